This is an optimization exercise on Yosys and OpenROAD, whose aim is small area, a short achievable clock period and few clock cycles per item, not a production implementation.
At most, simulation tests tie the RTL to the original design; equivalence was not proved.
Order is by start time. A run may have started before the one above it ended, and the first run may already hold edits.
Some runs may be left out. An edit can pass the tests and still lose a function that they never use.
Only the layout flow was run in runs 2 to 7, 10, 11, 18 and 19; the RTL was not checked for function there.
The clock port is modelled as an ideal driver, which makes a skipped or thinned clock tree look cheaper than it is; a real chip needs a root buffer or a tree.
Power and IR drop assume default switching activity.

### design.v
module packet_parser (
	input  logic         clk,
	input  logic         rst_n,       
	input  logic         s_tvalid,
	input  logic [7:0]   s_tdata,
	input  logic         s_tlast,
	output logic         s_tready,
	output logic         m_tvalid,
	input  logic         m_tready,
	output logic [367:0] m_tdata
	);
logic       fill;           
logic       pend;           
logic       pad;            
logic [5:0] pos;            
logic take, acc_b, adv, p48, stored, inwin, go_pend, go_pad;
assign take    = pend && m_tready;
assign acc_b   = s_tvalid && fill;
assign adv     = acc_b || pad;
assign p48     = (pos == 6'd48);
assign stored  = (pos <= 6'd14) || (pos == 6'd16) || (pos == 6'd17) ||
                 (pos == 6'd23) || (pos >= 6'd26 && pos <= 6'd47);
assign inwin   = (pos >= 6'd14) && (pos <= 6'd37);
assign go_pend = p48 && ((acc_b && s_tlast) || pad);
assign go_pad  = acc_b && s_tlast && !p48;
always_ff @(posedge clk or negedge rst_n) begin
	if (!rst_n) begin
		fill <= 1'b1;
		pend <= 1'b0;
		pad  <= 1'b0;
		pos  <= 6'd0;
	end
	else if (pend) begin
		if (m_tready) begin
			pend <= 1'b0;
			fill <= 1'b1;
			pos  <= 6'd0;
		end
	end
	else begin
		if (adv && !p48)
			pos <= pos + 6'd1;
		if (go_pend) begin
			pend <= 1'b1;
			fill <= 1'b0;
			pad  <= 1'b0;
		end
		else if (go_pad) begin
			pad  <= 1'b1;
			fill <= 1'b0;
		end
	end
end
logic [7:0]   in_byte;
logic [319:0] ch;           
logic [15:0]  cnt;          
logic [15:0]  cnt_inc;
logic [7:0]   din;          
logic         dstep, dfirst;
logic [15:0]  acc;          
logic         pc;           
assign in_byte = s_tdata & {8{fill}};
assign cnt_inc = (cnt == 16'hFFFF) ? cnt : cnt + 16'd1;
always_ff @(posedge clk) begin
	if (adv && stored)
		ch <= {ch[311:0], in_byte};
	if (acc_b)
		cnt <= (pos == 6'd0) ? 16'd1 : cnt_inc;
	din    <= in_byte & {8{pos <= 6'd33}};    
	dstep  <= adv && inwin;
	dfirst <= (pos == 6'd14);
	if (dstep)
		{pc, acc} <= (dfirst ? 17'd0 : {1'b0, acc[7:0], acc[15:8]}) +
		             {8'd0, pc && !dfirst, din};
end
function integer slot(input integer b);
	integer i;
	begin
		if (b <= 14)      i = b;
		else if (b == 16) i = 15;
		else if (b == 17) i = 16;
		else if (b == 23) i = 17;
		else              i = b - 8;
		slot = 8 * (39 - i);
	end
endfunction
logic [47:0]  dest_mac, src_mac;
logic [15:0]  eth_type, total_length;
logic [7:0]   b14, protocol;
logic [31:0]  src_ip, dest_ip;
logic [111:0] payload;
genvar g;
generate
	for (g = 0; g < 6; g++) begin : MAC
		assign dest_mac[47-8*g -: 8] = ch[slot(g)   +: 8];
		assign src_mac [47-8*g -: 8] = ch[slot(6+g) +: 8];
	end
	for (g = 0; g < 4; g++) begin : IP
		assign src_ip [31-8*g -: 8] = ch[slot(26+g) +: 8];
		assign dest_ip[31-8*g -: 8] = ch[slot(30+g) +: 8];
	end
	for (g = 0; g < 14; g++) begin : PAY
		assign payload[8*g +: 8] = ch[slot(34+g) +: 8];
	end
endgenerate
assign eth_type     = {ch[slot(12) +: 8], ch[slot(13) +: 8]};
assign b14          = ch[slot(14) +: 8];
assign total_length = {ch[slot(16) +: 8], ch[slot(17) +: 8]};
assign protocol     = ch[slot(23) +: 8];
logic        f_v4, f_v6, f_short, f_ck, f_len;
logic        is_ipv4;
logic [15:0] len_now;
assign is_ipv4 = (eth_type == 16'h0800);
assign len_now = fill ? cnt_inc : cnt;
always_ff @(posedge clk) begin
	if (go_pend) begin
		f_v4    <= is_ipv4;
		f_v6    <= (eth_type == 16'h86DD);
		f_short <= (len_now < 16'd48);
		f_ck    <= is_ipv4 && (b14 == 8'h45) && (acc == 16'hFFFF);
		f_len   <= is_ipv4 && ({1'b0, total_length} + 17'd14 == {1'b0, len_now});
	end
end
assign s_tready = fill;
assign m_tvalid = pend;
assign m_tdata  = {11'b0, f_len, f_ck, f_short, f_v6, f_v4, acc, cnt, payload,
                   dest_ip, src_ip, protocol, total_length, b14[7:4], b14[3:0],
                   eth_type, src_mac, dest_mac};
endmodule
### run.sh
#!/bin/bash
# synth_recipe.tcl (not shown) runs the flow's synth.tcl, then flattens the netlist and writes it again
# the make line also repeats each setting of config.mk as NAME=value (left out here)
make -C /OpenROAD-flow-scripts/flow DESIGN_CONFIG=/design/flow/config.mk WORK_HOME=/design/flow/orfs CLKGATE_MAP_FILE= SYNTH_SCRIPT=/design/flow/synth_recipe.tcl finish
### config.mk
export PLATFORM = sky130hd
export DESIGN_NAME = packet_parser
export DESIGN_NICKNAME = packet_parser
export VERILOG_FILES = /design/flow/design.v
export SDC_FILE = /design/flow/constraint.sdc
export NUM_CORES = 4
export LEC_CHECK = 0
export CAP_MARGIN = 20
export CORE_MARGIN = 2
export CORE_UTILIZATION = 40
export PLACE_DENSITY = 0.6
export SLEW_MARGIN = 20
### constraint.sdc
create_clock -name core_clock -period 13.5 [get_ports {clk}]
set_input_delay 2.7000 -clock core_clock [delete_from_list [all_inputs] [get_ports {clk}]]
set_output_delay 2.7000 -clock core_clock [all_outputs]
set_load 0.01 [all_outputs]
==> run_results.csv, run 1 <==
group,metric,value,unit
outcome,status,"finished clean",
finish,final_cell_mix,"371 x clkdlybuf4s50_1, 358 x edfxtp_1, 41 x clkbuf_16, 39 x xnor2_1, 37 x nand2_1",
clock_tree,clockBufferDepth,3,
sta,report.final.slew_viol_count,0,
clock_tree,htree_levels,2,
routing,vias,8251,
sta,setup_ws,6.72,ns
yosys,syn_area,13900,um^2
routing,via_per_inst,4.97,
finish,final_common_cell,"clkdlybuf4s50_1",
yosys,synth_cell_types,63,
finish,fin_area,19300,um^2
routing,route.detailed.wl_per_inst,21.2,um
finish,fillers,2780,
global_routing,grt_max_degree,189,
worst_setup_path,endpoint_kind,"flip-flop",
clock_tree,cts-root-buf,"clkbuf_16",
routing,drtIter0Drc,611,
worst_setup_path,arrival,6.94,ns
yosys,synthArstFlopShare,2.39,%
routing,routed_wl,35200,um
finish,drive_above_1_share,6.22,%
sta,hold_viol_final,0,
placed_design,pre_cts_slack,6.13,ns
routing,post-route-drc-count,0,
yosys,synthFlopType,"edfxtp_1",
hold_path,hp-class,"reg -> reg",
sta,relSlewSlack,12.7,%
worst_setup_path,start_kind,"input pin",
yosys,ys_seq_area_share,80.4,%
sta,tightest_slew,1.31,ns
yosys,ys_ff_latch,377,
global_routing,grt-ovfl-total,0,
sta,rsz0062_at_grt,"no",
placed_design,postPlaceCellArea,18000,um^2
clock_tree,post_cts_buffers,0,
routing,drtPass1Iterations,5,
yosys,avgSynthCellArea,17.6,um^2
worst_setup_path,critPathKind,"in -> reg",
global_routing,grtUsageTotal,18.9,%
yosys,syn_inst,788,
sta,fin_setup_tns,0,ns
die,rows,68,
finish,fin_cells,1660,
finish,final_nets,1204,
routing,ant_nets,0,
power_and_ir_drop,powerDensity,278,nW/um^2
finish,antenna_cells,0,
global_routing,grt_first_pass_wirelength,50800,um
sta,fin_crit_sh,50.2,%
clock_tree,clk_latency,0.54,ns
worst_setup_path,worstPathRequired,13.66,ns
placed_design,dp.cells,1587,
die,dieArea,36200,um^2
sta,finClkSkew,0.0141,ns
worst_setup_path,crit_fanout,188,
sta,finalSetupViolCount,0,
power_and_ir_drop,power_leakage,0.00688,uW
yosys,yosysWarnings,1,
sta,period_needed,6.78,ns
yosys,synth_edf_count,358,
power_and_ir_drop,fin_total_pwr,5360,uW
placed_design,post-dp-hpwl,25400,um
placed_design,port_buffers,371,
die,die_y,190,um
clock_tree,cts-buffers-inserted,41,
die,die_w,190,um
global_routing,grt_pass1_vias,8136,
placed_design,place_congestion,0.872,
die,start_util,40.4,%
clock_tree,cts_tree,"yes",
clock_tree,post_cts_resized,0,
die,io_pins,383,
clock_tree,clock-sinks,377,
finish,areaGrowthSynthToFinish,38.6,%
clock_tree,cts_hold_buf,0,
die,coreArea,34400,um^2
power_and_ir_drop,ir_worst_vdd,184,uV
global_routing,antenna_found_initial,0,
sta,fmax,147,MHz
flow_run,max_cap_violations,0,
clock_tree,clk_pin_slew_worst_paths,0.05,ns
stage by stage:
stage / hold slack, ns / util (%)
after CTS: 0.444 / 56.0
after global placement: 0.430 / 52.4
after floorplan: 0.483 / -
after global routing: 0.446 / 56.0
after detailed placement: 0.430 / 52.4
final: 0.442 / 56.0
worst max-delay path, cell delays in order:
cell             delay [ns]
clkdlybuf4s50_1        0.47
and2_1                 0.67
nor2_1                 0.20
a31o_2                 0.29
a21oi_4                0.13
buf_12                 0.44
buf_4                  0.87
buf_4                  0.69
synthesized netlist by cell type, types with 3 or more instances:
cell type | number | share of area (%)
a211o_1 | 3 | 0.19
a211oi_1 | 3 | 0.16
a21o_1 | 3 | 0.16
a21oi_1 | 29 | 1.0
a31oi_1 | 5 | 0.23
and2_1 | 11 | 0.50
and3_1 | 13 | 0.59
and4_1 | 6 | 0.38
buf_2 | 5 | 0.18
buf_4 | 22 | 1.2
clkbuf_1 | 11 | 0.30
dfrtp_1 | 8 | 1.4
dfxtp_1 | 10 | 1.4
edfxtp_1 | 358 | 77
ha_1 | 15 | 1.4
inv_1 | 8 | 0.22
mux2i_1 | 6 | 0.43
nand2_1 | 37 | 1.0
nand3_1 | 17 | 0.61
nand4_1 | 18 | 0.81
nor2_1 | 28 | 0.76
nor2b_1 | 18 | 0.81
nor3_1 | 14 | 0.50
nor4_1 | 10 | 0.45
o21ai_0 | 19 | 0.68
o21ai_1 | 3 | 0.11
or3_1 | 9 | 0.41
xnor2_1 | 39 | 2.5
xor2_1 | 16 | 1.0
state kept, by name (all words and copies together), names as in the netlist, 6 cells and up:
name and cells:
pos 6, cnt 16, din 8, ch 320, acc 16
worst paths after layout:
path | to | startpoint | slack [ns] | cells after the start
min reg2reg | ch[80] | ch[72] | 0.44 | 0
max in group asynchronous | fill | rst_n | 10.71 | 1
min in group asynchronous | pos[1] | rst_n | 2.46 | 1
min | ch[80] | ch[72] | 0.44 | 0
max | ch[271] | s_tvalid | 6.72 | 8
max reg2reg | ch[271] | fill | 8.45 | 7
routing by layer:
layer	vias to the layer above	wire, um	track usage [%]
met1	4026	13800	23.1
met2	390	16600	30.6
met4	0	883	5.99
met3	56	3890	7.66
met5	-	0	0
li1	3779	-	-
kinds of logic after synthesis:
logic type / count (synthesis) / share of synthesized area [%]
other: 1 / 0.0270
multiplexers: 7 / 0.513
AO/OA/AOI/OAI: 83 / 3.78
AND/OR/NAND/NOR: 199 / 8.23
adder cells (fa/ha/maj): 16 / 1.49
XOR/XNOR: 55 / 3.47
flip-flops: 377 / 80.4
buffers and inverters: 50 / 2.04
layout make-up:
cell class,instances,area (um^2),share of cell area (%)
clock inverters,24,181,0.942
flip-flops and latches,377,11200,58.0
multi-input cells,371,2480,12.9
inverters,9,33.8,0.175
repair buffers,375,3760,19.5
clock buffers,49,1060,5.48
well taps,455,569,2.96
power breakdown:
part | total, uW | internal (uW) | switching, uW
sequential | 2530 | 2110 | 416
clock | 1030 | 598 | 434
combinational | 1800 | 952 | 848
total | 5360 | 3660 | 1700
Testbench counts, summed over its fixed seeds: cycles 152,893, packets 320.
==> inputs of run 2 (changes only) <==
--- a/design.v
+++ b/design.v
@@ -9,69 +9,73 @@
 	input  logic         m_tready,
 	output logic [367:0] m_tdata
 	);
-logic       fill;           
+logic       rdy;            
 logic       pend;           
 logic       pad;            
 logic [5:0] pos;            
-logic take, acc_b, adv, p48, stored, inwin, go_pend, go_pad;
-assign take    = pend && m_tready;
-assign acc_b   = s_tvalid && fill;
-assign adv     = acc_b || pad;
+logic       dv;             
+logic [7:0] din;
+logic       dl;
+logic fill, proc, adv, p48, stored, inwin, go_pend, go_pad;
+logic next_pend, next_pad, dfull_next;
+assign fill    = !pend && !pad;
+assign proc    = dv && fill;
+assign adv     = proc || pad;
 assign p48     = (pos == 6'd48);
 assign stored  = (pos <= 6'd14) || (pos == 6'd16) || (pos == 6'd17) ||
                  (pos == 6'd23) || (pos >= 6'd26 && pos <= 6'd47);
 assign inwin   = (pos >= 6'd14) && (pos <= 6'd37);
-assign go_pend = p48 && ((acc_b && s_tlast) || pad);
-assign go_pad  = acc_b && s_tlast && !p48;
+assign go_pend = p48 && ((proc && dl) || pad);
+assign go_pad  = proc && dl && !p48;
+assign next_pend  = pend ? !m_tready : go_pend;
+assign next_pad   = !pend && (pad ? !go_pend : go_pad);
+assign dfull_next = (rdy && s_tvalid) || (dv && !proc);
 always_ff @(posedge clk or negedge rst_n) begin
 	if (!rst_n) begin
-		fill <= 1'b1;
+		rdy  <= 1'b1;
 		pend <= 1'b0;
 		pad  <= 1'b0;
 		pos  <= 6'd0;
-	end
-	else if (pend) begin
-		if (m_tready) begin
-			pend <= 1'b0;
-			fill <= 1'b1;
-			pos  <= 6'd0;
-		end
+		dv   <= 1'b0;
 	end
 	else begin
-		if (adv && !p48)
+		rdy  <= !(next_pend || next_pad) || !dfull_next;
+		pend <= next_pend;
+		pad  <= next_pad;
+		dv   <= dfull_next;
+		if (pend) begin
+			if (m_tready)
+				pos <= 6'd0;
+		end
+		else if (adv && !p48)
 			pos <= pos + 6'd1;
-		if (go_pend) begin
-			pend <= 1'b1;
-			fill <= 1'b0;
-			pad  <= 1'b0;
-		end
-		else if (go_pad) begin
-			pad  <= 1'b1;
-			fill <= 1'b0;
-		end
 	end
 end
-logic [7:0]   in_byte;
+always_ff @(posedge clk) begin
+	if (rdy) begin
+		din <= s_tdata;
+		dl  <= s_tlast;
+	end
+end
+logic [7:0]   in_byte, cs_byte;
 logic [319:0] ch;           
 logic [15:0]  cnt;          
 logic [15:0]  cnt_inc;
-logic [7:0]   din;          
-logic         dstep, dfirst;
 logic [15:0]  acc;          
 logic         pc;           
-assign in_byte = s_tdata & {8{fill}};
+logic         first;
+assign in_byte = din & {8{!pad}};
+assign cs_byte = in_byte & {8{pos <= 6'd33}};    
 assign cnt_inc = (cnt == 16'hFFFF) ? cnt : cnt + 16'd1;
+assign first   = (pos == 6'd14);
 always_ff @(posedge clk) begin
 	if (adv && stored)
 		ch <= {ch[311:0], in_byte};
-	if (acc_b)
+	if (proc)
 		cnt <= (pos == 6'd0) ? 16'd1 : cnt_inc;
-	din    <= in_byte & {8{pos <= 6'd33}};    
-	dstep  <= adv && inwin;
-	dfirst <= (pos == 6'd14);
-	if (dstep)
-		{pc, acc} <= (dfirst ? 17'd0 : {1'b0, acc[7:0], acc[15:8]}) +
-		             {8'd0, pc && !dfirst, din};
+	if (adv && inwin)
+		{pc, acc} <= (first ? 17'd0 : {1'b0, acc[7:0], acc[15:8]}) +
+		             {8'd0, pc && !first, cs_byte};
 end
 function integer slot(input integer b);
 	integer i;
@@ -111,7 +115,7 @@
 logic        is_ipv4;
 logic [15:0] len_now;
 assign is_ipv4 = (eth_type == 16'h0800);
-assign len_now = fill ? cnt_inc : cnt;
+assign len_now = pad ? cnt : cnt_inc;
 always_ff @(posedge clk) begin
 	if (go_pend) begin
 		f_v4    <= is_ipv4;
@@ -121,7 +125,7 @@
 		f_len   <= is_ipv4 && ({1'b0, total_length} + 17'd14 == {1'b0, len_now});
 	end
 end
-assign s_tready = fill;
+assign s_tready = rdy;
 assign m_tvalid = pend;
 assign m_tdata  = {11'b0, f_len, f_ck, f_short, f_v6, f_v4, acc, cnt, payload,
                    dest_ip, src_ip, protocol, total_length, b14[7:4], b14[3:0],
==> run_results.csv, run 2 <==
group,metric,value,unit
hold_path,holdPathStages,0,
placed_design,postPlaceCellArea,18300,um^2
power_and_ir_drop,power_leakage,0.00681,uW
routing,route.detailed.wl_per_inst,21.7,um
worst_setup_path,cpPeakStageDelay,0.67,ns
power_and_ir_drop,powerDensity,322,nW/um^2
hold_path,hp-class,"reg -> reg",
finish,final_cell_mix,"371 x clkdlybuf4s50_1, 367 x edfxtp_1, 46 x nor2_1, 44 x nand2_1, 43 x clkbuf_16",
global_routing,antenna_found_initial,0,
finish,areaGrowthSynthToFinish,38.3,%
finish,regMostFlops,"ch",
power_and_ir_drop,ir_worst_vdd,223,uV
worst_setup_path,endpoint_kind,"output pin",
finish,antenna_cells,0,
hold_path,min_from,"ch[27]",
finish,fillers,2834,
worst_setup_path,critPathKind,"reg -> out",
hold_path,hold_end,"ch[35]",
die,rows,68,
clock_tree,clk_pin_slew_worst_paths,0.06,ns
finish,largest_reg_flops,320,
worst_setup_path,reg2reg_to,"ch[4]",
routing,via_per_inst,4.98,
die,coreArea,34700,um^2
finish,final_nets,1241,
worst_setup_path,cp.buffers_inverters,1,
outcome,status,"finished clean",
yosys,avgSynthCellArea,17.2,um^2
yosys,synth_cell_types,58,
sta,hold_viol_final,0,
worst_setup_path,cpLargestDelayFamily,"flip-flops",
power_and_ir_drop,fin_total_pwr,6290,uW
routing,routed_wl,36800,um
yosys,syn_area,14100,um^2
worst_setup_path,start_kind,"flip-flop",
die,die_y,192,um
clock_tree,clk_latency,0.55,ns
finish,drive_above_1_share,5.56,%
global_routing,grt_first_pass_wirelength,52500,um
worst_setup_path,crit_fanout,11,
sta,relSlewSlack,33.1,%
global_routing,grt_max_degree,171,
routing,post-route-drc-count,0,
yosys,synth_top_area_share,78.0,%
sta,finClkSkew,0.0141,ns
yosys,synth_area_leaders,"edfxtp_1 78%, xnor2_1 2.4%, dfrtp_1 1.6%",
worst_setup_path,critical-path-slowest-cell,"dfstp_2",
sta,fin_crit_sh,33.4,%
die,die_w,192,um
sta,finalSetupViolCount,0,
finish,final_common_cell,"clkdlybuf4s50_1",
clock_tree,cts-root-buf,"clkbuf_16",
clock_tree,post_cts_buffers,0,
sta,fin_setup_tns,0,ns
global_routing,grt_pass1_vias,8265,
global_routing,grtUsageTotal,19.5,%
yosys,synth_edf_count,367,
routing,drtPass1Iterations,5,
yosys,synth_most_common_cell,"edfxtp_1",
worst_setup_path,r2r_setup_slack,9.76,ns
routing,ant_nets,0,
placed_design,port_buffers,371,
sta,report.final.slew_viol_count,0,
worst_setup_path,r2r_cells,6,
sta,tightest_slew,1.00,ns
die,dieArea,36900,um^2
worst_setup_path,crit_chain,"clkdlybuf4s50_1",
die,start_util,40.7,%
routing,drtIter0Drc,682,
yosys,ys_ff_latch,377,
yosys,yosysWarnings,1,
clock_tree,clock-sinks,377,
worst_setup_path,arrival,1.81,ns
worst_setup_path,worstPathRequired,10.80,ns
die,io_pins,383,
yosys,synthArstFlopShare,2.65,%
clock_tree,post_cts_resized,0,
yosys,synthFlopType,"edfxtp_1",
placed_design,place_congestion,0.878,
routing,vias,8447,
yosys,netlist_top_cells_count,"367 x edfxtp_1, 46 x nor2_1, 44 x nand2_1",
yosys,synth.largest_area_cell,"edfxtp_1",
clock_tree,cts_tree,"yes",
sta,rsz0062_at_grt,"no",
finish,fin_area,19500,um^2
clock_tree,cts-buffers-inserted,42,
yosys,syn_inst,824,
clock_tree,htree_levels,2,
worst_setup_path,path_depth,1,
sta,worst_hold_slack,0.438,ns
worst_setup_path,r2r-start,"pad",
sta,fmax,222,MHz
global_routing,grt-ovfl-total,0,
flow_run,max_cap_violations,0,
clock_tree,clockBufferDepth,3,
yosys,ys_seq_area_share,79.7,%
sta,period_needed,4.51,ns
clock_tree,cts_hold_buf,0,
placed_design,post-dp-hpwl,26500,um
run 2: cell types whose count changed after synthesis, moves of 7 or more:
cell | previous run | this run
edfxtp_1 | 358 | 367
buf_2 | 5 | 14
nand2_1 | 37 | 44
nor2_1 | 28 | 46
a21oi_1 | 29 | 19
nand3_1 | 17 | 26
dfxtp_1 | 10 | 0
run 2: metrics by stage:
step,worst slack [ns],cells,util [%]
after CTS,8.94,1696,56.3
after global routing,8.91,1696,56.3
after global placement,9.56,1622,52.7
after floorplan,2.73,834,-
final,8.99,1696,56.3
after detailed placement,9.55,1622,52.7
run 2: worst max-delay path by stage:
stage / startpoint / end / slack [ns]
final: rdy / s_tready / 8.99
after floorplan: pad / ch[0] / 2.73
after CTS: rdy / s_tready / 8.94
after global routing: cnt[8] / m_tdata[328] / 8.91
after detailed placement: rdy / s_tready / 9.55
after global placement: rdy / s_tready / 9.56
run 2: where the power goes:
group | switching [uW] | total [uW] | internal (uW)
Clock | 444 | 1050 | 607
Sequential | 508 | 2810 | 2310
Combinational | 1240 | 2420 | 1190
run 2: final cells by class:
class	instances	area, um^2	share of cell area [%]
Clock buffer	55	1130	5.79
Clock inverter	19	115	0.589
Inverter	12	45.0	0.230
Multi-Input combinational cell	401	2640	13.5
Sequential cell	377	11300	57.7
Tap cell	455	569	2.91
Timing Repair Buffer	377	3770	19.3
run 2: layer usage:
layer  part of all wire [%]  vias up  track usage [%]
li1                       -     3883                -
met1                     41     4121             25.5
met2                     46      388             30.0
met3                     11       55             7.44
met4                    2.1        0             6.34
met5                      0        -                0
run 2: logic make-up (layout without fill, tap and decap cells):
| logic type | count (synthesis) | after routing | synth area share (%) |
|---|---|---|---|
| AOI/OAI and AO/OA | 74 | 74 | 3.46 |
| other | 1 | 11 | 0.0265 |
| DFF | 377 | 377 | 79.7 |
| adders and majority gates | 17 | 17 | 1.56 |
| buffers and inverters | 56 | 463 | 2.08 |
| muxes | 6 | 6 | 0.434 |
| xor gates and xnor gates | 59 | 59 | 3.75 |
| and+or+nand+nor | 234 | 234 | 8.96 |
==> inputs of run 3 (changes only) <==
==> flow/run.sh (new file) <==
#!/bin/bash
# Own layout flow: the standard flow, with the port buffers made plain
# sky130 buffers instead of the delay buffer the resizer picks by default.
set -euo pipefail
bash standard.sh synth > synth.log 2>&1
bash standard.sh finish BUFFER_PORTS_ARGS="-buffer_cell sky130_fd_sc_hd__buf_1" > layout.log 2>&1
==> standard.sh (new file) <==
#!/bin/bash
# synth_recipe.tcl (not shown) runs the flow's synth.tcl, then flattens the netlist and writes it again
# the make line also repeats each setting of config.mk as NAME=value (left out here)
make -C /OpenROAD-flow-scripts/flow DESIGN_CONFIG=/design/flow/config.mk WORK_HOME=/design/flow/orfs CLKGATE_MAP_FILE= SYNTH_SCRIPT=/design/flow/synth_recipe.tcl "${@:-finish}"
removed: run.sh
==> run_results.csv, run 3 <==
group,metric,value,unit
routing,drtIter0Drc,486,
global_routing,grt_first_pass_wirelength,50100,um
global_routing,grtUsageTotal,18.6,%
yosys,synth-compound-area-share,3.46,%
flow_run,max_cap_violations,0,
finish,fillers,3037,
yosys,ys_seq_area_share,79.7,%
yosys,synth_top_family_by_area,"simple AND/OR/NAND/NOR gates",
worst_setup_path,endpoint_kind,"flip-flop",
die,start_util,40.7,%
sta,rsz0062_at_grt,"no",
clock_tree,cts_hold_buf,0,
sta,relSlewSlack,30.2,%
finish,final_cell_mix,"371 x buf_1, 367 x edfxtp_1, 46 x nor2_1, 44 x nand2_1, 40 x clkbuf_16",
power_and_ir_drop,clock_power_share,19.9,%
finish,final_nets,1240,
clock_tree,clock-sinks,377,
yosys,avgSynthCellArea,17.2,um^2
clock_tree,post_cts_buffers,0,
sta,fin_setup_tns,0,ns
finish,areaGrowthSynthToFinish,22.6,%
routing,route.detailed.wl_per_inst,20.8,um
die,die_w,192,um
sta,finalSetupViolCount,0,
die,dieArea,36900,um^2
routing,via_per_inst,5.02,
placed_design,port_buffers,371,
die,coreArea,34700,um^2
finish,largest_reg_flops,320,
yosys,synth.largest_area_cell,"edfxtp_1",
yosys,synthSimpleGateAreaFrac,8.96,%
yosys,synth_top_area_share,78.0,%
global_routing,grt_max_degree,166,
worst_setup_path,start_kind,"flip-flop",
yosys,synth_most_common_cell,"edfxtp_1",
worst_setup_path,reg2reg_to,"ch[283]",
sta,hold_viol_final,0,
global_routing,grt-ovfl-total,0,
yosys,yosys.area_share.adder,1.56,%
global_routing,antenna_found_initial,0,
placed_design,place_congestion,0.889,
finish,regMostFlops,"ch",
worst_setup_path,cp-startpoint,"pos[0]",
finish,drive_above_1_share,6.38,%
clock_tree,htree_levels,2,
yosys,synth_area_leaders,"edfxtp_1 78%, xnor2_1 2.4%, dfrtp_1 1.6%",
routing,drtPass1Iterations,5,
yosys,syn_area,14100,um^2
sta,report.final.slew_viol_count,0,
worst_setup_path,worstPathRequired,13.66,ns
sta,fin_crit_sh,32.8,%
sta,tightest_slew,1.05,ns
finish,antenna_cells,0,
clock_tree,cts_tree,"yes",
clock_tree,clk_pin_slew_worst_paths,0.06,ns
clock_tree,post_cts_resized,0,
hold_path,hp-class,"reg -> reg",
global_routing,grt_pass1_vias,8184,
worst_setup_path,crit_path_end,"ch[283]",
power_and_ir_drop,seqPwrFrac,50.0,%
yosys,netlist_top_cells_count,"367 x edfxtp_1, 46 x nor2_1, 44 x nand2_1",
worst_setup_path,r2r_cells,9,
yosys,ys_ff_latch,377,
finish,fin_util,49.9,%
worst_setup_path,r2r_setup_slack,9.07,ns
placed_design,post-dp-hpwl,25200,um
worst_setup_path,crit_fanout,165,
worst_setup_path,critPathKind,"reg -> reg",
power_and_ir_drop,power_leakage,0.00584,uW
routing,ant_nets,0,
outcome,status,"finished clean",
finish,final_common_cell,"buf_1",
sta,finClkSkew,0.0277,ns
worst_setup_path,arrival,4.59,ns
routing,routed_wl,35200,um
power_and_ir_drop,intPower,3500,uW
die,io_pins,383,
routing,vias,8505,
clock_tree,cts-buffers-inserted,40,
yosys,synth_cell_types,58,
die,rows,68,
power_and_ir_drop,p_sw,2160,uW
clock_tree,clk_latency,0.56,ns
yosys,synthFlopType,"edfxtp_1",
clock_tree,clockBufferDepth,3,
yosys,synthMuxAreaShare,0.434,%
yosys,synth_edf_count,367,
yosys,synthArstFlopShare,2.65,%
power_and_ir_drop,combPwrFrac,30.2,%
routing,post-route-drc-count,0,
power_and_ir_drop,ir_worst_vdd,220,uV
yosys,yosysWarnings,1,
power_and_ir_drop,powerDensity,326,nW/um^2
clock_tree,cts-root-buf,"clkbuf_16",
sta,fmax,226,MHz
yosys,yosys.area_share.xor_xnor,3.75,%
die,die_y,192,um
yosys,syn_inst,824,
power_and_ir_drop,switching_share,38.1,%
worst_setup_path,r2r-start,"pos[0]",
sta,period_needed,4.43,ns
run 3: critical path: stages, from the launching register on:
cell and delay (ns):
dfrtp_1 0.47, inv_1 0.18, ha_1 0.17, nor3_1 0.04, a21oi_1 0.16, o21ai_0 0.18
a211oi_4 0.27, buf_4 0.78, buf_12 0.67, buf_4 0.84
run 3: cell type report:
cell class / instances / area [um^2] / area share (%)
multi-input cells: 401 / 2640 / 15.2
well taps: 455 / 569 / 3.29
inverters: 12 / 45.0 / 0.260
clock buffers: 43 / 1010 / 5.84
flip-flops and latches: 377 / 11300 / 65.1
repair buffers: 378 / 1460 / 8.41
clock inverters: 27 / 332 / 1.91
run 3: cell families after synthesis:
family | Yosys count
fa+ha+maj | 17
xor+xnor | 59
compound gates | 74
mux | 6
buf+inv | 56
simple gates | 234
other cells | 1
flops | 377
run 3: how the worst min path moves through the flow:
stage	start	end	slack, ns	depth (start not counted)
after floorplan	dv	dv	0.47	2
after global placement	ch[86]	ch[94]	0.43	0
after detailed placement	ch[39]	ch[47]	0.43	0
after CTS	ch[92]	ch[100]	0.44	0
after global routing	ch[57]	ch[65]	0.45	0
final	ch[54]	ch[62]	0.44	0
run 3: metrics by stage:
stage	hold slack [ns]	power (uW)	area, um^2	setup slack [ns]	instances
after floorplan	0.472	3890	14200	2.73	834
after global placement	0.428	4550	16000	9.24	1623
after detailed placement	0.431	4580	16000	9.09	1623
after CTS	0.445	5730	17300	9.10	1693
after global routing	0.449	5990	17300	8.75	1693
final	0.443	5660	17300	9.07	1693
run 3: routing by layer:
layer  vias up  share of wire (%)  GRT usage, %
met5         -                  0             0
met4         0                2.7          7.08
met3        59                 10          5.96
met2       410                 48          30.4
met1      4156                 40          23.0
li1       3880                  -             -
run 3: power groups by stage:
stage	Sequential (uW)	Clock, uW	Combinational, uW
after floorplan	3090	0	804
after global placement	2820	0	1720
after detailed placement	2850	0	1730
after CTS	2840	1150	1730
after global routing	2910	1200	1880
final	2830	1120	1710
==> inputs of run 4 (changes only) <==
--- a/design.v
+++ b/design.v
@@ -16,20 +16,25 @@
 logic       dv;             
 logic [7:0] din;
 logic       dl;
-logic fill, proc, adv, p48, stored, inwin, go_pend, go_pad;
+logic fill, proc, adv, p48, inwin, go_pend, go_pad;
 logic next_pend, next_pad, dfull_next;
+logic [5:0] pos_next;
+logic shift_q;              
 assign fill    = !pend && !pad;
 assign proc    = dv && fill;
 assign adv     = proc || pad;
 assign p48     = (pos == 6'd48);
-assign stored  = (pos <= 6'd14) || (pos == 6'd16) || (pos == 6'd17) ||
-                 (pos == 6'd23) || (pos >= 6'd26 && pos <= 6'd47);
 assign inwin   = (pos >= 6'd14) && (pos <= 6'd37);
 assign go_pend = p48 && ((proc && dl) || pad);
 assign go_pad  = proc && dl && !p48;
 assign next_pend  = pend ? !m_tready : go_pend;
 assign next_pad   = !pend && (pad ? !go_pend : go_pad);
 assign dfull_next = (rdy && s_tvalid) || (dv && !proc);
+assign pos_next   = pend ? (m_tready ? 6'd0 : pos) : ((adv && !p48) ? pos + 6'd1 : pos);
+function logic stored_at(input logic [5:0] p);
+	stored_at = (p <= 6'd14) || (p == 6'd16) || (p == 6'd17) ||
+	            (p == 6'd23) || (p >= 6'd26 && p <= 6'd47);
+endfunction
 always_ff @(posedge clk or negedge rst_n) begin
 	if (!rst_n) begin
 		rdy  <= 1'b1;
@@ -37,18 +42,15 @@
 		pad  <= 1'b0;
 		pos  <= 6'd0;
 		dv   <= 1'b0;
+		shift_q <= 1'b0;
 	end
 	else begin
 		rdy  <= !(next_pend || next_pad) || !dfull_next;
 		pend <= next_pend;
 		pad  <= next_pad;
 		dv   <= dfull_next;
-		if (pend) begin
-			if (m_tready)
-				pos <= 6'd0;
-		end
-		else if (adv && !p48)
-			pos <= pos + 6'd1;
+		pos  <= pos_next;
+		shift_q <= ((dfull_next && !next_pend && !next_pad) || next_pad) && stored_at(pos_next);
 	end
 end
 always_ff @(posedge clk) begin
@@ -69,7 +71,7 @@
 assign cnt_inc = (cnt == 16'hFFFF) ? cnt : cnt + 16'd1;
 assign first   = (pos == 6'd14);
 always_ff @(posedge clk) begin
-	if (adv && stored)
+	if (shift_q)
 		ch <= {ch[311:0], in_byte};
 	if (proc)
 		cnt <= (pos == 6'd0) ? 16'd1 : cnt_inc;
==> flow/run.sh (replaced) <==
#!/bin/bash
# Own layout flow: the standard synthesis and layout, with
#  - plain sky130 buffers on the ports instead of the delay buffer the
#    resizer picks by default;
#  - timing repair asked to reach a setup slack margin, so that it works on
#    the paths that set the achieved period (the constraints are unchanged).
set -euo pipefail
bash standard.sh synth > synth.log 2>&1
bash standard.sh finish \
  BUFFER_PORTS_ARGS="-buffer_cell sky130_fd_sc_hd__buf_1" \
  SETUP_SLACK_MARGIN=9.5 > layout.log 2>&1
==> run_results.csv, run 4 <==
group,metric,value,unit
yosys,synth_edf_count,367,
placed_design,post-dp-hpwl,24800,um
die,start_util,40.7,%
die,coreArea,34600,um^2
worst_setup_path,path_depth,1,
sta,fin_setup_tns,0,ns
routing,vias,8423,
die,io_pins,383,
die,dieArea,36800,um^2
worst_setup_path,arrival,1.27,ns
yosys,netlist_top_cells_count,"367 x edfxtp_1, 38 x nand2_1, 34 x nor2_1",
worst_setup_path,r2r_cells,12,
finish,fin_util,50.8,%
power_and_ir_drop,clock_power_share,21.7,%
routing,routed_wl,34900,um
power_and_ir_drop,intPower,3420,uW
routing,ant_nets,0,
placed_design,port_buffers,371,
clock_tree,clk_pin_slew_worst_paths,0.06,ns
clock_tree,htree_levels,2,
yosys,yosysWarnings,1,
routing,post-route-drc-count,0,
finish,fillers,2974,
sta,setup_ws,9.53,ns
sta,fmax,252,MHz
finish,final_cell_mix,"368 x buf_1, 367 x edfxtp_1, 43 x clkbuf_16, 38 x nand2_1, 34 x nor2_1",
worst_setup_path,worstPathRequired,10.80,ns
worst_setup_path,reg2reg_to,"acc[15]",
worst_setup_path,cpPeakStageDelay,0.53,ns
yosys,synth_area_leaders,"edfxtp_1 78%, xnor2_1 1.9%, dfrtp_1 1.8%",
global_routing,grt_use_met2,30.1,%
clock_tree,clk_latency,0.55,ns
sta,hold_viol_final,0,
placed_design,place_congestion,0.871,
clock_tree,clock-sinks,378,
sta,relSlewSlack,34.0,%
worst_setup_path,critical-path-slowest-cell,"edfxtp_1",
global_routing,grtUsageTotal,18.3,%
worst_setup_path,r2r_setup_slack,10.01,ns
power_and_ir_drop,powerDensity,306,nW/um^2
die,rows,68,
sta,finClkSkew,0.0216,ns
worst_setup_path,endpoint_kind,"output pin",
yosys,synthArstFlopShare,2.91,%
clock_tree,cts_tree,"yes",
finish,final_common_cell,"buf_1",
sta,finalSetupViolCount,0,
finish,drive_above_1_share,9.90,%
sta,fin_crit_sh,29.4,%
global_routing,grt-ovfl-total,0,
sta,tightest_slew,0.989,ns
worst_setup_path,critPathKind,"reg -> out",
clock_tree,cts-root-buf,"clkbuf_16",
global_routing,grt_max_degree,88,
yosys,syn_inst,789,
worst_setup_path,r2r-start,"pos[0]",
finish,areaGrowthSynthToFinish,24.7,%
sta,period_needed,3.97,ns
worst_setup_path,cp.buffers_inverters,1,
power_and_ir_drop,combPwrFrac,29.8,%
clock_tree,clockBufferDepth,3,
routing,via_per_inst,4.96,
flow_run,max_cap_violations,0,
global_routing,antenna_found_initial,0,
outcome,status,"finished clean",
worst_setup_path,start_kind,"flip-flop",
power_and_ir_drop,fin_total_pwr,5390,uW
finish,largest_reg_flops,320,
global_routing,grt_util_met1,23.3,%
finish,final_nets,1239,
power_and_ir_drop,ir_worst_vdd,174,uV
sta,rsz0062_at_grt,"no",
die,die_y,192,um
die,die_w,192,um
yosys,synth.largest_area_cell,"edfxtp_1",
power_and_ir_drop,switching_share,36.6,%
power_and_ir_drop,p_sw,1970,uW
clock_tree,cts_hold_buf,0,
yosys,synth_top_area_share,78.2,%
yosys,ys_seq_area_share,80.2,%
global_routing,grt_use_met3,4.64,%
hold_path,hp-class,"reg -> reg",
routing,drtIter0Drc,469,
global_routing,grt_first_pass_wirelength,49700,um
worst_setup_path,cpLargestDelayFamily,"flip-flops",
yosys,synth_most_common_cell,"edfxtp_1",
power_and_ir_drop,power_leakage,0.00611,uW
worst_setup_path,crit_path_end,"m_tdata[132]",
finish,regMostFlops,"ch",
yosys,syn_area,14100,um^2
sta,report.final.slew_viol_count,0,
placed_design,pre_cts_slack,9.35,ns
global_routing,grt_pass1_vias,8114,
yosys,avgSynthCellArea,17.9,um^2
clock_tree,cts-buffers-inserted,41,
yosys,ys_ff_latch,378,
yosys,synthFlopType,"edfxtp_1",
yosys,synth_cell_types,68,
routing,drtPass1Iterations,5,
worst_setup_path,cp-startpoint,"ch[196]",
worst_setup_path,crit_fanout,5,
power_and_ir_drop,seqPwrFrac,48.5,%
worst_setup_path,crit_chain,"buf_1",
global_routing,busiest_layer,"met2",
routing,route.detailed.wl_per_inst,20.5,um
[run 4: cell types whose count changed in the layout (fill, tap and decap cells not counted), sizes merged, moves of 9 or more]
cell    delta
nand3      -9
clkbuf     +9
nor2      -12
buf       +26
[run 4: cell families after synthesis]
group / Yosys count / share of synthesized area, %
mux: 14 / 1.02
fa+ha+maj: 16 / 1.47
other cells: 1 / 0.0266
simple gates: 210 / 8.83
buf+inv: 48 / 1.93
flops: 378 / 80.2
compound gates: 73 / 3.52
xor+xnor: 49 / 3.04
[run 4: routing by layer]
metal	routed length (um)	vias to the layer above
met5	0	-
met4	1010	0
met3	3070	57
met2	16800	370
met1	14000	4118
li1	-	3878
[run 4: power groups by stage]
stage | Clock (uW) | Sequential, uW | Combinational, uW
after global routing | 1240 | 2680 | 1760
after global placement | 0 | 2680 | 1480
final | 1170 | 2610 | 1600
after CTS | 1200 | 2630 | 1610
after floorplan | 0 | 2920 | 494
after detailed placement | 0 | 2710 | 1490
[run 4: repair_timing]
action / in CTS / in global routing
setup buffers: 22 / 2
gates resized for setup: 4 / 0
pin swaps: 0 / 0
endpoints found under the setup margin: 24 / 2
[run 4: stage by stage]
stage / std cells / hold WS (ns) / instance area, um^2
after floorplan: 799 / 0.491 / 14100
after global placement: 1597 / 0.425 / 15900
after detailed placement: 1597 / 0.430 / 15900
after CTS: 1695 / 0.443 / 17500
after global routing: 1698 / 0.452 / 17600
final: 1699 / 0.439 / 17600
[run 4: how the worst min path moves through the flow]
stage,start,endpoint,slack [ns],depth (start not counted)
6_report,ch[250],ch[258],0.44,0
3_3_place_gp,ch[69],ch[77],0.43,0
4_1_cts,ch[250],ch[258],0.44,0
5_1_grt,ch[57],ch[65],0.45,0
3_5_place_dp,ch[158],ch[166],0.43,0
2_1_floorplan,dl,pad,0.49,1
[run 4: area by class of cell]
| type | instances | area, um^2 | share of cell area (%) |
|---|---|---|---|
| diodes | 1 | 2.50 | 0.0142 |
| inverters | 12 | 45.0 | 0.256 |
| clock buffers | 52 | 1110 | 6.31 |
| repair buffers | 404 | 1660 | 9.46 |
| multi-input cells | 373 | 2580 | 14.7 |
| flip-flops and latches | 378 | 11300 | 64.3 |
| clock inverters | 24 | 307 | 1.74 |
| well taps | 455 | 569 | 3.24 |
==> inputs of run 5 (changes only) <==
--- a/config.mk
+++ b/config.mk
@@ -7,6 +7,6 @@
 export LEC_CHECK = 0
 export CAP_MARGIN = 20
 export CORE_MARGIN = 2
-export CORE_UTILIZATION = 40
-export PLACE_DENSITY = 0.6
+export CORE_UTILIZATION = 65
+export PLACE_DENSITY = 0.8
 export SLEW_MARGIN = 20
==> run_results.csv, run 5 <==
group,metric,value,unit
outcome,status,"finished clean",
routing,drtIter0Drc,777,
routing,routed_wl,33600,um
global_routing,grtUsageTotal,28.6,%
worst_setup_path,path_depth,1,
clock_tree,cts-root-buf,"clkbuf_16",
placed_design,place_congestion,0.946,
worst_setup_path,crit_fanout,7,
routing,route.detailed.wl_per_inst,22.5,um
yosys,synth.largest_area_cell,"edfxtp_1",
global_routing,grt_first_pass_wirelength,47700,um
die,start_util,66.6,%
die,dieArea,22900,um^2
routing,via_per_inst,5.73,
finish,drive_above_1_share,8.44,%
sta,tightest_slew,1.05,ns
yosys,syn_inst,789,
power_and_ir_drop,power_leakage,0.00595,uW
die,coreArea,21200,um^2
global_routing,grt-ovfl-total,0,
global_routing,antenna_found_initial,0,
sta,report.final.slew_viol_count,0,
worst_setup_path,cpPeakStageDelay,0.51,ns
yosys,synth_top_area_share,78.2,%
yosys,netlist_top_cells_count,"367 x edfxtp_1, 38 x nand2_1, 34 x nor2_1",
clock_tree,clk_pin_slew_worst_paths,0.06,ns
clock_tree,clock-sinks,378,
routing,ant_nets,0,
worst_setup_path,critical-path-slowest-cell,"edfxtp_1",
die,rows,53,
finish,regMostFlops,"ch",
placed_design,postPlaceCellArea,15700,um^2
yosys,ys_seq_area_share,80.2,%
global_routing,grt_pass1_vias,7834,
yosys,synth_most_common_cell,"edfxtp_1",
finish,final_common_cell,"buf_1",
yosys,synthFlopType,"edfxtp_1",
worst_setup_path,start_kind,"flip-flop",
power_and_ir_drop,ir_worst_vdd,192,uV
sta,hold_viol_final,0,
routing,post-route-drc-count,0,
sta,finClkSkew,0.00992,ns
routing,vias,8571,
clock_tree,clk_latency,0.53,ns
worst_setup_path,r2r-start,"pos[0]",
finish,final_nets,1223,
worst_setup_path,worstPathRequired,10.80,ns
die,io_pins,383,
worst_setup_path,endpoint_kind,"output pin",
worst_setup_path,critPathKind,"reg -> out",
yosys,synth_area_leaders,"edfxtp_1 78%, xnor2_1 1.9%, dfrtp_1 1.8%",
sta,relSlewSlack,29.7,%
yosys,ys_ff_latch,378,
sta,rsz0062_at_grt,"no",
yosys,yosysWarnings,1,
clock_tree,cts_tree,"yes",
finish,final_cell_mix,"371 x buf_1, 367 x edfxtp_1, 38 x nand2_1, 38 x clkbuf_16, 34 x nor2_1",
worst_setup_path,cp.buffers_inverters,1,
global_routing,grt_max_degree,88,
yosys,synth_edf_count,367,
clock_tree,cts_hold_buf,0,
clock_tree,htree_levels,2,
power_and_ir_drop,powerDensity,307,nW/um^2
worst_setup_path,cpLargestDelayFamily,"flip-flops",
die,die_w,151,um
sta,fin_crit_sh,29.4,%
placed_design,post-dp-hpwl,23400,um
sta,fin_setup_tns,0,ns
placed_design,port_buffers,371,
finish,largest_reg_flops,320,
finish,areaGrowthSynthToFinish,20.9,%
worst_setup_path,arrival,1.26,ns
clock_tree,clockBufferDepth,3,
routing,drtPass1Iterations,5,
sta,fmax,252,MHz
hold_path,min_from,"ch[41]",
finish,fin_area,17000,um^2
die,die_y,151,um
sta,period_needed,3.96,ns
worst_setup_path,r2r_cells,13,
flow_run,max_cap_violations,0,
yosys,avgSynthCellArea,17.9,um^2
worst_setup_path,crit_chain,"buf_1",
yosys,synth_cell_types,68,
hold_path,holdPathStages,0,
sta,finalSetupViolCount,0,
yosys,synthArstFlopShare,2.91,%
clock_tree,cts-buffers-inserted,37,
hold_path,hp-class,"reg -> reg",
yosys,syn_area,14100,um^2
worst_setup_path,cp-startpoint,"ch[197]",
finish,antenna_cells,0,
## run 5: final timing paths
path | endpoint | slack [ns]
max | m_tdata[133] | 9.54
min | ch[49] | 0.44
max reg2reg | acc[12] | 9.86
min reg2reg | ch[49] | 0.44
max in group asynchronous | shift_q | 10.90
min in group asynchronous | shift_q | 2.16
## run 5: power by group
part / total, uW / switching [uW] / leakage (uW) / internal [uW]
Sequential: 2650 / 462 / 0.00382 / 2190
Combinational: 1560 / 1080 / 0.00153 / 484
Clock: 1020 / 427 / 0.000599 / 594
## run 5: per-stage QoR
| stage | cells | power [uW] | utilization [%] | hold slack [ns] | worst slack (ns) |
|---|---|---|---|---|---|
| after global placement | 1416 | 4100 | 74.3 | 0.427 | 9.52 |
| after global routing | 1495 | 5490 | 80.5 | 0.452 | 9.50 |
| final | 1495 | 5230 | 80.5 | 0.443 | 9.54 |
| after detailed placement | 1416 | 4170 | 74.3 | 0.430 | 9.42 |
| after CTS | 1489 | 5230 | 80.3 | 0.444 | 9.50 |
| after floorplan | 799 | 3410 | - | 0.491 | 9.70 |
## run 5: logic make-up after synthesis
logic type	after synthesis	share of synthesized area, %
buffers and inverters	48	1.93
XOR/XNOR	49	3.04
AO/OA/AOI/OAI	73	3.52
AND/OR/NAND/NOR	210	8.83
flip-flops	378	80.2
multiplexers	14	1.02
other	1	0.0266
adder cells (fa/ha/maj)	16	1.47
## run 5: area by class of cell
cell class | instances | area, um^2
clock inverters | 19 | 199
repair buffers | 392 | 1550
well taps | 275 | 344
multi-input cells | 373 | 2590
flip-flops and latches | 378 | 11300
fillers | 1145 | 4120
clock buffers | 46 | 1010
inverters | 12 | 45.0
## run 5: metal layers
metal | share of wire (%) | GRT usage [%]
met5 | 0 | 0
met2 | 49 | 46.8
met3 | 11 | 8.55
met4 | 3.0 | 8.88
met1 | 37 | 37.4
## run 5: timing repair
item,CTS,global route
buffers inserted,8,6
cloned,0,0
pin swaps,0,0
endpoints found under the setup margin,8,4
gates resized for setup,0,0
==> inputs of run 6 (changes only) <==
--- a/config.mk
+++ b/config.mk
@@ -7,6 +7,8 @@
 export LEC_CHECK = 0
 export CAP_MARGIN = 20
 export CORE_MARGIN = 2
-export CORE_UTILIZATION = 65
-export PLACE_DENSITY = 0.8
+export CORE_UTILIZATION = 75
+export CTS_BUF_LIST = sky130_fd_sc_hd__clkbuf_4
+export CTS_CLUSTER_SIZE = 30
+export PLACE_DENSITY = 0.85
 export SLEW_MARGIN = 20
==> run_results.csv, run 6 <==
group,metric,value,unit
yosys,synth_edf_count,367,
placed_design,place_congestion,0.921,
die,rows,50,
yosys,ys_ff_latch,378,
yosys,synth_top_family_by_area,"simple AND/OR/NAND/NOR gates",
clock_tree,htree_levels,3,
clock_tree,cts_hold_buf,0,
yosys,synth-compound-area-share,3.52,%
die,io_pins,383,
yosys,synth_most_common_cell,"edfxtp_1",
yosys,netlist_top_cells_count,"367 x edfxtp_1, 38 x nand2_1, 34 x nor2_1",
clock_tree,post_cts_buffers,125,
clock_tree,cts-root-buf,"clkbuf_4",
placed_design,post-dp-hpwl,24100,um
outcome,stop_error,"[ERROR DPL-0033] detailed placement checks failed during check placement.",
outcome,lastStage,"clock tree synthesis",
yosys,synth_area_leaders,"edfxtp_1 78%, xnor2_1 1.9%, dfrtp_1 1.8%",
yosys,synthMuxAreaShare,1.02,%
yosys,yosysWarnings,1,
yosys,synthArstFlopShare,2.91,%
clock_tree,post_cts_resized,157,
clock_tree,clockBufferDepth,3,
yosys,syn_area,14100,um^2
yosys,yosys.area_share.xor_xnor,3.04,%
yosys,synth_cell_types,68,
yosys,synthSimpleGateAreaFrac,8.83,%
clock_tree,cts-buffers-inserted,87,
yosys,synth_top_area_share,78.2,%
outcome,status,"stopped before the end",
yosys,yosys.area_share.adder,1.47,%
yosys,syn_inst,789,
die,die_w,141,um
yosys,synth.largest_area_cell,"edfxtp_1",
yosys,ys_seq_area_share,80.2,%
placed_design,postPlaceCellArea,15700,um^2
clock_tree,clock-sinks,378,
placed_design,port_buffers,371,
yosys,synthFlopType,"edfxtp_1",
die,start_util,75.9,%
die,die_y,141,um
yosys,avgSynthCellArea,17.9,um^2
==> run 6: cell counts after synthesis <==
Identical to the previous run, type by type.
==> run 6: power groups by stage <==
stage / logic (uW) / clock network (uW) / registers [uW]
floorplan: 494 / 0 / 2920
detailed placement: 1510 / 0 / 2680
global placement: 1470 / 0 / 2630
==> run 6: worst max-delay path by stage <==
stage / slack (ns) / to / startpoint / cells after the start
after floorplan: 9.70 / shift_q / m_tready / 7
after global placement: 9.49 / shift_q / m_tready / 8
after detailed placement: 9.42 / shift_q / m_tready / 8
==> run 6: cell families after synthesis <==
group,count (synthesis)
fa+ha+maj,16
xor+xnor,49
mux,14
flops,378
compound gates,73
buf+inv,48
other cells,1
simple gates,210
==> run 6: through the flow <==
step / hold slack, ns / power [uW] / setup slack [ns] / std cells
after floorplan: 0.491 / 3410 / 9.70 / 799
after global placement: 0.426 / 4100 / 9.49 / 1374
after detailed placement: 0.429 / 4190 / 9.42 / 1374
==> inputs of run 7 (changes only) <==
--- a/config.mk
+++ b/config.mk
@@ -7,8 +7,8 @@
 export LEC_CHECK = 0
 export CAP_MARGIN = 20
 export CORE_MARGIN = 2
-export CORE_UTILIZATION = 75
-export CTS_BUF_LIST = sky130_fd_sc_hd__clkbuf_4
-export CTS_CLUSTER_SIZE = 30
-export PLACE_DENSITY = 0.85
+export CORE_UTILIZATION = 65
+export CTS_BUF_LIST = sky130_fd_sc_hd__clkbuf_8
+export CTS_CLUSTER_SIZE = 40
+export PLACE_DENSITY = 0.8
 export SLEW_MARGIN = 20
==> run_results.csv, run 7 <==
group,metric,value,unit
yosys,synth.largest_area_cell,"edfxtp_1",
yosys,synth_most_common_cell,"edfxtp_1",
worst_setup_path,cpPeakStageDelay,0.49,ns
sta,relSlewSlack,29.2,%
clock_tree,cts-buffers-inserted,56,
die,rows,53,
yosys,synthFlopType,"edfxtp_1",
worst_setup_path,start_kind,"flip-flop",
sta,rsz0062_at_grt,"no",
worst_setup_path,r2r_cells,13,
clock_tree,htree_levels,2,
yosys,netlist_top_cells_count,"367 x edfxtp_1, 38 x nand2_1, 34 x nor2_1",
yosys,synthArstFlopShare,2.91,%
yosys,yosys.area_share.xor_xnor,3.04,%
yosys,syn_area,14100,um^2
sta,period_needed,3.95,ns
placed_design,place_congestion,0.946,
die,start_util,66.6,%
yosys,ys_seq_area_share,80.2,%
routing,route.detailed.wl_per_inst,21.6,um
finish,final_common_cell,"edfxtp_1",
yosys,syn_inst,789,
hold_path,hold_end,"ch[171]",
sta,fmax,253,MHz
sta,finClkSkew,0.0490,ns
hold_path,hp-class,"reg -> reg",
yosys,yosysWarnings,1,
yosys,synth_edf_count,367,
worst_setup_path,crit_chain,"buf_1",
finish,final_nets,1266,
global_routing,grtUsageTotal,28.4,%
worst_setup_path,r2r-start,"pos[0]",
worst_setup_path,arrival,1.25,ns
global_routing,grt-ovfl-total,0,
finish,largest_reg_flops,320,
routing,post-route-drc-count,0,
hold_path,holdPathStages,0,
clock_tree,clockBufferDepth,3,
worst_setup_path,cpLargestDelayFamily,"flip-flops",
worst_setup_path,cp.buffers_inverters,1,
clock_tree,clock-sinks,378,
yosys,synth-compound-area-share,3.52,%
global_routing,grt_pass1_vias,7992,
die,die_y,151,um
routing,ant_nets,0,
power_and_ir_drop,power_leakage,0.00609,uW
yosys,synth_top_family_by_area,"simple AND/OR/NAND/NOR gates",
clock_tree,cts_hold_buf,0,
yosys,avgSynthCellArea,17.9,um^2
worst_setup_path,critPathKind,"reg -> out",
finish,antenna_cells,0,
power_and_ir_drop,ir_worst_vdd,189,uV
placed_design,post-dp-hpwl,23400,um
placed_design,port_buffers,371,
worst_setup_path,crit_fanout,3,
routing,via_per_inst,5.62,
global_routing,grt_first_pass_wirelength,47400,um
die,dieArea,22900,um^2
routing,vias,8744,
die,coreArea,21200,um^2
routing,drtPass1Iterations,5,
yosys,synth_top_area_share,78.2,%
sta,fin_crit_sh,29.3,%
sta,tightest_slew,1.06,ns
yosys,yosys.area_share.adder,1.47,%
yosys,synthMuxAreaShare,1.02,%
clock_tree,cts-root-buf,"clkbuf_8",
clock_tree,clk_latency,0.61,ns
sta,report.final.slew_viol_count,0,
finish,fillers,1137,
finish,final_cell_mix,"367 x edfxtp_1, 364 x buf_1, 58 x clkbuf_8, 45 x buf_4, 38 x nand2_1",
routing,drtIter0Drc,781,
worst_setup_path,reg2reg_to,"acc[12]",
worst_setup_path,r2r_setup_slack,9.89,ns
yosys,ys_ff_latch,378,
clock_tree,cts_tree,"yes",
hold_path,min_from,"ch[163]",
power_and_ir_drop,powerDensity,300,nW/um^2
yosys,synth_area_leaders,"edfxtp_1 78%, xnor2_1 1.9%, dfrtp_1 1.8%",
sta,fin_setup_tns,0,ns
outcome,status,"finished clean",
yosys,synth_cell_types,68,
yosys,synthSimpleGateAreaFrac,8.83,%
routing,routed_wl,33700,um
sta,finalSetupViolCount,0,
die,io_pins,383,
global_routing,antenna_found_initial,0,
finish,drive_above_1_share,11.9,%
die,die_w,151,um
flow_run,max_cap_violations,0,
worst_setup_path,critical-path-slowest-cell,"edfxtp_1",
clock_tree,clk_pin_slew_worst_paths,0.06,ns
worst_setup_path,worstPathRequired,10.80,ns
finish,areaGrowthSynthToFinish,21.0,%
sta,worst_hold_slack,0.430,ns
worst_setup_path,endpoint_kind,"output pin",
global_routing,grt_max_degree,88,
finish,regMostFlops,"ch",
sta,hold_viol_final,0,
==> run 7: power by group <==
group          internal, uW  switching [uW]  total [uW]  leakage, uW
Clock                   423             433         856     0.000595
Sequential             2190             417        2610      0.00382
Combinational           527            1120        1650      0.00167
==> run 7: worst max path at each step <==
| stage | from | slack (ns) | endpoint | depth (start not counted) |
|---|---|---|---|---|
| 2_1_floorplan | m_tready | 9.70 | shift_q | 7 |
| 3_3_place_gp | m_tready | 9.52 | shift_q | 8 |
| 3_5_place_dp | m_tready | 9.42 | shift_q | 8 |
| 4_1_cts | acc[2] | 9.50 | m_tdata[338] | 1 |
| 5_1_grt | ch[184] | 9.50 | m_tdata[120] | 1 |
| 6_report | ch[184] | 9.55 | m_tdata[120] | 1 |
==> run 7: area by class of cell <==
type,instances,area (um^2),share of cell area (%)
Clock inverter,45,234,1.37
Inverter,12,45.0,0.264
Multi-Input combinational cell,373,2590,15.2
Sequential cell,378,11300,66.3
Timing Repair Buffer,416,1740,10.2
Tap cell,275,344,2.02
Clock buffer,58,798,4.68
==> run 7: cell families after synthesis <==
| family | after synthesis |
|---|---|
| multiplexers | 14 |
| AND/OR/NAND/NOR | 210 |
| flip-flops | 378 |
| other | 1 |
| adder cells (fa/ha/maj) | 16 |
| XOR/XNOR | 49 |
| buffers and inverters | 48 |
| AO/OA/AOI/OAI | 73 |
==> run 7: per-stage QoR <==
stage	area, um^2	power [uW]	util (%)	setup slack, ns	instances
finish	17000	5110	80.6	9.55	1557
global route	17000	5380	80.6	9.50	1557
CTS	16900	5080	80.0	9.50	1542
detailed placement	15700	4170	74.3	9.42	1416
global placement	15700	4100	74.3	9.52	1416
floorplan	14100	3410	-	9.70	799
==> run 7: routing by layer <==
metal / vias up / wire length [um] / GRT usage, %
met5: - / 0 / 0
li1: 3920 / - / -
met1: 4310 / 12500 / 36.6
met4: 0 / 870 / 8.74
met3: 60 / 3550 / 8.70
met2: 454 / 16800 / 47.0
==> run 7: repair_timing <==
item,in CTS,in global routing
resized for setup,2,5
endpoints found under the hold margin,0,0
setup endpoints to repair,24,13
buffers inserted,23,15
==> inputs of run 8 (changes only) <==
--- a/design.v
+++ b/design.v
@@ -73,8 +73,8 @@
 always_ff @(posedge clk) begin
 	if (shift_q)
 		ch <= {ch[311:0], in_byte};
-	if (proc)
-		cnt <= (pos == 6'd0) ? 16'd1 : cnt_inc;
+	if ((proc && (!dl || pos == 6'd0)) || go_pend)
+		cnt <= (proc && pos == 6'd0) ? {15'd0, !dl} : cnt_inc;
 	if (adv && inwin)
 		{pc, acc} <= (first ? 17'd0 : {1'b0, acc[7:0], acc[15:8]}) +
 		             {8'd0, pc && !first, cs_byte};
@@ -117,7 +117,7 @@
 logic        is_ipv4;
 logic [15:0] len_now;
 assign is_ipv4 = (eth_type == 16'h0800);
-assign len_now = pad ? cnt : cnt_inc;
+assign len_now = cnt_inc;
 always_ff @(posedge clk) begin
 	if (go_pend) begin
 		f_v4    <= is_ipv4;
==> flow/run.sh (replaced) <==
#!/bin/bash
# Own layout flow: the standard synthesis and layout, with
#  - plain sky130 buffers on the ports instead of the delay buffer the
#    resizer picks by default;
#  - a clock tree of fewer, larger sink clusters and no dummy loads;
#  - timing repair asked to reach a setup slack margin, so that it works on
#    the paths that set the achieved period (the constraints are unchanged).
set -euo pipefail
bash standard.sh synth > synth.log 2>&1
bash standard.sh finish \
  BUFFER_PORTS_ARGS="-buffer_cell sky130_fd_sc_hd__buf_1" \
  CTS_ARGS="-sink_clustering_enable -repair_clock_nets -sink_clustering_size 20 -sink_clustering_max_diameter 60 -buf_list sky130_fd_sc_hd__clkbuf_8 -dont_use_dummy_load" \
  SETUP_SLACK_MARGIN=9.5 > layout.log 2>&1
--- a/config.mk
+++ b/config.mk
@@ -8,7 +8,5 @@
 export CAP_MARGIN = 20
 export CORE_MARGIN = 2
 export CORE_UTILIZATION = 65
-export CTS_BUF_LIST = sky130_fd_sc_hd__clkbuf_8
-export CTS_CLUSTER_SIZE = 40
 export PLACE_DENSITY = 0.8
 export SLEW_MARGIN = 20
==> run_results.csv, run 8 <==
group,metric,value,unit
outcome,status,"finished clean",
finish,multi_input_area,2390,um^2
clock_tree,clockBufferDepth,3,
sta,period_needed,3.95,ns
yosys,syn_area,13900,um^2
worst_setup_path,path_depth,1,
worst_setup_path,critical-path-slowest-cell,"edfxtp_1",
hold_path,hold_end,"ch[100]",
yosys,netlist_top_cells_count,"367 x edfxtp_1, 44 x nor2_1, 41 x nand2_1",
global_routing,grt_first_pass_wirelength,44500,um
yosys,synth_top_area_share,79.6,%
routing,drtPass1Iterations,5,
die,rows,53,
sta,tightest_slew,1.05,ns
die,start_util,66.1,%
yosys,synthFlopType,"edfxtp_1",
worst_setup_path,cpPeakStageDelay,0.49,ns
sta,relSlewSlack,29.8,%
finish,areaGrowthSynthToFinish,16.2,%
finish,drive_above_1_share,6.98,%
sta,fmax,253,MHz
worst_setup_path,r2r-start,"pos[0]",
clock_tree,clk_pin_slew_worst_paths,0.11,ns
finish,area.sequential,11300,um^2
sta,finalSetupViolCount,0,
finish,final_nets,1192,
placed_design,port_buffers,371,
finish,regMostFlops,"ch",
clock_tree,cts-buffers-inserted,25,
power_and_ir_drop,seqPwrFrac,58.6,%
sta,fin_crit_sh,29.3,%
sta,finClkSkew,0.0514,ns
worst_setup_path,r2r_cells,13,
global_routing,grtUsageTotal,27.0,%
power_and_ir_drop,powerDensity,277,nW/um^2
routing,vias,8181,
hold_path,holdPathStages,0,
power_and_ir_drop,intPower,2760,uW
yosys,ys_seq_area_share,81.6,%
finish,largest_reg_flops,320,
sta,hold_viol_final,0,
die,coreArea,21000,um^2
finish,antenna_cells,0,
global_routing,grt_max_degree,92,
clock_tree,clock-sinks,378,
power_and_ir_drop,power_leakage,0.00559,uW
worst_setup_path,cpLargestDelayFamily,"flip-flops",
flow_run,max_cap_violations,0,
sta,report.final.slew_viol_count,0,
sta,rsz0062_at_grt,"no",
global_routing,grt-ovfl-total,0,
die,die_y,150,um
yosys,synthArstFlopShare,2.91,%
power_and_ir_drop,combPwrFrac,30.6,%
worst_setup_path,crit_chain,"buf_2",
worst_setup_path,critPathKind,"reg -> out",
finish,final_cell_mix,"369 x buf_1, 367 x edfxtp_1, 44 x nor2_1, 41 x nand2_1, 33 x buf_4",
finish,fillers,1279,
routing,routed_wl,32100,um
power_and_ir_drop,ir_worst_vdd,165,uV
yosys,synth.largest_area_cell,"edfxtp_1",
finish,final_common_cell,"buf_1",
yosys,synth_cell_types,69,
hold_path,min_from,"ch[92]",
yosys,synth_edf_count,367,
worst_setup_path,reg2reg_to,"acc[12]",
yosys,yosysWarnings,1,
die,dieArea,22500,um^2
routing,route.detailed.wl_per_inst,22.3,um
clock_tree,clk_latency,0.57,ns
worst_setup_path,worstPathRequired,10.80,ns
global_routing,antenna_found_initial,0,
clock_tree,cts-root-buf,"clkbuf_8",
die,io_pins,383,
yosys,ys_ff_latch,378,
yosys,syn_inst,748,
power_and_ir_drop,clock_power_share,10.8,%
routing,ant_nets,0,
global_routing,grt_pass1_vias,7493,
power_and_ir_drop,p_sw,1700,uW
worst_setup_path,r2r_setup_slack,9.80,ns
routing,via_per_inst,5.70,
clock_tree,htree_levels,1,
yosys,avgSynthCellArea,18.5,um^2
sta,worst_hold_slack,0.424,ns
worst_setup_path,endpoint_kind,"output pin",
worst_setup_path,start_kind,"flip-flop",
hold_path,hp-class,"reg -> reg",
worst_setup_path,cp.buffers_inverters,1,
worst_setup_path,arrival,1.25,ns
routing,drtIter0Drc,775,
yosys,synth_most_common_cell,"edfxtp_1",
yosys,synth_area_leaders,"edfxtp_1 80%, dfrtp_1 1.8%, xnor2_1 1.5%",
placed_design,post-dp-hpwl,23500,um
clock_tree,cts_tree,"yes",
placed_design,place_congestion,0.917,
die,die_w,150,um
routing,post-route-drc-count,0,
power_and_ir_drop,switching_share,38.1,%
sta,fin_setup_tns,0,ns
worst_setup_path,crit_fanout,4,
run 8: cell types whose count changed after synthesis, moves of 4 or more:
cell      previous run  this run
o21ai_0             17         5
and2_1              11        16
xnor2_1             30        23
nand3_1             15         9
nor3_1              14        10
nor4_1              15         5
buf_2                7         3
nor3b_1              6         2
nor2_1              34        44
mux2i_1             11        16
a31oi_1              6         1
and3_1               9         4
a211oi_1             5         0
nand4_1             10        15
run 8: repair_timing:
action,4_1_cts,5_1_grt
buffers inserted,14,14
gates resized for setup,2,1
hold buffers,0,0
endpoints found under the setup margin,16,7
pin swaps,0,0
run 8: logic make-up after synthesis:
kind of cell,synth area share [%]
DFF,81.6
and+or+nand+nor,8.15
AOI/OAI and AO/OA,3.02
xor gates and xnor gates,3.07
buffers and inverters,1.52
adders and majority gates,1.50
muxes,1.16
other,0.0271
run 8: per-layer routing:
| metal | part of all wire [%] | track usage, % | up-vias |
|---|---|---|---|
| met3 | 10 | 6.77 | 72 |
| met2 | 50 | 46.0 | 485 |
| met5 | 0 | 0 | - |
| met1 | 36 | 34.7 | 3995 |
| met4 | 3.3 | 8.30 | 0 |
| li1 | - | - | 3629 |
run 8: stage by stage:
stage / instance area [um^2] / total power [uW] / utilization [%] / worst slack [ns] / cells
after floorplan: 13900 / 3220 / - / 9.79 / 758
after global placement: 15500 / 3860 / 74.0 / 9.61 / 1382
after detailed placement: 15500 / 3940 / 74.0 / 9.57 / 1382
after CTS: 16000 / 4440 / 76.1 / 9.50 / 1421
after global routing: 16100 / 4670 / 76.8 / 9.50 / 1436
final: 16100 / 4460 / 76.8 / 9.55 / 1436
run 8: worst max-delay path by stage:
stage	end	from	slack, ns
after floorplan	shift_q	m_tready	9.79
after global placement	shift_q	m_tready	9.61
after detailed placement	shift_q	m_tready	9.57
after CTS	m_tdata[123]	ch[187]	9.50
after global routing	m_tdata[121]	ch[185]	9.50
final	m_tdata[100]	ch[212]	9.55
run 8: final cells by class:
| cell class | instances | area share [%] |
|---|---|---|
| Inverter | 11 | 0.257 |
| Tap cell | 275 | 2.14 |
| Multi-Input combinational cell | 342 | 14.8 |
| Sequential cell | 378 | 70.2 |
| Timing Repair Buffer | 405 | 10.4 |
| Clock buffer | 25 | 2.14 |
run 8: power groups by stage:
stage	combinational, uW	sequential [uW]	clock, uW
final	1360	2610	482
after global routing	1470	2670	531
after CTS	1330	2620	494
after detailed placement	1270	2670	0
after global placement	1250	2610	0
after floorplan	330	2890	0
Testbench counts for the RTL of run 8, summed over its fixed seeds: cycles 152,901, packets 320.
==> inputs of run 9 (changes only) <==
--- a/flow/run.sh
+++ b/flow/run.sh
@@ -9,5 +9,5 @@
 bash standard.sh synth > synth.log 2>&1
 bash standard.sh finish \
   BUFFER_PORTS_ARGS="-buffer_cell sky130_fd_sc_hd__buf_1" \
-  CTS_ARGS="-sink_clustering_enable -repair_clock_nets -sink_clustering_size 20 -sink_clustering_max_diameter 60 -buf_list sky130_fd_sc_hd__clkbuf_8 -dont_use_dummy_load" \
+  CTS_ARGS="-sink_clustering_enable -repair_clock_nets -sink_clustering_size 30 -sink_clustering_max_diameter 100 -buf_list sky130_fd_sc_hd__clkbuf_16 -dont_use_dummy_load" \
   SETUP_SLACK_MARGIN=9.5 > layout.log 2>&1
==> run_results.csv, run 9 <==
group,metric,value,unit
hold_path,holdPathStages,0,
sta,relSlewSlack,28.9,%
finish,final_nets,1164,
clock_tree,htree_levels,1,
global_routing,grt_pass1_vias,7392,
yosys,ys_ff_latch,378,
sta,finalSetupViolCount,0,
yosys,avgSynthCellArea,18.5,um^2
yosys,synth.largest_area_cell,"edfxtp_1",
worst_setup_path,reg2reg_to,"acc[12]",
sta,setup_ws,9.56,ns
clock_tree,clk_pin_slew_worst_paths,0.11,ns
placed_design,place_congestion,0.917,
worst_setup_path,arrival,1.24,ns
sta,rsz0062_at_grt,"no",
clock_tree,clk_latency,0.52,ns
sta,fmax,254,MHz
yosys,synth_area_leaders,"edfxtp_1 80%, dfrtp_1 1.8%, xnor2_1 1.5%",
worst_setup_path,r2r-start,"pos[0]",
sta,period_needed,3.94,ns
routing,vias,8044,
routing,drtPass1Iterations,4,
die,die_w,150,um
sta,tightest_slew,1.07,ns
die,rows,53,
clock_tree,post_cts_buffers,3,
worst_setup_path,r2r_cells,13,
placed_design,pre_cts_slack,9.57,ns
finish,antenna_cells,0,
global_routing,antenna_found_initial,0,
yosys,syn_inst,748,
sta,fin_setup_tns,0,ns
placed_design,dp.cells,1382,
worst_setup_path,start_kind,"flip-flop",
outcome,status,"finished clean",
global_routing,busiest_layer,"met2",
worst_setup_path,worstPathRequired,10.80,ns
global_routing,grt_use_met2,46.0,%
clock_tree,cts-root-buf,"clkbuf_16",
worst_setup_path,r2r_setup_slack,9.83,ns
yosys,yosysWarnings,1,
sta,report.final.slew_viol_count,0,
sta,hold_viol_final,0,
clock_tree,cts_hold_buf,0,
clock_tree,post_cts_resized,0,
yosys,synthArstFlopShare,2.91,%
yosys,ys_seq_area_share,81.6,%
worst_setup_path,cp.buffers_inverters,1,
worst_setup_path,critPathKind,"reg -> out",
yosys,netlist_top_cells_count,"367 x edfxtp_1, 44 x nor2_1, 41 x nand2_1",
sta,finClkSkew,0.0453,ns
worst_setup_path,critical-path-slowest-cell,"edfxtp_1",
hold_path,hp-class,"reg -> reg",
placed_design,post-dp-hpwl,23500,um
finish,final_cell_mix,"371 x buf_1, 367 x edfxtp_1, 44 x nor2_1, 41 x nand2_1, 23 x xnor2_1",
worst_setup_path,crit_chain,"buf_1",
finish,fillers,1269,
finish,regMostFlops,"ch",
yosys,syn_area,13900,um^2
die,die_y,150,um
power_and_ir_drop,fin_total_pwr,4460,uW
finish,final_common_cell,"buf_1",
routing,drtIter0Drc,648,
yosys,synthFlopType,"edfxtp_1",
die,coreArea,21000,um^2
flow_run,max_cap_violations,0,
yosys,synth_most_common_cell,"edfxtp_1",
routing,post-route-drc-count,0,
routing,ant_nets,0,
global_routing,grtUsageTotal,27.0,%
global_routing,grt-ovfl-total,0,
yosys,synth_edf_count,367,
finish,fin_area,16000,um^2
worst_setup_path,cpPeakStageDelay,0.56,ns
routing,routed_wl,31400,um
global_routing,grt_max_degree,92,
die,start_util,66.1,%
finish,fin_cells,1408,
clock_tree,cts_tree,"yes",
hold_path,min_from,"ch[27]",
clock_tree,cts-buffers-inserted,16,
clock_tree,clockBufferDepth,3,
sta,fin_crit_sh,29.2,%
yosys,synth_top_area_share,79.6,%
placed_design,postPlaceCellArea,15500,um^2
global_routing,grt_util_met1,35.0,%
die,dieArea,22500,um^2
power_and_ir_drop,powerDensity,279,nW/um^2
finish,areaGrowthSynthToFinish,15.4,%
placed_design,port_buffers,371,
routing,route.detailed.wl_per_inst,22.3,um
finish,largest_reg_flops,320,
power_and_ir_drop,power_leakage,0.00550,uW
worst_setup_path,cpLargestDelayFamily,"flip-flops",
global_routing,grt_use_met3,6.34,%
worst_setup_path,crit_fanout,6,
routing,via_per_inst,5.71,
die,io_pins,383,
finish,drive_above_1_share,4.41,%
yosys,synth_cell_types,69,
hold_path,hold_end,"ch[35]",
worst_setup_path,endpoint_kind,"output pin",
power_and_ir_drop,ir_worst_vdd,185,uV
global_routing,grt_first_pass_wirelength,44600,um
clock_tree,clock-sinks,378,
## run 9: cell counts after synthesis
No cell type changed its count.
## run 9: per-layer routing
metal,vias to the layer above,wire length [um]
met1,3999,11800
met4,0,945
met5,-,0
li1,3580,-
met3,55,2890
met2,410,15800
## run 9: cell families (layout without fill, tap and decap cells)
kind of cell	count (synthesis)	after routing	synth area share [%]
AO/OA/AOI/OAI	57	57	3.02
adder cells (fa/ha/maj)	16	16	1.50
buffers and inverters	38	413	1.52
multiplexers	16	16	1.16
other	1	11	0.0271
XOR/XNOR	43	43	3.07
flip-flops	378	378	81.6
AND/OR/NAND/NOR	199	199	8.15
## run 9: final cells by class
class | count | area, um^2 | share of cell area [%]
Clock buffer | 16 | 400 | 2.51
Inverter | 11 | 41.3 | 0.258
Multi-Input combinational cell | 342 | 2390 | 14.9
Timing Repair Buffer | 386 | 1510 | 9.44
Tap cell | 275 | 344 | 2.15
Sequential cell | 378 | 11300 | 70.7
## run 9: how the worst max path moves through the flow
stage,depth (start not counted),start,endpoint
finish,1,ch[189],m_tdata[125]
global route,1,ch[189],m_tdata[125]
CTS,1,ch[188],m_tdata[124]
detailed placement,7,m_tready,shift_q
global placement,7,m_tready,shift_q
floorplan,6,m_tready,shift_q
## run 9: power breakdown
group | internal (uW) | switching [uW]
Clock | 215 | 313
Sequential | 2170 | 465
Combinational | 397 | 908
## run 9: stage by stage
stage | hold WS, ns | util (%)
finish | 0.428 | 76.3
floorplan | 0.499 | -
detailed placement | 0.432 | 74.0
global placement | 0.429 | 74.0
CTS | 0.433 | 76.0
global route | 0.442 | 76.3
==> inputs of run 10 (changes only) <==
==> design.v (replaced) <==
module packet_parser (
	input  logic         clk,
	input  logic         rst_n,       
	input  logic         s_tvalid,
	input  logic [7:0]   s_tdata,
	input  logic         s_tlast,
	output logic         s_tready,
	output logic         m_tvalid,
	input  logic         m_tready,
	output logic [367:0] m_tdata
	);
logic       fill;           
logic       pend;           
logic       pad;            
logic [5:0] pos;            
logic take, acc_b, adv, p48, stored, inwin, go_pend, go_pad;
assign take    = pend && m_tready;
assign acc_b   = s_tvalid && fill;
assign adv     = acc_b || pad;
assign p48     = (pos == 6'd48);
assign stored  = (pos <= 6'd14) || (pos == 6'd16) || (pos == 6'd17) ||
                 (pos == 6'd23) || (pos >= 6'd26 && pos <= 6'd47);
assign inwin   = (pos >= 6'd14) && (pos <= 6'd37);
assign go_pend = p48 && ((acc_b && s_tlast) || pad);
assign go_pad  = acc_b && s_tlast && !p48;
always_ff @(posedge clk or negedge rst_n) begin
	if (!rst_n) begin
		fill <= 1'b1;
		pend <= 1'b0;
		pad  <= 1'b0;
		pos  <= 6'd0;
	end
	else if (pend) begin
		if (m_tready) begin
			pend <= 1'b0;
			fill <= 1'b1;
			pos  <= 6'd0;
		end
	end
	else begin
		if (adv && !p48)
			pos <= pos + 6'd1;
		if (go_pend) begin
			pend <= 1'b1;
			fill <= 1'b0;
			pad  <= 1'b0;
		end
		else if (go_pad) begin
			pad  <= 1'b1;
			fill <= 1'b0;
		end
	end
end
logic [7:0]   in_byte;
logic [319:0] ch;           
logic [15:0]  cnt;          
logic [15:0]  cnt_inc;
logic [7:0]   din;          
logic         dstep, dfirst;
logic [15:0]  acc;          
logic         pc;           
assign in_byte = s_tdata & {8{fill}};
assign cnt_inc = (cnt == 16'hFFFF) ? cnt : cnt + 16'd1;
always_ff @(posedge clk) begin
	if (adv && stored)
		ch <= {ch[311:0], in_byte};
	if ((acc_b && (!s_tlast || pos == 6'd0)) || go_pend)
		cnt <= (acc_b && pos == 6'd0) ? {15'd0, !s_tlast} : cnt_inc;
	din    <= in_byte & {8{pos <= 6'd33}};    
	dstep  <= adv && inwin;
	dfirst <= (pos == 6'd14);
	if (dstep)
		{pc, acc} <= (dfirst ? 17'd0 : {1'b0, acc[7:0], acc[15:8]}) +
		             {8'd0, pc && !dfirst, din};
end
function integer slot(input integer b);
	integer i;
	begin
		if (b <= 14)      i = b;
		else if (b == 16) i = 15;
		else if (b == 17) i = 16;
		else if (b == 23) i = 17;
		else              i = b - 8;
		slot = 8 * (39 - i);
	end
endfunction
logic [47:0]  dest_mac, src_mac;
logic [15:0]  eth_type, total_length;
logic [7:0]   b14, protocol;
logic [31:0]  src_ip, dest_ip;
logic [111:0] payload;
genvar g;
generate
	for (g = 0; g < 6; g++) begin : MAC
		assign dest_mac[47-8*g -: 8] = ch[slot(g)   +: 8];
		assign src_mac [47-8*g -: 8] = ch[slot(6+g) +: 8];
	end
	for (g = 0; g < 4; g++) begin : IP
		assign src_ip [31-8*g -: 8] = ch[slot(26+g) +: 8];
		assign dest_ip[31-8*g -: 8] = ch[slot(30+g) +: 8];
	end
	for (g = 0; g < 14; g++) begin : PAY
		assign payload[8*g +: 8] = ch[slot(34+g) +: 8];
	end
endgenerate
assign eth_type     = {ch[slot(12) +: 8], ch[slot(13) +: 8]};
assign b14          = ch[slot(14) +: 8];
assign total_length = {ch[slot(16) +: 8], ch[slot(17) +: 8]};
assign protocol     = ch[slot(23) +: 8];
logic        f_v4, f_v6, f_short, f_ck, f_len;
logic        is_ipv4;
logic [15:0] len_now;
assign is_ipv4 = (eth_type == 16'h0800);
assign len_now = cnt_inc;
always_ff @(posedge clk) begin
	if (go_pend) begin
		f_v4    <= is_ipv4;
		f_v6    <= (eth_type == 16'h86DD);
		f_short <= (len_now < 16'd48);
		f_ck    <= is_ipv4 && (b14 == 8'h45) && (acc == 16'hFFFF);
		f_len   <= is_ipv4 && ({1'b0, total_length} + 17'd14 == {1'b0, len_now});
	end
end
assign s_tready = fill;
assign m_tvalid = pend;
assign m_tdata  = {11'b0, f_len, f_ck, f_short, f_v6, f_v4, acc, cnt, payload,
                   dest_ip, src_ip, protocol, total_length, b14[7:4], b14[3:0],
                   eth_type, src_mac, dest_mac};
endmodule
==> run_results.csv, run 10 <==
group,metric,value,unit
yosys,yosysWarnings,1,
yosys,synth_cell_types,64,
sta,report.final.slew_viol_count,0,
finish,fin_area,16000,um^2
worst_setup_path,cp.buffers_inverters,1,
finish,fillers,1170,
yosys,syn_area,13500,um^2
global_routing,grt_pass1_vias,7540,
worst_setup_path,r2r_cells,8,
yosys,ys_ff_latch,377,
routing,drtPass1Iterations,6,
sta,fmax,253,MHz
finish,antenna_cells,0,
worst_setup_path,critical-path-slowest-cell,"edfxtp_1",
worst_setup_path,r2r_setup_slack,10.04,ns
outcome,status,"finished clean",
sta,period_needed,3.95,ns
yosys,synth_area_leaders,"edfxtp_1 79%, xnor2_1 2.1%, dfrtp_1 1.5%",
yosys,yosys.area_share.xor_xnor,2.65,%
worst_setup_path,path_depth,1,
worst_setup_path,critPathKind,"reg -> out",
yosys,synth.largest_area_cell,"edfxtp_1",
yosys,synth_top_family_by_area,"simple AND/OR/NAND/NOR gates",
routing,vias,8183,
sta,rsz0062_at_grt,"no",
routing,drtIter0Drc,832,
finish,regMostFlops,"ch",
worst_setup_path,crit_fanout,8,
yosys,avgSynthCellArea,18.3,um^2
worst_setup_path,start_kind,"flip-flop",
hold_path,hp-class,"reg -> reg",
routing,route.detailed.wl_per_inst,23.4,um
finish,final_nets,1167,
die,rows,52,
sta,relSlewSlack,40.1,%
sta,fin_setup_tns,0,ns
clock_tree,clock-sinks,377,
sta,fin_crit_sh,29.3,%
yosys,syn_inst,739,
die,start_util,66.5,%
worst_setup_path,endpoint_kind,"output pin",
clock_tree,htree_levels,1,
die,dieArea,22000,um^2
global_routing,antenna_found_initial,0,
routing,routed_wl,32800,um
flow_run,max_cap_violations,0,
clock_tree,clk_pin_slew_worst_paths,0.12,ns
placed_design,post-dp-hpwl,22300,um
clock_tree,clockBufferDepth,3,
finish,final_common_cell,"buf_1",
finish,fin_cells,1406,
sta,finClkSkew,0.0416,ns
clock_tree,clk_latency,0.53,ns
sta,tightest_slew,0.892,ns
yosys,synth_most_common_cell,"edfxtp_1",
sta,finalSetupViolCount,0,
yosys,synthMuxAreaShare,0.545,%
clock_tree,cts-buffers-inserted,16,
worst_setup_path,cpLargestDelayFamily,"flip-flops",
yosys,synthFlopType,"edfxtp_1",
routing,via_per_inst,5.82,
finish,final_cell_mix,"371 x buf_1, 358 x edfxtp_1, 38 x nor2_1, 35 x nand2_1, 32 x xnor2_1",
finish,areaGrowthSynthToFinish,17.9,%
worst_setup_path,arrival,1.25,ns
finish,largest_reg_flops,320,
yosys,synthSimpleGateAreaFrac,7.86,%
die,io_pins,383,
placed_design,port_buffers,371,
yosys,synth_edf_count,358,
sta,hold_viol_final,0,
yosys,synth_top_area_share,79.3,%
routing,ant_nets,0,
worst_setup_path,crit_chain,"buf_1",
clock_tree,cts_tree,"yes",
finish,drive_above_1_share,5.72,%
worst_setup_path,cpPeakStageDelay,0.54,ns
die,die_y,148,um
global_routing,grt_max_degree,79,
placed_design,place_congestion,0.892,
placed_design,postPlaceCellArea,15200,um^2
yosys,synth-compound-area-share,3.23,%
global_routing,grtUsageTotal,29.4,%
yosys,yosys.area_share.adder,1.53,%
routing,post-route-drc-count,0,
die,die_w,148,um
die,coreArea,20400,um^2
global_routing,grt-ovfl-total,0,
clock_tree,cts-root-buf,"clkbuf_16",
yosys,synthArstFlopShare,2.39,%
global_routing,grt_first_pass_wirelength,47600,um
worst_setup_path,worstPathRequired,10.80,ns
yosys,netlist_top_cells_count,"358 x edfxtp_1, 38 x nor2_1, 35 x nand2_1",
placed_design,dp.cells,1367,
hold_path,holdPathStages,0,
yosys,ys_seq_area_share,82.5,%
[run 10: cell count changes after synthesis, sizes merged, moves of 6 or more]
cell    previous run  this run
and2              17         8
dfxtp              0        10
edfxtp           367       358
mux2i             16         4
nand2             41        35
nor2              44        38
nor2b             19        25
o21ai              5        14
xnor2             23        32
xor2              17         9
[run 10: routing by layer]
metal | GRT usage, % | vias to the layer above | routed length, um
met3 | 5.67 | 71 | 2940
met1 | 36.9 | 4038 | 11500
met5 | 0 | - | 0
met4 | 9.33 | 0 | 1120
met2 | 52.2 | 491 | 17300
li1 | - | 3583 | -
[run 10: logic make-up after synthesis]
logic type                 count (synthesis)
adders and majority gates                 16
muxes                                      7
DFF                                      377
buffers and inverters                     42
and+or+nand+nor                          191
other                                      1
AOI/OAI and AO/OA                         64
xor gates and xnor gates                  41
[run 10: path summary, 6_finish.rpt]
kind,startpoint,endpoint
setup / recovery,cnt[1],m_tdata[321]
hold / removal,ch[101],ch[109]
setup reg to reg,cnt[12],f_len
hold reg to reg,ch[101],ch[109]
max in group asynchronous,rst_n,fill
min in group asynchronous,rst_n,pad
[run 10: what timing repair did]
action                                  in CTS  in global routing
resized for setup                            9                  1
pin swaps                                    1                  0
endpoints found under the hold margin        0                  0
hold buffers                                 0                  0
gates cloned                                 6                  0
buffers inserted                             3                 14
endpoints found under the setup margin     250                  9
[run 10: stage by stage]
stage	util, %	hold slack, ns	worst slack (ns)
2_1_floorplan	-	0.499	2.21
3_3_place_gp	74.7	0.428	7.48
3_5_place_dp	74.7	0.430	7.41
4_1_cts	77.9	0.434	9.51
5_1_grt	78.5	0.438	9.51
6_report	78.5	0.434	9.55
[run 10: area by class of cell]
| type | instances | area, um^2 | share of cell area (%) |
|---|---|---|---|
| Tap cell | 270 | 338 | 2.11 |
| Timing Repair Buffer | 398 | 1790 | 11.2 |
| Multi-Input combinational cell | 330 | 2210 | 13.9 |
| Clock buffer | 16 | 400 | 2.51 |
| Sequential cell | 377 | 11200 | 69.9 |
| Inverter | 15 | 56.3 | 0.352 |
Power of run 10 is not shown: the default activity estimate is doubtful for this run.
==> inputs of run 11 (changes only) <==
--- a/design.v
+++ b/design.v
@@ -55,23 +55,22 @@
 logic [319:0] ch;           
 logic [15:0]  cnt;          
 logic [15:0]  cnt_inc;
-logic [7:0]   din;          
-logic         dstep, dfirst;
+logic [7:0]   cs_byte;      
+logic         first;
 logic [15:0]  acc;          
 logic         pc;           
 assign in_byte = s_tdata & {8{fill}};
+assign cs_byte = in_byte & {8{pos <= 6'd33}};    
+assign first   = (pos == 6'd14);
 assign cnt_inc = (cnt == 16'hFFFF) ? cnt : cnt + 16'd1;
 always_ff @(posedge clk) begin
 	if (adv && stored)
 		ch <= {ch[311:0], in_byte};
 	if ((acc_b && (!s_tlast || pos == 6'd0)) || go_pend)
 		cnt <= (acc_b && pos == 6'd0) ? {15'd0, !s_tlast} : cnt_inc;
-	din    <= in_byte & {8{pos <= 6'd33}};    
-	dstep  <= adv && inwin;
-	dfirst <= (pos == 6'd14);
-	if (dstep)
-		{pc, acc} <= (dfirst ? 17'd0 : {1'b0, acc[7:0], acc[15:8]}) +
-		             {8'd0, pc && !dfirst, din};
+	if (adv && inwin)
+		{pc, acc} <= (first ? 17'd0 : {1'b0, acc[7:0], acc[15:8]}) +
+		             {8'd0, pc && !first, cs_byte};
 end
 function integer slot(input integer b);
 	integer i;
==> run_results.csv, run 11 <==
group,metric,value,unit
global_routing,grt_max_degree,101,
finish,fin_area,16100,um^2
clock_tree,clk_latency,0.52,ns
sta,finalSetupViolCount,0,
die,coreArea,20400,um^2
worst_setup_path,critPathKind,"in -> reg",
yosys,yosysWarnings,1,
routing,routed_wl,34400,um
flow_run,max_cap_violations,0,
sta,fin_setup_tns,0,ns
die,die_y,149,um
routing,vias,8341,
routing,ant_nets,0,
routing,drtIter0Drc,652,
worst_setup_path,crit_fanout,3,
yosys,synth_area_leaders,"edfxtp_1 79%, xnor2_1 2.0%, dfrtp_1 1.5%",
routing,via_per_inst,5.81,
clock_tree,cts-root-buf,"clkbuf_16",
worst_setup_path,r2r_setup_slack,9.65,ns
worst_setup_path,r2r_cells,7,
global_routing,grtUsageTotal,29.8,%
worst_setup_path,reg2reg_to,"f_len",
worst_setup_path,crit_path_end,"acc[14]",
finish,final_nets,1197,
finish,multi_input_area,2540,um^2
yosys,synth_edf_count,358,
finish,final_cell_mix,"371 x buf_1, 358 x edfxtp_1, 50 x nor2_1, 33 x nand2_1, 31 x xnor2_1",
global_routing,grt_pass1_vias,7668,
yosys,netlist_top_cells_count,"358 x edfxtp_1, 50 x nor2_1, 33 x nand2_1",
finish,largest_reg_flops,320,
yosys,syn_inst,764,
clock_tree,htree_levels,1,
yosys,synth_most_common_cell,"edfxtp_1",
die,io_pins,383,
clock_tree,clk_pin_slew_worst_paths,0.11,ns
sta,finClkSkew,0.0438,ns
worst_setup_path,r2r-start,"cnt[9]",
sta,fin_crit_sh,31.5,%
finish,fin_cells,1435,
finish,fin_util,79.3,%
yosys,synth_cell_types,64,
sta,fmax,235,MHz
yosys,synth_top_area_share,79.0,%
global_routing,grt_first_pass_wirelength,48500,um
placed_design,place_congestion,0.949,
finish,regMostFlops,"ch",
worst_setup_path,arrival,4.50,ns
global_routing,antenna_found_initial,0,
placed_design,dp.cells,1389,
clock_tree,clockBufferDepth,3,
sta,report.final.slew_viol_count,0,
yosys,synth.largest_area_cell,"edfxtp_1",
finish,drive_above_1_share,8.58,%
sta,relSlewSlack,29.4,%
yosys,synthFlopType,"edfxtp_1",
finish,area.sequential,11000,um^2
finish,final_common_cell,"buf_1",
yosys,ys_seq_area_share,80.7,%
routing,route.detailed.wl_per_inst,24.0,um
worst_setup_path,worstPathRequired,13.74,ns
yosys,syn_area,13600,um^2
worst_setup_path,cp-startpoint,"s_tdata[0]",
hold_path,hp-class,"reg -> reg",
routing,post-route-drc-count,0,
clock_tree,cts_tree,"yes",
die,start_util,66.8,%
die,rows,52,
outcome,status,"finished clean",
yosys,synthArstFlopShare,2.45,%
placed_design,port_buffers,371,
sta,rsz0062_at_grt,"yes",
global_routing,grt-ovfl-total,0,
placed_design,post-dp-hpwl,23200,um
die,dieArea,22100,um^2
finish,areaGrowthSynthToFinish,18.7,%
yosys,avgSynthCellArea,17.8,um^2
routing,drtPass1Iterations,5,
sta,period_needed,4.26,ns
sta,tightest_slew,1.05,ns
clock_tree,cts-buffers-inserted,16,
clock_tree,cts_hold_buf,0,
sta,hold_viol_final,0,
placed_design,postPlaceCellArea,15300,um^2
finish,fillers,1145,
die,die_w,149,um
worst_setup_path,endpoint_kind,"flip-flop",
yosys,ys_ff_latch,367,
worst_setup_path,start_kind,"input pin",
clock_tree,clock-sinks,367,
finish,antenna_cells,0,
## run 11: worst min-delay path by stage
stage | from | endpoint | depth (start not counted)
2_1_floorplan | ch[92] | ch[100] | 0
3_3_place_gp | ch[247] | ch[255] | 0
3_5_place_dp | ch[67] | ch[75] | 0
4_1_cts | ch[70] | ch[78] | 0
5_1_grt | ch[70] | ch[78] | 0
6_report | ch[70] | ch[78] | 0
## run 11: cell families after synthesis
| kind of cell | Yosys count | share of synthesized area (%) |
|---|---|---|
| other | 1 | 0.0276 |
| multiplexers | 6 | 0.451 |
| AO/OA/AOI/OAI | 67 | 3.39 |
| adder cells (fa/ha/maj) | 17 | 1.62 |
| AND/OR/NAND/NOR | 212 | 8.63 |
| buffers and inverters | 48 | 2.15 |
| XOR/XNOR | 46 | 3.06 |
| flip-flops | 367 | 80.7 |
## run 11: metal layers
layer | up-vias | global-route usage (%) | part of all wire [%]
met2 | 517 | 53.7 | 52
met1 | 4088 | 37.2 | 35
met3 | 66 | 7.24 | 11
met4 | 0 | 6.33 | 2.8
met5 | - | 0 | 0
li1 | 3670 | - | -
## run 11: per-stage QoR
stage | worst slack (ns) | hold WS, ns
global placement | 7.75 | 0.427
floorplan | 2.65 | 0.499
CTS | 9.24 | 0.406
detailed placement | 7.68 | 0.430
finish | 9.24 | 0.409
global route | 9.15 | 0.420
## run 11: area by class of cell
| type | instances | area share [%] |
|---|---|---|
| Sequential cell | 367 | 68.0 |
| Multi-Input combinational cell | 359 | 15.7 |
| Timing Repair Buffer | 407 | 11.3 |
| Clock buffer | 16 | 2.48 |
| Tap cell | 270 | 2.09 |
| Inverter | 16 | 0.372 |
## run 11: worst max-delay path, stage by stage
cell	delay (ns)
buf_1	0.07
and2_4	0.14
nor2b_4	0.15
ha_4	0.16
inv_2	0.04
fa_2	0.36
nor2b_4	0.12
o21ai_2	0.07
a21boi_2	0.14
o211ai_1	0.18
a21oi_2	0.18
xnor2_1	0.13
nor2_1	0.06
## run 11: timing repair
action,in CTS,in global routing
pin swaps,11,6
cloned,4,1
resized for setup,17,8
setup endpoints to repair,296,159
setup buffers,6,19
Power of run 11 is not shown: the default activity estimate is doubtful for this run.
==> inputs of run 12 (changes only) <==
==> design.v: back to that of run 8 <==
--- a/flow/run.sh
+++ b/flow/run.sh
@@ -10,4 +10,4 @@
 bash standard.sh finish \
   BUFFER_PORTS_ARGS="-buffer_cell sky130_fd_sc_hd__buf_1" \
   CTS_ARGS="-sink_clustering_enable -repair_clock_nets -sink_clustering_size 30 -sink_clustering_max_diameter 100 -buf_list sky130_fd_sc_hd__clkbuf_16 -dont_use_dummy_load" \
-  SETUP_SLACK_MARGIN=9.5 > layout.log 2>&1
+  SETUP_SLACK_MARGIN=9.8 > layout.log 2>&1
==> run_results.csv, run 12 <==
group,metric,value,unit
finish,final_nets,1470,
routing,post-route-drc-count,0,
worst_setup_path,crit_fanout,2,
yosys,netlist_top_cells_count,"367 x edfxtp_1, 44 x nor2_1, 41 x nand2_1",
finish,drive_above_1_share,48.2,%
power_and_ir_drop,power_leakage,0.00807,uW
finish,final_cell_mix,"367 x edfxtp_1, 321 x buf_4, 224 x clkbuf_2, 61 x buf_6, 49 x buf_2",
yosys,synth_cell_types,69,
clock_tree,clock-sinks,378,
worst_setup_path,critPathKind,"reg -> out",
power_and_ir_drop,p_sw,2160,uW
worst_setup_path,crit_chain,"clkbuf_2",
routing,dr.max_layer_used,"met5",
outcome,status,"finished clean",
yosys,ys_seq_area_share,81.6,%
yosys,yosysWarnings,1,
global_routing,grtUsageTotal,31.8,%
power_and_ir_drop,clock_power_share,9.9,%
sta,report.final.slew_viol_count,0,
placed_design,place_congestion,0.915,
global_routing,grt_max_degree,88,
power_and_ir_drop,seqPwrFrac,47.5,%
worst_setup_path,endpoint_kind,"output pin",
global_routing,grt_pass1_vias,8625,
yosys,synth_most_common_cell,"edfxtp_1",
worst_setup_path,cpPeakStageDelay,0.64,ns
yosys,syn_inst,748,
worst_setup_path,arrival,1.39,ns
sta,hold_viol_final,0,
sta,fin_crit_sh,30.3,%
routing,routed_wl,47100,um
sta,finalSetupViolCount,0,
die,die_y,150,um
power_and_ir_drop,combPwrFrac,42.7,%
global_routing,grt_first_pass_wirelength,52400,um
routing,drtPass1Iterations,5,
sta,period_needed,4.09,ns
die,rows,53,
clock_tree,clk_pin_slew_worst_paths,0.12,ns
clock_tree,clockBufferDepth,3,
worst_setup_path,cpLargestDelayFamily,"flip-flops",
sta,setup_ws,9.41,ns
yosys,synth.largest_area_cell,"edfxtp_1",
routing,wl_met2,22900,um
yosys,synthFlopType,"edfxtp_1",
routing,via_per_inst,6.10,
die,dieArea,22500,um^2
global_routing,antenna_found_initial,1,
die,die_w,150,um
sta,fmax,244,MHz
die,io_pins,383,
clock_tree,cts-root-buf,"clkbuf_16",
placed_design,pre_cts_slack,9.56,ns
sta,finClkSkew,0.0518,ns
routing,vias,10451,
placed_design,post-dp-hpwl,23600,um
clock_tree,cts_tree,"yes",
sta,fin_setup_tns,0,ns
power_and_ir_drop,ir_worst_vdd,209,uV
yosys,synth_area_leaders,"edfxtp_1 80%, dfrtp_1 1.8%, xnor2_1 1.5%",
routing,route.detailed.wl_per_inst,27.5,um
finish,areaGrowthSynthToFinish,37.8,%
yosys,syn_area,13900,um^2
power_and_ir_drop,powerDensity,298,nW/um^2
clock_tree,cts_hold_buf,0,
worst_setup_path,start_kind,"flip-flop",
hold_path,hp-class,"reg -> reg",
clock_tree,clk_latency,0.54,ns
clock_tree,htree_levels,1,
power_and_ir_drop,intPower,3530,uW
yosys,synth_top_area_share,79.6,%
clock_tree,cts-buffers-inserted,16,
yosys,avgSynthCellArea,18.5,um^2
routing,drtIter0Drc,1334,
yosys,ys_ff_latch,378,
routing,wl_met1,14800,um
finish,antenna_cells,0,
sta,tightest_slew,1.12,ns
global_routing,grt-ovfl-total,0,
die,coreArea,21000,um^2
finish,regMostFlops,"ch",
yosys,synth_edf_count,367,
worst_setup_path,critical-path-slowest-cell,"edfxtp_1",
sta,rsz0062_at_grt,"yes",
worst_setup_path,cp.buffers_inverters,1,
routing,ant_nets,0,
routing,wl_met3,5870,um
yosys,synthArstFlopShare,2.91,%
flow_run,max_cap_violations,0,
power_and_ir_drop,switching_share,37.9,%
placed_design,port_buffers,371,
worst_setup_path,worstPathRequired,10.80,ns
finish,final_common_cell,"edfxtp_1",
sta,relSlewSlack,25.4,%
die,start_util,66.1,%
finish,largest_reg_flops,320,
==> run 12: cell count changes in the layout (fill, tap and decap cells not counted), moves of 7 or more <==
cell      before  now
buf_2          0   49
buf_1        371   37
nand2_1       33   40
buf_4         27  321
clkbuf_2       0  224
xnor2_1       31   23
nand3_1       21    9
buf_6          1   61
nor2b_1        8   19
mux2i_1        5   15
edfxtp_1     358  367
==> run 12: area by class of cell <==
cell class                 instances  area (um^2)
timing repair buffer             692         4600
fill                             712         1870
multi-input combinational        342         2400
clock buffer                      16          400
inverter                          11         41.3
sequential                       378        11300
tap                              275          344
==> run 12: logic make-up after synthesis <==
kind of cell               count (synthesis)  synth area share, %
other                                      1               0.0271
and+or+nand+nor                          199                 8.15
xor gates and xnor gates                  43                 3.07
muxes                                     16                 1.16
buffers and inverters                     38                 1.52
adders and majority gates                 16                 1.50
DFF                                      378                 81.6
AOI/OAI and AO/OA                         57                 3.02
==> run 12: power by group through the flow <==
stage / combinational (uW) / sequential (uW) / clock (uW)
after floorplan: 331 / 2890 / 0
after global placement: 1240 / 2620 / 0
after detailed placement: 1270 / 2680 / 0
after CTS: 1870 / 2560 / 535
after global routing: 2520 / 2730 / 592
final: 2430 / 2700 / 563
==> run 12: final timing paths <==
path                                end  slack, ns     from  cells after the start
max                        m_tdata[141]       9.41  ch[181]                      1
min                              ch[38]       0.44   ch[30]                      0
max reg2reg                     acc[12]       9.87   pos[0]                     14
min reg2reg                      ch[38]       0.44   ch[30]                      0
max in group asynchronous       shift_q      10.89    rst_n                      1
min in group asynchronous        pos[0]       2.17    rst_n                      1
==> run 12: timing repair <==
action                                  CTS  global route
resized for setup                       143           298
setup buffers                           201           115
endpoints found under the setup margin  359           365
==> run 12: metal layers <==
metal,vias up,track usage [%]
li1,4197,-
met4,2,9.48
met2,1014,54.9
met1,4992,40.6
met3,246,7.65
met5,-,0
==> run 12: through the flow <==
stage	cell area [um^2]	power (uW)	hold slack, ns	cells	utilization (%)
finish	19100	5690	0.442	1714	91.1
global route	19100	5850	0.458	1714	91.1
CTS	17700	4960	0.433	1599	84.5
detailed placement	15500	3950	0.431	1382	74.0
global placement	15500	3870	0.426	1382	74.0
floorplan	13900	3220	0.499	758	-
Testbench counts for the RTL of run 12, summed over its fixed seeds: cycles 152,901, packets 320.
==> inputs of run 13 (changes only) <==
--- a/flow/run.sh
+++ b/flow/run.sh
@@ -9,5 +9,5 @@
 bash standard.sh synth > synth.log 2>&1
 bash standard.sh finish \
   BUFFER_PORTS_ARGS="-buffer_cell sky130_fd_sc_hd__buf_1" \
-  CTS_ARGS="-sink_clustering_enable -repair_clock_nets -sink_clustering_size 30 -sink_clustering_max_diameter 100 -buf_list sky130_fd_sc_hd__clkbuf_16 -dont_use_dummy_load" \
-  SETUP_SLACK_MARGIN=9.8 > layout.log 2>&1
+  CTS_ARGS="-sink_clustering_enable -repair_clock_nets -sink_clustering_size 25 -sink_clustering_max_diameter 100 -buf_list sky130_fd_sc_hd__clkbuf_16 -dont_use_dummy_load" \
+  SETUP_SLACK_MARGIN=9.5 > layout.log 2>&1
--- a/config.mk
+++ b/config.mk
@@ -7,6 +7,6 @@
 export LEC_CHECK = 0
 export CAP_MARGIN = 20
 export CORE_MARGIN = 2
-export CORE_UTILIZATION = 65
-export PLACE_DENSITY = 0.8
+export CORE_UTILIZATION = 70
+export PLACE_DENSITY = 0.85
 export SLEW_MARGIN = 20
==> run_results.csv, run 13 <==
group,metric,value,unit
outcome,status,"finished clean",
yosys,synth_edf_count,367,
routing,drtPass1Iterations,5,
clock_tree,cts-root-buf,"clkbuf_16",
die,coreArea,19500,um^2
yosys,synth_area_leaders,"edfxtp_1 80%, dfrtp_1 1.8%, xnor2_1 1.5%",
worst_setup_path,start_kind,"flip-flop",
yosys,avgSynthCellArea,18.5,um^2
worst_setup_path,cpLargestDelayFamily,"flip-flops",
global_routing,grt_pass1_vias,7669,
finish,regMostFlops,"ch",
flow_run,max_cap_violations,0,
clock_tree,htree_levels,1,
power_and_ir_drop,power_leakage,0.00556,uW
die,start_util,71.2,%
clock_tree,clk_pin_slew_worst_paths,0.09,ns
routing,ant_nets,0,
clock_tree,cts_tree,"yes",
worst_setup_path,endpoint_kind,"output pin",
placed_design,place_congestion,0.955,
finish,area.sequential,11300,um^2
yosys,yosysWarnings,1,
yosys,synth_cell_types,69,
yosys,syn_inst,748,
worst_setup_path,critical-path-slowest-cell,"edfxtp_1",
yosys,synthSimpleGateAreaFrac,8.15,%
worst_setup_path,cpPeakStageDelay,0.52,ns
global_routing,antenna_found_initial,0,
placed_design,port_buffers,371,
worst_setup_path,crit_chain,"buf_1",
global_routing,grt-ovfl-total,0,
yosys,synthFlopType,"edfxtp_1",
die,io_pins,383,
yosys,synth_top_area_share,79.6,%
yosys,synthMuxAreaShare,1.16,%
sta,report.final.slew_viol_count,0,
die,die_y,145,um
hold_path,hp-class,"reg -> reg",
yosys,syn_area,13900,um^2
power_and_ir_drop,powerDensity,282,nW/um^2
die,dieArea,20900,um^2
clock_tree,cts_hold_buf,0,
clock_tree,clk_latency,0.52,ns
die,rows,51,
die,die_w,145,um
worst_setup_path,critPathKind,"reg -> out",
worst_setup_path,arrival,1.26,ns
finish,antenna_cells,0,
routing,via_per_inst,5.85,
sta,period_needed,3.96,ns
finish,fin_area,16100,um^2
yosys,yosys.area_share.xor_xnor,3.07,%
yosys,yosys.area_share.adder,1.50,%
routing,route.detailed.wl_per_inst,22.9,um
sta,fin_setup_tns,0,ns
sta,tightest_slew,1.11,ns
worst_setup_path,worstPathRequired,10.80,ns
finish,fillers,973,
finish,drive_above_1_share,4.92,%
sta,fin_crit_sh,29.3,%
global_routing,grt_max_degree,213,
sta,finClkSkew,0.0565,ns
yosys,synth_top_family_by_area,"simple AND/OR/NAND/NOR gates",
clock_tree,clock-sinks,378,
global_routing,grt_first_pass_wirelength,45200,um
clock_tree,cts-buffers-inserted,19,
routing,routed_wl,32100,um
sta,rsz0062_at_grt,"no",
worst_setup_path,r2r_setup_slack,9.90,ns
placed_design,post-dp-hpwl,23300,um
finish,largest_reg_flops,320,
yosys,synth-compound-area-share,3.02,%
yosys,synth.largest_area_cell,"edfxtp_1",
power_and_ir_drop,ir_worst_vdd,215,uV
global_routing,grtUsageTotal,29.9,%
yosys,ys_seq_area_share,81.6,%
worst_setup_path,crit_fanout,6,
sta,relSlewSlack,26.0,%
placed_design,postPlaceCellArea,15500,um^2
finish,final_cell_mix,"371 x buf_1, 367 x edfxtp_1, 44 x nor2_1, 41 x nand2_1, 23 x xnor2_1",
yosys,synthArstFlopShare,2.91,%
sta,finalSetupViolCount,0,
routing,vias,8207,
finish,final_nets,1170,
yosys,netlist_top_cells_count,"367 x edfxtp_1, 44 x nor2_1, 41 x nand2_1",
finish,final_common_cell,"buf_1",
sta,hold_viol_final,0,
finish,multi_input_area,2390,um^2
finish,areaGrowthSynthToFinish,16.1,%
clock_tree,clockBufferDepth,3,
sta,fmax,253,MHz
routing,drtIter0Drc,754,
yosys,ys_ff_latch,378,
worst_setup_path,cp.buffers_inverters,1,
routing,post-route-drc-count,0,
yosys,synth_most_common_cell,"edfxtp_1",
run 13: metal layers:
metal | GRT usage, % | part of all wire [%] | vias up
met1 | 37.1 | 36 | 4002
li1 | - | - | 3605
met5 | 0 | 0 | -
met4 | 12.7 | 4.5 | 0
met3 | 7.73 | 10 | 92
met2 | 50.6 | 50 | 508
run 13: report_power, final:
group          switching, uW  internal, uW  leakage [uW]  total [uW]
Clock                    320           252      0.000234         572
Combinational            940           395       0.00153        1340
Sequential               451          2170       0.00379        2620
Total                   1710          2820       0.00556        4530
run 13: cell families (layout without fill, tap and decap cells):
family                   after synthesis  after routing
adder cells (fa/ha/maj)               16             16
other                                  1             11
AO/OA/AOI/OAI                         57             57
AND/OR/NAND/NOR                      199            199
flip-flops                           378            378
multiplexers                          16             16
XOR/XNOR                              43             43
buffers and inverters                 38            419
run 13: layout make-up:
class / count / area share [%]
well taps: 265 / 2.06
flip-flops and latches: 378 / 70.3
repair buffers: 389 / 9.58
inverters: 11 / 0.257
clock buffers: 19 / 2.96
multi-input cells: 342 / 14.8
run 13: what timing repair did:
item,CTS,global route
gates resized for setup,0,0
setup buffers,3,11
setup endpoints to repair,3,7
run 13: worst paths after layout:
kind	start	to	cells after the start
hold reg to reg	ch[38]	ch[46]	0
setup reg to reg	pos[0]	acc[13]	13
max in group asynchronous	rst_n	shift_q	1
setup / recovery	ch[196]	m_tdata[132]	1
hold / removal	ch[38]	ch[46]	0
min in group asynchronous	rst_n	pos[0]	1
run 13: per-stage QoR:
step	util (%)	hold slack, ns	setup slack (ns)	total power, uW	std cells
floorplan	-	0.499	9.79	3220	758
global placement	79.6	0.427	9.62	3860	1371
detailed placement	79.6	0.430	9.50	3940	1371
CTS	82.2	0.397	9.50	4530	1393
global route	82.6	0.396	9.50	4750	1404
finish	82.6	0.399	9.54	4530	1404
run 13: worst register-to-register path: stages, from the launching register on:
cell and delay [ns]:
dfrtp_1 0.55, inv_1 0.11, ha_1 0.24, nor2_1 0.14, o21a_1 0.36, nor2b_1 0.16
ha_1 0.30, a21oi_1 0.08, o21ai_0 0.28, a21boi_0 0.17, o31ai_1 0.57, nand2_1 0.15
xor2_1 0.17, nor2_1 0.06
==> inputs of run 14 (changes only) <==
--- a/flow/run.sh
+++ b/flow/run.sh
@@ -9,5 +9,5 @@
 bash standard.sh synth > synth.log 2>&1
 bash standard.sh finish \
   BUFFER_PORTS_ARGS="-buffer_cell sky130_fd_sc_hd__buf_1" \
-  CTS_ARGS="-sink_clustering_enable -repair_clock_nets -sink_clustering_size 25 -sink_clustering_max_diameter 100 -buf_list sky130_fd_sc_hd__clkbuf_16 -dont_use_dummy_load" \
-  SETUP_SLACK_MARGIN=9.5 > layout.log 2>&1
+  CTS_ARGS="-sink_clustering_enable -repair_clock_nets -sink_clustering_size 30 -sink_clustering_max_diameter 100 -buf_list sky130_fd_sc_hd__clkbuf_16 -dont_use_dummy_load" \
+  SETUP_SLACK_MARGIN=9.65 > layout.log 2>&1
--- a/config.mk
+++ b/config.mk
@@ -7,6 +7,6 @@
 export LEC_CHECK = 0
 export CAP_MARGIN = 20
 export CORE_MARGIN = 2
-export CORE_UTILIZATION = 70
-export PLACE_DENSITY = 0.85
+export CORE_UTILIZATION = 65
+export PLACE_DENSITY = 0.8
 export SLEW_MARGIN = 20
==> run_results.csv, run 14 <==
group,metric,value,unit
placed_design,post-dp-hpwl,23500,um
worst_setup_path,arrival,1.18,ns
routing,drtIter0Drc,713,
sta,report.final.slew_viol_count,0,
sta,setup_ws,9.62,ns
sta,hold_viol_final,0,
routing,routed_wl,32700,um
worst_setup_path,endpoint_kind,"output pin",
yosys,synth_cell_types,69,
routing,via_per_inst,5.70,
finish,final_cell_mix,"367 x edfxtp_1, 326 x buf_1, 92 x buf_4, 44 x nor2_1, 41 x nand2_1",
finish,fillers,1174,
yosys,avgSynthCellArea,18.5,um^2
clock_tree,clock-sinks,378,
global_routing,grt_max_degree,92,
worst_setup_path,worstPathRequired,10.80,ns
global_routing,grt_pass1_vias,7605,
routing,ant_nets,0,
sta,fmax,257,MHz
sta,finClkSkew,0.0452,ns
yosys,synth_most_common_cell,"edfxtp_1",
clock_tree,cts-buffers-inserted,16,
clock_tree,htree_levels,1,
sta,relSlewSlack,28.7,%
finish,areaGrowthSynthToFinish,20.7,%
placed_design,postPlaceCellArea,15500,um^2
die,rows,53,
power_and_ir_drop,power_leakage,0.00604,uW
yosys,netlist_top_cells_count,"367 x edfxtp_1, 44 x nor2_1, 41 x nand2_1",
clock_tree,clockBufferDepth,3,
yosys,syn_inst,748,
die,die_y,150,um
yosys,ys_ff_latch,378,
routing,route.detailed.wl_per_inst,22.0,um
placed_design,pre_cts_slack,9.57,ns
worst_setup_path,critPathKind,"reg -> out",
placed_design,port_buffers,371,
outcome,status,"finished clean",
worst_setup_path,start_kind,"flip-flop",
power_and_ir_drop,ir_worst_vdd,186,uV
finish,final_nets,1242,
yosys,synthArstFlopShare,2.91,%
worst_setup_path,cpPeakStageDelay,0.49,ns
die,die_w,150,um
yosys,synth_top_area_share,79.6,%
sta,fin_crit_sh,28.8,%
finish,antenna_cells,0,
sta,fin_setup_tns,0,ns
finish,fin_area,16700,um^2
power_and_ir_drop,powerDensity,279,nW/um^2
finish,final_common_cell,"edfxtp_1",
power_and_ir_drop,fin_total_pwr,4660,uW
routing,vias,8468,
clock_tree,clk_pin_slew_worst_paths,0.11,ns
yosys,synth_edf_count,367,
finish,regMostFlops,"ch",
global_routing,antenna_found_initial,0,
sta,rsz0062_at_grt,"yes",
die,dieArea,22500,um^2
die,coreArea,21000,um^2
yosys,synthFlopType,"edfxtp_1",
clock_tree,cts-root-buf,"clkbuf_16",
routing,drtPass1Iterations,6,
sta,period_needed,3.88,ns
global_routing,grt-ovfl-total,0,
flow_run,max_cap_violations,0,
finish,largest_reg_flops,320,
die,io_pins,383,
hold_path,hp-class,"reg -> reg",
sta,tightest_slew,1.07,ns
worst_setup_path,critical-path-slowest-cell,"edfxtp_1",
die,start_util,66.1,%
yosys,yosysWarnings,1,
placed_design,place_congestion,0.917,
clock_tree,cts_tree,"yes",
sta,finalSetupViolCount,0,
yosys,ys_seq_area_share,81.6,%
worst_setup_path,cpLargestDelayFamily,"flip-flops",
worst_setup_path,crit_fanout,4,
sta,worst_hold_slack,0.425,ns
yosys,synth.largest_area_cell,"edfxtp_1",
finish,drive_above_1_share,14.5,%
worst_setup_path,crit_chain,"buf_1",
global_routing,grtUsageTotal,27.8,%
worst_setup_path,cp.buffers_inverters,1,
yosys,syn_area,13900,um^2
clock_tree,clk_latency,0.52,ns
routing,post-route-drc-count,0,
global_routing,grt_first_pass_wirelength,45700,um
yosys,synth_area_leaders,"edfxtp_1 80%, dfrtp_1 1.8%, xnor2_1 1.5%",
==> run 14: power by group <==
part | internal (uW) | switching [uW]
Combinational | 552 | 997
Clock | 215 | 312
Sequential | 2160 | 423
==> run 14: logic make-up (layout without fill, tap and decap cells) <==
logic type / Yosys count / count (layout) / share of synthesized area (%)
xor gates and xnor gates: 43 / 43 / 3.07
muxes: 16 / 16 / 1.16
DFF: 378 / 378 / 81.6
adders and majority gates: 16 / 16 / 1.50
other: 1 / 11 / 0.0271
and+or+nand+nor: 199 / 199 / 8.15
buffers and inverters: 38 / 491 / 1.52
AOI/OAI and AO/OA: 57 / 57 / 3.02
==> run 14: final timing paths <==
check / from / to / slack, ns / cells after the start
setup / recovery: acc[3] / m_tdata[339] / 9.62 / 1
max in group asynchronous: rst_n / shift_q / 10.89 / 1
hold reg to reg: ch[27] / ch[35] / 0.42 / 0
min in group asynchronous: rst_n / dv / 2.18 / 1
setup reg to reg: pos[0] / acc[12] / 9.80 / 13
hold / removal: ch[27] / ch[35] / 0.42 / 0
==> run 14: cell type report <==
type | count | area, um^2 | share of cell area [%]
Inverter | 11 | 41.3 | 0.247
Multi-Input combinational cell | 342 | 2390 | 14.3
Sequential cell | 378 | 11300 | 67.6
Tap cell | 275 | 344 | 2.06
Clock buffer | 16 | 400 | 2.40
Timing Repair Buffer | 464 | 2230 | 13.4
==> run 14: timing repair <==
action	4_1_cts	5_1_grt
buffers inserted	45	43
endpoints found under the setup margin	64	70
hold buffers	0	0
gates resized for setup	25	44
==> run 14: stage by stage <==
stage,utilization [%],cells
after global routing,79.8,1486
after CTS,77.8,1443
after global placement,74.0,1382
after detailed placement,74.0,1382
final,79.8,1486
after floorplan,-,758
==> run 14: layer usage <==
layer | track usage [%] | up-vias | share of wire [%]
li1 | - | 3742 | -
met1 | 35.7 | 4188 | 36
met2 | 47.6 | 469 | 50
met3 | 6.37 | 69 | 9.6
met4 | 8.82 | 0 | 3.6
met5 | 0 | - | 0
==> inputs of run 15 (changes only) <==
--- a/flow/run.sh
+++ b/flow/run.sh
@@ -9,5 +9,5 @@
 bash standard.sh synth > synth.log 2>&1
 bash standard.sh finish \
   BUFFER_PORTS_ARGS="-buffer_cell sky130_fd_sc_hd__buf_1" \
-  CTS_ARGS="-sink_clustering_enable -repair_clock_nets -sink_clustering_size 30 -sink_clustering_max_diameter 100 -buf_list sky130_fd_sc_hd__clkbuf_16 -dont_use_dummy_load" \
-  SETUP_SLACK_MARGIN=9.65 > layout.log 2>&1
+  CTS_ARGS="-sink_clustering_enable -repair_clock_nets -sink_clustering_size 30 -sink_clustering_max_diameter 60 -buf_list sky130_fd_sc_hd__clkbuf_16 -dont_use_dummy_load" \
+  SETUP_SLACK_MARGIN=9.5 > layout.log 2>&1
==> run_results.csv, run 15 <==
group,metric,value,unit
global_routing,antenna_found_initial,0,
yosys,ys_seq_area_share,81.6,%
clock_tree,htree_levels,1,
power_and_ir_drop,combPwrFrac,28.4,%
routing,vias,8099,
yosys,yosysWarnings,1,
hold_path,hp-class,"reg -> reg",
power_and_ir_drop,ir_worst_vdd,194,uV
placed_design,post-dp-hpwl,23500,um
global_routing,grt-ovfl-total,0,
yosys,synth_top_area_share,79.6,%
clock_tree,cts_tree,"yes",
yosys,synth_most_common_cell,"edfxtp_1",
global_routing,grt_pass1_vias,7474,
outcome,status,"finished clean",
finish,drive_above_1_share,4.83,%
die,dieArea,22500,um^2
yosys,synth_area_leaders,"edfxtp_1 80%, dfrtp_1 1.8%, xnor2_1 1.5%",
clock_tree,clk_latency,0.53,ns
yosys,avgSynthCellArea,18.5,um^2
sta,period_needed,3.95,ns
global_routing,grt_max_degree,92,
routing,post-route-drc-count,0,
yosys,ys_ff_latch,378,
sta,fmax,253,MHz
routing,via_per_inst,5.73,
worst_setup_path,cp.buffers_inverters,1,
yosys,synth_cell_types,69,
power_and_ir_drop,intPower,2880,uW
finish,fin_util,77.2,%
sta,finalSetupViolCount,0,
worst_setup_path,worstPathRequired,10.80,ns
placed_design,place_congestion,0.917,
worst_setup_path,cpPeakStageDelay,0.54,ns
die,io_pins,383,
finish,final_nets,1169,
worst_setup_path,start_kind,"flip-flop",
sta,finClkSkew,0.0522,ns
flow_run,max_cap_violations,0,
worst_setup_path,crit_chain,"buf_1",
sta,report.final.slew_viol_count,0,
clock_tree,post_cts_resized,0,
finish,largest_reg_flops,320,
routing,drtPass1Iterations,5,
yosys,netlist_top_cells_count,"367 x edfxtp_1, 44 x nor2_1, 41 x nand2_1",
power_and_ir_drop,clock_power_share,14.2,%
sta,fin_crit_sh,29.3,%
yosys,syn_inst,748,
power_and_ir_drop,p_sw,1710,uW
clock_tree,clk_pin_slew_worst_paths,0.10,ns
yosys,synthArstFlopShare,2.91,%
die,die_w,150,um
worst_setup_path,endpoint_kind,"output pin",
clock_tree,clockBufferDepth,3,
placed_design,port_buffers,371,
die,rows,53,
worst_setup_path,critPathKind,"reg -> out",
die,die_y,150,um
global_routing,grtUsageTotal,27.3,%
power_and_ir_drop,powerDensity,284,nW/um^2
worst_setup_path,cpLargestDelayFamily,"flip-flops",
yosys,synth_edf_count,367,
power_and_ir_drop,switching_share,37.3,%
routing,drtIter0Drc,765,
sta,fin_setup_tns,0,ns
finish,final_common_cell,"buf_1",
worst_setup_path,crit_fanout,6,
routing,ant_nets,0,
finish,regMostFlops,"ch",
finish,areaGrowthSynthToFinish,16.8,%
finish,antenna_cells,0,
power_and_ir_drop,power_leakage,0.00559,uW
routing,route.detailed.wl_per_inst,22.6,um
sta,relSlewSlack,28.8,%
die,coreArea,21000,um^2
die,start_util,66.1,%
clock_tree,cts-root-buf,"clkbuf_16",
global_routing,grt_first_pass_wirelength,45100,um
sta,hold_viol_final,0,
worst_setup_path,critical-path-slowest-cell,"edfxtp_1",
yosys,synthFlopType,"edfxtp_1",
sta,rsz0062_at_grt,"no",
worst_setup_path,arrival,1.25,ns
sta,tightest_slew,1.07,ns
yosys,syn_area,13900,um^2
routing,routed_wl,31900,um
clock_tree,clock-sinks,378,
finish,final_cell_mix,"371 x buf_1, 367 x edfxtp_1, 44 x nor2_1, 41 x nand2_1, 24 x clkbuf_16",
clock_tree,cts-buffers-inserted,24,
clock_tree,cts_hold_buf,0,
yosys,synth.largest_area_cell,"edfxtp_1",
power_and_ir_drop,seqPwrFrac,57.4,%
## run 15: layout make-up
| class | count | area, um^2 |
|---|---|---|
| clock buffer | 24 | 601 |
| fill | 1242 | 4780 |
| inverter | 11 | 41.3 |
| multi-input combinational | 342 | 2390 |
| sequential | 378 | 11300 |
| tap | 275 | 344 |
| timing repair buffer | 383 | 1500 |
## run 15: repair_timing
action / in CTS / in global routing
cloned: 0 / 0
pin swaps: 0 / 0
setup endpoints to repair: 4 / 2
buffers inserted: 4 / 2
## run 15: kinds of logic after synthesis
kind of cell | synth area share (%)
compound gates | 3.02
xor+xnor | 3.07
flops | 81.6
other cells | 0.0271
fa+ha+maj | 1.50
mux | 1.16
buf+inv | 1.52
simple gates | 8.15
## run 15: final timing paths
path / startpoint / endpoint / slack [ns] / depth (start not counted)
setup / recovery: ch[189] / m_tdata[125] / 9.55 / 1
max in group asynchronous: rst_n / shift_q / 10.90 / 1
min in group asynchronous: rst_n / pos[1] / 2.15 / 1
setup reg to reg: pos[0] / acc[11] / 9.74 / 12
hold reg to reg: ch[241] / ch[249] / 0.41 / 0
hold / removal: ch[241] / ch[249] / 0.41 / 0
## run 15: power by group through the flow
stage                     Sequential, uW  Combinational, uW  Clock, uW
after floorplan                     2890                330          0
after global placement              2610               1250          0
after detailed placement            2670               1270          0
after CTS                           2650               1300        663
after global routing                2700               1410        700
final                               2640               1310        651
## run 15: metrics by stage
stage / total power, uW / cell area [um^2] / instances / hold slack (ns) / worst slack (ns)
global placement: 3860 / 15500 / 1382 / 0.429 / 9.61
detailed placement: 3940 / 15500 / 1382 / 0.432 / 9.57
floorplan: 3220 / 13900 / 758 / 0.499 / 9.79
global route: 4820 / 16200 / 1413 / 0.420 / 9.51
finish: 4600 / 16200 / 1413 / 0.411 / 9.55
CTS: 4610 / 16100 / 1410 / 0.415 / 9.51
## run 15: per-layer routing
metal | routed length (um) | vias up | global-route usage [%]
met4 | 1170 | 0 | 8.82
li1 | - | 3596 | -
met2 | 16000 | 462 | 46.2
met1 | 11400 | 3963 | 35.1
met3 | 3370 | 78 | 6.98
met5 | 0 | - | 0
==> inputs of run 16 (changes only) <==
--- a/design.v
+++ b/design.v
@@ -68,16 +68,18 @@
 logic         first;
 assign in_byte = din & {8{!pad}};
 assign cs_byte = in_byte & {8{pos <= 6'd33}};    
-assign cnt_inc = (cnt == 16'hFFFF) ? cnt : cnt + 16'd1;
-assign first   = (pos == 6'd14);
+assign cnt_inc = cnt + {15'd0, ~&cnt};    
+assign first   = (pos == 6'd14) || (pos == 6'd15);
 always_ff @(posedge clk) begin
 	if (shift_q)
 		ch <= {ch[311:0], in_byte};
 	if ((proc && (!dl || pos == 6'd0)) || go_pend)
 		cnt <= (proc && pos == 6'd0) ? {15'd0, !dl} : cnt_inc;
-	if (adv && inwin)
-		{pc, acc} <= (first ? 17'd0 : {1'b0, acc[7:0], acc[15:8]}) +
-		             {8'd0, pc && !first, cs_byte};
+	if (adv && inwin) begin
+		acc[15:8]      <= acc[7:0];
+		{pc, acc[7:0]} <= (first ? 9'd0 : {1'b0, acc[15:8]}) + {1'b0, cs_byte} +
+		                  {8'd0, pc && !first};
+	end
 end
 function integer slot(input integer b);
 	integer i;
@@ -117,6 +119,12 @@
 logic        is_ipv4;
 logic [15:0] len_now;
 assign is_ipv4 = (eth_type == 16'h0800);
+logic [16:0] lx, ly, lz;
+logic        len_eq;
+assign lx     = {1'b0, total_length};
+assign ly     = 17'd14;
+assign lz     = {1'b0, len_now};
+assign len_eq = ((lx ^ ly ^ lz) == (((lx & ly) | ((lx | ly) & ~lz)) << 1));
 assign len_now = cnt_inc;
 always_ff @(posedge clk) begin
 	if (go_pend) begin
@@ -124,7 +132,7 @@
 		f_v6    <= (eth_type == 16'h86DD);
 		f_short <= (len_now < 16'd48);
 		f_ck    <= is_ipv4 && (b14 == 8'h45) && (acc == 16'hFFFF);
-		f_len   <= is_ipv4 && ({1'b0, total_length} + 17'd14 == {1'b0, len_now});
+		f_len   <= is_ipv4 && len_eq;
 	end
 end
 assign s_tready = rdy;
--- a/flow/run.sh
+++ b/flow/run.sh
@@ -9,5 +9,5 @@
 bash standard.sh synth > synth.log 2>&1
 bash standard.sh finish \
   BUFFER_PORTS_ARGS="-buffer_cell sky130_fd_sc_hd__buf_1" \
-  CTS_ARGS="-sink_clustering_enable -repair_clock_nets -sink_clustering_size 30 -sink_clustering_max_diameter 60 -buf_list sky130_fd_sc_hd__clkbuf_16 -dont_use_dummy_load" \
+  CTS_ARGS="-sink_clustering_enable -repair_clock_nets -sink_clustering_size 30 -sink_clustering_max_diameter 100 -buf_list sky130_fd_sc_hd__clkbuf_16 -dont_use_dummy_load" \
   SETUP_SLACK_MARGIN=9.5 > layout.log 2>&1
==> run_results.csv, run 16 <==
group,metric,value,unit
finish,final_nets,1100,
routing,ant_nets,0,
yosys,synth_area_leaders,"edfxtp_1 82%, ha_1 2.8%, dfrtp_1 1.9%",
worst_setup_path,endpoint_kind,"output pin",
worst_setup_path,crit_fanout,4,
finish,areaGrowthSynthToFinish,15.6,%
sta,report.final.slew_viol_count,0,
worst_setup_path,crit_chain,"buf_1",
yosys,netlist_top_cells_count,"367 x edfxtp_1, 34 x nor2_1, 30 x ha_1",
die,die_w,147,um
global_routing,antenna_found_initial,0,
yosys,synth_edf_count,367,
sta,relSlewSlack,27.4,%
global_routing,grt-ovfl-total,0,
clock_tree,clk_latency,0.52,ns
hold_path,hp-class,"reg -> reg",
power_and_ir_drop,fin_total_pwr,4390,uW
yosys,ys_seq_area_share,84.5,%
placed_design,post-dp-hpwl,19600,um
clock_tree,clock-sinks,378,
yosys,ys_ff_latch,378,
global_routing,grt_pass1_vias,6696,
die,start_util,66.0,%
yosys,synth.largest_area_cell,"edfxtp_1",
yosys,syn_area,13400,um^2
global_routing,grt_first_pass_wirelength,39600,um
yosys,synth_cell_types,54,
routing,vias,7260,
worst_setup_path,r2r_setup_slack,9.83,ns
yosys,synthFlopType,"edfxtp_1",
finish,final_cell_mix,"371 x buf_1, 367 x edfxtp_1, 34 x nor2_1, 30 x ha_1, 23 x xnor2_1",
routing,routed_wl,27200,um
die,dieArea,21700,um^2
power_and_ir_drop,power_leakage,0.00526,uW
yosys,synth_top_area_share,82.5,%
finish,fin_util,76.3,%
global_routing,grt_max_degree,160,
sta,fin_setup_tns,0,ns
flow_run,max_cap_violations,0,
sta,hold_viol_final,0,
clock_tree,cts_hold_buf,0,
routing,via_per_inst,5.49,
clock_tree,cts_tree,"yes",
sta,fin_crit_sh,29.0,%
sta,period_needed,3.92,ns
finish,final_common_cell,"buf_1",
finish,drive_above_1_share,3.32,%
sta,tightest_slew,1.08,ns
sta,rsz0062_at_grt,"no",
worst_setup_path,cpPeakStageDelay,0.52,ns
clock_tree,cts-buffers-inserted,16,
clock_tree,cts-root-buf,"clkbuf_16",
clock_tree,clk_pin_slew_worst_paths,0.11,ns
outcome,status,"finished clean",
yosys,syn_inst,674,
finish,antenna_cells,0,
power_and_ir_drop,powerDensity,284,nW/um^2
yosys,avgSynthCellArea,19.8,um^2
worst_setup_path,cpLargestDelayFamily,"flip-flops",
worst_setup_path,critical-path-slowest-cell,"edfxtp_1",
routing,post-route-drc-count,0,
clock_tree,clockBufferDepth,3,
placed_design,port_buffers,371,
placed_design,place_congestion,0.870,
finish,regMostFlops,"ch",
finish,largest_reg_flops,320,
clock_tree,htree_levels,1,
worst_setup_path,critPathKind,"reg -> out",
sta,finClkSkew,0.0329,ns
die,rows,52,
worst_setup_path,worstPathRequired,10.80,ns
yosys,synthArstFlopShare,2.91,%
global_routing,grtUsageTotal,24.0,%
die,io_pins,383,
worst_setup_path,start_kind,"flip-flop",
routing,route.detailed.wl_per_inst,20.5,um
routing,drtIter0Drc,559,
routing,drtPass1Iterations,5,
sta,fmax,255,MHz
yosys,synth_most_common_cell,"edfxtp_1",
sta,finalSetupViolCount,0,
power_and_ir_drop,ir_worst_vdd,191,uV
worst_setup_path,cp.buffers_inverters,1,
yosys,yosysWarnings,1,
die,coreArea,20200,um^2
die,die_y,147,um
worst_setup_path,arrival,1.22,ns
-- run 16: final timing paths --
path                          from           end  cells past startpoint
setup / recovery           ch[214]  m_tdata[102]                      1
hold / removal              ch[99]       ch[107]                      0
setup reg to reg            cnt[4]         f_len                     13
hold reg to reg             ch[99]       ch[107]                      0
max in group asynchronous    rst_n       shift_q                      1
min in group asynchronous    rst_n        pos[0]                      1
-- run 16: cell type report --
class	instances	area, um^2
Timing Repair Buffer	377	1450
Tap cell	270	338
Fill cell	1185	4790
Sequential cell	378	11300
Multi-Input combinational cell	267	1900
Clock buffer	16	400
Inverter	15	56.3
-- run 16: logic make-up after synthesis --
group | share of synthesized area (%)
xor+xnor | 2.36
other cells | 0.0281
buf+inv | 1.66
compound gates | 2.15
fa+ha+maj | 3.11
mux | 0.300
flops | 84.5
simple gates | 5.86
-- run 16: through the flow --
step,hold slack [ns],instance area [um^2],cells,setup slack (ns)
finish,0.421,15400,1323,9.58
global route,0.432,15400,1323,9.53
CTS,0.421,15400,1322,9.50
detailed placement,0.430,15000,1305,9.30
global placement,0.426,15000,1305,9.31
floorplan,0.499,13400,684,9.66
-- run 16: power by group --
| part | internal [uW] | total [uW] | switching, uW |
|---|---|---|---|
| Clock | 215 | 528 | 313 |
| Sequential | 2180 | 2630 | 451 |
| Combinational | 387 | 1230 | 846 |
-- run 16: timing repair --
| item | CTS | global route |
|---|---|---|
| gates resized for setup | 1 | 1 |
| setup buffers | 1 | 1 |
| endpoints found under the setup margin | 2 | 2 |
| pin swaps | 0 | 0 |
-- run 16: metal layers --
metal / GRT usage, % / vias up / wire, um
met5: 0 / - / 0
met4: 7.40 / 0 / 828
met3: 4.72 / 47 / 2100
met2: 39.8 / 368 / 13600
met1: 33.2 / 3550 / 10600
li1: - / 3295 / -
Testbench counts for the RTL of run 16, summed over its fixed seeds: cycles 152,901, packets 320.
==> inputs of run 17 (changes only) <==
==> flow/run.sh (replaced) <==
#!/bin/bash
# Own layout flow: the standard synthesis and layout, with
#  - plain sky130 buffers on the ports instead of the delay buffer the
#    resizer picks by default;
#  - a clock tree of fewer, larger sink clusters and no dummy loads, whose
#    middle level is then taken out (flow/bypass.tcl);
#  - timing repair asked to reach a setup slack margin, so that it works on
#    the paths that set the achieved period (the constraints are unchanged).
set -euo pipefail
bash standard.sh synth > synth.log 2>&1
bash standard.sh finish \
  BUFFER_PORTS_ARGS="-buffer_cell sky130_fd_sc_hd__buf_1" \
  CTS_ARGS="-sink_clustering_enable -repair_clock_nets -sink_clustering_size 30 -sink_clustering_max_diameter 100 -buf_list sky130_fd_sc_hd__clkbuf_16 -dont_use_dummy_load" \
  POST_CTS_TCL="$PWD/flow/bypass.tcl" \
  SETUP_SLACK_MARGIN=9.5 > layout.log 2>&1
==> flow/bypass.tcl (new file) <==
# Run after clock tree synthesis (POST_CTS_TCL): take out the middle level
# of the clock tree, so that the root buffer drives the leaf buffers
# directly. Every register keeps the same number of buffers (two) between
# it and the clock port, so the tree stays balanced.
set block [ord::get_db_block]
set cnet [[$block findBTerm clk] getNet]
set root ""
foreach it [$cnet getITerms] { set root [$it getInst] }
set rnet ""
foreach it [$root getITerms] {
  if {[$it isOutputSignal]} { set rnet [$it getNet] }
}
set mids {}
foreach it [$rnet getITerms] {
  if {[$it isInputSignal]} { lappend mids [$it getInst] }
}
set n 0
foreach mid $mids {
  if {![string match "*clkbuf*" [[$mid getMaster] getName]]} continue
  set onet ""
  foreach o [$mid getITerms] {
    if {[$o isOutputSignal]} { set onet [$o getNet] }
  }
  if {$onet eq ""} continue
  set loads {}
  set ok 1
  foreach l [$onet getITerms] {
    if {[$l isInputSignal]} {
      lappend loads $l
      if {![string match "*clkbuf*" [[[$l getInst] getMaster] getName]]} { set ok 0 }
    }
  }
  if {!$ok} continue
  foreach l $loads {
    $l disconnect
    $l connect $rnet
  }
  odb::dbInst_destroy $mid
  odb::dbNet_destroy $onet
  incr n
}
puts "bypass.tcl: removed $n middle clock buffers; root drives [llength [$rnet getITerms]] pins"
==> run_results.csv, run 17 <==
group,metric,value,unit
routing,routed_wl,27100,um
flow_run,max_cap_violations,0,
power_and_ir_drop,clock_power_share,11.3,%
placed_design,port_buffers,371,
sta,report.final.slew_viol_count,0,
worst_setup_path,crit_fanout,7,
die,start_util,66.0,%
die,die_w,147,um
sta,fin_setup_tns,0,ns
yosys,synth_area_leaders,"edfxtp_1 82%, ha_1 2.8%, dfrtp_1 1.9%",
power_and_ir_drop,switching_share,36.8,%
sta,setup_ws,9.63,ns
worst_setup_path,r2r_setup_slack,9.85,ns
routing,vias,7219,
hold_path,hp-class,"reg -> reg",
sta,period_needed,3.87,ns
die,rows,52,
finish,largest_reg_flops,320,
placed_design,place_congestion,0.870,
power_and_ir_drop,combPwrFrac,28.2,%
die,io_pins,383,
worst_setup_path,critical-path-slowest-cell,"edfxtp_1",
sta,rsz0062_at_grt,"no",
global_routing,antenna_found_initial,0,
clock_tree,clock-sinks,378,
sta,fmax,259,MHz
die,die_y,147,um
worst_setup_path,cp.buffers_inverters,1,
yosys,yosysWarnings,1,
yosys,netlist_top_cells_count,"367 x edfxtp_1, 34 x nor2_1, 30 x ha_1",
die,dieArea,21700,um^2
finish,final_nets,1098,
clock_tree,clk_pin_slew_worst_paths,0.12,ns
global_routing,grt_first_pass_wirelength,39600,um
worst_setup_path,crit_chain,"buf_1",
power_and_ir_drop,fin_total_pwr,4360,uW
routing,drtIter0Drc,613,
die,coreArea,20200,um^2
routing,route.detailed.wl_per_inst,20.6,um
routing,ant_nets,0,
outcome,status,"finished clean",
routing,drtPass1Iterations,5,
placed_design,pre_cts_slack,9.30,ns
worst_setup_path,endpoint_kind,"output pin",
worst_setup_path,arrival,1.17,ns
global_routing,grt_pass1_vias,6673,
worst_setup_path,cpPeakStageDelay,0.51,ns
yosys,synth_most_common_cell,"edfxtp_1",
yosys,syn_inst,674,
finish,antenna_cells,0,
placed_design,post-dp-hpwl,19600,um
sta,finalSetupViolCount,0,
worst_setup_path,critPathKind,"reg -> out",
yosys,synth.largest_area_cell,"edfxtp_1",
global_routing,grtUsageTotal,24.9,%
worst_setup_path,start_kind,"flip-flop",
yosys,synthArstFlopShare,2.91,%
power_and_ir_drop,seqPwrFrac,60.4,%
yosys,ys_seq_area_share,84.5,%
sta,hold_viol_final,0,
power_and_ir_drop,power_leakage,0.00524,uW
power_and_ir_drop,powerDensity,283,nW/um^2
yosys,ys_ff_latch,378,
finish,final_cell_mix,"371 x buf_1, 367 x edfxtp_1, 34 x nor2_1, 30 x ha_1, 23 x xnor2_1",
global_routing,grt-ovfl-total,0,
clock_tree,clk_latency,0.46,ns
sta,tightest_slew,1.08,ns
finish,drive_above_1_share,3.14,%
yosys,syn_area,13400,um^2
worst_setup_path,worstPathRequired,10.80,ns
yosys,avgSynthCellArea,19.8,um^2
yosys,synthFlopType,"edfxtp_1",
routing,via_per_inst,5.46,
worst_setup_path,cpLargestDelayFamily,"flip-flops",
finish,final_common_cell,"buf_1",
sta,relSlewSlack,27.4,%
global_routing,grt_max_degree,160,
power_and_ir_drop,ir_worst_vdd,191,uV
finish,areaGrowthSynthToFinish,15.2,%
routing,post-route-drc-count,0,
sta,finClkSkew,0.0280,ns
sta,fin_crit_sh,28.7,%
finish,regMostFlops,"ch",
power_and_ir_drop,p_sw,1610,uW
yosys,synth_edf_count,367,
power_and_ir_drop,intPower,2760,uW
yosys,synth_cell_types,54,
yosys,synth_top_area_share,82.5,%
-- run 17: cell counts after synthesis --
Identical to the previous run, type by type.
-- run 17: worst register-to-register path, delay by kind of cell, from the launching register on --
kind / cells / cell delay, ns
DFF: 1 / 0.47
xor gates and xnor gates: 2 / 0.40
adders and majority gates: 3 / 0.78
and+or+nand+nor: 8 / 1.87
-- run 17: final cells by class --
class                           instances  area [um^2]
Sequential cell                       378        11300
Fill cell                            1190         4840
Multi-Input combinational cell        267         1900
Timing Repair Buffer                  377         1450
Clock buffer                           14          350
Tap cell                              270          338
Inverter                               15         56.3
-- run 17: path summary, 6_finish.rpt --
check                       start            to  depth (start not counted)
max                        cnt[1]  m_tdata[321]                          1
min                        ch[99]       ch[107]                          0
max reg2reg                cnt[4]         f_len                         13
min reg2reg                ch[99]       ch[107]                          0
max in group asynchronous   rst_n       shift_q                          1
min in group asynchronous   rst_n           pad                          1
-- run 17: kinds of logic after synthesis --
family,after synthesis,share of synthesized area (%)
DFF,378,84.5
and+or+nand+nor,145,5.86
AOI/OAI and AO/OA,39,2.15
buffers and inverters,39,1.66
xor gates and xnor gates,36,2.36
adders and majority gates,32,3.11
muxes,4,0.300
other,1,0.0281
-- run 17: metal layers --
metal | vias up | share of wire (%) | global-route usage [%] | wire length (um)
met5 | - | 0 | 0 | 0
met4 | 0 | 3.2 | 10.5 | 873
met3 | 57 | 7.8 | 6.67 | 2120
met2 | 361 | 50 | 39.6 | 13500
met1 | 3512 | 39 | 33.2 | 10600
li1 | 3289 | - | - | -
-- run 17: power groups by stage --
stage / combinational [uW] / sequential [uW] / clock, uW
after floorplan: 320 / 2910 / 0
after global placement: 1220 / 2620 / 0
after detailed placement: 1240 / 2660 / 0
after global routing: 1340 / 2710 / 540
final: 1230 / 2640 / 493
-- run 17: metrics by stage --
stage          area [um^2]  std cells  utilization [%]  hold WS [ns]
2_1_floorplan        13400        684                -         0.499
3_3_place_gp         15000       1305             74.3         0.426
3_5_place_dp         15000       1305             74.3         0.430
5_1_grt              15400       1321             76.1         0.432
6_report             15400       1321             76.1         0.420
==> inputs of run 18 (changes only) <==
--- a/design.v
+++ b/design.v
@@ -130,7 +130,7 @@
 	if (go_pend) begin
 		f_v4    <= is_ipv4;
 		f_v6    <= (eth_type == 16'h86DD);
-		f_short <= (len_now < 16'd48);
+		f_short <= pad && (cnt[5:0] != 6'd47);
 		f_ck    <= is_ipv4 && (b14 == 8'h45) && (acc == 16'hFFFF);
 		f_len   <= is_ipv4 && len_eq;
 	end
==> run_results.csv, run 18 <==
group,metric,value,unit
die,rows,52,
routing,via_per_inst,5.48,
sta,fin_setup_tns,0,ns
power_and_ir_drop,intPower,2740,uW
routing,drtPass1Iterations,5,
yosys,synth_most_common_cell,"edfxtp_1",
sta,fin_crit_sh,28.9,%
clock_tree,clock-sinks,378,
worst_setup_path,cp.buffers_inverters,1,
routing,post-route-drc-count,0,
clock_tree,clk_latency,0.46,ns
routing,routed_wl,28000,um
yosys,synth_top_area_share,83.0,%
sta,report.final.slew_viol_count,0,
placed_design,port_buffers,371,
global_routing,grt_max_degree,172,
die,die_y,147,um
outcome,status,"finished clean",
yosys,ys_ff_latch,378,
hold_path,hp-class,"reg -> reg",
finish,final_cell_mix,"371 x buf_1, 367 x edfxtp_1, 30 x ha_1, 29 x nor2_1, 25 x nand2_1",
yosys,synth_edf_count,367,
yosys,yosysWarnings,1,
sta,finalSetupViolCount,0,
global_routing,antenna_found_initial,0,
sta,finClkSkew,0.0234,ns
worst_setup_path,endpoint_kind,"output pin",
routing,drtIter0Drc,564,
finish,final_nets,1087,
yosys,synth.largest_area_cell,"edfxtp_1",
sta,hold_viol_final,0,
finish,largest_reg_flops,320,
worst_setup_path,crit_chain,"buf_1",
power_and_ir_drop,combPwrFrac,28.4,%
finish,fin_cells,1310,
placed_design,post-dp-hpwl,20700,um
worst_setup_path,crit_fanout,3,
finish,final_common_cell,"buf_1",
power_and_ir_drop,seqPwrFrac,60.3,%
power_and_ir_drop,powerDensity,284,nW/um^2
die,coreArea,20200,um^2
sta,period_needed,3.90,ns
flow_run,max_cap_violations,0,
worst_setup_path,critPathKind,"reg -> out",
power_and_ir_drop,switching_share,36.9,%
die,die_w,147,um
worst_setup_path,worstPathRequired,10.80,ns
finish,antenna_cells,0,
finish,area.sequential,11300,um^2
routing,ant_nets,0,
finish,drive_above_1_share,3.46,%
clock_tree,clk_pin_slew_worst_paths,0.10,ns
placed_design,place_congestion,0.868,
worst_setup_path,start_kind,"flip-flop",
finish,multi_input_area,1830,um^2
finish,fillers,1184,
power_and_ir_drop,p_sw,1600,uW
yosys,avgSynthCellArea,20.0,um^2
sta,relSlewSlack,30.9,%
yosys,syn_area,13300,um^2
finish,areaGrowthSynthToFinish,15.3,%
die,start_util,65.9,%
worst_setup_path,critical-path-slowest-cell,"edfxtp_1",
yosys,ys_seq_area_share,85.0,%
global_routing,grt-ovfl-total,0,
finish,regMostFlops,"ch",
routing,vias,7181,
yosys,netlist_top_cells_count,"367 x edfxtp_1, 30 x ha_1, 29 x nor2_1",
yosys,synthFlopType,"edfxtp_1",
sta,tightest_slew,1.03,ns
routing,route.detailed.wl_per_inst,21.3,um
yosys,syn_inst,663,
worst_setup_path,arrival,1.20,ns
global_routing,grt_first_pass_wirelength,40200,um
worst_setup_path,cpLargestDelayFamily,"flip-flops",
placed_design,dp.cells,1295,
global_routing,grtUsageTotal,25.9,%
yosys,synth_area_leaders,"edfxtp_1 83%, ha_1 2.8%, dfrtp_1 1.9%",
sta,rsz0062_at_grt,"no",
yosys,synthArstFlopShare,2.91,%
global_routing,grt_pass1_vias,6752,
yosys,synth_cell_types,55,
power_and_ir_drop,clock_power_share,11.3,%
die,io_pins,383,
worst_setup_path,r2r_setup_slack,9.96,ns
sta,fmax,256,MHz
die,dieArea,21600,um^2
power_and_ir_drop,ir_worst_vdd,282,uV
power_and_ir_drop,power_leakage,0.00523,uW
worst_setup_path,cpPeakStageDelay,0.54,ns
==> run 18: cell types whose count changed after synthesis, moves of 3 or more <==
cell | previous run | this run
nand2_1 | 19 | 25
xnor2_1 | 23 | 17
nor2_1 | 34 | 29
xor2_1 | 13 | 18
and3_1 | 6 | 2
a21oi_1 | 6 | 9
mux2i_1 | 4 | 1
o2111ai_1 | 4 | 1
==> run 18: cell type report <==
class	instances	area share, %
Timing Repair Buffer	376	9.42
Tap cell	270	2.21
Multi-Input combinational cell	257	11.9
Clock buffer	14	2.29
Inverter	15	0.368
Sequential cell	378	73.8
==> run 18: power groups by stage <==
stage                     Combinational (uW)  Clock [uW]  Sequential [uW]
after floorplan                          309           0             2890
after global placement                  1210           0             2600
after detailed placement                1240           0             2640
after global routing                    1330         535             2690
final                                   1230         491             2620
==> run 18: logic make-up (layout without fill, tap and decap cells) <==
kind of cell	count (synthesis)	in the layout	share of synthesized area, %
AND/OR/NAND/NOR	136	136	5.48
multiplexers	4	4	0.358
other	1	11	0.0282
AO/OA/AOI/OAI	39	39	2.08
XOR/XNOR	35	35	2.31
adder cells (fa/ha/maj)	32	32	3.13
flip-flops	378	378	85.0
buffers and inverters	38	405	1.58
==> run 18: per-layer routing <==
metal  wire [um]  track usage [%]
met5           0                0
met4         903             11.0
met3        2400             7.45
met2       14300             44.2
met1       10400             31.4
==> run 18: final timing paths <==
| check | from | to | depth (start not counted) |
|---|---|---|---|
| max in group asynchronous | rst_n | shift_q | 1 |
| hold / removal | ch[33] | ch[41] | 0 |
| setup / recovery | ch[189] | m_tdata[125] | 1 |
| min in group asynchronous | rst_n | pos[3] | 1 |
| hold reg to reg | ch[33] | ch[41] | 0 |
| setup reg to reg | cnt[6] | f_len | 13 |
==> run 18: through the flow <==
step                util (%)  total power (uW)  hold WS [ns]  setup slack (ns)  cell area, um^2
global placement        74.2              3810         0.427              9.33            15000
detailed placement      74.2              3880         0.431              9.26            15000
floorplan                  -              3200         0.499              9.52            13300
finish                  75.9              4340         0.435              9.60            15300
global route            75.9              4560         0.438              9.57            15300
==> inputs of run 19 (changes only) <==
--- a/design.v
+++ b/design.v
@@ -29,7 +29,7 @@
 assign go_pad  = proc && dl && !p48;
 assign next_pend  = pend ? !m_tready : go_pend;
 assign next_pad   = !pend && (pad ? !go_pend : go_pad);
-assign dfull_next = (rdy && s_tvalid) || (dv && !proc);
+assign dfull_next = rdy && s_tvalid;
 assign pos_next   = pend ? (m_tready ? 6'd0 : pos) : ((adv && !p48) ? pos + 6'd1 : pos);
 function logic stored_at(input logic [5:0] p);
 	stored_at = (p <= 6'd14) || (p == 6'd16) || (p == 6'd17) ||
@@ -45,7 +45,7 @@
 		shift_q <= 1'b0;
 	end
 	else begin
-		rdy  <= !(next_pend || next_pad) || !dfull_next;
+		rdy  <= !(next_pend || next_pad) && !(rdy && s_tvalid && s_tlast);
 		pend <= next_pend;
 		pad  <= next_pad;
 		dv   <= dfull_next;
@@ -54,10 +54,8 @@
 	end
 end
 always_ff @(posedge clk) begin
-	if (rdy) begin
-		din <= s_tdata;
-		dl  <= s_tlast;
-	end
+	din <= s_tdata;
+	dl  <= s_tlast;
 end
 logic [7:0]   in_byte, cs_byte;
 logic [319:0] ch;           
==> run_results.csv, run 19 <==
group,metric,value,unit
outcome,status,"finished clean",
worst_setup_path,start_kind,"flip-flop",
sta,tightest_slew,1.03,ns
routing,vias,7214,
finish,fillers,1237,
routing,wl_met3,2320,um
routing,dr.max_layer_used,"met4",
power_and_ir_drop,clock_power_share,11.6,%
hold_path,holdPathStages,0,
routing,drtIter0Drc,560,
worst_setup_path,r2r-start,"cnt[6]",
worst_setup_path,arrival,1.20,ns
power_and_ir_drop,switching_share,36.8,%
power_and_ir_drop,fin_total_pwr,4280,uW
power_and_ir_drop,power_leakage,0.00519,uW
worst_setup_path,critPathKind,"reg -> out",
power_and_ir_drop,combPwrFrac,27.6,%
sta,fin_crit_sh,28.9,%
routing,wl_met2,14400,um
sta,fin_setup_tns,0,ns
finish,final_cell_mix,"371 x buf_1, 358 x edfxtp_1, 30 x ha_1, 29 x nor2_1, 21 x nand2_1",
worst_setup_path,crit_fanout,4,
routing,route.detailed.wl_per_inst,21.3,um
worst_setup_path,cpLargestDelayFamily,"flip-flops",
yosys,syn_inst,655,
hold_path,min_from,"ch[83]",
power_and_ir_drop,p_sw,1580,uW
yosys,synth_area_leaders,"edfxtp_1 82%, ha_1 2.8%, dfrtp_1 1.9%",
placed_design,place_congestion,0.833,
routing,drtPass1Iterations,5,
global_routing,grt_first_pass_wirelength,40400,um
worst_setup_path,cpPeakStageDelay,0.52,ns
hold_path,hold_end,"ch[91]",
yosys,netlist_top_cells_count,"358 x edfxtp_1, 30 x ha_1, 29 x nor2_1",
sta,period_needed,3.90,ns
yosys,yosysWarnings,1,
yosys,synth_cell_types,57,
sta,finClkSkew,0.0316,ns
clock_tree,clk_latency,0.46,ns
power_and_ir_drop,intPower,2700,uW
worst_setup_path,path_depth,1,
placed_design,port_buffers,371,
worst_setup_path,worstPathRequired,10.80,ns
finish,areaGrowthSynthToFinish,15.2,%
yosys,synthFlopType,"edfxtp_1",
global_routing,grt-ovfl-total,0,
yosys,synth_edf_count,358,
finish,antenna_cells,0,
routing,routed_wl,27700,um
worst_setup_path,reg2reg_to,"f_len",
power_and_ir_drop,powerDensity,282,nW/um^2
yosys,ys_ff_latch,378,
die,dieArea,21400,um^2
power_and_ir_drop,ir_worst_vdd,182,uV
finish,largest_reg_flops,320,
worst_setup_path,r2r_cells,14,
yosys,avgSynthCellArea,20.1,um^2
yosys,ys_seq_area_share,85.0,%
finish,final_common_cell,"buf_1",
finish,drive_above_1_share,2.81,%
global_routing,grtUsageTotal,25.9,%
flow_run,max_cap_violations,0,
global_routing,grt_max_degree,174,
yosys,synth_most_common_cell,"edfxtp_1",
worst_setup_path,cp.buffers_inverters,1,
clock_tree,clk_pin_slew_worst_paths,0.11,ns
sta,rsz0062_at_grt,"no",
routing,via_per_inst,5.54,
global_routing,antenna_found_initial,0,
worst_setup_path,crit_chain,"buf_1",
power_and_ir_drop,seqPwrFrac,60.8,%
die,coreArea,20000,um^2
routing,post-route-drc-count,0,
sta,report.final.slew_viol_count,0,
die,io_pins,383,
sta,worst_hold_slack,0.426,ns
sta,finalSetupViolCount,0,
die,start_util,65.8,%
hold_path,hp-class,"reg -> reg",
placed_design,post-dp-hpwl,19900,um
die,die_w,146,um
global_routing,grt_pass1_vias,6903,
worst_setup_path,r2r_setup_slack,9.89,ns
sta,hold_viol_final,0,
worst_setup_path,critical-path-slowest-cell,"edfxtp_1",
yosys,synth.largest_area_cell,"edfxtp_1",
die,die_y,146,um
sta,fmax,256,MHz
worst_setup_path,endpoint_kind,"output pin",
sta,relSlewSlack,31.3,%
routing,ant_nets,0,
yosys,synthArstFlopShare,2.91,%
finish,final_nets,1079,
die,rows,52,
clock_tree,clock-sinks,378,
finish,regMostFlops,"ch",
yosys,syn_area,13200,um^2
yosys,synth_top_area_share,81.5,%
routing,wl_met1,10300,um
-- run 19: cell count changes in the layout (fill, tap and decap cells not counted), moves of 3 or more --
| cell | change |
|---|---|
| edfxtp_1 | -9 |
| xnor2_1 | -3 |
| dfxtp_1 | +9 |
| nand2_1 | -4 |
-- run 19: worst reg2reg max path, stage by stage, from the launching register on --
cell,delay (ns)
edfxtp_1,0.49
and4_1,0.27
and3_1,0.23
and4_1,0.23
nand4_1,0.10
ha_1,0.18
ha_1,0.22
nand2_1,0.07
nor2_1,0.32
nand4_1,0.16
xor2_1,0.25
ha_1,0.29
xnor2_1,0.13
nor4_1,0.31
and4_1,0.22
-- run 19: stage by stage --
| step | util (%) | setup slack [ns] | area, um^2 | std cells |
|---|---|---|---|---|
| 6_report | 75.8 | 9.60 | 15200 | 1302 |
| 5_1_grt | 75.8 | 9.55 | 15200 | 1302 |
| 3_5_place_dp | 74.1 | 9.52 | 14800 | 1288 |
| 3_3_place_gp | 74.1 | 9.64 | 14800 | 1288 |
| 2_1_floorplan | - | 9.82 | 13200 | 665 |
-- run 19: power groups by stage --
stage                     registers, uW  clock network, uW  logic (uW)
final                              2610                496        1180
after global routing               2680                538        1280
after detailed placement           2620                  0        1190
after global placement             2570                  0        1170
after floorplan                    2880                  0         279
-- run 19: worst max-delay path by stage --
stage	start	to	slack [ns]
2_1_floorplan	m_tready	shift_q	9.82
3_3_place_gp	m_tready	shift_q	9.64
3_5_place_dp	m_tready	shift_q	9.52
5_1_grt	ch[212]	m_tdata[100]	9.55
6_report	ch[214]	m_tdata[102]	9.60
-- run 19: cell type report --
cell class | instances | area (um^2) | share of cell area, %
flip-flops and latches | 378 | 11200 | 73.8
multi-input cells | 249 | 1800 | 11.8
repair buffers | 375 | 1440 | 9.45
clock buffers | 14 | 350 | 2.31
well taps | 270 | 338 | 2.22
inverters | 16 | 60.1 | 0.395
-- run 19: logic make-up (layout without fill, tap and decap cells) --
logic type	after synthesis	count (layout)	synth area share (%)
DFF	378	378	85.0
and+or+nand+nor	133	133	5.47
buffers and inverters	38	405	1.66
AOI/OAI and AO/OA	36	36	2.16
xor gates and xnor gates	34	34	2.26
adders and majority gates	32	32	3.15
muxes	3	3	0.275
other	1	11	0.0284
-- run 19: layer usage --
layer / up-vias / global-route usage [%]
li1: 3212 / -
met2: 352 / 44.3
met4: 0 / 8.79
met1: 3609 / 32.0
met5: - / 0
met3: 41 / 7.94

afterwards: timing with drivers on the ports:
No port has a modelled driver above. Below, the same layouts with a new extraction and two added sets of constraints.
Step 1 assumes that a clkbuf_16 drives the clock port and a buf_2 every other input.
Step 2 adds t to the input delays and takes it off the output delays; t is the mean of the earliest and latest rising clock arrival at the registers after step 1. Input paths then give back, and output paths get back, about the clock's delay inside the block.
Three values: no drivers, after step 1, after step 2; two values: the first two.
| run | shift t [ns] | slack for setup (ns) | latest minus earliest clock arrival (ns) | worst register clock-pin slew, ns | pins driven straight from the clock port |
|---|---|---|---|---|---|
| run 1 | 0.580 | 6.719 / 6.746 / 6.166 | 0.016 / 0.016 | 0.06 / 0.06 | 1 |
| run 2 | 0.596 | 8.991 / 8.939 / 9.535 | 0.018 / 0.018 | 0.07 / 0.07 | 1 |
| run 3 | 0.593 | 9.069 / 9.069 / 9.069 | 0.027 / 0.028 | 0.06 / 0.06 | 1 |
| run 4 | 0.595 | 9.530 / 9.477 / 9.330 | 0.022 / 0.021 | 0.06 / 0.06 | 1 |
| run 5 | 0.567 | 9.535 / 9.488 / 9.322 | 0.014 / 0.014 | 0.07 / 0.07 | 1 |
| run 7 | 0.629 | 9.546 / 9.502 / 9.372 | 0.049 / 0.049 | 0.07 / 0.07 | 1 |
| run 8 | 0.585 | 9.546 / 9.507 / 9.568 | 0.054 / 0.053 | 0.12 / 0.12 | 1 |
| run 9 | 0.545 | 9.562 / 9.512 / 9.541 | 0.051 / 0.051 | 0.12 / 0.12 | 1 |
| run 10 | 0.555 | 9.550 / 9.503 / 9.090 | 0.042 / 0.042 | 0.12 / 0.12 | 1 |
| run 11 | 0.541 | 9.241 / 9.267 / 8.725 | 0.049 / 0.049 | 0.11 / 0.11 | 1 |
| run 12 | 0.553 | 9.408 / 9.361 / 9.462 | 0.065 / 0.066 | 0.12 / 0.12 | 1 |
| run 13 | 0.536 | 9.542 / 9.495 / 9.483 | 0.061 / 0.061 | 0.10 / 0.10 | 1 |
| run 14 | 0.547 | 9.616 / 9.564 / 9.532 | 0.052 / 0.052 | 0.12 / 0.12 | 1 |
| run 15 | 0.561 | 9.550 / 9.503 / 9.563 | 0.076 / 0.076 | 0.10 / 0.10 | 1 |
| run 16 | 0.545 | 9.580 / 9.533 / 9.288 | 0.038 / 0.038 | 0.11 / 0.11 | 1 |
| run 17 | 0.498 | 9.632 / 9.584 / 9.287 | 0.038 / 0.039 | 0.12 / 0.12 | 1 |
| run 18 | 0.504 | 9.601 / 9.551 / 9.282 | 0.027 / 0.027 | 0.11 / 0.11 | 1 |
| run 19 | 0.492 | 9.595 / 9.551 / 9.468 | 0.038 / 0.038 | 0.12 / 0.12 | 1 |
After both steps every run listed still meets setup and hold. The setup slack of run 1, which loses most, moves by +0.027 ns with the drivers and by -0.553 ns with both steps.
